Source: an optimization exercise on an open RTL-to-GDS flow (aim: small area). Production flows keep margins and buffers that such runs may drop. RTL that was checked went through simulation tests only; none was proved equivalent to the original. The runs stand in the order in which they began. Some may have run side by side, so a run need not build on the results above it, and the first need not be the original design. The series may have gaps, and a smaller design here may also do less where the tests do not look. For runs 5 and 6, only the layout was checked, not whether the RTL still works. Power and IR drop assume default switching activity.

<file path="flow/run.sh">
#!/bin/bash
# synth_recipe.tcl (not shown) runs the flow's synth.tcl, then flattens the netlist and writes it again
# the make line also repeats each setting of config.mk as NAME=value (left out here)
make -C /OpenROAD-flow-scripts/flow DESIGN_CONFIG=/design/flow/config.mk WORK_HOME=/design/flow/orfs CLKGATE_MAP_FILE= SYNTH_SCRIPT=/design/flow/synth_recipe.tcl finish
</file>
<file path="flow/config.mk">
export PLATFORM = sky130hd
export DESIGN_NAME = Smiley_Block_T
export DESIGN_NICKNAME = Smiley_Block_T
export VERILOG_FILES = /design/flow/design.v
export SDC_FILE = /design/flow/constraint.sdc
export NUM_CORES = 4
export LEC_CHECK = 0
export CAP_MARGIN = 20
export CORE_MARGIN = 2
export CORE_UTILIZATION = 40
export SLEW_MARGIN = 20
</file>
<file path="flow/constraint.sdc">
create_clock -name core_clock -period 8.0 [get_ports {clk}]
set_input_delay 1.6000 -clock core_clock [delete_from_list [all_inputs] [get_ports {clk}]]
set_output_delay 1.6000 -clock core_clock [all_outputs]
set_load 0.01 [all_outputs]
</file>
<file path="flow/design.v">
module	smiley_move	(	
					input	logic	clk,
					input	logic	resetN,
					input	logic	startOfFrame,   
					input	logic	up_key,   
					input	logic	down_key,   
					input	logic	right_key,   
					input	logic	left_key,   
					input logic collision,   
					input	logic	[3:0] HitEdgeCode,  
					output	 logic signed 	[10:0]	topLeftX,  
					output	 logic signed	[10:0]	topLeftY,   
					output    logic         [1:0]    direction,
					output    logic         move   
);
parameter int INITIAL_X = 280;
parameter int INITIAL_Y = 185;
parameter int SPEED = 150;
parameter int up = 0;
parameter int down = 1;
parameter int right = 2;
parameter int left = 3;
localparam int MAX_Y_speed = 400;
const int	FIXED_POINT_MULTIPLIER	=	64;  
const int   OBJECT_WIDTH_X = 64;
const int   OBJECT_HIGHT_Y = 64;
const int	SafetyMargin =	2;
const int	x_FRAME_LEFT	=	(SafetyMargin)* FIXED_POINT_MULTIPLIER; 
const int	x_FRAME_RIGHT	=	(639 - SafetyMargin - OBJECT_WIDTH_X)* FIXED_POINT_MULTIPLIER; 
const int	y_FRAME_TOP		=	(SafetyMargin) * FIXED_POINT_MULTIPLIER;
const int	y_FRAME_BOTTOM	=	(479 -SafetyMargin - OBJECT_HIGHT_Y ) * FIXED_POINT_MULTIPLIER;  
enum  logic [2:0] {IDLE_ST,  
					MOVE_ST,  
					WAIT_FOR_EOF_ST,  
					POSITION_CHANGE_ST, 
					POSITION_LIMITS_ST  
					}  SM_PS, 
						SM_NS ;
 int Xspeed_PS,  Xspeed_NS  ;  
 int Yspeed_PS,  Yspeed_NS  ; 
 int Xposition_PS, Xposition_NS ;  
 int Yposition_PS, Yposition_NS ;  
 int direction_PS, direction_NS ;  
 always_ff @(posedge clk or negedge resetN)
		begin : fsm_sync_proc
			if (resetN == 1'b0) begin 
				SM_PS <= IDLE_ST ; 
				Xspeed_PS <= 0   ; 
				Yspeed_PS <= 0  ; 
				Xposition_PS <= 0  ; 
				Yposition_PS <= 0   ;
				direction_PS <= 0;
			end 	
			else begin 
				SM_PS  <= SM_NS ;
				Xspeed_PS   <= Xspeed_NS    ; 
				Yspeed_PS    <=   Yspeed_NS  ; 
				Xposition_PS <=  Xposition_NS    ; 
				Yposition_PS <=  Yposition_NS    ;
				direction_PS <= direction_NS  ;
			end ; 
		end  
always_comb 
begin
		 SM_NS = SM_PS  ;
		 Xspeed_NS  = Xspeed_PS ; 
		 Yspeed_NS  = Yspeed_PS  ; 
		 Xposition_NS =  Xposition_PS ; 
		 Yposition_NS  = Yposition_PS ; 
		 direction_NS = direction_PS  ;
	case(SM_PS)
		IDLE_ST: begin
		 Xspeed_NS  = SPEED ; 
		 Yspeed_NS  = SPEED  ; 
		 Xposition_NS = INITIAL_X; 
		 Yposition_NS = INITIAL_Y; 
		 if (startOfFrame) 
				SM_NS = MOVE_ST ;
	end
		MOVE_ST:  begin      
			if (up_key) begin
						Yspeed_NS = -SPEED ;
						Xspeed_NS = 0 ;
						direction_NS = up;
			end 
			else if (down_key) begin
						Yspeed_NS = SPEED ;
						Xspeed_NS = 0 ;
						direction_NS = down;
			end 
			else if (right_key) begin
						Yspeed_NS = 0 ;
						Xspeed_NS = SPEED ;
						direction_NS = right;
			end 
			else if (left_key) begin
						Yspeed_NS = 0 ;
						Xspeed_NS = -SPEED ;
						direction_NS = left;
			end 
			if (collision) begin   
					if (HitEdgeCode [2] == 1 )   
								Yposition_NS = Yposition_PS + SafetyMargin;
								Yspeed_NS = 0 ; 
					if ( HitEdgeCode [0] == 1 ) 
							Yposition_NS = Yposition_PS - SafetyMargin;
							Yspeed_NS = 0 ; 
					if (HitEdgeCode [3] == 1)   
						Xposition_NS = Xposition_PS + SafetyMargin;
						Xspeed_NS = 0 ; 
					if ( HitEdgeCode [1] == 1 )    
						Xposition_NS = Xposition_PS - SafetyMargin;
						Xspeed_NS = 0 ; 
					SM_NS = WAIT_FOR_EOF_ST ; 
				end 	
			if (startOfFrame) 
						SM_NS = POSITION_CHANGE_ST ; 
		end 
		WAIT_FOR_EOF_ST: begin   
			if (startOfFrame) 
				SM_NS = POSITION_CHANGE_ST ; 
		end 
 		POSITION_CHANGE_ST : begin   
			 Xposition_NS =  Xposition_PS + Xspeed_PS; 
			 Yposition_NS  = Yposition_PS + Yspeed_PS ;
				SM_NS = POSITION_LIMITS_ST ; 
		end
		POSITION_LIMITS_ST : begin   
				 if (Xposition_PS < x_FRAME_LEFT ) 
						begin  
							Xposition_NS = x_FRAME_LEFT; 
							if (Xspeed_PS < 0 )  
									Xspeed_NS = 0- Xspeed_PS ;  
						end ; 
				 if (Xposition_PS > x_FRAME_RIGHT) 
						begin  
							Xposition_NS = x_FRAME_RIGHT; 
							if (Xspeed_PS > 0 )  
									Xspeed_NS = 0- Xspeed_PS ;  
						end ; 
				if (Yposition_PS < y_FRAME_TOP ) 
						begin  
							Yposition_NS = y_FRAME_TOP; 
							if (Yspeed_PS < 0 )  
									Yspeed_NS = 0- Yspeed_PS ;  
						end ; 
				 if (Yposition_PS > y_FRAME_BOTTOM) 
						begin  
							Yposition_NS = y_FRAME_BOTTOM; 
							if (Yspeed_PS > 0 )  
									Yspeed_NS = 0- Yspeed_PS ;  
						end ;
			SM_NS = MOVE_ST ; 
		end
endcase   
end		
assign 	topLeftX = Xposition_PS / FIXED_POINT_MULTIPLIER ;    
assign 	topLeftY = Yposition_PS / FIXED_POINT_MULTIPLIER ;
assign   direction = direction_PS;    
assign	move = ( Yspeed_PS != 0 ||  Xspeed_PS != 0) ;
endmodule	
module	square_object	(	
					input		logic	clk,
					input		logic	resetN,
					input 	logic signed	[10:0] pixelX, 
					input 	logic signed	[10:0] pixelY,
					input 	logic signed	[10:0] topLeftX,  
					input 	logic	signed [10:0] topLeftY,    
					output 	logic	[10:0] offsetX, 
					output 	logic	[10:0] offsetY,
					output	logic	drawingRequest,  
					output	logic	[7:0]	 RGBout  
);
parameter  int OBJECT_WIDTH_X = 100;
parameter  int OBJECT_HEIGHT_Y = 100;
parameter  logic [7:0] OBJECT_COLOR = 8'h5b ; 
localparam logic [7:0] TRANSPARENT_ENCODING = 8'hFF ; 
int rightX ;  
int bottomY ;
logic insideBracket ; 
assign rightX	= (topLeftX + OBJECT_WIDTH_X);
assign bottomY	= (topLeftY + OBJECT_HEIGHT_Y);
assign	insideBracket  = 	 ( (pixelX  >= topLeftX) &&  (pixelX < rightX)  
						   && (pixelY  >= topLeftY) &&  (pixelY < bottomY) )  ;  
always_ff@(posedge clk or negedge resetN)
begin
	if(!resetN) begin
		RGBout			<=	8'b0;
		drawingRequest	<=	1'b0;
	end
	else begin 
	      RGBout <= TRANSPARENT_ENCODING ;  
			drawingRequest <= 1'b0 ; 
			offsetX	<= 0;  
			offsetY	<= 0;  
		if (insideBracket)  
		begin 
			RGBout  <= OBJECT_COLOR ;	 
			drawingRequest <= 1'b1 ;
			offsetX	<= (pixelX - topLeftX);  
			offsetY	<= (pixelY - topLeftY);
		end 
	end
end 
endmodule 
module	smileyBitMap	(	
					input	logic	clk,
					input	logic	resetN,
					input logic	[10:0] offsetX, 
					input logic	[10:0] offsetY,
					input	logic	InsideRectangle,  
					input    logic [1:0] direction,
					output	logic	drawingRequest,  
					output	logic	[7:0] RGBout,   
					output	logic	[3:0] HitEdgeCode  
 ) ;
localparam  int OBJECT_NUMBER_OF_Y_BITS = 5;   
localparam  int OBJECT_NUMBER_OF_X_BITS = 5;   
localparam  int OBJECT_HEIGHT_Y = 1 <<  OBJECT_NUMBER_OF_Y_BITS ;
localparam  int OBJECT_WIDTH_X = 1 <<  OBJECT_NUMBER_OF_X_BITS;
localparam  int OBJECT_HEIGHT_Y_DIVIDER = OBJECT_NUMBER_OF_Y_BITS - 2;  
localparam  int OBJECT_WIDTH_X_DIVIDER =  OBJECT_NUMBER_OF_X_BITS - 2;
localparam  int UP = 0;
localparam  int DOWN = 1;
localparam  int RIGHT = 2;
localparam  int LEFT = 3;
localparam logic [7:0] TRANSPARENT_ENCODING = 8'hFF ; 
wire logic[0:31][0:31][7:0] object_colors = {
	{8'hff,8'hff,8'hff,8'hff,8'hff,8'hff,8'hff,8'hff,8'hff,8'hff,8'hff,8'hff,8'hff,8'hff,8'hfc,8'hfc,8'hfc,8'hfc,8'hfc,8'hfe,8'hff,8'hff,8'hff,8'hff,8'hff,8'hff,8'hff,8'hff,8'hff,8'hff,8'hff,8'hff},
	{8'hff,8'hff,8'hff,8'hff,8'hff,8'hff,8'hff,8'hff,8'hff,8'hff,8'hfe,8'hfc,8'hfc,8'hfc,8'hfc,8'hfc,8'hfc,8'hfc,8'hfc,8'hfc,8'hfc,8'hfc,8'hfc,8'hff,8'hff,8'hff,8'hff,8'hff,8'hff,8'hff,8'hff,8'hff},
	{8'hff,8'hff,8'hff,8'hff,8'hff,8'hff,8'hff,8'hff,8'hfc,8'hfc,8'hfc,8'hfc,8'hfc,8'hfc,8'hfc,8'hfc,8'hfc,8'hfc,8'hfc,8'hfc,8'hfc,8'hfc,8'hfc,8'hfc,8'hfc,8'hff,8'hff,8'hff,8'hff,8'hff,8'hff,8'hff},
	{8'hff,8'hff,8'hff,8'hff,8'hff,8'hff,8'hff,8'hfc,8'hfc,8'hfc,8'hfc,8'hfc,8'hfc,8'hfc,8'hfc,8'hfc,8'hfc,8'hfc,8'hfc,8'hfc,8'hfc,8'hfc,8'hfc,8'hfc,8'hfc,8'hfc,8'hfc,8'hff,8'hff,8'hff,8'hff,8'hff},
	{8'hff,8'hff,8'hff,8'hff,8'hff,8'hfd,8'hfc,8'hfc,8'hfc,8'hfc,8'hfc,8'hfc,8'hfc,8'hfc,8'hfc,8'hfc,8'hfc,8'hfc,8'hfc,8'hfc,8'hfc,8'hfc,8'hfc,8'hfc,8'hfc,8'hfc,8'hfc,8'hfc,8'hff,8'hff,8'hff,8'hff},
	{8'hff,8'hff,8'hff,8'hff,8'hfd,8'hfc,8'hfc,8'hfc,8'hfc,8'hfc,8'hfc,8'hfc,8'hfc,8'hfc,8'hfc,8'hfc,8'hfc,8'hfc,8'hfc,8'hfc,8'hfc,8'hfc,8'hfc,8'hfc,8'hfc,8'hfc,8'hfc,8'hfc,8'hfc,8'hff,8'hff,8'hff},
	{8'hff,8'hff,8'hff,8'hff,8'hfc,8'hfc,8'hfc,8'hfc,8'hfc,8'hfc,8'hfc,8'hfc,8'hfc,8'hfc,8'hfc,8'hfc,8'hfc,8'hfc,8'hfc,8'hfc,8'hfc,8'hfc,8'hfc,8'hfc,8'hfc,8'hfc,8'hfc,8'hfc,8'hfc,8'hfc,8'hff,8'hff},
	{8'hff,8'hff,8'hff,8'hfc,8'hfc,8'hfc,8'hfc,8'hfc,8'hfc,8'hfc,8'hfc,8'hfc,8'hfc,8'hfc,8'hfc,8'hfc,8'hfc,8'hfc,8'hfc,8'hfc,8'hfc,8'hfc,8'hfc,8'hfc,8'hfc,8'hfc,8'hfc,8'hfc,8'hfc,8'hfc,8'hfc,8'hff},
	{8'hff,8'hff,8'hfc,8'hfc,8'hfc,8'hfc,8'hfc,8'hfc,8'hfc,8'hfc,8'hfc,8'hfc,8'hfc,8'hfc,8'hfc,8'hfc,8'hfc,8'hfc,8'hfc,8'hfc,8'hfc,8'hfc,8'hfc,8'hfc,8'hfc,8'hfc,8'hfc,8'hfc,8'hfc,8'hfc,8'hfc,8'hff},
	{8'hff,8'hff,8'hfc,8'hfc,8'hfc,8'hfc,8'hfc,8'hfc,8'hfc,8'hfc,8'hfc,8'hfc,8'hfc,8'hfc,8'hfc,8'hfc,8'hfc,8'hfc,8'hfc,8'hfc,8'hfc,8'hfc,8'hfc,8'hfc,8'hfc,8'hfc,8'hfc,8'hfc,8'hfc,8'hfc,8'hfd,8'hff},
	{8'hff,8'hfc,8'hfc,8'hfc,8'hfc,8'hfc,8'hfc,8'hfc,8'hfc,8'hfc,8'hfc,8'hfc,8'hfc,8'hfc,8'hfc,8'hfc,8'hfc,8'hfc,8'hfc,8'hfc,8'hfc,8'hfc,8'hfc,8'hfc,8'hfc,8'hfc,8'hfc,8'hfc,8'hfd,8'hff,8'hff,8'hff},
	{8'hff,8'hfc,8'hfc,8'hfc,8'hfc,8'hfc,8'hfc,8'hfc,8'hfc,8'hfc,8'hfc,8'hfc,8'hfc,8'hfc,8'hfc,8'hfc,8'hfc,8'hfc,8'hfc,8'hfc,8'hfc,8'hfc,8'hfc,8'hfc,8'hfc,8'hfc,8'hff,8'hff,8'hff,8'hff,8'hff,8'hff},
	{8'hff,8'hfc,8'hfc,8'hfc,8'hfc,8'hfc,8'hfc,8'hfc,8'hfc,8'hfc,8'hfc,8'hfc,8'hfc,8'hfc,8'hfc,8'hfc,8'hfc,8'hfc,8'hfc,8'hfc,8'hfc,8'hfc,8'hfc,8'hfc,8'hff,8'hff,8'hff,8'hff,8'hff,8'hff,8'hff,8'hff},
	{8'hfc,8'hfc,8'hfc,8'hfc,8'hfc,8'hfc,8'hfc,8'hfc,8'hfc,8'hfc,8'hfc,8'hfc,8'hfc,8'hfc,8'hfc,8'hfc,8'hfc,8'hfc,8'hfc,8'hfc,8'hfc,8'hfc,8'hff,8'hff,8'hff,8'hff,8'hff,8'hff,8'hff,8'hff,8'hff,8'hff},
	{8'hfc,8'hfc,8'hfc,8'hfc,8'hfc,8'hfc,8'hfc,8'hfc,8'hfc,8'hfc,8'hfc,8'hfc,8'hfc,8'hfc,8'hfc,8'hfc,8'hfc,8'hfc,8'hfc,8'hfc,8'hff,8'hff,8'hff,8'hff,8'hff,8'hff,8'hff,8'hff,8'hff,8'hff,8'hff,8'hff},
	{8'hfc,8'hfc,8'hfc,8'hfc,8'hfc,8'hfc,8'hfc,8'hfc,8'hfc,8'hfc,8'hfc,8'hfc,8'hfc,8'hfc,8'hfc,8'hfc,8'hfc,8'hfc,8'hff,8'hff,8'hff,8'hff,8'hff,8'hff,8'hff,8'hff,8'hff,8'hff,8'hff,8'hff,8'hff,8'hff},
	{8'hfc,8'hfc,8'hfc,8'hfc,8'hfc,8'hfc,8'hfc,8'hfc,8'hfc,8'hfc,8'hfc,8'hfc,8'hfc,8'hfc,8'hfc,8'hfc,8'hfc,8'hfc,8'hff,8'hff,8'hff,8'hff,8'hff,8'hff,8'hff,8'hff,8'hff,8'hff,8'hff,8'hff,8'hff,8'hff},
	{8'hfc,8'hfc,8'hfc,8'hfc,8'hfc,8'hfc,8'hfc,8'hfc,8'hfc,8'hfc,8'hfc,8'hfc,8'hfc,8'hfc,8'hfc,8'hfc,8'hfc,8'hfc,8'hfc,8'hfc,8'hff,8'hff,8'hff,8'hff,8'hff,8'hff,8'hff,8'hff,8'hff,8'hff,8'hff,8'hff},
	{8'hfc,8'hfc,8'hfc,8'hfc,8'hfc,8'hfc,8'hfc,8'hfc,8'hfc,8'hfc,8'hfc,8'hfc,8'hfc,8'hfc,8'hfc,8'hfc,8'hfc,8'hfc,8'hfc,8'hfc,8'hfc,8'hfc,8'hff,8'hff,8'hff,8'hff,8'hff,8'hff,8'hff,8'hff,8'hff,8'hff},
	{8'hff,8'hfc,8'hfc,8'hfc,8'hfc,8'hfc,8'hfc,8'hfc,8'hfc,8'hfc,8'hfc,8'hfc,8'hfc,8'hfc,8'hfc,8'hfc,8'hfc,8'hfc,8'hfc,8'hfc,8'hfc,8'hfc,8'hfc,8'hfc,8'hff,8'hff,8'hff,8'hff,8'hff,8'hff,8'hff,8'hff},
	{8'hff,8'hfc,8'hfc,8'hfc,8'hfc,8'hfc,8'hfc,8'hfc,8'hfc,8'hfc,8'hfc,8'hfc,8'hfc,8'hfc,8'hfc,8'hfc,8'hfc,8'hfc,8'hfc,8'hfc,8'hfc,8'hfc,8'hfc,8'hfc,8'hfc,8'hfc,8'hff,8'hff,8'hff,8'hff,8'hff,8'hff},
	{8'hff,8'hfc,8'hfc,8'hfc,8'hfc,8'hfc,8'hfc,8'hfc,8'hfc,8'hfc,8'hfc,8'hfc,8'hfc,8'hfc,8'hfc,8'hfc,8'hfc,8'hfc,8'hfc,8'hfc,8'hfc,8'hfc,8'hfc,8'hfc,8'hfc,8'hfc,8'hfc,8'hfc,8'hff,8'hff,8'hff,8'hff},
	{8'hff,8'hff,8'hfc,8'hfc,8'hfc,8'hfc,8'hfc,8'hfc,8'hfc,8'hfc,8'hfc,8'hfc,8'hfc,8'hfc,8'hfc,8'hfc,8'hfc,8'hfc,8'hfc,8'hfc,8'hfc,8'hfc,8'hfc,8'hfc,8'hfc,8'hfc,8'hfc,8'hfc,8'hfc,8'hfc,8'hff,8'hff},
	{8'hff,8'hff,8'hfc,8'hfc,8'hfc,8'hfc,8'hfc,8'hfc,8'hfc,8'hfc,8'hfc,8'hfc,8'hfc,8'hfc,8'hfc,8'hfc,8'hfc,8'hfc,8'hfc,8'hfc,8'hfc,8'hfc,8'hfc,8'hfc,8'hfc,8'hfc,8'hfc,8'hfc,8'hfc,8'hfc,8'hfc,8'hff},
	{8'hff,8'hff,8'hff,8'hfc,8'hfc,8'hfc,8'hfc,8'hfc,8'hfc,8'hfc,8'hfc,8'hfc,8'hfc,8'hfc,8'hfc,8'hfc,8'hfc,8'hfc,8'hfc,8'hfc,8'hfc,8'hfc,8'hfc,8'hfc,8'hfc,8'hfc,8'hfc,8'hfc,8'hfc,8'hfc,8'hfc,8'hff},
	{8'hff,8'hff,8'hff,8'hfd,8'hfc,8'hfc,8'hfc,8'hfc,8'hfc,8'hfc,8'hfc,8'hfc,8'hfc,8'hfc,8'hfc,8'hfc,8'hfc,8'hfc,8'hfc,8'hfc,8'hfc,8'hfc,8'hfc,8'hfc,8'hfc,8'hfc,8'hfc,8'hfc,8'hfc,8'hfc,8'hff,8'hff},
	{8'hff,8'hff,8'hff,8'hff,8'hfc,8'hfc,8'hfc,8'hfc,8'hfc,8'hfc,8'hfc,8'hfc,8'hfc,8'hfc,8'hfc,8'hfc,8'hfc,8'hfc,8'hfc,8'hfc,8'hfc,8'hfc,8'hfc,8'hfc,8'hfc,8'hfc,8'hfc,8'hfc,8'hfc,8'hff,8'hff,8'hff},
	{8'hff,8'hff,8'hff,8'hff,8'hff,8'hfc,8'hfc,8'hfc,8'hfc,8'hfc,8'hfc,8'hfc,8'hfc,8'hfc,8'hfc,8'hfc,8'hfc,8'hfc,8'hfc,8'hfc,8'hfc,8'hfc,8'hfc,8'hfc,8'hfc,8'hfc,8'hfc,8'hfc,8'hff,8'hff,8'hff,8'hff},
	{8'hff,8'hff,8'hff,8'hff,8'hff,8'hff,8'hff,8'hfc,8'hfc,8'hfc,8'hfc,8'hfc,8'hfc,8'hfc,8'hfc,8'hfc,8'hfc,8'hfc,8'hfc,8'hfc,8'hfc,8'hfc,8'hfc,8'hfc,8'hfc,8'hfc,8'hfc,8'hff,8'hff,8'hff,8'hff,8'hff},
	{8'hff,8'hff,8'hff,8'hff,8'hff,8'hff,8'hff,8'hff,8'hfc,8'hfc,8'hfc,8'hfc,8'hfc,8'hfc,8'hfc,8'hfc,8'hfc,8'hfc,8'hfc,8'hfc,8'hfc,8'hfc,8'hfc,8'hfc,8'hfc,8'hff,8'hff,8'hff,8'hff,8'hff,8'hff,8'hff},
	{8'hff,8'hff,8'hff,8'hff,8'hff,8'hff,8'hff,8'hff,8'hff,8'hff,8'hfc,8'hfc,8'hfc,8'hfc,8'hfc,8'hfc,8'hfc,8'hfc,8'hfc,8'hfc,8'hfc,8'hfc,8'hfc,8'hff,8'hff,8'hff,8'hff,8'hff,8'hff,8'hff,8'hff,8'hff},
	{8'hff,8'hff,8'hff,8'hff,8'hff,8'hff,8'hff,8'hff,8'hff,8'hff,8'hff,8'hff,8'hff,8'hfd,8'hfc,8'hfc,8'hfc,8'hfc,8'hfc,8'hfc,8'hff,8'hff,8'hff,8'hff,8'hff,8'hff,8'hff,8'hff,8'hff,8'hff,8'hff,8'hff}};
wire logic [0:3] [0:3] [3:0] hit_colors = 
		  {16'hC446,     
			16'h8C62,    
			16'h8932,
			16'h9113};
always_ff@(posedge clk or negedge resetN)
begin
	if(!resetN) begin
		HitEdgeCode <= 4'h0;
		RGBout <= 8'h00;
	end
	else begin
		RGBout <= TRANSPARENT_ENCODING ;  
		HitEdgeCode <= 4'h0;
		if (InsideRectangle == 1'b1 ) 
		begin  
			HitEdgeCode <= hit_colors[offsetY >> OBJECT_HEIGHT_Y_DIVIDER][offsetX >> OBJECT_WIDTH_X_DIVIDER];	 
			case(direction)
				UP: RGBout <= object_colors[offsetX][OBJECT_HEIGHT_Y-offsetY -1];
				DOWN: RGBout <= object_colors[offsetX][offsetY];
				RIGHT: RGBout <= object_colors[offsetY][offsetX];
				LEFT: RGBout <= object_colors[offsetY][OBJECT_WIDTH_X-offsetX -1];
			endcase
		end  	
	end
end
assign drawingRequest = (RGBout != TRANSPARENT_ENCODING ) ? 1'b1 : 1'b0 ;  
endmodule
module	Smiley_Block_T	(
					input	logic	clk,
					input	logic	resetN,
					input	logic	startOfFrame,
					input	logic	[10:0] pixelX,
					input	logic	[10:0] pixelY,
					input	logic	collision,
					input	logic	up_key,
					input	logic	down_key,
					input	logic	right_key,
					input	logic	left_key,
					output	logic	smileyDR,
					output	logic	[7:0] smileyRGB,
					output	logic	move,
					output	logic	[10:0] topLeftX,
					output	logic	[10:0] topLeftY
);
logic	[10:0] offsetX;
logic	[10:0] offsetY;
logic	insideRect;
logic	[7:0] squareRGB;
logic	[1:0] direction;
logic	[3:0] HitEdgeCode;
smiley_move #(
	.INITIAL_X(280),
	.INITIAL_Y(185),
	.SPEED(40),
	.up(0),
	.down(1),
	.right(2),
	.left(3)
) inst (
	.clk(clk),
	.resetN(resetN),
	.startOfFrame(startOfFrame),
	.up_key(up_key),
	.down_key(down_key),
	.right_key(right_key),
	.left_key(left_key),
	.collision(collision),
	.HitEdgeCode(HitEdgeCode),
	.topLeftX(topLeftX),
	.topLeftY(topLeftY),
	.direction(direction),
	.move(move)
);
square_object #(
	.OBJECT_WIDTH_X(32),
	.OBJECT_HEIGHT_Y(32),
	.OBJECT_COLOR(8'h00)
) inst6 (
	.clk(clk),
	.resetN(resetN),
	.pixelX(pixelX),
	.pixelY(pixelY),
	.topLeftX(topLeftX),
	.topLeftY(topLeftY),
	.offsetX(offsetX),
	.offsetY(offsetY),
	.drawingRequest(insideRect),
	.RGBout(squareRGB)
);
smileyBitMap inst1 (
	.clk(clk),
	.resetN(resetN),
	.offsetX(offsetX),
	.offsetY(offsetY),
	.InsideRectangle(insideRect),
	.direction(direction),
	.drawingRequest(smileyDR),
	.RGBout(smileyRGB),
	.HitEdgeCode(HitEdgeCode)
);
endmodule
</file>
==> metrics.md, run 1 <==
| Metric | Value |
|---|---|
| R2r setup slk | 3.16 ns |
| Most common cell in the synthesized netlist | o21ai_0 |
| Crit path DAT | 3.96 ns |
| Via count | 18,400 |
| Maxcap violations | 0 |
| Worst Path Max Fanout | 6 |
| Clock latency (worst-skew pair) | 0.47 ns |
| Routed Antenna Nets | 0 |
| Diodes inserted | 0 |
| Hold EP | inst.Xspeed_PS[23]$_DFFE_PN0P_ |
| Area of the multi-input gates | 0.0140 sq mm |
| Filler cell count | 4,614 |
| Post-route DRC | 0 |
| WS Path Type | reg -> out |
| Synth top area share | 18.6% |
| Simple logic cell fraction of the synthesized area | 19.3% |
| RD Place Congestion | 0.907 |
| TritonCTS clock tree | done |
| Crit path launch | inst.Xspeed_PS[1]$_DFFE_PN0P_ |
| Most frequent CP cell | or3_1 |
| R2r startpoint | inst.Yspeed_PS[8]$_DFFE_PN0P_ |
| Ys async rst share | 86.5% |
| Status | complete, no violations |
| TritonRoute pass-1 iters | 6 |
| Resized Gates After CTS | 0 |
| Worst Hold Class | reg -> reg |
| Max-Slew Margin vs Limit | 35.9% |
| H-tree Lvls | 4 |
| Adder-Cell Fraction of Synth Area | 14.4% |
| Die ar. | 0.0493 sq mm |
| Final HPWL from detailed placement | 43,700 microns |
| CP Capture Type | output port |
| Bufs on Longest Clock Path | 2 |
| Type of origin of the critical path | flop |
| Final hold viol count | 0 |
| Root buffer cell | clkbuf_16 |
| CP cell instances | inv_1 > ha_1 > nand3_1 > nor2_1 > and3_1 > nand2_1 > or3_1 > or4_1 > or3_1 > or2_1 > clkdlybuf4s50_1 |
| Netlist cell types | 90 |
| Chip Height | 222 microns |
| Worst path max stage delay | 0.51 ns |
| Gate Count Post-Synth | 2,470 |
| Share of cells above drive strength 1 | 4.14% |
| Cts-stage hold buffer count | 0 |
| Clock sink total | 163 |
| Core area | 0.0468 sq mm |
| Peak supply drop | 0.000218 V |
| Final setup vio count | 0 |
| Leakage power total | 9.40 nW |
| # rows | 79 |
| Largest family of logic cells by synthesized area | compound AO/OA/AOI/OAI gates |
| Mux contribution to synthesized area | 1.56% |
| Post-CTS setup buffers | 0 |
| Worst-Margin Slew | 0.961 ns |
| Largest net degree at the start of global routing | 71 |
| Seq cells post-synth | 163 |
| Ys Warns | 3 |
| CP delay by family, top | simple AND/OR/NAND/NOR gates |
| Initial antenna violation count | 0 |
| Dpl cell area | 0.0202 sq mm |
| Grt ovf | 0 |
| Final TNS setup | 0 ns |
| Pre-CTS setup slack | 2.91 ns |
| Synth area leaders | dfrtp_1, ha_1, xnor2_1 |
| Area leader, netlist | dfrtp_1 |
| Final period util | 69.5% |
| Worst-path clk slew | 0.07 ns |
| Unrepaired setup endpoints after global routing | false |
| Syn_area_per_cell | 7.70 sq um |
| Wirelength per Cell | 18.7 microns |
| Critical Path RT | 6.40 ns |
| GRT Overall Usage | 23.3% |
| XOR/XNOR share of the synthesized area | 9.95% |
| Clock skew | 0.0149 ns |
| Routed wire length | 57,800 microns |
| Post-synthesis cell area | 0.0190 sq mm |
| Synth Area in Compound Gates | 28.2% |
| Minimum clock period | 5.56 ns |
| Post-synth EDFFs | 22 |
| Synth top cells by count | o21ai_0, nand2_1, a21oi_1 |
| IO buf count | 61 |
| # nets final | 2,715 |
| Pwr dens | 357 mW/mm^2 |
| R2r endpoint | inst.Yspeed_PS[23]$_DFFE_PN0P_ |
| Slowest cell on crit path | clkdlybuf4s50_1 |
| Vias/cell | 5.96 |
| Area grow syn2layout | 9.43% |
| Starting density of the core | 40.7% |
| R2R depth | 16 |
| Vias in the first global route | 17,600 |
| I/O pin count | 62 |
| CTS buffer count | 17 |
| Leading register cell type out of synthesis | dfrtp_1 |
| Highest Clock Rate | 180 MHz |
| First-pass GRT wire length | 93,400 microns |
| Post-route cell area | 0.0208 sq mm |
| DR iter-0 viols | 1,530 |
| Setup slack after layout | 2.44 ns |
| Storage cell area | 0.00419 sq mm |
| Post-synthesis sequential area ratio | 22.0% |
| Critical path buffers and inverters | 2 |
| Hold Path Origin | inst.Xspeed_PS[23]$_DFFE_PN0P_ |
| Horiz. Die Dim | 222 microns |
| Hold Path Depth | 2 |
| Max-slew violations | 0 |
metal layers:
metal  up-vias  track usage, %  wire length, microns
li1       9072               -                     -
met1      8783            30.7                 26600
met2       476            39.8                 27400
met3        90            2.90                  2370
met4         0            7.02                  1450
met5         -               0                     0
cells by family (layout without fill, tap and decap cells):
family / after synthesis / count (layout)
simple gates: 775 / 775
mux: 24 / 24
compound gates: 857 / 857
buf+inv: 222 / 238
flops: 163 / 163
fa+ha+maj: 213 / 213
xor+xnor: 216 / 216
cells in the final DEF (no fill, tap or decap), drive strengths merged, types with 78 or more instances in the layout:
cell type  instances
o21ai            262
nand2            243
a21oi            243
ha               201
nor2             192
xnor2            147
dfrtp            141
inv              126
nor3              79
a21o              78
final cells by class:
type                    count  share of cell area, %
multi-input cells        2085                   67.2
flip-flops and latches    163                   20.1
repair buffers             85                   3.84
well taps                 607                   3.65
inverters                 121                   2.18
clock buffers              18                   2.16
clock inverters            14                  0.788
metrics by stage:
stage	hold slack (ns)	cells	utilization [%]	power (mW)
finish	0.554	3093	44.5	7.42
global route	0.577	3093	44.5	8.09
CTS	0.558	3093	44.5	7.38
detailed placement	0.546	3061	43.2	6.46
global placement	0.529	3060	43.2	6.39
floorplan	0.443	2470	-	5.17
state kept, by name, summed over array words and instances (netlist names), 3 cells and up:
register and cells:
inst.Yposition_PS 32, inst.SM_PS 3, inst.Xposition_PS 32, inst.Yspeed_PS 32, inst6.offsetX 11, inst1.HitEdgeCode 4, inst.Xspeed_PS 32, inst1.RGBout 3
inst6.offsetY 11
report_power, final:
group / switching, mW / internal, mW / total [mW]
combinational: 3.13 / 1.87 / 5.00
clock: 0.400 / 0.487 / 0.887
sequential: 0.449 / 1.08 / 1.53
how the worst max path moves through the flow:
stage                                                end  slack [ns]  cells past startpoint
after floorplan           inst6.offsetY[2]$_SDFFCE_PN0P_        3.77                     13
after global placement    inst6.offsetX[7]$_SDFFCE_PN0P_        3.02                     17
after detailed placement  inst6.offsetY[2]$_SDFFCE_PN0P_        2.91                     17
after CTS                                           move        2.43                     11
after global routing                                move        2.21                     11
final                                               move        2.44                     11
worst min-delay path, delay by kind of cell (launching register included):
kind,cells,cell delay (ns)
AOI/OAI and AO/OA,1,0.07
DFF,1,0.39
and+or+nand+nor,1,0.06
==> run 2: changes to the inputs <==
==> flow/design.v (replaced) <==
module	Smiley_Block_T	(
					input	logic	clk,
					input	logic	resetN,
					input	logic	startOfFrame,
					input	logic	[10:0] pixelX,
					input	logic	[10:0] pixelY,
					input	logic	collision,
					input	logic	up_key,
					input	logic	down_key,
					input	logic	right_key,
					input	logic	left_key,
					output	logic	smileyDR,
					output	logic	[7:0] smileyRGB,
					output	logic	move,
					output	logic	[10:0] topLeftX,
					output	logic	[10:0] topLeftY
);
localparam logic [2:0] IDLE0 = 3'd0, IDLE1 = 3'd1, MOVE = 3'd2, WAITF = 3'd3,
                       PCHG = 3'd4, PLIM = 3'd5;
logic [2:0]  state, state_n;
logic [15:1] xpos, xpos_n;       
logic [14:0] ypos, ypos_n;       
logic [15:6] xpos_h;             
logic [5:1]  xpos_l;             
logic [14:6] ypos_h;
logic [5:0]  ypos_l;
assign xpos = {xpos_h, xpos_l};
assign ypos = {ypos_h, ypos_l};
logic        xnz, xneg, ynz, yneg;       
logic        xnz_n, xneg_n, ynz_n, yneg_n;
logic [1:0]  dir, dir_n;         
logic        inbox;             
logic [4:0]  offx, offy;         
logic [1:0]  rgb;                
logic [3:0]  hit;                
logic        started;            
assign started = (state != IDLE0);
logic [15:1] xadd;
logic [14:0] yadd;
logic        xlo, xhi, ylo, yhi;
always_comb begin
	xadd = '0;
	yadd = '0;
	if (state == PCHG) begin
		if (xnz) xadd = xneg ? -15'sd20 : 15'sd20;
		if (ynz) yadd = yneg ? -15'sd40 : 15'sd40;
	end else if (state == MOVE && collision) begin
		if (hit[1])      xadd = -15'sd1;
		else if (hit[3]) xadd = 15'sd1;
		if (hit[0])      yadd = -15'sd2;
		else if (hit[2]) yadd = 15'sd2;
	end
end
assign xlo = (xpos[15:7] == 9'd0);                                   
assign xhi = xpos[15] & (&xpos[11:8]) & xpos[6] & (|xpos[5:1]);      
assign ylo = (ypos[14:7] == 8'd0);                                   
assign yhi = ypos[14] & ypos[13] & (&ypos[10:8]) & ypos[6] & (|ypos[5:0]);  
always_comb begin
	state_n = state;
	xpos_n  = xpos + xadd;
	ypos_n  = ypos + yadd;
	xnz_n = xnz; xneg_n = xneg; ynz_n = ynz; yneg_n = yneg;
	dir_n = dir;
	case (state)
	IDLE0, IDLE1: begin
		xpos_n = 15'd140;    
		ypos_n = 15'd185;
		xnz_n = 1'b1; xneg_n = 1'b0; ynz_n = 1'b1; yneg_n = 1'b0;
		state_n = startOfFrame ? MOVE : IDLE1;
	end
	MOVE: begin
		if (up_key) begin
			ynz_n = 1'b1; yneg_n = 1'b1; xnz_n = 1'b0; dir_n = 2'd0;
		end else if (down_key) begin
			ynz_n = 1'b1; yneg_n = 1'b0; xnz_n = 1'b0; dir_n = 2'd1;
		end else if (right_key) begin
			xnz_n = 1'b1; xneg_n = 1'b0; ynz_n = 1'b0; dir_n = 2'd2;
		end else if (left_key) begin
			xnz_n = 1'b1; xneg_n = 1'b1; ynz_n = 1'b0; dir_n = 2'd3;
		end
		if (collision) begin
			xnz_n = 1'b0; ynz_n = 1'b0;
			state_n = WAITF;
		end
		if (startOfFrame) state_n = PCHG;
	end
	WAITF: if (startOfFrame) state_n = PCHG;
	PCHG: state_n = PLIM;
	PLIM: begin
		if (xlo) begin xpos_n = 15'd64;    xneg_n = 1'b0; end    
		if (xhi) begin xpos_n = 15'd18336; xneg_n = 1'b1; end    
		if (ylo) begin ypos_n = 15'd128;   yneg_n = 1'b0; end
		if (yhi) begin ypos_n = 15'd26432; yneg_n = 1'b1; end
		state_n = MOVE;
	end
	default: state_n = IDLE0;
	endcase
end
always_ff @(posedge clk or negedge resetN)
	if (!resetN) begin
		state <= IDLE0;
		dir   <= 2'd0;
		xpos_h <= '0;
		ypos_h <= '0;
	end else begin
		state <= state_n;
		dir   <= dir_n;
		xpos_h <= xpos_n[15:6];
		ypos_h <= ypos_n[14:6];
	end
always_ff @(posedge clk) begin
	xpos_l <= xpos_n[5:1];
	ypos_l <= ypos_n[5:0];
	xnz <= xnz_n; xneg <= xneg_n; ynz <= ynz_n; yneg <= yneg_n;
end
assign topLeftX = {1'b0, xpos[15:6]};
assign topLeftY = {2'b0, ypos[14:6]};
assign move     = started & (xnz | ynz);
logic [11:0] dx, dy;
assign dx = {pixelX[10], pixelX} - {2'b0, xpos[15:6]};
assign dy = {pixelY[10], pixelY} - {3'b0, ypos[14:6]};
always_ff @(posedge clk or negedge resetN)
	if (!resetN) inbox <= 1'b0;
	else         inbox <= (dx[11:5] == 7'd0) && (dy[11:5] == 7'd0);
always_ff @(posedge clk) begin
	offx <= dx[4:0];
	offy <= dy[4:0];
end
logic [4:0] row, col;
always_comb begin
	case (dir)
	2'd0: begin row = offx; col = ~offy; end
	2'd1: begin row = offx; col = offy;  end
	2'd2: begin row = offy; col = offx;  end
	default: begin row = offy; col = ~offx; end
	endcase
end
logic [4:0] l1, r1, l0, r0;
always_comb
	case (row)
	5'd0: l1 = 5'd14;
	5'd1: l1 = 5'd11;
	5'd2: l1 = 5'd8;
	5'd3: l1 = 5'd7;
	5'd4: l1 = 5'd5;
	5'd5: l1 = 5'd4;
	5'd6: l1 = 5'd4;
	5'd7: l1 = 5'd3;
	5'd8: l1 = 5'd2;
	5'd9: l1 = 5'd2;
	5'd10: l1 = 5'd1;
	5'd11: l1 = 5'd1;
	5'd12: l1 = 5'd1;
	5'd13: l1 = 5'd0;
	5'd14: l1 = 5'd0;
	5'd15: l1 = 5'd0;
	5'd16: l1 = 5'd0;
	5'd17: l1 = 5'd0;
	5'd18: l1 = 5'd0;
	5'd19: l1 = 5'd1;
	5'd20: l1 = 5'd1;
	5'd21: l1 = 5'd1;
	5'd22: l1 = 5'd2;
	5'd23: l1 = 5'd2;
	5'd24: l1 = 5'd3;
	5'd25: l1 = 5'd3;
	5'd26: l1 = 5'd4;
	5'd27: l1 = 5'd5;
	5'd28: l1 = 5'd7;
	5'd29: l1 = 5'd8;
	5'd30: l1 = 5'd10;
	5'd31: l1 = 5'd13;
	endcase
always_comb
	case (row)
	5'd0: r1 = 5'd18;
	5'd1: r1 = 5'd22;
	5'd2: r1 = 5'd24;
	5'd3: r1 = 5'd26;
	5'd4: r1 = 5'd27;
	5'd5: r1 = 5'd28;
	5'd6: r1 = 5'd29;
	5'd7: r1 = 5'd30;
	5'd8: r1 = 5'd30;
	5'd9: r1 = 5'd30;
	5'd10: r1 = 5'd28;
	5'd11: r1 = 5'd25;
	5'd12: r1 = 5'd23;
	5'd13: r1 = 5'd21;
	5'd14: r1 = 5'd19;
	5'd15: r1 = 5'd17;
	5'd16: r1 = 5'd17;
	5'd17: r1 = 5'd19;
	5'd18: r1 = 5'd21;
	5'd19: r1 = 5'd23;
	5'd20: r1 = 5'd25;
	5'd21: r1 = 5'd27;
	5'd22: r1 = 5'd29;
	5'd23: r1 = 5'd30;
	5'd24: r1 = 5'd30;
	5'd25: r1 = 5'd29;
	5'd26: r1 = 5'd28;
	5'd27: r1 = 5'd27;
	5'd28: r1 = 5'd26;
	5'd29: r1 = 5'd24;
	5'd30: r1 = 5'd22;
	5'd31: r1 = 5'd19;
	endcase
always_comb
	case (row)
	5'd0: l0 = 5'd14;
	5'd1: l0 = 5'd10;
	5'd2: l0 = 5'd8;
	5'd3: l0 = 5'd7;
	5'd4: l0 = 5'd6;
	5'd5: l0 = 5'd5;
	5'd6: l0 = 5'd4;
	5'd7: l0 = 5'd3;
	5'd8: l0 = 5'd2;
	5'd9: l0 = 5'd2;
	5'd10: l0 = 5'd1;
	5'd11: l0 = 5'd1;
	5'd12: l0 = 5'd1;
	5'd13: l0 = 5'd0;
	5'd14: l0 = 5'd0;
	5'd15: l0 = 5'd0;
	5'd16: l0 = 5'd0;
	5'd17: l0 = 5'd0;
	5'd18: l0 = 5'd0;
	5'd19: l0 = 5'd1;
	5'd20: l0 = 5'd1;
	5'd21: l0 = 5'd1;
	5'd22: l0 = 5'd2;
	5'd23: l0 = 5'd2;
	5'd24: l0 = 5'd3;
	5'd25: l0 = 5'd4;
	5'd26: l0 = 5'd4;
	5'd27: l0 = 5'd5;
	5'd28: l0 = 5'd7;
	5'd29: l0 = 5'd8;
	5'd30: l0 = 5'd10;
	5'd31: l0 = 5'd14;
	endcase
always_comb
	case (row)
	5'd0: r0 = 5'd19;
	5'd1: r0 = 5'd22;
	5'd2: r0 = 5'd24;
	5'd3: r0 = 5'd26;
	5'd4: r0 = 5'd27;
	5'd5: r0 = 5'd28;
	5'd6: r0 = 5'd29;
	5'd7: r0 = 5'd30;
	5'd8: r0 = 5'd30;
	5'd9: r0 = 5'd29;
	5'd10: r0 = 5'd27;
	5'd11: r0 = 5'd25;
	5'd12: r0 = 5'd23;
	5'd13: r0 = 5'd21;
	5'd14: r0 = 5'd19;
	5'd15: r0 = 5'd17;
	5'd16: r0 = 5'd17;
	5'd17: r0 = 5'd19;
	5'd18: r0 = 5'd21;
	5'd19: r0 = 5'd23;
	5'd20: r0 = 5'd25;
	5'd21: r0 = 5'd27;
	5'd22: r0 = 5'd29;
	5'd23: r0 = 5'd30;
	5'd24: r0 = 5'd30;
	5'd25: r0 = 5'd29;
	5'd26: r0 = 5'd28;
	5'd27: r0 = 5'd27;
	5'd28: r0 = 5'd26;
	5'd29: r0 = 5'd24;
	5'd30: r0 = 5'd22;
	5'd31: r0 = 5'd19;
	endcase
function automatic logic ge5(input logic [4:0] a, input logic [4:0] b);
	logic g;
	g = 1'b1;
	for (int i = 0; i < 5; i++)
		g = (a[i] & ~b[i]) | ((a[i] | ~b[i]) & g);
	ge5 = g;
endfunction
logic [1:0] pix;
assign pix[1] = ~(ge5(col, l1) & ge5(r1, col));
assign pix[0] = ~(ge5(col, l0) & ge5(r0, col));
logic [3:0] hit_lut;
always_comb begin
	case ({offy[4:3], offx[4:3]})
	4'h0: hit_lut = 4'hC; 4'h1: hit_lut = 4'h4; 4'h2: hit_lut = 4'h4; 4'h3: hit_lut = 4'h6;
	4'h4: hit_lut = 4'h8; 4'h5: hit_lut = 4'hC; 4'h6: hit_lut = 4'h6; 4'h7: hit_lut = 4'h2;
	4'h8: hit_lut = 4'h8; 4'h9: hit_lut = 4'h9; 4'hA: hit_lut = 4'h3; 4'hB: hit_lut = 4'h2;
	4'hC: hit_lut = 4'h9; 4'hD: hit_lut = 4'h1; 4'hE: hit_lut = 4'h1; default: hit_lut = 4'h3;
	endcase
end
always_ff @(posedge clk or negedge resetN)
	if (!resetN) rgb <= 2'b00;
	else         rgb <= inbox ? pix : 2'b11;
always_ff @(posedge clk)
	hit <= inbox ? hit_lut : 4'h0;
assign smileyRGB = {{6{started}}, rgb};
assign smileyDR  = ~(started & rgb[1] & rgb[0]);
endmodule
--- a/flow/config.mk
+++ b/flow/config.mk
@@ -8,4 +8,4 @@
 export CAP_MARGIN = 20
 export CORE_MARGIN = 2
-export CORE_UTILIZATION = 40
+export CORE_UTILIZATION = 65
 export SLEW_MARGIN = 20
==> run 2 against run 1 <==
Effect of this change: first-iteration DRC count shrank 79%; combinational power shrank 71%; core utilization grew 30 points; wire length shrank 78%; hold slack gained 0.028 ns; sequential power shrank 66%; non-clock buffer count shrank 25; via count shrank 75%; highest routed layer unchanged.
==> metrics.md, run 2 <==
| Metric | Value |
|---|---|
| Share of cells above drive strength 1 | 4.95% (+0.81 points) |
| Crit path launch | collision |
| R2r endpoint | xpos_h[15]$_DFF_PN0_ |
| R2r setup slk | 4.03 ns (+0.87 ns) |
| Worst-Margin Slew | 0.917 ns (-0.0445 ns) |
| H-tree Lvls | 2 (-2) |
| Syn_area_per_cell | 8.31 sq um (+8.0%) |
| Chip Height | 93.0 microns (-58%) |
| Gate Count Post-Synth | 619 (-75%) |
| Worst-path clk slew | 0.10 ns (+0.03 ns) |
| Ys Warns | 1 (-2) |
| Ys async rst share | 48.2% (-38 points) |
| Maxcap violations | 0 (unchanged) |
| Final HPWL from detailed placement | 9960 microns (-77%) |
| Wirelength per Cell | 17.1 microns (-8.2%) |
| Synth area leaders | dfrtp_1, ha_1, dfxtp_1 |
| Most common cell after layout, fill and taps aside | clkdlybuf4s50_1 |
| Core area | 0.00769 sq mm (-84%) |
| DR iter-0 viols | 316 (-79%) |
| Vias in the first global route | 4,433 (-75%) |
| Synth top area share | 13.1% (-5.4 points) |
| Leakage power total | 2.59 nW (-72%) |
| Peak supply drop | 0.000156 V (-28%) |
| Hold EP | hit[0]$_SDFF_PN0_ |
| # rows | 32 (-59%) |
| IO buf count | 58 (-4.9%) |
| Routed Antenna Nets | 0 (unchanged) |
| Starting density of the core | 66.9% (+26 points) |
| R2r startpoint | state[2]$_DFFE_PN0P_ |
| Max-slew violations | 0 (unchanged) |
| Seq cells post-synth | 56 (-66%) |
| Routed wire length | 12,800 microns (-78%) |
| Horiz. Die Dim | 93.0 microns (-58%) |
| Post-synthesis cell area | 0.00515 sq mm (-73%) |
| Via count | 4,589 (-75%) |
| Most frequent cells in the layout | clkdlybuf4s50_1, inv_1, ha_1, nand2_1, a21oi_1 |
| GRT Overall Usage | 30.7% (+7.4 points) |
| Clock latency (worst-skew pair) | 0.31 ns (-0.16 ns) |
| Final period util | 56.0% (-14 points) |
| Unrepaired setup endpoints after global routing | false |
| Hold Path Origin | offy[4]$_DFF_P_ |
| Final setup vio count | 0 (unchanged) |
| Pwr dens | 377 mW/mm^2 (+5.8%) |
| Clock sink total | 56 (-66%) |
| R2R depth | 10 (-6) |
| Area leader, netlist | dfrtp_1 |
| CTS buffer count | 5 (-12) |
| WS Path Type | in -> reg |
| Minimum clock period | 4.48 ns (-1.08 ns) |
| Post-synthesis sequential area ratio | 25.4% (+3.4 points) |
| TritonRoute pass-1 iters | 5 (-1) |
| Clock skew | 0.00892 ns (-0.00600 ns) |
| Die ar. | 0.00865 sq mm (-82%) |
| Leading register cell type out of synthesis | dfrtp_1 |
| Final hold slack | 0.582 ns (+0.0281 ns) |
| Total Power | 2.15 mW (-71%) |
| Hold Path Depth | 1 (-1) |
| Crit path DAT | 4.71 ns (+0.75 ns) |
| Type of origin of the critical path | input pin |
| Diodes inserted | 0 (unchanged) |
| First-pass GRT wire length | 21,200 microns (-77%) |
| RD Place Congestion | 0.890 (-1.9%) |
| # nets final | 732 (-73%) |
| Max-Slew Margin vs Limit | 37.1% (+1.2 points) |
| Worst Hold Class | reg -> reg |
| Area grow syn2layout | 10.8% |
| Largest net degree at the start of global routing | 28 (-61%) |
| Cts-stage hold buffer count | 0 (unchanged) |
| Post-route DRC | 0 (unchanged) |
| Root buffer cell | clkbuf_8 |
| Final hold viol count | 0 (unchanged) |
| Netlist cell types | 70 (-22%) |
| Highest Clock Rate | 223 MHz (+24%) |
| Top Registers | xpos_h x10, ypos_h x9, ypos_l x6 |
| I/O pin count | 62 (unchanged) |
| Post-synth EDFFs | 5 (-77%) |
| Initial antenna violation count | 0 (unchanged) |
| Critical Path RT | 8.23 ns (+1.83 ns) |
| CP Capture Type | flop |
| Bufs on Longest Clock Path | 2 (unchanged) |
| Grt ovf | 0 (unchanged) |
| Final TNS setup | 0 ns (unchanged) |
| Synth top cells by count | ha_1, inv_1, nand2_1 |
| Max reg flops | 10 |
| Core Util, Final | 74.2% (+30 points) |
| Largest Register | xpos_h |
| TritonCTS clock tree | done |
| Worst Path Max Fanout | 11 (+5) |
| Resized Gates After CTS | 0 (unchanged) |
| Vias/cell | 6.14 (+3.0%) |
| Post-CTS setup buffers | 0 (unchanged) |
| Status | complete, no violations |
==> run 2: routing by layer <==
metal	wire length (microns)	vias up	share of wire, %	GRT usage [%]
li1	-	2215	-	-
met1	5700	2158	44	41.8
met2	6110	190	48	51.5
met3	778	26	6.1	4.03
met4	238	0	1.9	8.46
met5	0	-	0	0
==> run 2: power breakdown <==
group / switching (mW) / internal (mW)
Sequential: 0.140 / 0.376
Clock: 0.0981 / 0.100
Combinational: 0.811 / 0.625
==> run 2: cell type report <==
| cell class | instances | area [sq um] |
|---|---|---|
| fill | 634 | 1990 |
| timing repair buffer | 60 | 596 |
| sequential | 56 | 1310 |
| inverter | 54 | 208 |
| multi-input combinational | 468 | 3340 |
| tap | 102 | 128 |
| clock buffer | 8 | 123 |
==> run 2: cell families after synthesis <==
kind of cell,after synthesis,share of synthesized area [%]
other,1,0.0729
multiplexers,16,3.79
adder cells (fa/ha/maj),66,16.3
XOR/XNOR,43,7.85
AO/OA/AOI/OAI,172,21.3
buffers and inverters,97,9.82
AND/OR/NAND/NOR,168,15.6
flip-flops,56,25.4
==> run 2: worst max-delay path by stage <==
stage | end | slack (ns) | cells past startpoint
4_1_cts | xpos_h[15]$_DFF_PN0_ | 3.61 | 11
6_report | xpos_h[15]$_DFF_PN0_ | 3.52 | 11
2_1_floorplan | ypos_h[13]$_DFF_PN0_ | 4.22 | 12
5_1_grt | xpos_h[15]$_DFF_PN0_ | 3.29 | 11
3_5_place_dp | xpos_h[15]$_DFF_PN0_ | 3.30 | 11
3_3_place_gp | xpos_h[15]$_DFF_PN0_ | 3.47 | 11
==> run 2: worst max-delay path, stage by stage <==
cell	delay, ns
clkdlybuf4s50_1	0.61
and3_1	0.30
a31o_2	0.32
ha_1	0.33
a21oi_1	0.22
o21bai_1	0.12
a31oi_1	0.36
o211ai_1	0.14
a31oi_1	0.26
xnor3_1	0.28
o21ai_0	0.17
==> run 2: through the flow <==
stage | worst slack, ns | area (sq um) | cells
finish | 3.52 | 5700 | 748
global route | 3.29 | 5700 | 748
detailed placement | 3.30 | 5580 | 740
CTS | 3.61 | 5700 | 748
global placement | 3.47 | 5580 | 740
floorplan | 4.22 | 5150 | 621
==> run 3: changes to the inputs <==
==> flow/flow/run.sh (new file) <==
#!/bin/bash
# Own layout flow: the standard layout (standard.sh), with two changes:
#  - synthesis maps the logic with an area-oriented ABC script (flow/area.abc)
#    and without adder-cell extraction; registers are mapped as in the
#    standard synthesis (flow/synth_area.tcl sources synth_recipe.tcl's steps);
#  - port buffers use the smallest buffer cell (buf_1).
# Each tool's output is in orfs/logs; make's own output is in flow_make.log.
set -euo pipefail
W=$(pwd)
export AREA_ABC_SCRIPT=$W/flow/area.abc
bash standard.sh SYNTH_SCRIPT=$W/flow/synth_area.tcl \
  "BUFFER_PORTS_ARGS=-buffer_cell sky130_fd_sc_hd__buf_1" finish > $W/flow_make.log 2>&1
==> flow/flow/area.abc (new file) <==
strash
&get -n
&deepsyn -J 50 -T 120 -S 1
&put
dch -f
amap
topo
==> flow/flow/synth_area.tcl (new file) <==
# The standard flow's synthesis (synth_recipe.tcl) with an area-oriented ABC script in place of
# ORFS's, and without the full/half adder cell extraction. Registers are
# mapped exactly as in the standard synthesis (ABC only remaps the logic).
proc synth {args} { yosys synth -nofsm -noshare {*}$args }
proc extract_fa {args} { }
proc abc {args} {
  set i [lsearch -exact $args -script]
  if { $i >= 0 } { set args [lreplace $args $i [expr {$i + 1}] -script $::env(AREA_ABC_SCRIPT)] }
  set i [lsearch -exact $args -D]
  if { $i >= 0 } { set args [lreplace $args $i [expr {$i + 1}]] }
  yosys abc {*}$args
}
source $::env(SCRIPTS_DIR)/synth.tcl
# left out here: clear keep_hierarchy, flatten, clean up, hide names made inside functions, write 1_2_yosys.v
==> flow/standard.sh (new file) <==
#!/bin/bash
# synth_recipe.tcl (not shown) runs the flow's synth.tcl, then flattens the netlist and writes it again
# the make line also repeats each setting of config.mk as NAME=value (left out here)
make -C /OpenROAD-flow-scripts/flow DESIGN_CONFIG=/design/flow/config.mk WORK_HOME=/design/flow/orfs CLKGATE_MAP_FILE= SYNTH_SCRIPT=/design/flow/synth_recipe.tcl "${@:-finish}"
removed: flow/run.sh
==> run 3 against run 2 <==
Effect of this change: still clean on timing, DRC and antenna; synthesized cell count fell by 14%; global-route usage decreased by 1.5 points; via count is 18% lower; sequential power shrank 9.7%; critical endpoint unchanged; clock power hardly changed; first-iteration DRC count fell by 42%; core utilization is 2.3 points lower; highest routed layer unchanged; critical path type unchanged.
==> metrics.md, run 3 <==
| Metric | Value |
|---|---|
| CP Capture Type | flop |
| Post-synthesis sequential area ratio | 35.1% (+9.8 points) |
| Max reg flops | 10 (unchanged) |
| Chip Height | 79.6 microns (-14%) |
| Vias/cell | 5.83 (-5.0%) |
| Minimum clock period | 4.82 ns (+0.342 ns) |
| Clock skew | 0.0172 ns (+0.00828 ns) |
| Max-slew violations | 0 (unchanged) |
| H-tree Lvls | 2 (unchanged) |
| Pre-CTS setup slack | 2.99 ns (-0.307 ns) |
| Share of cells above drive strength 1 | 1.74% (-3.2 points) |
| Clock sink total | 56 (unchanged) |
| Clock latency (worst-skew pair) | 0.32 ns (about the same) |
| Worst-Margin Slew | 0.836 ns (-0.0806 ns) |
| Setup slack after layout | 3.18 ns (-0.342 ns) |
| GRT Overall Usage | 29.2% (-1.5 points) |
| Synth area leaders | dfrtp_1, dfxtp_1, nor2_1 |
| IO buf count | 58 (unchanged) |
| Worst Path Max Fanout | 6 (-5) |
| Leakage power total | 1.46 nW (-43%) |
| Area grow syn2layout | 6.50% |
| Status | complete, no violations |
| Post-Place Cells | 640 (-14%) |
| Highest Clock Rate | 207 MHz (-7.1%) |
| Top Registers | xpos_h x10, ypos_h x9, ypos_l x6 |
| Diodes inserted | 0 (unchanged) |
| Max-Slew Margin vs Limit | 44.3% (+7.1 points) |
| Final TNS setup | 0 ns (unchanged) |
| Type of origin of the critical path | input pin |
| Bufs on Longest Clock Path | 2 (unchanged) |
| Slowest cell on crit path | nor4_1 |
| Routed Antenna Nets | 0 (unchanged) |
| Syn_area_per_cell | 6.96 sq um (-16%) |
| Ys async rst share | 48.2% (unchanged) |
| Cts-stage hold buffer count | 0 (unchanged) |
| Core Util, Final | 71.9% (-2.3 points) |
| Filler-free cell count of the finished design | 648 (-13%) |
| Leading register cell type out of synthesis | dfrtp_1 |
| Post-synthesis cell area | 0.00372 sq mm (-28%) |
| Ys Warns | 1 (unchanged) |
| Final HPWL from detailed placement | 6860 microns (-31%) |
| Vias in the first global route | 3,330 (-25%) |
| Area leader, netlist | dfrtp_1 |
| Horiz. Die Dim | 79.6 microns (-14%) |
| Peak supply drop | 0.000206 V (+32%) |
| Initial antenna violation count | 0 (unchanged) |
| Final period util | 60.3% (+4.3 points) |
| Worst path max stage delay | 0.41 ns (-0.20 ns) |
| CTS buffer count | 5 (unchanged) |
| DR iter-0 viols | 182 (-42%) |
| Wirelength per Cell | 13.5 microns (-21%) |
| TritonRoute pass-1 iters | 5 (unchanged) |
| Synth top area share | 18.2% (+5.0 points) |
| Crit path DAT | 5.05 ns (+0.34 ns) |
| Post-CTS setup buffers | 0 (unchanged) |
| Grt ovf | 0 (unchanged) |
| Maxcap violations | 0 (unchanged) |
| Largest net degree at the start of global routing | 28 (unchanged) |
| Most common cell after layout, fill and taps aside | nor2_1 |
| Gate Count Post-Synth | 534 (-14%) |
| Final setup vio count | 0 (unchanged) |
| Synth top cells by count | nor2_1, clkinv_1, nand2_1 |
| # rows | 27 (-16%) |
| Most frequent cells in the layout | nor2_1, clkinv_1, buf_1, nand2_1, o21ai_0 |
| Seq cells post-synth | 56 (unchanged) |
| Post-synth EDFFs | 5 (unchanged) |
| Final hold viol count | 0 (unchanged) |
| Largest Register | xpos_h |
| TritonCTS clock tree | done |
| RD Place Congestion | 0.904 (+1.6%) |
| Post-route DRC | 0 (unchanged) |
| Root buffer cell | clkbuf_8 |
| Netlist cell types | 41 (-41%) |
| WS Path Type | in -> reg |
| Unrepaired setup endpoints after global routing | false |
| Critical Path RT | 8.23 ns (about the same) |
| Via count | 3,775 (-18%) |
| CP cell instances | buf_1 > nand2_1 > clkinv_1 > o21ai_0 > o21ai_0 > nand2_1 > nand2_1 > o211ai_1 > o21ai_0 > nand2_1 > o21ai_0 > clkinv_1 > nor3_1 > clkinv_1 > nor4_1 > a22oi_1 > clkinv_1 > o221ai_1 > nor2_1 > nor2_1 > a211oi_1 |
| # nets final | 605 (-17%) |
| Resized Gates After CTS | 0 (unchanged) |
| Die ar. | 0.00634 sq mm (-27%) |
| Core area | 0.00551 sq mm (-28%) |
| Filler cell count | 461 (-27%) |
| I/O pin count | 62 (unchanged) |
| Pwr dens | 412 mW/mm^2 (+9.4%) |
| Worst-path clk slew | 0.10 ns (about the same) |
| First-pass GRT wire length | 14,700 microns (-31%) |
| Worst Hold Class | reg -> reg |
| Routed wire length | 8740 microns (-32%) |
| Most common cell in the synthesized netlist | nor2_1 |
| Starting density of the core | 67.5% (+0.56 points) |
-- run 3: metal layers --
metal  track usage, %  vias to the layer above  wire, microns
li1                 -                     1940              -
met2             48.7                      122           4140
met5                0                        -              0
met4             11.0                        0            215
met3             5.09                       18            418
met1             38.0                     1695           3970
-- run 3: path summary, 6_finish.rpt --
kind / startpoint / to / slack (ns) / cells after the start
worst max-delay path: collision / xpos_h[15]$_DFF_PN0_ / 3.18 / 21
worst min-delay path: offx[4]$_DFF_P_ / hit[3]$_SDFF_PN0_ / 0.48 / 1
worst max register to register: state[2]$_DFFE_PN0P_ / xpos_h[15]$_DFF_PN0_ / 3.68 / 23
worst min register to register: offx[4]$_DFF_P_ / hit[3]$_SDFF_PN0_ / 0.48 / 1
max in group asynchronous: resetN / ypos_h[6]$_DFF_PN0_ / 6.44 / 2
min in group asynchronous: resetN / xpos_h[14]$_DFF_PN0_ / 1.26 / 2
-- run 3: kinds of logic after synthesis --
group | after synthesis | share of synthesized area, %
and+or+nand+nor | 216 | 24.4
xor gates and xnor gates | 1 | 0.236
other | 1 | 0.101
buffers and inverters | 97 | 12.6
AOI/OAI and AO/OA | 163 | 27.5
DFF | 56 | 35.1
-- run 3: power by group --
part	leakage [nW]	switching [mW]	internal (mW)
logic	0.812	0.639	0.331
clock network	0.0614	0.0936	0.102
registers	0.591	0.0902	0.375
total	1.46	0.823	0.809
-- run 3: worst max-delay path: cells and delay by family --
kind | cells | cell delay (ns)
compound gates | 8 | 1.41
simple gates | 8 | 1.37
buf+inv | 5 | 0.67
-- run 3: area by class of cell --
cell class / instances / area [sq um] / share of cell area [%]
Clock buffer: 6 / 82.6 / 2.09
Tap cell: 72 / 90.1 / 2.28
Timing Repair Buffer: 60 / 233 / 5.88
Inverter: 69 / 259 / 6.54
Sequential cell: 56 / 1310 / 33.0
Multi-Input combinational cell: 383 / 1950 / 49.2
Clock inverter: 2 / 38.8 / 0.980
-- run 3: through the flow --
step / hold slack [ns] / instance area (sq um) / power, mW
after detailed placement: 0.465 / 3840 / 1.42
after global placement: 0.466 / 3840 / 1.40
final: 0.477 / 3960 / 1.63
after global routing: 0.489 / 3960 / 1.79
after floorplan: 0.421 / 3720 / 1.23
after CTS: 0.471 / 3960 / 1.62
==> run 4: changes to the inputs <==
==> flow/flow/run.sh (replaced) <==
#!/bin/bash
# Own layout flow: the standard layout (standard.sh), with two changes:
#  - synthesis maps the logic with an area-oriented ABC script (flow/area.abc)
#    and without adder-cell extraction; registers are mapped as in the
#    standard synthesis (flow/synth_area.tcl sources synth_recipe.tcl's steps);
#  - port buffers use the smallest buffer cell (buf_1);
#  - clock tree synthesis without dummy loads, from the smaller clock buffers.
# Each tool's output is in orfs/logs; make's own output is in flow_make.log.
set -euo pipefail
W=$(pwd)
export AREA_ABC_SCRIPT=$W/flow/area.abc
bash standard.sh SYNTH_SCRIPT=$W/flow/synth_area.tcl \
  "BUFFER_PORTS_ARGS=-buffer_cell sky130_fd_sc_hd__buf_1" \
  "CTS_ARGS=-sink_clustering_enable -repair_clock_nets -dont_use_dummy_load -buf_list {sky130_fd_sc_hd__clkbuf_4 sky130_fd_sc_hd__clkbuf_8}" \
  finish > $W/flow_make.log 2>&1
==> run 4 against run 3 <==
Effect of this change: count of clock-buffer cells in the layout is 1 lower; critical path depth stayed put; sequential cell count stayed put; wire length is 0.54% lower; area after synthesis stayed put; still clean; combinational power hardly changed.
==> metrics.md, run 4 <==
| Metric | Value |
|---|---|
| Status | complete, no violations |
| Switch share | 51.5% (+1.1 points) |
| Worst-Margin Slew | 0.836 ns (-0.00000554 ns) |
| Die ar. | 0.00634 sq mm (unchanged) |
| Clock power share | 9.0% (-3.0 points) |
| Ys Warns | 1 (unchanged) |
| Max-Slew Margin vs Limit | 44.3% (about the same) |
| Peak supply drop | 0.000205 V (-0.48%) |
| Initial antenna violation count | 0 (unchanged) |
| Most common cell in the synthesized netlist | nor2_1 |
| M3 GR Usage | 5.32% (+0.23 points) |
| Post-synth EDFFs | 5 (unchanged) |
| Worst Hold Class | reg -> reg |
| Synth top area share | 18.2% (unchanged) |
| Pwr dens | 403 mW/mm^2 (-2.2%) |
| Area leader, netlist | dfrtp_1 |
| Leakage power total | 1.44 nW (-1.7%) |
| Total Power | 1.58 mW (-3.5%) |
| Post-synthesis cell area | 0.00372 sq mm (unchanged) |
| Post-route DRC | 0 (unchanged) |
| Top Registers | xpos_h x10, ypos_h x9, ypos_l x6 |
| IO buf count | 58 (unchanged) |
| Leading register cell type out of synthesis | dfrtp_1 |
| Post-CTS setup buffers | 0 (unchanged) |
| Chip Height | 79.6 microns (unchanged) |
| First-pass GRT wire length | 14,700 microns (-0.28%) |
| Final setup vio count | 0 (unchanged) |
| I/O pin count | 62 (unchanged) |
| Share of cells above drive strength 1 | 1.22% (-0.51 points) |
| Starting density of the core | 67.5% (unchanged) |
| Synth top cells by count | nor2_1, clkinv_1, nand2_1 |
| Routed Antenna Nets | 0 (unchanged) |
| Via count | 3,765 (-0.26%) |
| Seq cells post-synth | 56 (unchanged) |
| CP delay by family, top | compound AO/OA/AOI/OAI gates |
| Syn_area_per_cell | 6.96 sq um (unchanged) |
| GR Layer Usage met2 | 48.8% (+0.17 points) |
| Worst Path Max Fanout | 6 (unchanged) |
| Final period util | 60.2% (about the same) |
| Largest Register | xpos_h |
| DR iter-0 viols | 206 (+13%) |
| Type of origin of the critical path | input pin |
| Clock skew | 0.0296 ns (+0.0124 ns) |
| Crit path DAT | 5.04 ns (about the same) |
| Diodes inserted | 0 (unchanged) |
| Critical Path RT | 8.22 ns (about the same) |
| Post-route cell area | 0.00391 sq mm (-1.3%) |
| Unrepaired setup endpoints after global routing | false |
| Routed wire length | 8700 microns (-0.54%) |
| Ys async rst share | 48.2% (unchanged) |
| RD Place Congestion | 0.904 (unchanged) |
| Max reg flops | 10 (unchanged) |
| CTS buffer count | 5 (unchanged) |
| Most common cell after layout, fill and taps aside | nor2_1 |
| H-tree Lvls | 2 (unchanged) |
| Final TNS setup | 0 ns (unchanged) |
| # rows | 27 (unchanged) |
| Worst-path clk slew | 0.10 ns (about the same) |
| Core area | 0.00551 sq mm (unchanged) |
| Post-synthesis sequential area ratio | 35.1% (unchanged) |
| Most frequent cells in the layout | nor2_1, clkinv_1, buf_1, nand2_1, o21ai_0 |
| TritonCTS clock tree | done |
| Minimum clock period | 4.82 ns (-0.00175 ns) |
| Netlist cell types | 41 (unchanged) |
| CP Capture Type | flop |
| Wirelength per Cell | 13.5 microns (about the same) |
| TritonRoute pass-1 iters | 6 (+1) |
| Vias in the first global route | 3,330 (unchanged) |
| Synth area leaders | dfrtp_1, dfxtp_1, nor2_1 |
| Largest net degree at the start of global routing | 28 (unchanged) |
| Slowest cell on crit path | nor4_1 |
| Sequential share of power | 29.5% (+1.0 points) |
| Final hold viol count | 0 (unchanged) |
| Filler cell count | 470 (+2.0%) |
| Max-slew violations | 0 (unchanged) |
| Bufs on Longest Clock Path | 2 (unchanged) |
| Gate Count Post-Synth | 534 (unchanged) |
| GRT met1 Usage | 37.7% (-0.22 points) |
| Final HPWL from detailed placement | 6860 microns (unchanged) |
| Cts-stage hold buffer count | 0 (unchanged) |
| Grt ovf | 0 (unchanged) |
| Clock latency (worst-skew pair) | 0.31 ns (about the same) |
| Global routing's busiest layer | met2 |
| Logic pwr share | 61.5% (+2.0 points) |
| Dpl cell area | 0.00384 sq mm (unchanged) |
| # nets final | 605 (unchanged) |
| Core Util, Final | 70.9% (-0.95 points) |
| Area grow syn2layout | 5.08% |
| Maxcap violations | 0 (unchanged) |
| P_int | 0.764 mW (-5.6%) |
| Horiz. Die Dim | 79.6 microns (unchanged) |
| Root buffer cell | clkbuf_8 |
| Worst path max stage delay | 0.42 ns (about the same) |
| Critical path buffers and inverters | 5 (unchanged) |
| CP cell instances | buf_1 > nand2_1 > clkinv_1 > o21ai_0 > o21ai_0 > nand2_1 > nand2_1 > o211ai_1 > o21ai_0 > nand2_1 > o21ai_0 > clkinv_1 > nor3_1 > clkinv_1 > nor4_1 > a22oi_1 > clkinv_1 > o221ai_1 > nor2_1 > nor2_1 > a211oi_1 |
| Clock sink total | 56 (unchanged) |
| Resized Gates After CTS | 0 (unchanged) |
| Vias/cell | 5.84 (+0.20%) |
| GRT Overall Usage | 29.1% (-0.14 points) |
| Net Switching | 0.812 mW (-1.3%) |
| WS Path Type | in -> reg |
| Highest Clock Rate | 207 MHz (about the same) |
## run 4: final timing paths
path	start	endpoint	slack (ns)	depth (start not counted)
min in group asynchronous	resetN	xpos_h[14]$_DFF_PN0_	1.28	2
worst min-delay path	offy[4]$_DFF_P_	hit[2]$_SDFF_PP0_	0.47	1
worst min register to register	offy[4]$_DFF_P_	hit[2]$_SDFF_PP0_	0.47	1
max in group asynchronous	resetN	ypos_h[6]$_DFF_PN0_	6.42	2
worst max register to register	state[2]$_DFFE_PN0P_	xpos_h[15]$_DFF_PN0_	3.68	23
worst max-delay path	collision	xpos_h[15]$_DFF_PN0_	3.18	21
## run 4: through the flow
step           cells  setup slack, ns  hold slack (ns)
3_5_place_dp     640             2.99            0.465
2_1_floorplan    536             3.66            0.421
4_1_cts          645             3.28            0.452
3_3_place_gp     640             3.17            0.466
6_report         645             3.18            0.466
5_1_grt          645             2.75            0.468
## run 4: kinds of logic (layout without fill, tap and decap cells)
kind of cell	Yosys count	in the layout	synth area share (%)
DFF	56	56	35.1
other	1	3	0.101
buffers and inverters	97	134	12.6
and+or+nand+nor	216	216	24.4
xor gates and xnor gates	1	1	0.236
AOI/OAI and AO/OA	163	163	27.5
## run 4: layout make-up
type / instances / area, sq um / share of cell area, %
Inverter: 69 / 259 / 6.63
Clock buffer: 5 / 68.8 / 1.76
Timing Repair Buffer: 60 / 233 / 5.96
Sequential cell: 56 / 1310 / 33.4
Multi-Input combinational cell: 383 / 1950 / 49.9
Tap cell: 72 / 90.1 / 2.31
## run 4: power groups by stage
stage	sequential (mW)	combinational, mW	clock [mW]
2_1_floorplan	0.446	0.788	0
3_3_place_gp	0.467	0.930	0
3_5_place_dp	0.468	0.952	0
4_1_cts	0.462	0.956	0.144
5_1_grt	0.479	1.10	0.154
6_report	0.465	0.969	0.142
## run 4: routing by layer
metal / vias to the layer above / part of all wire [%]
met1: 1680 / 45
met4: 0 / 2.1
li1: 1938 / -
met3: 16 / 5.3
met5: - / 0
met2: 131 / 47
## run 4: worst reg2reg max path, delay by kind of cell, from the launching register on
kind | cells | cell delay [ns]
and+or+nand+nor | 10 | 1.74
AOI/OAI and AO/OA | 8 | 1.41
buffers and inverters | 5 | 0.64
DFF | 1 | 0.43
==> run 5: changes to the inputs <==
--- a/flow/design.v
+++ b/flow/design.v
@@ -30,8 +30,8 @@
 logic        xnz_n, xneg_n, ynz_n, yneg_n;
 logic [1:0]  dir, dir_n;         
-logic        inbox;             
+logic        inbox;              
 logic [4:0]  offx, offy;         
-logic [1:0]  rgb;                
-logic [3:0]  hit;                
+logic [1:0]  rgb1, rgb;          
+logic [3:0]  hit1, hit;          
 logic        started;            
 assign started = (state != IDLE0);
@@ -120,14 +120,10 @@
 assign dx = {pixelX[10], pixelX} - {2'b0, xpos[15:6]};
 assign dy = {pixelY[10], pixelY} - {3'b0, ypos[14:6]};
-always_ff @(posedge clk or negedge resetN)
-	if (!resetN) inbox <= 1'b0;
-	else         inbox <= (dx[11:5] == 7'd0) && (dy[11:5] == 7'd0);
-always_ff @(posedge clk) begin
-	offx <= dx[4:0];
-	offy <= dy[4:0];
-end
+assign inbox = (dx[11:5] == 7'd0) && (dy[11:5] == 7'd0);
+assign offx = dx[4:0];
+assign offy = dy[4:0];
 logic [4:0] row, col;
 always_comb begin
-	case (dir)
+	case (dir_n)
 	2'd0: begin row = offx; col = ~offy; end
 	2'd1: begin row = offx; col = offy;  end
@@ -297,8 +293,15 @@
 end
 always_ff @(posedge clk or negedge resetN)
-	if (!resetN) rgb <= 2'b00;
-	else         rgb <= inbox ? pix : 2'b11;
+	if (!resetN) begin
+		rgb1 <= 2'b11;
+		hit1 <= 4'h0;
+		rgb  <= 2'b00;
+	end else begin
+		rgb1 <= inbox ? pix : 2'b11;
+		hit1 <= inbox ? hit_lut : 4'h0;
+		rgb  <= rgb1;
+	end
 always_ff @(posedge clk)
-	hit <= inbox ? hit_lut : 4'h0;
+	hit <= hit1;
 assign smileyRGB = {{6{started}}, rgb};
 assign smileyDR  = ~(started & rgb[1] & rgb[0]);
==> run 5 against run 4 <==
Effect of this change: cell area shrank 1.7%; core utilization shrank 0.75 points; still clean; area after synthesis shrank 1.4%; global-route usage grew 5.2 points; sequential cell count shrank 5; synthesized cell count shrank 0.19%; first-iteration DRC count grew 90%; critical endpoint is now rgb1[0]$_DFF_PN1_; wire length grew 18%; largest cell class unchanged; highest routed layer unchanged.
==> metrics.md, run 5 <==
| Metric | Value |
|---|---|
| Final hold slack | 0.334 ns (-0.132 ns) |
| Routed wire length | 10,300 microns (+18%) |
| Clock skew | 0.0227 ns (-0.00687 ns) |
| Grt ovf | 0 (unchanged) |
| Core area | 0.00547 sq mm (-0.61%) |
| Highest Clock Rate | 174 MHz (-16%) |
| Slowest cell on crit path | o21ai_0 |
| Top Registers | xpos_h x10, ypos_h x9, ypos_l x6 |
| RD Place Congestion | 1.03 (+14%) |
| Synth top cells by count | nor2_1, clkinv_1, o21ai_0 |
| Worst-Margin Slew | 0.887 ns (+0.0504 ns) |
| Critical path buffers and inverters | 5 (unchanged) |
| Die ar. | 0.00626 sq mm (-1.3%) |
| Pwr dens | 442 mW/mm^2 (+9.5%) |
| Initial antenna violation count | 0 (unchanged) |
| Routed Antenna Nets | 0 (unchanged) |
| I/O pin count | 62 (unchanged) |
| Post-route DRC | 0 (unchanged) |
| Wirelength per Cell | 16.0 microns (+18%) |
| Clock sink total | 51 (-8.9%) |
| Gate Count Post-Synth | 533 (-0.19%) |
| Largest net degree at the start of global routing | 33 (+18%) |
| Bufs on Longest Clock Path | 2 (unchanged) |
| Vias in the first global route | 3,668 (+10%) |
| # nets final | 602 (-0.50%) |
| WS Path Type | in -> reg |
| Post-synthesis cell area | 0.00367 sq mm (-1.4%) |
| Unrepaired setup endpoints after global routing | false |
| DR iter-0 viols | 391 (+90%) |
| Chip Height | 79.1 microns (-0.66%) |
| Final HPWL from detailed placement | 7980 microns (+16%) |
| Ys async rst share | 62.7% (+15 points) |
| Most common cell after layout, fill and taps aside | nor2_1 |
| Diodes inserted | 0 (unchanged) |
| Most frequent cells in the layout | nor2_1, clkinv_1, buf_1, o21ai_0, nand2_1 |
| Max reg flops | 10 (unchanged) |
| Maxcap violations | 0 (unchanged) |
| Seq cells post-synth | 51 (-8.9%) |
| Leading register cell type out of synthesis | dfrtp_1 |
| Status | complete, no violations |
| Synth area leaders | dfrtp_1, nor2_1, clkinv_1 |
| Synth top area share | 20.5% (+2.3 points) |
| Post-synthesis sequential area ratio | 33.7% (-1.5 points) |
| Resized Gates After CTS | 0 (unchanged) |
| Worst Path Max Fanout | 12 (+6) |
| Type of origin of the critical path | input pin |
| # rows | 27 (unchanged) |
| Largest Register | xpos_h |
| Final hold viol count | 0 (unchanged) |
| CP delay by family, top | compound AO/OA/AOI/OAI gates |
| Leakage power total | 1.40 nW (-2.8%) |
| Area grow syn2layout | 4.78% |
| Minimum clock period | 5.75 ns (+0.932 ns) |
| Horiz. Die Dim | 79.1 microns (-0.66%) |
| Peak supply drop | 0.000233 V (+14%) |
| Share of cells above drive strength 1 | 1.40% (+0.18 points) |
| Cts-stage hold buffer count | 0 (unchanged) |
| Critical Path RT | 8.20 ns (-0.02 ns) |
| Via count | 4,007 (+6.4%) |
| IO buf count | 58 (unchanged) |
| Most common cell in the synthesized netlist | nor2_1 |
| Total Power | 1.70 mW (+7.7%) |
| Most frequent CP cell | clkinv_1 |
| Ys Warns | 1 (unchanged) |
| Filler cell count | 451 (-4.0%) |
| TritonCTS clock tree | done |
| CTS buffer count | 5 (unchanged) |
| Vias/cell | 6.24 (+6.9%) |
| Final period util | 71.9% (+12 points) |
| Worst path max stage delay | 0.81 ns (+0.39 ns) |
| Netlist cell types | 39 (-4.9%) |
| Max-Slew Margin vs Limit | 40.3% (-4.0 points) |
| Final TNS setup | 0 ns (unchanged) |
| Root buffer cell | clkbuf_8 |
| Starting density of the core | 67.0% (-0.52 points) |
| Worst-path clk slew | 0.09 ns (about the same) |
| Syn_area_per_cell | 6.88 sq um (-1.2%) |
| Post-Place Cells | 637 (-0.47%) |
| Post-CTS setup buffers | 0 (unchanged) |
| First-pass GRT wire length | 17,000 microns (+15%) |
| TritonRoute pass-1 iters | 6 (unchanged) |
| Crit path DAT | 5.95 ns (+0.91 ns) |
| Worst Hold Class | reg -> reg |
| Filler-free cell count of the finished design | 642 (-0.47%) |
| GRT Overall Usage | 34.3% (+5.2 points) |
| H-tree Lvls | 2 (unchanged) |
| Clock latency (worst-skew pair) | 0.31 ns (about the same) |
| Final setup vio count | 0 (unchanged) |
| CP Capture Type | flop |
| Area leader, netlist | dfrtp_1 |
| Post-synth EDFFs | 5 (unchanged) |
| CP cell instances | buf_1 > o21ai_0 > clkinv_1 > o22ai_1 > clkinv_1 > o21ai_0 > clkinv_1 > nor2_1 > nor2_1 > nand2_1 > nand2_1 > nor2_1 > o21a_1 > nor3_1 > a221oi_1 > clkinv_1 > a31oi_1 > o221ai_1 |
| Max-slew violations | 0 (unchanged) |
==> run 5: cell types whose count changed in the layout (fill, tap and decap cells not counted), sizes merged, moves of 4 or more <==
cell | before | now
o21ai | 49 | 56
o22ai | 16 | 23
nand2 | 56 | 48
dfxtp | 24 | 14
a31oi | 4 | 8
clkinv | 69 | 81
nor2 | 112 | 104
==> run 5: per-layer routing <==
layer	wire, microns	track usage (%)	vias to the layer above
li1	-	-	1928
met1	4270	43.1	1817
met5	0	0	-
met4	354	17.1	0
met3	745	4.89	37
met2	4890	57.8	225
==> run 5: cell type report <==
cell class / instances / area (sq um) / share of cell area [%]
sequential: 51 / 1230 / 32.1
timing repair buffer: 58 / 219 / 5.70
inverter: 81 / 304 / 7.92
tap: 72 / 90.1 / 2.35
clock buffer: 5 / 68.8 / 1.79
multi-input combinational: 375 / 1930 / 50.1
==> run 5: final timing paths <==
| kind | slack (ns) | startpoint | end | cells past startpoint |
|---|---|---|---|---|
| setup / recovery | 2.25 | right_key | rgb1[0]$_DFF_PN1_ | 18 |
| hold / removal | 0.33 | hit1[0]$_DFF_PN0_ | hit[0]$_DFF_P_ | 0 |
| setup reg to reg | 2.91 | state[2]$_DFFE_PN0P_ | rgb1[0]$_DFF_PN1_ | 19 |
| hold reg to reg | 0.33 | hit1[0]$_DFF_PN0_ | hit[0]$_DFF_P_ | 0 |
| max in group asynchronous | 6.06 | resetN | rgb[1]$_DFF_PN0_ | 1 |
| min in group asynchronous | 1.39 | resetN | state[0]$_DFFE_PN0P_ | 1 |
==> run 5: cells by family (layout without fill, tap and decap cells) <==
group	Yosys count	in the layout	synth area share, %
compound gates	178	178	30.2
buf+inv	109	144	14.0
flops	51	51	33.7
other cells	1	3	0.102
simple gates	194	194	22.0
==> run 5: power by group <==
group	switching (mW)	internal, mW
Combinational	0.805	0.361
Clock	0.0804	0.0567
Sequential	0.0640	0.330
Total	0.949	0.748
==> run 5: through the flow <==
| step | utilization, % | setup WS, ns | instance area (sq um) |
|---|---|---|---|
| global placement | 68.9 | 2.22 | 3770 |
| detailed placement | 68.9 | 2.20 | 3770 |
| finish | 70.2 | 2.25 | 3840 |
| floorplan | - | 3.07 | 3670 |
| CTS | 70.2 | 2.40 | 3840 |
| global route | 70.2 | 1.91 | 3840 |
==> run 6: changes to the inputs <==
--- a/flow/flow/run.sh
+++ b/flow/flow/run.sh
@@ -12,4 +12,4 @@
 bash standard.sh SYNTH_SCRIPT=$W/flow/synth_area.tcl \
   "BUFFER_PORTS_ARGS=-buffer_cell sky130_fd_sc_hd__buf_1" \
-  "CTS_ARGS=-sink_clustering_enable -repair_clock_nets -dont_use_dummy_load -buf_list {sky130_fd_sc_hd__clkbuf_4 sky130_fd_sc_hd__clkbuf_8}" \
+  "CTS_ARGS=-sink_clustering_enable -sink_clustering_size 64 -sink_clustering_max_diameter 300 -repair_clock_nets -dont_use_dummy_load -buf_list {sky130_fd_sc_hd__clkbuf_16}" \
   finish > $W/flow_make.log 2>&1
==> run 6 against run 5 <==
Effect of this change: first-iteration DRC count down 5.4%; clock skew fell by 0.010 ns; sequential share of layout area is 0.46 points lower; hold slack improved by 0.0059 ns; non-clock buffer count is the same; cell area is 1.5% higher; clock power grew 43%; worst setup slack improved by 0.0064 ns.
==> metrics.md, run 6 <==
| Metric | Value |
|---|---|
| Status | complete, no violations |
| Storage cell area | 0.00123 sq mm (unchanged) |
| Horiz. Die Dim | 79.1 microns (unchanged) |
| Most common cell after layout, fill and taps aside | nor2_1 |
| Final setup vio count | 0 (unchanged) |
| Leakage power total | 1.42 nW (+1.8%) |
| Routed wire length | 10,300 microns (+0.73%) |
| Unrepaired setup endpoints after global routing | false |
| Vias/cell | 6.33 (+1.5%) |
| CTS buffer count | 5 (unchanged) |
| Final period util | 71.8% (-0.080 points) |
| Grt ovf | 0 (unchanged) |
| Maxcap violations | 0 (unchanged) |
| Final TNS setup | 0 ns (unchanged) |
| Largest net degree at the start of global routing | 33 (unchanged) |
| Root buffer cell | clkbuf_16 |
| Crit path launch | right_key |
| Vias in the first global route | 3,647 (-0.57%) |
| Core Util, Final | 71.2% (+1.0 points) |
| Area grow syn2layout | 6.31% |
| Worst Hold Class | reg -> reg |
| Most common cell in the synthesized netlist | nor2_1 |
| Largest family of logic cells by synthesized area | compound AO/OA/AOI/OAI gates |
| Cts-stage hold buffer count | 0 (unchanged) |
| Setup slack after layout | 2.25 ns (+0.00640 ns) |
| RD Place Congestion | 1.03 (unchanged) |
| Critical Path RT | 8.19 ns (about the same) |
| Max reg flops | 10 (unchanged) |
| Worst Path Max Fanout | 12 (unchanged) |
| Total Power | 1.76 mW (+3.5%) |
| Area leader, netlist | dfrtp_1 |
| Most frequent cells in the layout | nor2_1, clkinv_1, buf_1, o21ai_0, nand2_1 |
| Synth Area in Compound Gates | 30.2% (unchanged) |
| Clock skew | 0.0125 ns (-0.0103 ns) |
| Synth top cells by count | nor2_1, clkinv_1, o21ai_0 |
| Post-synthesis sequential area ratio | 33.7% (unchanged) |
| Minimum clock period | 5.75 ns (-0.00640 ns) |
| Netlist cell types | 39 (unchanged) |
| Share of cells above drive strength 1 | 1.40% (unchanged) |
| Resized Gates After CTS | 0 (unchanged) |
| GRT Overall Usage | 34.4% (+0.13 points) |
| Hold Path Origin | hit1[0]$_DFF_PN0_ |
| Largest Register | xpos_h |
| Post-Place Cells | 637 (unchanged) |
| Ys async rst share | 62.7% (unchanged) |
| Chip Height | 79.1 microns (unchanged) |
| Peak supply drop | 0.000225 V (-3.6%) |
| Post-synthesis cell area | 0.00367 sq mm (unchanged) |
| Routed Antenna Nets | 0 (unchanged) |
| Filler cell count | 441 (-2.2%) |
| Synth top area share | 20.5% (unchanged) |
| R2r startpoint | state[2]$_DFFE_PN0P_ |
| Synth area leaders | dfrtp_1, nor2_1, clkinv_1 |
| Die ar. | 0.00626 sq mm (unchanged) |
| Adder-Cell Fraction of Synth Area | 0% (unchanged) |
| Post-route DRC | 0 (unchanged) |
| Leading register cell type out of synthesis | dfrtp_1 |
| Bufs on Longest Clock Path | 2 (unchanged) |
| Post-synth EDFFs | 5 (unchanged) |
| Type of origin of the critical path | input pin |
| Filler-free cell count of the finished design | 642 (unchanged) |
| # nets final | 602 (unchanged) |
| Final hold viol count | 0 (unchanged) |
| Via count | 4,067 (+1.5%) |
| Starting density of the core | 67.0% (unchanged) |
| Max-slew violations | 0 (unchanged) |
| CP Capture Type | flop |
| Global routing's busiest layer | met2 |
| Clock sink total | 51 (unchanged) |
| Core area | 0.00547 sq mm (unchanged) |
| Worst-path clk slew | 0.06 ns (-0.03 ns) |
| Crit path DAT | 5.93 ns (-0.02 ns) |
| TritonCTS clock tree | done |
| Clock latency (worst-skew pair) | 0.29 ns (-0.02 ns) |
| Area of the multi-input gates | 0.00193 sq mm (unchanged) |
| WS Path Type | in -> reg |
| # rows | 27 (unchanged) |
| DR iter-0 viols | 370 (-5.4%) |
| Initial antenna violation count | 0 (unchanged) |
| H-tree Lvls | 2 (unchanged) |
| Seq cells post-synth | 51 (unchanged) |
| GR Layer Usage met2 | 57.8% (unchanged) |
| Pwr dens | 451 mW/mm^2 (+2.0%) |
| M3 GR Usage | 6.36% (+1.5 points) |
| Max-Slew Margin vs Limit | 41.5% (+1.2 points) |
| I/O pin count | 62 (unchanged) |
| Top Registers | xpos_h x10, ypos_h x9, ypos_l x6 |
| Wirelength per Cell | 16.1 microns (+0.73%) |
| XOR/XNOR share of the synthesized area | 0% (unchanged) |
| Worst-Margin Slew | 0.868 ns (-0.0185 ns) |
| Post-CTS setup buffers | 0 (unchanged) |
| TritonRoute pass-1 iters | 7 (+1) |
| Mux contribution to synthesized area | 0% (unchanged) |
| Final HPWL from detailed placement | 7980 microns (unchanged) |
| Syn_area_per_cell | 6.88 sq um (unchanged) |
| Simple logic cell fraction of the synthesized area | 22.0% (unchanged) |
| Highest Clock Rate | 174 MHz (+0.11%) |
| Diodes inserted | 0 (unchanged) |
| IO buf count | 58 (unchanged) |
| GRT met1 Usage | 43.7% (+0.62 points) |
| Gate Count Post-Synth | 533 (unchanged) |
| Ys Warns | 1 (unchanged) |
| First-pass GRT wire length | 17,000 microns (+0.45%) |
| Pre-CTS setup slack | 2.20 ns (unchanged) |
==> run 6: cell count changes in the layout (fill, tap and decap cells not counted) <==
cell	delta
clkbuf_8	-5
clkbuf_16	+5
==> run 6: cells by family (layout without fill, tap and decap cells) <==
kind of cell           Yosys count  after routing
AOI/OAI and AO/OA              178            178
buffers and inverters          109            144
DFF                             51             51
other                            1              3
and+or+nand+nor                194            194
==> run 6: worst paths after layout <==
| path | to | slack (ns) | cells after the start |
|---|---|---|---|
| max | rgb1[0]$_DFF_PN1_ | 2.25 | 18 |
| min | hit[0]$_DFF_P_ | 0.34 | 0 |
| max reg2reg | rgb1[0]$_DFF_PN1_ | 2.93 | 19 |
| min reg2reg | hit[0]$_DFF_P_ | 0.34 | 0 |
| max in group asynchronous | rgb[1]$_DFF_PN0_ | 6.03 | 1 |
| min in group asynchronous | xpos_h[13]$_DFF_PN0_ | 1.42 | 1 |
==> run 6: metrics by stage <==
step / hold WS [ns] / cell area (sq um)
after floorplan: 0.324 / 3670
after global placement: 0.325 / 3770
after detailed placement: 0.335 / 3770
after CTS: 0.339 / 3900
after global routing: 0.351 / 3900
final: 0.340 / 3900
==> run 6: layout make-up <==
cell class	count	area share, %
timing repair buffer	58	5.62
tap	72	2.31
inverter	81	7.80
multi-input combinational	375	49.4
clock buffer	5	3.21
sequential	51	31.7
==> run 6: power by group <==
group,leakage (nW),internal (mW),switching (mW)
clock network,0.0616,0.111,0.0857
registers,0.567,0.331,0.0653
logic,0.796,0.361,0.804
total,1.42,0.802,0.955
==> run 6: metal layers <==
| layer | part of all wire (%) | wire length (microns) |
|---|---|---|
| met3 | 9.0 | 925 |
| met5 | 0 | 0 |
| met1 | 40 | 4130 |
| met4 | 3.5 | 357 |
| met2 | 48 | 4920 |
==> run 6: worst max-delay path: stages <==
cell and delay, ns:
buf_1 0.12, o21ai_0 0.27, clkinv_1 0.14, o22ai_1 0.54
clkinv_1 0.46, o21ai_0 0.80, clkinv_1 0.37, nor2_1 0.28
nor2_1 0.10, nand2_1 0.11, nand2_1 0.06, nor2_1 0.13
o21a_1 0.15, nor3_1 0.05, a221oi_1 0.35, clkinv_1 0.12
a31oi_1 0.16, o221ai_1 0.13
==> run 7: changes to the inputs <==
--- a/flow/design.v
+++ b/flow/design.v
@@ -46,8 +46,8 @@
 		if (ynz) yadd = yneg ? -15'sd40 : 15'sd40;
 	end else if (state == MOVE && collision) begin
-		if (hit[1])      xadd = -15'sd1;
-		else if (hit[3]) xadd = 15'sd1;
-		if (hit[0])      yadd = -15'sd2;
-		else if (hit[2]) yadd = 15'sd2;
+		if (hit[3])      xadd = -15'sd1;
+		else if (hit[2]) xadd = 15'sd1;
+		if (hit[1])      yadd = -15'sd2;
+		else if (hit[0]) yadd = 15'sd2;
 	end
 end
@@ -64,6 +64,8 @@
 	case (state)
 	IDLE0, IDLE1: begin
-		xpos_n = 15'd140;    
-		ypos_n = 15'd185;
+		xpos_n[8]   = 1'b1;
+		xpos_n[5:1] = 5'b01100;
+		ypos_n[7]   = 1'b1;
+		ypos_n[5:0] = 6'b111001;
 		xnz_n = 1'b1; xneg_n = 1'b0; ynz_n = 1'b1; yneg_n = 1'b0;
 		state_n = startOfFrame ? MOVE : IDLE1;
@@ -88,8 +90,8 @@
 	PCHG: state_n = PLIM;
 	PLIM: begin
-		if (xlo) begin xpos_n = 15'd64;    xneg_n = 1'b0; end    
-		if (xhi) begin xpos_n = 15'd18336; xneg_n = 1'b1; end    
-		if (ylo) begin ypos_n = 15'd128;   yneg_n = 1'b0; end
-		if (yhi) begin ypos_n = 15'd26432; yneg_n = 1'b1; end
+		if (xlo) begin xpos_n[7:1] = 7'b1000000; xneg_n = 1'b0; end    
+		if (xhi) begin xpos_n[5:1] = 5'b00000;   xneg_n = 1'b1; end    
+		if (ylo) begin ypos_n[7:0] = 8'b10000000; yneg_n = 1'b0; end   
+		if (yhi) begin ypos_n[5:0] = 6'b000000;  yneg_n = 1'b1; end    
 		state_n = MOVE;
 	end
@@ -132,144 +134,74 @@
 	endcase
 end
-logic [4:0] l1, r1, l0, r0;
+logic [4:0] lb, rb;
 always_comb
 	case (row)
-	5'd0: l1 = 5'd14;
-	5'd1: l1 = 5'd11;
-	5'd2: l1 = 5'd8;
-	5'd3: l1 = 5'd7;
-	5'd4: l1 = 5'd5;
-	5'd5: l1 = 5'd4;
-	5'd6: l1 = 5'd4;
-	5'd7: l1 = 5'd3;
-	5'd8: l1 = 5'd2;
-	5'd9: l1 = 5'd2;
-	5'd10: l1 = 5'd1;
-	5'd11: l1 = 5'd1;
-	5'd12: l1 = 5'd1;
-	5'd13: l1 = 5'd0;
-	5'd14: l1 = 5'd0;
-	5'd15: l1 = 5'd0;
-	5'd16: l1 = 5'd0;
-	5'd17: l1 = 5'd0;
-	5'd18: l1 = 5'd0;
-	5'd19: l1 = 5'd1;
-	5'd20: l1 = 5'd1;
-	5'd21: l1 = 5'd1;
-	5'd22: l1 = 5'd2;
-	5'd23: l1 = 5'd2;
-	5'd24: l1 = 5'd3;
-	5'd25: l1 = 5'd3;
-	5'd26: l1 = 5'd4;
-	5'd27: l1 = 5'd5;
-	5'd28: l1 = 5'd7;
-	5'd29: l1 = 5'd8;
-	5'd30: l1 = 5'd10;
-	5'd31: l1 = 5'd13;
+	5'd0: lb = 5'd14;
+	5'd1: lb = 5'd10;
+	5'd2: lb = 5'd8;
+	5'd3: lb = 5'd7;
+	5'd4: lb = 5'd5;
+	5'd5: lb = 5'd4;
+	5'd6: lb = 5'd4;
+	5'd7: lb = 5'd3;
+	5'd8: lb = 5'd2;
+	5'd9: lb = 5'd2;
+	5'd10: lb = 5'd1;
+	5'd11: lb = 5'd1;
+	5'd12: lb = 5'd1;
+	5'd13: lb = 5'd0;
+	5'd14: lb = 5'd0;
+	5'd15: lb = 5'd0;
+	5'd16: lb = 5'd0;
+	5'd17: lb = 5'd0;
+	5'd18: lb = 5'd0;
+	5'd19: lb = 5'd1;
+	5'd20: lb = 5'd1;
+	5'd21: lb = 5'd1;
+	5'd22: lb = 5'd2;
+	5'd23: lb = 5'd2;
+	5'd24: lb = 5'd3;
+	5'd25: lb = 5'd3;
+	5'd26: lb = 5'd4;
+	5'd27: lb = 5'd5;
+	5'd28: lb = 5'd7;
+	5'd29: lb = 5'd8;
+	5'd30: lb = 5'd10;
+	5'd31: lb = 5'd13;
 	endcase
 always_comb
 	case (row)
-	5'd0: r1 = 5'd18;
-	5'd1: r1 = 5'd22;
-	5'd2: r1 = 5'd24;
-	5'd3: r1 = 5'd26;
-	5'd4: r1 = 5'd27;
-	5'd5: r1 = 5'd28;
-	5'd6: r1 = 5'd29;
-	5'd7: r1 = 5'd30;
-	5'd8: r1 = 5'd30;
-	5'd9: r1 = 5'd30;
-	5'd10: r1 = 5'd28;
-	5'd11: r1 = 5'd25;
-	5'd12: r1 = 5'd23;
-	5'd13: r1 = 5'd21;
-	5'd14: r1 = 5'd19;
-	5'd15: r1 = 5'd17;
-	5'd16: r1 = 5'd17;
-	5'd17: r1 = 5'd19;
-	5'd18: r1 = 5'd21;
-	5'd19: r1 = 5'd23;
-	5'd20: r1 = 5'd25;
-	5'd21: r1 = 5'd27;
-	5'd22: r1 = 5'd29;
-	5'd23: r1 = 5'd30;
-	5'd24: r1 = 5'd30;
-	5'd25: r1 = 5'd29;
-	5'd26: r1 = 5'd28;
-	5'd27: r1 = 5'd27;
-	5'd28: r1 = 5'd26;
-	5'd29: r1 = 5'd24;
-	5'd30: r1 = 5'd22;
-	5'd31: r1 = 5'd19;
-	endcase
-always_comb
-	case (row)
-	5'd0: l0 = 5'd14;
-	5'd1: l0 = 5'd10;
-	5'd2: l0 = 5'd8;
-	5'd3: l0 = 5'd7;
-	5'd4: l0 = 5'd6;
-	5'd5: l0 = 5'd5;
-	5'd6: l0 = 5'd4;
-	5'd7: l0 = 5'd3;
-	5'd8: l0 = 5'd2;
-	5'd9: l0 = 5'd2;
-	5'd10: l0 = 5'd1;
-	5'd11: l0 = 5'd1;
-	5'd12: l0 = 5'd1;
-	5'd13: l0 = 5'd0;
-	5'd14: l0 = 5'd0;
-	5'd15: l0 = 5'd0;
-	5'd16: l0 = 5'd0;
-	5'd17: l0 = 5'd0;
-	5'd18: l0 = 5'd0;
-	5'd19: l0 = 5'd1;
-	5'd20: l0 = 5'd1;
-	5'd21: l0 = 5'd1;
-	5'd22: l0 = 5'd2;
-	5'd23: l0 = 5'd2;
-	5'd24: l0 = 5'd3;
-	5'd25: l0 = 5'd4;
-	5'd26: l0 = 5'd4;
-	5'd27: l0 = 5'd5;
-	5'd28: l0 = 5'd7;
-	5'd29: l0 = 5'd8;
-	5'd30: l0 = 5'd10;
-	5'd31: l0 = 5'd14;
-	endcase
-always_comb
-	case (row)
-	5'd0: r0 = 5'd19;
-	5'd1: r0 = 5'd22;
-	5'd2: r0 = 5'd24;
-	5'd3: r0 = 5'd26;
-	5'd4: r0 = 5'd27;
-	5'd5: r0 = 5'd28;
-	5'd6: r0 = 5'd29;
-	5'd7: r0 = 5'd30;
-	5'd8: r0 = 5'd30;
-	5'd9: r0 = 5'd29;
-	5'd10: r0 = 5'd27;
-	5'd11: r0 = 5'd25;
-	5'd12: r0 = 5'd23;
-	5'd13: r0 = 5'd21;
-	5'd14: r0 = 5'd19;
-	5'd15: r0 = 5'd17;
-	5'd16: r0 = 5'd17;
-	5'd17: r0 = 5'd19;
-	5'd18: r0 = 5'd21;
-	5'd19: r0 = 5'd23;
-	5'd20: r0 = 5'd25;
-	5'd21: r0 = 5'd27;
-	5'd22: r0 = 5'd29;
-	5'd23: r0 = 5'd30;
-	5'd24: r0 = 5'd30;
-	5'd25: r0 = 5'd29;
-	5'd26: r0 = 5'd28;
-	5'd27: r0 = 5'd27;
-	5'd28: r0 = 5'd26;
-	5'd29: r0 = 5'd24;
-	5'd30: r0 = 5'd22;
-	5'd31: r0 = 5'd19;
+	5'd0: rb = 5'd19;
+	5'd1: rb = 5'd22;
+	5'd2: rb = 5'd24;
+	5'd3: rb = 5'd26;
+	5'd4: rb = 5'd27;
+	5'd5: rb = 5'd28;
+	5'd6: rb = 5'd29;
+	5'd7: rb = 5'd30;
+	5'd8: rb = 5'd30;
+	5'd9: rb = 5'd30;
+	5'd10: rb = 5'd28;
+	5'd11: rb = 5'd25;
+	5'd12: rb = 5'd23;
+	5'd13: rb = 5'd21;
+	5'd14: rb = 5'd19;
+	5'd15: rb = 5'd17;
+	5'd16: rb = 5'd17;
+	5'd17: rb = 5'd19;
+	5'd18: rb = 5'd21;
+	5'd19: rb = 5'd23;
+	5'd20: rb = 5'd25;
+	5'd21: rb = 5'd27;
+	5'd22: rb = 5'd29;
+	5'd23: rb = 5'd30;
+	5'd24: rb = 5'd30;
+	5'd25: rb = 5'd29;
+	5'd26: rb = 5'd28;
+	5'd27: rb = 5'd27;
+	5'd28: rb = 5'd26;
+	5'd29: rb = 5'd24;
+	5'd30: rb = 5'd22;
+	5'd31: rb = 5'd19;
 	endcase
 function automatic logic ge5(input logic [4:0] a, input logic [4:0] b);
@@ -280,7 +212,10 @@
 	ge5 = g;
 endfunction
+logic inr, is1, is2;
+assign inr = ge5(col, lb) & ge5(rb, col);
+assign is1 = ({row,col}==10'd133) | ({row,col}==10'd164) | ({row,col}==10'd318) | ({row,col}==10'd348) | ({row,col}==10'd803) | ({row,col}==10'd1005);
+assign is2 = ({row,col}==10'd19) | ({row,col}==10'd42);
 logic [1:0] pix;
-assign pix[1] = ~(ge5(col, l1) & ge5(r1, col));
-assign pix[0] = ~(ge5(col, l0) & ge5(r0, col));
+assign pix = {~inr | is2, ~inr | is1};
 logic [3:0] hit_lut;
 always_comb begin
@@ -299,5 +234,5 @@
 	end else begin
 		rgb1 <= inbox ? pix : 2'b11;
-		hit1 <= inbox ? hit_lut : 4'h0;
+		hit1 <= inbox ? {hit_lut[1], hit_lut[3] & ~hit_lut[1], hit_lut[0], hit_lut[2] & ~hit_lut[0]} : 4'h0;
 		rgb  <= rgb1;
 	end
--- a/flow/flow/run.sh
+++ b/flow/flow/run.sh
@@ -12,4 +12,4 @@
 bash standard.sh SYNTH_SCRIPT=$W/flow/synth_area.tcl \
   "BUFFER_PORTS_ARGS=-buffer_cell sky130_fd_sc_hd__buf_1" \
-  "CTS_ARGS=-sink_clustering_enable -sink_clustering_size 64 -sink_clustering_max_diameter 300 -repair_clock_nets -dont_use_dummy_load -buf_list {sky130_fd_sc_hd__clkbuf_16}" \
+  "CTS_ARGS=-sink_clustering_enable -repair_clock_nets -dont_use_dummy_load -buf_list {sky130_fd_sc_hd__clkbuf_4 sky130_fd_sc_hd__clkbuf_8}" \
   finish > $W/flow_make.log 2>&1
==> run 7 against run 6 <==
Effect of this change: combinational power up 3%; critical path depth up 1; core utilization up 0.56 points; highest routed layer unchanged; sequential share of layout area up 1.4 points; sequential cell count unchanged; cell area down 4.1%; count of clock-buffer cells in the layout unchanged; hold slack better by 0.0094 ns; non-clock buffer count unchanged; worst setup slack better by 0.093 ns; power up 1.4%; largest cell class unchanged.
==> metrics.md, run 7 <==
| Metric | Value |
|---|---|
| Dpl cell area | 0.00367 sq mm (-2.8%) |
| Peak supply drop | 0.000431 V (+92%) |
| Critical Path RT | 8.21 ns (+0.02 ns) |
| Most frequent cells in the layout | nor2_1, clkinv_1, buf_1, nand2_1, o21ai_0 |
| # nets final | 590 (-2.0%) |
| CP Capture Type | flop |
| Syn_area_per_cell | 6.84 sq um (-0.56%) |
| CP delay by family, top | compound AO/OA/AOI/OAI gates |
| Horiz. Die Dim | 78.0 microns (-1.3%) |
| Met3 routed WL | 625 microns (-32%) |
| Final hold viol count | 0 (unchanged) |
| I/O pin count | 62 (unchanged) |
| Highest Clock Rate | 177 MHz (+1.7%) |
| Critical path buffers and inverters | 5 (unchanged) |
| Worst Hold Class | reg -> reg |
| Post-CTS setup buffers | 0 (unchanged) |
| Routed Antenna Nets | 0 (unchanged) |
| Resized Gates After CTS | 0 (unchanged) |
| Switch share | 55.5% (+1.2 points) |
| Leakage power total | 1.39 nW (-2.7%) |
| Final HPWL from detailed placement | 6880 microns (-14%) |
| Bufs on Longest Clock Path | 2 (unchanged) |
| Post-synth EDFFs | 5 (unchanged) |
| Final setup vio count | 0 (unchanged) |
| Pwr dens | 477 mW/mm^2 (+5.7%) |
| Grt ovf | 0 (unchanged) |
| Most common cell in the synthesized netlist | nor2_1 |
| Largest net degree at the start of global routing | 33 (unchanged) |
| Max-Slew Margin vs Limit | 42.7% (+1.2 points) |
| Wirelength per Cell | 14.0 microns (-13%) |
| Ys Warns | 1 (unchanged) |
| Clock skew | 0.0149 ns (+0.00242 ns) |
| Initial antenna violation count | 0 (unchanged) |
| IO buf count | 58 (unchanged) |
| Type of origin of the critical path | input pin |
| Net Switching | 0.988 mW (+3.5%) |
| Gate Count Post-Synth | 521 (-2.3%) |
| Clock sink total | 51 (unchanged) |
| Worst-Margin Slew | 0.860 ns (-0.00844 ns) |
| Status | complete, no violations |
| TritonRoute pass-1 iters | 6 (-1) |
| Slowest cell on crit path | o22ai_1 |
| # rows | 26 (-3.7%) |
| Total Power | 1.78 mW (+1.4%) |
| Synth area leaders | dfrtp_1, nor2_1, dfxtp_1 |
| Routed wire length | 8780 microns (-15%) |
| Final hold slack | 0.349 ns (+0.00938 ns) |
| Final TNS setup | 0 ns (unchanged) |
| Hold Path Depth | 0 (unchanged) |
| R2r setup slk | 2.64 ns (-0.29 ns) |
| Top Registers | xpos_h x10, ypos_h x9, ypos_l x6 |
| Post-route cell area | 0.00374 sq mm (-4.1%) |
| Most common cell after layout, fill and taps aside | nor2_1 |
| H-tree Lvls | 2 (unchanged) |
| Crit path DAT | 5.86 ns (-0.07 ns) |
| Share of cells above drive strength 1 | 1.43% (+0.030 points) |
| Synth top cells by count | nor2_1, clkinv_1, nand2_1 |
| Top sig layer | met4 |
| DR iter-0 viols | 292 (-21%) |
| Post-synthesis cell area | 0.00356 sq mm (-2.8%) |
| Cts-stage hold buffer count | 0 (unchanged) |
| Routed wire length on met2 | 4150 microns (-16%) |
| GRT Overall Usage | 29.4% (-5.1 points) |
| Filler cell count | 456 (+3.4%) |
| R2R depth | 19 (unchanged) |
| Vias in the first global route | 3,355 (-8.0%) |
| Leading register cell type out of synthesis | dfrtp_1 |
| Die ar. | 0.00609 sq mm (-2.7%) |
| Clock latency (worst-skew pair) | 0.30 ns (about the same) |
| TritonCTS clock tree | done |
| Seq cells post-synth | 51 (unchanged) |
| Ys async rst share | 62.7% (unchanged) |
| Worst path max stage delay | 0.63 ns (-0.17 ns) |
| Sequential share of power | 24.8% (+2.3 points) |
| RD Place Congestion | 1.01 (-1.9%) |
| Clock power share | 7.7% (-3.5 points) |
| Wl on met1 | 3760 microns (-9.0%) |
| Worst Path Max Fanout | 12 (unchanged) |
| Area leader, netlist | dfrtp_1 |
| Core area | 0.00520 sq mm (-4.9%) |
| Post-synthesis sequential area ratio | 34.6% (+0.97 points) |
| Post-route DRC | 0 (unchanged) |
| Worst-path clk slew | 0.09 ns (+0.03 ns) |
| Chip Height | 78.0 microns (-1.3%) |
| Max-slew violations | 0 (unchanged) |
| Netlist cell types | 39 (unchanged) |
| Logic pwr share | 67.5% (+1.2 points) |
| Number of cells on the critical path | 19 (+1) |
| Maxcap violations | 0 (unchanged) |
| Minimum clock period | 5.65 ns (-0.0933 ns) |
| Via count | 3,692 (-9.2%) |
| Starting density of the core | 68.5% (+1.5 points) |
| CP cell instances | buf_1 > o21ai_0 > clkinv_1 > o22ai_1 > clkinv_1 > o22ai_1 > clkinv_1 > nor2_1 > clkinv_1 > o21ai_0 > nand2_1 > o21a_1 > o21ai_0 > nor2_1 > o21a_1 > o21ai_0 > nand3_1 > a311oi_1 > o311ai_0 |
| Unrepaired setup endpoints after global routing | false |
| P_int | 0.793 mW (-1.2%) |
| Root buffer cell | clkbuf_8 |
| Final period util | 70.6% (-1.2 points) |
| Area grow syn2layout | 4.85% |
| Max reg flops | 10 (unchanged) |
| WS Path Type | in -> reg |
| Synth top area share | 21.1% (+0.59 points) |
| Largest Register | xpos_h |
| Vias/cell | 5.88 (-7.2%) |
| CTS buffer count | 5 (unchanged) |
| First-pass GRT wire length | 14,400 microns (-15%) |
| Diodes inserted | 0 (unchanged) |
[run 7: cell types whose count changed after synthesis, sizes merged, moves of 6 or more]
cell | previous run | this run
a211oi | 17 | 7
a21oi | 33 | 46
a31oi | 8 | 2
clkinv | 81 | 68
nand2 | 48 | 56
o22ai | 23 | 16
or2 | 6 | 0
[run 7: cell families after synthesis]
| kind of cell | after synthesis | share of synthesized area, % |
|---|---|---|
| AO/OA/AOI/OAI | 164 | 27.9 |
| AND/OR/NAND/NOR | 209 | 24.3 |
| buffers and inverters | 96 | 13.1 |
| other | 1 | 0.105 |
| flip-flops | 51 | 34.6 |
[run 7: through the flow]
| step | cells | setup WS [ns] | utilization, % |
|---|---|---|---|
| 2_1_floorplan | 523 | 2.97 | - |
| 3_3_place_gp | 623 | 2.47 | 70.5 |
| 3_5_place_dp | 623 | 2.16 | 70.5 |
| 4_1_cts | 628 | 2.48 | 71.8 |
| 5_1_grt | 628 | 1.83 | 71.8 |
| 6_report | 628 | 2.35 | 71.8 |
[run 7: area by class of cell]
type | instances | area (sq um) | area share [%]
timing repair buffer | 58 | 219 | 5.86
clock buffer | 5 | 68.8 | 1.84
multi-input combinational | 376 | 1870 | 50.1
tap | 70 | 87.6 | 2.34
sequential | 51 | 1230 | 33.0
inverter | 68 | 255 | 6.83
[run 7: metal layers]
layer	vias to the layer above	GRT usage, %
met4	0	13.7
met2	154	49.1
met5	-	0
li1	1867	-
met1	1643	37.2
met3	28	5.06
[run 7: worst paths after layout]
kind | start | to
worst max-delay path | left_key | rgb1[0]$_DFF_PN1_
worst min-delay path | hit1[0]$_DFF_PN0_ | hit[0]$_DFF_P_
worst max register to register | state[1]$_DFFE_PN0P_ | rgb1[0]$_DFF_PN1_
worst min register to register | hit1[0]$_DFF_PN0_ | hit[0]$_DFF_P_
max in group asynchronous | resetN | ypos_h[10]$_DFF_PN0_
min in group asynchronous | resetN | state[1]$_DFFE_PN0P_
[run 7: power by group through the flow]
stage / sequential [mW] / clock [mW] / combinational [mW]
after floorplan: 0.423 / 0 / 0.972
after global placement: 0.440 / 0 / 1.11
after detailed placement: 0.445 / 0 / 1.16
after CTS: 0.440 / 0.138 / 1.17
after global routing: 0.455 / 0.147 / 1.33
final: 0.442 / 0.137 / 1.20
==> run 8: changes to the inputs <==
--- a/flow/design.v
+++ b/flow/design.v
@@ -134,88 +134,1035 @@
 	endcase
 end
-logic [4:0] lb, rb;
+logic [3:0] u, v;
+assign u = row[3:0] ^ {4{~row[4]}};
+assign v = col[3:0] ^ {4{~col[4]}};
+logic [1:0] pix;    
 always_comb
-	case (row)
-	5'd0: lb = 5'd14;
-	5'd1: lb = 5'd10;
-	5'd2: lb = 5'd8;
-	5'd3: lb = 5'd7;
-	5'd4: lb = 5'd5;
-	5'd5: lb = 5'd4;
-	5'd6: lb = 5'd4;
-	5'd7: lb = 5'd3;
-	5'd8: lb = 5'd2;
-	5'd9: lb = 5'd2;
-	5'd10: lb = 5'd1;
-	5'd11: lb = 5'd1;
-	5'd12: lb = 5'd1;
-	5'd13: lb = 5'd0;
-	5'd14: lb = 5'd0;
-	5'd15: lb = 5'd0;
-	5'd16: lb = 5'd0;
-	5'd17: lb = 5'd0;
-	5'd18: lb = 5'd0;
-	5'd19: lb = 5'd1;
-	5'd20: lb = 5'd1;
-	5'd21: lb = 5'd1;
-	5'd22: lb = 5'd2;
-	5'd23: lb = 5'd2;
-	5'd24: lb = 5'd3;
-	5'd25: lb = 5'd3;
-	5'd26: lb = 5'd4;
-	5'd27: lb = 5'd5;
-	5'd28: lb = 5'd7;
-	5'd29: lb = 5'd8;
-	5'd30: lb = 5'd10;
-	5'd31: lb = 5'd13;
+	case ({row[4], col[4], u, v})
+	10'd255: pix = 2'd3;
+	10'd254: pix = 2'd3;
+	10'd253: pix = 2'd3;
+	10'd252: pix = 2'd3;
+	10'd251: pix = 2'd3;
+	10'd250: pix = 2'd3;
+	10'd249: pix = 2'd3;
+	10'd248: pix = 2'd3;
+	10'd247: pix = 2'd3;
+	10'd246: pix = 2'd3;
+	10'd245: pix = 2'd3;
+	10'd244: pix = 2'd3;
+	10'd243: pix = 2'd3;
+	10'd242: pix = 2'd3;
+	10'd241: pix = 2'd0;
+	10'd240: pix = 2'd0;
+	10'd496: pix = 2'd0;
+	10'd497: pix = 2'd0;
+	10'd498: pix = 2'd0;
+	10'd499: pix = 2'd2;
+	10'd500: pix = 2'd3;
+	10'd501: pix = 2'd3;
+	10'd502: pix = 2'd3;
+	10'd503: pix = 2'd3;
+	10'd504: pix = 2'd3;
+	10'd505: pix = 2'd3;
+	10'd506: pix = 2'd3;
+	10'd507: pix = 2'd3;
+	10'd508: pix = 2'd3;
+	10'd509: pix = 2'd3;
+	10'd510: pix = 2'd3;
+	10'd511: pix = 2'd3;
+	10'd239: pix = 2'd3;
+	10'd238: pix = 2'd3;
+	10'd237: pix = 2'd3;
+	10'd236: pix = 2'd3;
+	10'd235: pix = 2'd3;
+	10'd234: pix = 2'd3;
+	10'd233: pix = 2'd3;
+	10'd232: pix = 2'd3;
+	10'd231: pix = 2'd3;
+	10'd230: pix = 2'd3;
+	10'd229: pix = 2'd2;
+	10'd228: pix = 2'd0;
+	10'd227: pix = 2'd0;
+	10'd226: pix = 2'd0;
+	10'd225: pix = 2'd0;
+	10'd224: pix = 2'd0;
+	10'd480: pix = 2'd0;
+	10'd481: pix = 2'd0;
+	10'd482: pix = 2'd0;
+	10'd483: pix = 2'd0;
+	10'd484: pix = 2'd0;
+	10'd485: pix = 2'd0;
+	10'd486: pix = 2'd0;
+	10'd487: pix = 2'd3;
+	10'd488: pix = 2'd3;
+	10'd489: pix = 2'd3;
+	10'd490: pix = 2'd3;
+	10'd491: pix = 2'd3;
+	10'd492: pix = 2'd3;
+	10'd493: pix = 2'd3;
+	10'd494: pix = 2'd3;
+	10'd495: pix = 2'd3;
+	10'd223: pix = 2'd3;
+	10'd222: pix = 2'd3;
+	10'd221: pix = 2'd3;
+	10'd220: pix = 2'd3;
+	10'd219: pix = 2'd3;
+	10'd218: pix = 2'd3;
+	10'd217: pix = 2'd3;
+	10'd216: pix = 2'd3;
+	10'd215: pix = 2'd0;
+	10'd214: pix = 2'd0;
+	10'd213: pix = 2'd0;
+	10'd212: pix = 2'd0;
+	10'd211: pix = 2'd0;
+	10'd210: pix = 2'd0;
+	10'd209: pix = 2'd0;
+	10'd208: pix = 2'd0;
+	10'd464: pix = 2'd0;
+	10'd465: pix = 2'd0;
+	10'd466: pix = 2'd0;
+	10'd467: pix = 2'd0;
+	10'd468: pix = 2'd0;
+	10'd469: pix = 2'd0;
+	10'd470: pix = 2'd0;
+	10'd471: pix = 2'd0;
+	10'd472: pix = 2'd0;
+	10'd473: pix = 2'd3;
+	10'd474: pix = 2'd3;
+	10'd475: pix = 2'd3;
+	10'd476: pix = 2'd3;
+	10'd477: pix = 2'd3;
+	10'd478: pix = 2'd3;
+	10'd479: pix = 2'd3;
+	10'd207: pix = 2'd3;
+	10'd206: pix = 2'd3;
+	10'd205: pix = 2'd3;
+	10'd204: pix = 2'd3;
+	10'd203: pix = 2'd3;
+	10'd202: pix = 2'd3;
+	10'd201: pix = 2'd3;
+	10'd200: pix = 2'd0;
+	10'd199: pix = 2'd0;
+	10'd198: pix = 2'd0;
+	10'd197: pix = 2'd0;
+	10'd196: pix = 2'd0;
+	10'd195: pix = 2'd0;
+	10'd194: pix = 2'd0;
+	10'd193: pix = 2'd0;
+	10'd192: pix = 2'd0;
+	10'd448: pix = 2'd0;
+	10'd449: pix = 2'd0;
+	10'd450: pix = 2'd0;
+	10'd451: pix = 2'd0;
+	10'd452: pix = 2'd0;
+	10'd453: pix = 2'd0;
+	10'd454: pix = 2'd0;
+	10'd455: pix = 2'd0;
+	10'd456: pix = 2'd0;
+	10'd457: pix = 2'd0;
+	10'd458: pix = 2'd0;
+	10'd459: pix = 2'd3;
+	10'd460: pix = 2'd3;
+	10'd461: pix = 2'd3;
+	10'd462: pix = 2'd3;
+	10'd463: pix = 2'd3;
+	10'd191: pix = 2'd3;
+	10'd190: pix = 2'd3;
+	10'd189: pix = 2'd3;
+	10'd188: pix = 2'd3;
+	10'd187: pix = 2'd3;
+	10'd186: pix = 2'd1;
+	10'd185: pix = 2'd0;
+	10'd184: pix = 2'd0;
+	10'd183: pix = 2'd0;
+	10'd182: pix = 2'd0;
+	10'd181: pix = 2'd0;
+	10'd180: pix = 2'd0;
+	10'd179: pix = 2'd0;
+	10'd178: pix = 2'd0;
+	10'd177: pix = 2'd0;
+	10'd176: pix = 2'd0;
+	10'd432: pix = 2'd0;
+	10'd433: pix = 2'd0;
+	10'd434: pix = 2'd0;
+	10'd435: pix = 2'd0;
+	10'd436: pix = 2'd0;
+	10'd437: pix = 2'd0;
+	10'd438: pix = 2'd0;
+	10'd439: pix = 2'd0;
+	10'd440: pix = 2'd0;
+	10'd441: pix = 2'd0;
+	10'd442: pix = 2'd0;
+	10'd443: pix = 2'd0;
+	10'd444: pix = 2'd3;
+	10'd445: pix = 2'd3;
+	10'd446: pix = 2'd3;
+	10'd447: pix = 2'd3;
+	10'd175: pix = 2'd3;
+	10'd174: pix = 2'd3;
+	10'd173: pix = 2'd3;
+	10'd172: pix = 2'd3;
+	10'd171: pix = 2'd1;
+	10'd170: pix = 2'd0;
+	10'd169: pix = 2'd0;
+	10'd168: pix = 2'd0;
+	10'd167: pix = 2'd0;
+	10'd166: pix = 2'd0;
+	10'd165: pix = 2'd0;
+	10'd164: pix = 2'd0;
+	10'd163: pix = 2'd0;
+	10'd162: pix = 2'd0;
+	10'd161: pix = 2'd0;
+	10'd160: pix = 2'd0;
+	10'd416: pix = 2'd0;
+	10'd417: pix = 2'd0;
+	10'd418: pix = 2'd0;
+	10'd419: pix = 2'd0;
+	10'd420: pix = 2'd0;
+	10'd421: pix = 2'd0;
+	10'd422: pix = 2'd0;
+	10'd423: pix = 2'd0;
+	10'd424: pix = 2'd0;
+	10'd425: pix = 2'd0;
+	10'd426: pix = 2'd0;
+	10'd427: pix = 2'd0;
+	10'd428: pix = 2'd0;
+	10'd429: pix = 2'd3;
+	10'd430: pix = 2'd3;
+	10'd431: pix = 2'd3;
+	10'd159: pix = 2'd3;
+	10'd158: pix = 2'd3;
+	10'd157: pix = 2'd3;
+	10'd156: pix = 2'd3;
+	10'd155: pix = 2'd0;
+	10'd154: pix = 2'd0;
+	10'd153: pix = 2'd0;
+	10'd152: pix = 2'd0;
+	10'd151: pix = 2'd0;
+	10'd150: pix = 2'd0;
+	10'd149: pix = 2'd0;
+	10'd148: pix = 2'd0;
+	10'd147: pix = 2'd0;
+	10'd146: pix = 2'd0;
+	10'd145: pix = 2'd0;
+	10'd144: pix = 2'd0;
+	10'd400: pix = 2'd0;
+	10'd401: pix = 2'd0;
+	10'd402: pix = 2'd0;
+	10'd403: pix = 2'd0;
+	10'd404: pix = 2'd0;
+	10'd405: pix = 2'd0;
+	10'd406: pix = 2'd0;
+	10'd407: pix = 2'd0;
+	10'd408: pix = 2'd0;
+	10'd409: pix = 2'd0;
+	10'd410: pix = 2'd0;
+	10'd411: pix = 2'd0;
+	10'd412: pix = 2'd0;
+	10'd413: pix = 2'd0;
+	10'd414: pix = 2'd3;
+	10'd415: pix = 2'd3;
+	10'd143: pix = 2'd3;
+	10'd142: pix = 2'd3;
+	10'd141: pix = 2'd3;
+	10'd140: pix = 2'd0;
+	10'd139: pix = 2'd0;
+	10'd138: pix = 2'd0;
+	10'd137: pix = 2'd0;
+	10'd136: pix = 2'd0;
+	10'd135: pix = 2'd0;
+	10'd134: pix = 2'd0;
+	10'd133: pix = 2'd0;
+	10'd132: pix = 2'd0;
+	10'd131: pix = 2'd0;
+	10'd130: pix = 2'd0;
+	10'd129: pix = 2'd0;
+	10'd128: pix = 2'd0;
+	10'd384: pix = 2'd0;
+	10'd385: pix = 2'd0;
+	10'd386: pix = 2'd0;
+	10'd387: pix = 2'd0;
+	10'd388: pix = 2'd0;
+	10'd389: pix = 2'd0;
+	10'd390: pix = 2'd0;
+	10'd391: pix = 2'd0;
+	10'd392: pix = 2'd0;
+	10'd393: pix = 2'd0;
+	10'd394: pix = 2'd0;
+	10'd395: pix = 2'd0;
+	10'd396: pix = 2'd0;
+	10'd397: pix = 2'd0;
+	10'd398: pix = 2'd0;
+	10'd399: pix = 2'd3;
+	10'd127: pix = 2'd3;
+	10'd126: pix = 2'd3;
+	10'd125: pix = 2'd0;
+	10'd124: pix = 2'd0;
+	10'd123: pix = 2'd0;
+	10'd122: pix = 2'd0;
+	10'd121: pix = 2'd0;
+	10'd120: pix = 2'd0;
+	10'd119: pix = 2'd0;
+	10'd118: pix = 2'd0;
+	10'd117: pix = 2'd0;
+	10'd116: pix = 2'd0;
+	10'd115: pix = 2'd0;
+	10'd114: pix = 2'd0;
+	10'd113: pix = 2'd0;
+	10'd112: pix = 2'd0;
+	10'd368: pix = 2'd0;
+	10'd369: pix = 2'd0;
+	10'd370: pix = 2'd0;
+	10'd371: pix = 2'd0;
+	10'd372: pix = 2'd0;
+	10'd373: pix = 2'd0;
+	10'd374: pix = 2'd0;
+	10'd375: pix = 2'd0;
+	10'd376: pix = 2'd0;
+	10'd377: pix = 2'd0;
+	10'd378: pix = 2'd0;
+	10'd379: pix = 2'd0;
+	10'd380: pix = 2'd0;
+	10'd381: pix = 2'd0;
+	10'd382: pix = 2'd0;
+	10'd383: pix = 2'd3;
+	10'd111: pix = 2'd3;
+	10'd110: pix = 2'd3;
+	10'd109: pix = 2'd0;
+	10'd108: pix = 2'd0;
+	10'd107: pix = 2'd0;
+	10'd106: pix = 2'd0;
+	10'd105: pix = 2'd0;
+	10'd104: pix = 2'd0;
+	10'd103: pix = 2'd0;
+	10'd102: pix = 2'd0;
+	10'd101: pix = 2'd0;
+	10'd100: pix = 2'd0;
+	10'd99: pix = 2'd0;
+	10'd98: pix = 2'd0;
+	10'd97: pix = 2'd0;
+	10'd96: pix = 2'd0;
+	10'd352: pix = 2'd0;
+	10'd353: pix = 2'd0;
+	10'd354: pix = 2'd0;
+	10'd355: pix = 2'd0;
+	10'd356: pix = 2'd0;
+	10'd357: pix = 2'd0;
+	10'd358: pix = 2'd0;
+	10'd359: pix = 2'd0;
+	10'd360: pix = 2'd0;
+	10'd361: pix = 2'd0;
+	10'd362: pix = 2'd0;
+	10'd363: pix = 2'd0;
+	10'd364: pix = 2'd0;
+	10'd365: pix = 2'd0;
+	10'd366: pix = 2'd1;
+	10'd367: pix = 2'd3;
+	10'd95: pix = 2'd3;
+	10'd94: pix = 2'd0;
+	10'd93: pix = 2'd0;
+	10'd92: pix = 2'd0;
+	10'd91: pix = 2'd0;
+	10'd90: pix = 2'd0;
+	10'd89: pix = 2'd0;
+	10'd88: pix = 2'd0;
+	10'd87: pix = 2'd0;
+	10'd86: pix = 2'd0;
+	10'd85: pix = 2'd0;
+	10'd84: pix = 2'd0;
+	10'd83: pix = 2'd0;
+	10'd82: pix = 2'd0;
+	10'd81: pix = 2'd0;
+	10'd80: pix = 2'd0;
+	10'd336: pix = 2'd0;
+	10'd337: pix = 2'd0;
+	10'd338: pix = 2'd0;
+	10'd339: pix = 2'd0;
+	10'd340: pix = 2'd0;
+	10'd341: pix = 2'd0;
+	10'd342: pix = 2'd0;
+	10'd343: pix = 2'd0;
+	10'd344: pix = 2'd0;
+	10'd345: pix = 2'd0;
+	10'd346: pix = 2'd0;
+	10'd347: pix = 2'd0;
+	10'd348: pix = 2'd1;
+	10'd349: pix = 2'd3;
+	10'd350: pix = 2'd3;
+	10'd351: pix = 2'd3;
+	10'd79: pix = 2'd3;
+	10'd78: pix = 2'd0;
+	10'd77: pix = 2'd0;
+	10'd76: pix = 2'd0;
+	10'd75: pix = 2'd0;
+	10'd74: pix = 2'd0;
+	10'd73: pix = 2'd0;
+	10'd72: pix = 2'd0;
+	10'd71: pix = 2'd0;
+	10'd70: pix = 2'd0;
+	10'd69: pix = 2'd0;
+	10'd68: pix = 2'd0;
+	10'd67: pix = 2'd0;
+	10'd66: pix = 2'd0;
+	10'd65: pix = 2'd0;
+	10'd64: pix = 2'd0;
+	10'd320: pix = 2'd0;
+	10'd321: pix = 2'd0;
+	10'd322: pix = 2'd0;
+	10'd323: pix = 2'd0;
+	10'd324: pix = 2'd0;
+	10'd325: pix = 2'd0;
+	10'd326: pix = 2'd0;
+	10'd327: pix = 2'd0;
+	10'd328: pix = 2'd0;
+	10'd329: pix = 2'd0;
+	10'd330: pix = 2'd3;
+	10'd331: pix = 2'd3;
+	10'd332: pix = 2'd3;
+	10'd333: pix = 2'd3;
+	10'd334: pix = 2'd3;
+	10'd335: pix = 2'd3;
+	10'd63: pix = 2'd3;
+	10'd62: pix = 2'd0;
+	10'd61: pix = 2'd0;
+	10'd60: pix = 2'd0;
+	10'd59: pix = 2'd0;
+	10'd58: pix = 2'd0;
+	10'd57: pix = 2'd0;
+	10'd56: pix = 2'd0;
+	10'd55: pix = 2'd0;
+	10'd54: pix = 2'd0;
+	10'd53: pix = 2'd0;
+	10'd52: pix = 2'd0;
+	10'd51: pix = 2'd0;
+	10'd50: pix = 2'd0;
+	10'd49: pix = 2'd0;
+	10'd48: pix = 2'd0;
+	10'd304: pix = 2'd0;
+	10'd305: pix = 2'd0;
+	10'd306: pix = 2'd0;
+	10'd307: pix = 2'd0;
+	10'd308: pix = 2'd0;
+	10'd309: pix = 2'd0;
+	10'd310: pix = 2'd0;
+	10'd311: pix = 2'd0;
+	10'd312: pix = 2'd3;
+	10'd313: pix = 2'd3;
+	10'd314: pix = 2'd3;
+	10'd315: pix = 2'd3;
+	10'd316: pix = 2'd3;
+	10'd317: pix = 2'd3;
+	10'd318: pix = 2'd3;
+	10'd319: pix = 2'd3;
+	10'd47: pix = 2'd0;
+	10'd46: pix = 2'd0;
+	10'd45: pix = 2'd0;
+	10'd44: pix = 2'd0;
+	10'd43: pix = 2'd0;
+	10'd42: pix = 2'd0;
+	10'd41: pix = 2'd0;
+	10'd40: pix = 2'd0;
+	10'd39: pix = 2'd0;
+	10'd38: pix = 2'd0;
+	10'd37: pix = 2'd0;
+	10'd36: pix = 2'd0;
+	10'd35: pix = 2'd0;
+	10'd34: pix = 2'd0;
+	10'd33: pix = 2'd0;
+	10'd32: pix = 2'd0;
+	10'd288: pix = 2'd0;
+	10'd289: pix = 2'd0;
+	10'd290: pix = 2'd0;
+	10'd291: pix = 2'd0;
+	10'd292: pix = 2'd0;
+	10'd293: pix = 2'd0;
+	10'd294: pix = 2'd3;
+	10'd295: pix = 2'd3;
+	10'd296: pix = 2'd3;
+	10'd297: pix = 2'd3;
+	10'd298: pix = 2'd3;
+	10'd299: pix = 2'd3;
+	10'd300: pix = 2'd3;
+	10'd301: pix = 2'd3;
+	10'd302: pix = 2'd3;
+	10'd303: pix = 2'd3;
+	10'd31: pix = 2'd0;
+	10'd30: pix = 2'd0;
+	10'd29: pix = 2'd0;
+	10'd28: pix = 2'd0;
+	10'd27: pix = 2'd0;
+	10'd26: pix = 2'd0;
+	10'd25: pix = 2'd0;
+	10'd24: pix = 2'd0;
+	10'd23: pix = 2'd0;
+	10'd22: pix = 2'd0;
+	10'd21: pix = 2'd0;
+	10'd20: pix = 2'd0;
+	10'd19: pix = 2'd0;
+	10'd18: pix = 2'd0;
+	10'd17: pix = 2'd0;
+	10'd16: pix = 2'd0;
+	10'd272: pix = 2'd0;
+	10'd273: pix = 2'd0;
+	10'd274: pix = 2'd0;
+	10'd275: pix = 2'd0;
+	10'd276: pix = 2'd3;
+	10'd277: pix = 2'd3;
+	10'd278: pix = 2'd3;
+	10'd279: pix = 2'd3;
+	10'd280: pix = 2'd3;
+	10'd281: pix = 2'd3;
+	10'd282: pix = 2'd3;
+	10'd283: pix = 2'd3;
+	10'd284: pix = 2'd3;
+	10'd285: pix = 2'd3;
+	10'd286: pix = 2'd3;
+	10'd287: pix = 2'd3;
+	10'd15: pix = 2'd0;
+	10'd14: pix = 2'd0;
+	10'd13: pix = 2'd0;
+	10'd12: pix = 2'd0;
+	10'd11: pix = 2'd0;
+	10'd10: pix = 2'd0;
+	10'd9: pix = 2'd0;
+	10'd8: pix = 2'd0;
+	10'd7: pix = 2'd0;
+	10'd6: pix = 2'd0;
+	10'd5: pix = 2'd0;
+	10'd4: pix = 2'd0;
+	10'd3: pix = 2'd0;
+	10'd2: pix = 2'd0;
+	10'd1: pix = 2'd0;
+	10'd0: pix = 2'd0;
+	10'd256: pix = 2'd0;
+	10'd257: pix = 2'd0;
+	10'd258: pix = 2'd3;
+	10'd259: pix = 2'd3;
+	10'd260: pix = 2'd3;
+	10'd261: pix = 2'd3;
+	10'd262: pix = 2'd3;
+	10'd263: pix = 2'd3;
+	10'd264: pix = 2'd3;
+	10'd265: pix = 2'd3;
+	10'd266: pix = 2'd3;
+	10'd267: pix = 2'd3;
+	10'd268: pix = 2'd3;
+	10'd269: pix = 2'd3;
+	10'd270: pix = 2'd3;
+	10'd271: pix = 2'd3;
+	10'd527: pix = 2'd0;
+	10'd526: pix = 2'd0;
+	10'd525: pix = 2'd0;
+	10'd524: pix = 2'd0;
+	10'd523: pix = 2'd0;
+	10'd522: pix = 2'd0;
+	10'd521: pix = 2'd0;
+	10'd520: pix = 2'd0;
+	10'd519: pix = 2'd0;
+	10'd518: pix = 2'd0;
+	10'd517: pix = 2'd0;
+	10'd516: pix = 2'd0;
+	10'd515: pix = 2'd0;
+	10'd514: pix = 2'd0;
+	10'd513: pix = 2'd0;
+	10'd512: pix = 2'd0;
+	10'd768: pix = 2'd0;
+	10'd769: pix = 2'd0;
+	10'd770: pix = 2'd3;
+	10'd771: pix = 2'd3;
+	10'd772: pix = 2'd3;
+	10'd773: pix = 2'd3;
+	10'd774: pix = 2'd3;
+	10'd775: pix = 2'd3;
+	10'd776: pix = 2'd3;
+	10'd777: pix = 2'd3;
+	10'd778: pix = 2'd3;
+	10'd779: pix = 2'd3;
+	10'd780: pix = 2'd3;
+	10'd781: pix = 2'd3;
+	10'd782: pix = 2'd3;
+	10'd783: pix = 2'd3;
+	10'd543: pix = 2'd0;
+	10'd542: pix = 2'd0;
+	10'd541: pix = 2'd0;
+	10'd540: pix = 2'd0;
+	10'd539: pix = 2'd0;
+	10'd538: pix = 2'd0;
+	10'd537: pix = 2'd0;
+	10'd536: pix = 2'd0;
+	10'd535: pix = 2'd0;
+	10'd534: pix = 2'd0;
+	10'd533: pix = 2'd0;
+	10'd532: pix = 2'd0;
+	10'd531: pix = 2'd0;
+	10'd530: pix = 2'd0;
+	10'd529: pix = 2'd0;
+	10'd528: pix = 2'd0;
+	10'd784: pix = 2'd0;
+	10'd785: pix = 2'd0;
+	10'd786: pix = 2'd0;
+	10'd787: pix = 2'd0;
+	10'd788: pix = 2'd3;
+	10'd789: pix = 2'd3;
+	10'd790: pix = 2'd3;
+	10'd791: pix = 2'd3;
+	10'd792: pix = 2'd3;
+	10'd793: pix = 2'd3;
+	10'd794: pix = 2'd3;
+	10'd795: pix = 2'd3;
+	10'd796: pix = 2'd3;
+	10'd797: pix = 2'd3;
+	10'd798: pix = 2'd3;
+	10'd799: pix = 2'd3;
+	10'd559: pix = 2'd0;
+	10'd558: pix = 2'd0;
+	10'd557: pix = 2'd0;
+	10'd556: pix = 2'd0;
+	10'd555: pix = 2'd0;
+	10'd554: pix = 2'd0;
+	10'd553: pix = 2'd0;
+	10'd552: pix = 2'd0;
+	10'd551: pix = 2'd0;
+	10'd550: pix = 2'd0;
+	10'd549: pix = 2'd0;
+	10'd548: pix = 2'd0;
+	10'd547: pix = 2'd0;
+	10'd546: pix = 2'd0;
+	10'd545: pix = 2'd0;
+	10'd544: pix = 2'd0;
+	10'd800: pix = 2'd0;
+	10'd801: pix = 2'd0;
+	10'd802: pix = 2'd0;
+	10'd803: pix = 2'd0;
+	10'd804: pix = 2'd0;
+	10'd805: pix = 2'd0;
+	10'd806: pix = 2'd3;
+	10'd807: pix = 2'd3;
+	10'd808: pix = 2'd3;
+	10'd809: pix = 2'd3;
+	10'd810: pix = 2'd3;
+	10'd811: pix = 2'd3;
+	10'd812: pix = 2'd3;
+	10'd813: pix = 2'd3;
+	10'd814: pix = 2'd3;
+	10'd815: pix = 2'd3;
+	10'd575: pix = 2'd3;
+	10'd574: pix = 2'd0;
+	10'd573: pix = 2'd0;
+	10'd572: pix = 2'd0;
+	10'd571: pix = 2'd0;
+	10'd570: pix = 2'd0;
+	10'd569: pix = 2'd0;
+	10'd568: pix = 2'd0;
+	10'd567: pix = 2'd0;
+	10'd566: pix = 2'd0;
+	10'd565: pix = 2'd0;
+	10'd564: pix = 2'd0;
+	10'd563: pix = 2'd0;
+	10'd562: pix = 2'd0;
+	10'd561: pix = 2'd0;
+	10'd560: pix = 2'd0;
+	10'd816: pix = 2'd0;
+	10'd817: pix = 2'd0;
+	10'd818: pix = 2'd0;
+	10'd819: pix = 2'd0;
+	10'd820: pix = 2'd0;
+	10'd821: pix = 2'd0;
+	10'd822: pix = 2'd0;
+	10'd823: pix = 2'd0;
+	10'd824: pix = 2'd3;
+	10'd825: pix = 2'd3;
+	10'd826: pix = 2'd3;
+	10'd827: pix = 2'd3;
+	10'd828: pix = 2'd3;
+	10'd829: pix = 2'd3;
+	10'd830: pix = 2'd3;
+	10'd831: pix = 2'd3;
+	10'd591: pix = 2'd3;
+	10'd590: pix = 2'd0;
+	10'd589: pix = 2'd0;
+	10'd588: pix = 2'd0;
+	10'd587: pix = 2'd0;
+	10'd586: pix = 2'd0;
+	10'd585: pix = 2'd0;
+	10'd584: pix = 2'd0;
+	10'd583: pix = 2'd0;
+	10'd582: pix = 2'd0;
+	10'd581: pix = 2'd0;
+	10'd580: pix = 2'd0;
+	10'd579: pix = 2'd0;
+	10'd578: pix = 2'd0;
+	10'd577: pix = 2'd0;
+	10'd576: pix = 2'd0;
+	10'd832: pix = 2'd0;
+	10'd833: pix = 2'd0;
+	10'd834: pix = 2'd0;
+	10'd835: pix = 2'd0;
+	10'd836: pix = 2'd0;
+	10'd837: pix = 2'd0;
+	10'd838: pix = 2'd0;
+	10'd839: pix = 2'd0;
+	10'd840: pix = 2'd0;
+	10'd841: pix = 2'd0;
+	10'd842: pix = 2'd3;
+	10'd843: pix = 2'd3;
+	10'd844: pix = 2'd3;
+	10'd845: pix = 2'd3;
+	10'd846: pix = 2'd3;
+	10'd847: pix = 2'd3;
+	10'd607: pix = 2'd3;
+	10'd606: pix = 2'd0;
+	10'd605: pix = 2'd0;
+	10'd604: pix = 2'd0;
+	10'd603: pix = 2'd0;
+	10'd602: pix = 2'd0;
+	10'd601: pix = 2'd0;
+	10'd600: pix = 2'd0;
+	10'd599: pix = 2'd0;
+	10'd598: pix = 2'd0;
+	10'd597: pix = 2'd0;
+	10'd596: pix = 2'd0;
+	10'd595: pix = 2'd0;
+	10'd594: pix = 2'd0;
+	10'd593: pix = 2'd0;
+	10'd592: pix = 2'd0;
+	10'd848: pix = 2'd0;
+	10'd849: pix = 2'd0;
+	10'd850: pix = 2'd0;
+	10'd851: pix = 2'd0;
+	10'd852: pix = 2'd0;
+	10'd853: pix = 2'd0;
+	10'd854: pix = 2'd0;
+	10'd855: pix = 2'd0;
+	10'd856: pix = 2'd0;
+	10'd857: pix = 2'd0;
+	10'd858: pix = 2'd0;
+	10'd859: pix = 2'd0;
+	10'd860: pix = 2'd3;
+	10'd861: pix = 2'd3;
+	10'd862: pix = 2'd3;
+	10'd863: pix = 2'd3;
+	10'd623: pix = 2'd3;
+	10'd622: pix = 2'd3;
+	10'd621: pix = 2'd0;
+	10'd620: pix = 2'd0;
+	10'd619: pix = 2'd0;
+	10'd618: pix = 2'd0;
+	10'd617: pix = 2'd0;
+	10'd616: pix = 2'd0;
+	10'd615: pix = 2'd0;
+	10'd614: pix = 2'd0;
+	10'd613: pix = 2'd0;
+	10'd612: pix = 2'd0;
+	10'd611: pix = 2'd0;
+	10'd610: pix = 2'd0;
+	10'd609: pix = 2'd0;
+	10'd608: pix = 2'd0;
+	10'd864: pix = 2'd0;
+	10'd865: pix = 2'd0;
+	10'd866: pix = 2'd0;
+	10'd867: pix = 2'd0;
+	10'd868: pix = 2'd0;
+	10'd869: pix = 2'd0;
+	10'd870: pix = 2'd0;
+	10'd871: pix = 2'd0;
+	10'd872: pix = 2'd0;
+	10'd873: pix = 2'd0;
+	10'd874: pix = 2'd0;
+	10'd875: pix = 2'd0;
+	10'd876: pix = 2'd0;
+	10'd877: pix = 2'd0;
+	10'd878: pix = 2'd3;
+	10'd879: pix = 2'd3;
+	10'd639: pix = 2'd3;
+	10'd638: pix = 2'd3;
+	10'd637: pix = 2'd0;
+	10'd636: pix = 2'd0;
+	10'd635: pix = 2'd0;
+	10'd634: pix = 2'd0;
+	10'd633: pix = 2'd0;
+	10'd632: pix = 2'd0;
+	10'd631: pix = 2'd0;
+	10'd630: pix = 2'd0;
+	10'd629: pix = 2'd0;
+	10'd628: pix = 2'd0;
+	10'd627: pix = 2'd0;
+	10'd626: pix = 2'd0;
+	10'd625: pix = 2'd0;
+	10'd624: pix = 2'd0;
+	10'd880: pix = 2'd0;
+	10'd881: pix = 2'd0;
+	10'd882: pix = 2'd0;
+	10'd883: pix = 2'd0;
+	10'd884: pix = 2'd0;
+	10'd885: pix = 2'd0;
+	10'd886: pix = 2'd0;
+	10'd887: pix = 2'd0;
+	10'd888: pix = 2'd0;
+	10'd889: pix = 2'd0;
+	10'd890: pix = 2'd0;
+	10'd891: pix = 2'd0;
+	10'd892: pix = 2'd0;
+	10'd893: pix = 2'd0;
+	10'd894: pix = 2'd0;
+	10'd895: pix = 2'd3;
+	10'd655: pix = 2'd3;
+	10'd654: pix = 2'd3;
+	10'd653: pix = 2'd3;
+	10'd652: pix = 2'd0;
+	10'd651: pix = 2'd0;
+	10'd650: pix = 2'd0;
+	10'd649: pix = 2'd0;
+	10'd648: pix = 2'd0;
+	10'd647: pix = 2'd0;
+	10'd646: pix = 2'd0;
+	10'd645: pix = 2'd0;
+	10'd644: pix = 2'd0;
+	10'd643: pix = 2'd0;
+	10'd642: pix = 2'd0;
+	10'd641: pix = 2'd0;
+	10'd640: pix = 2'd0;
+	10'd896: pix = 2'd0;
+	10'd897: pix = 2'd0;
+	10'd898: pix = 2'd0;
+	10'd899: pix = 2'd0;
+	10'd900: pix = 2'd0;
+	10'd901: pix = 2'd0;
+	10'd902: pix = 2'd0;
+	10'd903: pix = 2'd0;
+	10'd904: pix = 2'd0;
+	10'd905: pix = 2'd0;
+	10'd906: pix = 2'd0;
+	10'd907: pix = 2'd0;
+	10'd908: pix = 2'd0;
+	10'd909: pix = 2'd0;
+	10'd910: pix = 2'd0;
+	10'd911: pix = 2'd3;
+	10'd671: pix = 2'd3;
+	10'd670: pix = 2'd3;
+	10'd669: pix = 2'd3;
+	10'd668: pix = 2'd1;
+	10'd667: pix = 2'd0;
+	10'd666: pix = 2'd0;
+	10'd665: pix = 2'd0;
+	10'd664: pix = 2'd0;
+	10'd663: pix = 2'd0;
+	10'd662: pix = 2'd0;
+	10'd661: pix = 2'd0;
+	10'd660: pix = 2'd0;
+	10'd659: pix = 2'd0;
+	10'd658: pix = 2'd0;
+	10'd657: pix = 2'd0;
+	10'd656: pix = 2'd0;
+	10'd912: pix = 2'd0;
+	10'd913: pix = 2'd0;
+	10'd914: pix = 2'd0;
+	10'd915: pix = 2'd0;
+	10'd916: pix = 2'd0;
+	10'd917: pix = 2'd0;
+	10'd918: pix = 2'd0;
+	10'd919: pix = 2'd0;
+	10'd920: pix = 2'd0;
+	10'd921: pix = 2'd0;
+	10'd922: pix = 2'd0;
+	10'd923: pix = 2'd0;
+	10'd924: pix = 2'd0;
+	10'd925: pix = 2'd0;
+	10'd926: pix = 2'd3;
+	10'd927: pix = 2'd3;
+	10'd687: pix = 2'd3;
+	10'd686: pix = 2'd3;
+	10'd685: pix = 2'd3;
+	10'd684: pix = 2'd3;
+	10'd683: pix = 2'd0;
+	10'd682: pix = 2'd0;
+	10'd681: pix = 2'd0;
+	10'd680: pix = 2'd0;
+	10'd679: pix = 2'd0;
+	10'd678: pix = 2'd0;
+	10'd677: pix = 2'd0;
+	10'd676: pix = 2'd0;
+	10'd675: pix = 2'd0;
+	10'd674: pix = 2'd0;
+	10'd673: pix = 2'd0;
+	10'd672: pix = 2'd0;
+	10'd928: pix = 2'd0;
+	10'd929: pix = 2'd0;
+	10'd930: pix = 2'd0;
+	10'd931: pix = 2'd0;
+	10'd932: pix = 2'd0;
+	10'd933: pix = 2'd0;
+	10'd934: pix = 2'd0;
+	10'd935: pix = 2'd0;
+	10'd936: pix = 2'd0;
+	10'd937: pix = 2'd0;
+	10'd938: pix = 2'd0;
+	10'd939: pix = 2'd0;
+	10'd940: pix = 2'd0;
+	10'd941: pix = 2'd3;
+	10'd942: pix = 2'd3;
+	10'd943: pix = 2'd3;
+	10'd703: pix = 2'd3;
+	10'd702: pix = 2'd3;
+	10'd701: pix = 2'd3;
+	10'd700: pix = 2'd3;
+	10'd699: pix = 2'd3;
+	10'd698: pix = 2'd0;
+	10'd697: pix = 2'd0;
+	10'd696: pix = 2'd0;
+	10'd695: pix = 2'd0;
+	10'd694: pix = 2'd0;
+	10'd693: pix = 2'd0;
+	10'd692: pix = 2'd0;
+	10'd691: pix = 2'd0;
+	10'd690: pix = 2'd0;
+	10'd689: pix = 2'd0;
+	10'd688: pix = 2'd0;
+	10'd944: pix = 2'd0;
+	10'd945: pix = 2'd0;
+	10'd946: pix = 2'd0;
+	10'd947: pix = 2'd0;
+	10'd948: pix = 2'd0;
+	10'd949: pix = 2'd0;
+	10'd950: pix = 2'd0;
+	10'd951: pix = 2'd0;
+	10'd952: pix = 2'd0;
+	10'd953: pix = 2'd0;
+	10'd954: pix = 2'd0;
+	10'd955: pix = 2'd0;
+	10'd956: pix = 2'd3;
+	10'd957: pix = 2'd3;
+	10'd958: pix = 2'd3;
+	10'd959: pix = 2'd3;
+	10'd719: pix = 2'd3;
+	10'd718: pix = 2'd3;
+	10'd717: pix = 2'd3;
+	10'd716: pix = 2'd3;
+	10'd715: pix = 2'd3;
+	10'd714: pix = 2'd3;
+	10'd713: pix = 2'd3;
+	10'd712: pix = 2'd0;
+	10'd711: pix = 2'd0;
+	10'd710: pix = 2'd0;
+	10'd709: pix = 2'd0;
+	10'd708: pix = 2'd0;
+	10'd707: pix = 2'd0;
+	10'd706: pix = 2'd0;
+	10'd705: pix = 2'd0;
+	10'd704: pix = 2'd0;
+	10'd960: pix = 2'd0;
+	10'd961: pix = 2'd0;
+	10'd962: pix = 2'd0;
+	10'd963: pix = 2'd0;
+	10'd964: pix = 2'd0;
+	10'd965: pix = 2'd0;
+	10'd966: pix = 2'd0;
+	10'd967: pix = 2'd0;
+	10'd968: pix = 2'd0;
+	10'd969: pix = 2'd0;
+	10'd970: pix = 2'd0;
+	10'd971: pix = 2'd3;
+	10'd972: pix = 2'd3;
+	10'd973: pix = 2'd3;
+	10'd974: pix = 2'd3;
+	10'd975: pix = 2'd3;
+	10'd735: pix = 2'd3;
+	10'd734: pix = 2'd3;
+	10'd733: pix = 2'd3;
+	10'd732: pix = 2'd3;
+	10'd731: pix = 2'd3;
+	10'd730: pix = 2'd3;
+	10'd729: pix = 2'd3;
+	10'd728: pix = 2'd3;
+	10'd727: pix = 2'd0;
+	10'd726: pix = 2'd0;
+	10'd725: pix = 2'd0;
+	10'd724: pix = 2'd0;
+	10'd723: pix = 2'd0;
+	10'd722: pix = 2'd0;
+	10'd721: pix = 2'd0;
+	10'd720: pix = 2'd0;
+	10'd976: pix = 2'd0;
+	10'd977: pix = 2'd0;
+	10'd978: pix = 2'd0;
+	10'd979: pix = 2'd0;
+	10'd980: pix = 2'd0;
+	10'd981: pix = 2'd0;
+	10'd982: pix = 2'd0;
+	10'd983: pix = 2'd0;
+	10'd984: pix = 2'd0;
+	10'd985: pix = 2'd3;
+	10'd986: pix = 2'd3;
+	10'd987: pix = 2'd3;
+	10'd988: pix = 2'd3;
+	10'd989: pix = 2'd3;
+	10'd990: pix = 2'd3;
+	10'd991: pix = 2'd3;
+	10'd751: pix = 2'd3;
+	10'd750: pix = 2'd3;
+	10'd749: pix = 2'd3;
+	10'd748: pix = 2'd3;
+	10'd747: pix = 2'd3;
+	10'd746: pix = 2'd3;
+	10'd745: pix = 2'd3;
+	10'd744: pix = 2'd3;
+	10'd743: pix = 2'd3;
+	10'd742: pix = 2'd3;
+	10'd741: pix = 2'd0;
+	10'd740: pix = 2'd0;
+	10'd739: pix = 2'd0;
+	10'd738: pix = 2'd0;
+	10'd737: pix = 2'd0;
+	10'd736: pix = 2'd0;
+	10'd992: pix = 2'd0;
+	10'd993: pix = 2'd0;
+	10'd994: pix = 2'd0;
+	10'd995: pix = 2'd0;
+	10'd996: pix = 2'd0;
+	10'd997: pix = 2'd0;
+	10'd998: pix = 2'd0;
+	10'd999: pix = 2'd3;
+	10'd1000: pix = 2'd3;
+	10'd1001: pix = 2'd3;
+	10'd1002: pix = 2'd3;
+	10'd1003: pix = 2'd3;
+	10'd1004: pix = 2'd3;
+	10'd1005: pix = 2'd3;
+	10'd1006: pix = 2'd3;
+	10'd1007: pix = 2'd3;
+	10'd767: pix = 2'd3;
+	10'd766: pix = 2'd3;
+	10'd765: pix = 2'd3;
+	10'd764: pix = 2'd3;
+	10'd763: pix = 2'd3;
+	10'd762: pix = 2'd3;
+	10'd761: pix = 2'd3;
+	10'd760: pix = 2'd3;
+	10'd759: pix = 2'd3;
+	10'd758: pix = 2'd3;
+	10'd757: pix = 2'd3;
+	10'd756: pix = 2'd3;
+	10'd755: pix = 2'd3;
+	10'd754: pix = 2'd1;
+	10'd753: pix = 2'd0;
+	10'd752: pix = 2'd0;
+	10'd1008: pix = 2'd0;
+	10'd1009: pix = 2'd0;
+	10'd1010: pix = 2'd0;
+	10'd1011: pix = 2'd0;
+	10'd1012: pix = 2'd3;
+	10'd1013: pix = 2'd3;
+	10'd1014: pix = 2'd3;
+	10'd1015: pix = 2'd3;
+	10'd1016: pix = 2'd3;
+	10'd1017: pix = 2'd3;
+	10'd1018: pix = 2'd3;
+	10'd1019: pix = 2'd3;
+	10'd1020: pix = 2'd3;
+	10'd1021: pix = 2'd3;
+	10'd1022: pix = 2'd3;
+	10'd1023: pix = 2'd3;
 	endcase
-always_comb
-	case (row)
-	5'd0: rb = 5'd19;
-	5'd1: rb = 5'd22;
-	5'd2: rb = 5'd24;
-	5'd3: rb = 5'd26;
-	5'd4: rb = 5'd27;
-	5'd5: rb = 5'd28;
-	5'd6: rb = 5'd29;
-	5'd7: rb = 5'd30;
-	5'd8: rb = 5'd30;
-	5'd9: rb = 5'd30;
-	5'd10: rb = 5'd28;
-	5'd11: rb = 5'd25;
-	5'd12: rb = 5'd23;
-	5'd13: rb = 5'd21;
-	5'd14: rb = 5'd19;
-	5'd15: rb = 5'd17;
-	5'd16: rb = 5'd17;
-	5'd17: rb = 5'd19;
-	5'd18: rb = 5'd21;
-	5'd19: rb = 5'd23;
-	5'd20: rb = 5'd25;
-	5'd21: rb = 5'd27;
-	5'd22: rb = 5'd29;
-	5'd23: rb = 5'd30;
-	5'd24: rb = 5'd30;
-	5'd25: rb = 5'd29;
-	5'd26: rb = 5'd28;
-	5'd27: rb = 5'd27;
-	5'd28: rb = 5'd26;
-	5'd29: rb = 5'd24;
-	5'd30: rb = 5'd22;
-	5'd31: rb = 5'd19;
-	endcase
-function automatic logic ge5(input logic [4:0] a, input logic [4:0] b);
-	logic g;
-	g = 1'b1;
-	for (int i = 0; i < 5; i++)
-		g = (a[i] & ~b[i]) | ((a[i] | ~b[i]) & g);
-	ge5 = g;
-endfunction
-logic inr, is1, is2;
-assign inr = ge5(col, lb) & ge5(rb, col);
-assign is1 = ({row,col}==10'd133) | ({row,col}==10'd164) | ({row,col}==10'd318) | ({row,col}==10'd348) | ({row,col}==10'd803) | ({row,col}==10'd1005);
-assign is2 = ({row,col}==10'd19) | ({row,col}==10'd42);
-logic [1:0] pix;
-assign pix = {~inr | is2, ~inr | is1};
 logic [3:0] hit_lut;
 always_comb begin
==> run 8 against run 7 <==
Effect of this change: area after synthesis shrank 1.2%; sequential share of layout area rose by 0.39 points; clock skew grew 0.0078 ns; final cell count is 2.5% lower; worst setup slack got worse by 0.72 ns; via count is 1.7% lower; critical path depth is 1 higher; sequential power is 7.2% lower; global-route usage fell by 1.5 points.
==> metrics.md, run 8 <==
| Metric | Value |
|---|---|
| Max-Slew Margin vs Limit | 36.0% (-6.7 points) |
| Top Registers | xpos_h x10, ypos_h x9, ypos_l x6 |
| Area leader, netlist | dfrtp_1 |
| XOR/XNOR share of the synthesized area | 0% (unchanged) |
| Synth top cells by count | nor2_1, clkinv_1, nand2_1 |
| Worst Hold Class | reg -> reg |
| Core Util, Final | 71.4% (-0.40 points) |
| Clock sink total | 51 (unchanged) |
| H-tree Lvls | 2 (unchanged) |
| Leading register cell type out of synthesis | dfrtp_1 |
| Unrepaired setup endpoints after global routing | false |
| Post-CTS setup buffers | 0 (unchanged) |
| I/O pin count | 62 (unchanged) |
| Filler cell count | 452 (-0.88%) |
| Max reg flops | 10 (unchanged) |
| Type of origin of the critical path | input pin |
| Pwr dens | 445 mW/mm^2 (-6.7%) |
| CP Capture Type | flop |
| Post-Place Cells | 607 (-2.6%) |
| # rows | 26 (unchanged) |
| Horiz. Die Dim | 77.6 microns (-0.58%) |
| Chip Height | 77.6 microns (-0.58%) |
| Syn_area_per_cell | 6.97 sq um (+1.9%) |
| Post-route cell area | 0.00369 sq mm (-1.2%) |
| Clock latency (worst-skew pair) | 0.30 ns (about the same) |
| Gate Count Post-Synth | 505 (-3.1%) |
| Wirelength per Cell | 14.0 microns (+0.31%) |
| Filler-free cell count of the finished design | 612 (-2.5%) |
| TritonRoute pass-1 iters | 5 (-1) |
| Dpl cell area | 0.00362 sq mm (-1.2%) |
| Ys async rst share | 62.7% (unchanged) |
| Final period util | 79.6% (+9.0 points) |
| IO buf count | 58 (unchanged) |
| First-pass GRT wire length | 13,600 microns (-5.6%) |
| Most common cell after layout, fill and taps aside | nor2_1 |
| CTS buffer count | 5 (unchanged) |
| Post-synth EDFFs | 5 (unchanged) |
| Clock skew | 0.0227 ns (+0.00778 ns) |
| Bufs on Longest Clock Path | 2 (unchanged) |
| Status | complete, no violations |
| GRT Overall Usage | 27.9% (-1.5 points) |
| Synth area leaders | dfrtp_1, nor2_1, dfxtp_1 |
| Seq cells post-synth | 51 (unchanged) |
| Worst Path Max Fanout | 13 (+1) |
| Netlist cell types | 40 (+2.6%) |
| TritonCTS clock tree | done |
| Max-slew violations | 0 (unchanged) |
| Initial antenna violation count | 0 (unchanged) |
| Final TNS setup | 0 ns (unchanged) |
| Most frequent cells in the layout | nor2_1, clkinv_1, buf_1, nand2_1, o21ai_0 |
| Grt ovf | 0 (unchanged) |
| Vias/cell | 5.93 (+0.84%) |
| Via count | 3,628 (-1.7%) |
| Ys Warns | 1 (unchanged) |
| Routed Antenna Nets | 0 (unchanged) |
| Logic pwr share | 66.9% (-0.6 points) |
| Synth Area in Compound Gates | 28.5% (+0.63 points) |
| Adder-Cell Fraction of Synth Area | 0% (unchanged) |
| Mux contribution to synthesized area | 0% (unchanged) |
| Most common cell in the synthesized netlist | nor2_1 |
| Area grow syn2layout | 4.91% (about the same) |
| Maxcap violations | 0 (unchanged) |
| Largest net degree at the start of global routing | 33 (unchanged) |
| R2r startpoint | state[2]$_DFFE_PN0P_ |
| Net Switching | 0.903 mW (-8.6%) |
| Synth top area share | 21.3% (+0.26 points) |
| Final hold slack | 0.327 ns (-0.0225 ns) |
| Final setup vio count | 0 (unchanged) |
| Switch share | 55.0% (-0.47 points) |
| Cts-stage hold buffer count | 0 (unchanged) |
| Vias in the first global route | 3,135 (-6.6%) |
| Leakage power total | 1.34 nW (-3.5%) |
| Resized Gates After CTS | 0 (unchanged) |
| Diodes inserted | 0 (unchanged) |
| Peak supply drop | 0.000431 V (about the same) |
| Highest Clock Rate | 157 MHz (-11%) |
| WS Path Type | in -> reg |
| Worst-path clk slew | 0.09 ns (about the same) |
| P_int | 0.738 mW (-6.9%) |
| Largest Register | xpos_h |
| Crit path launch | up_key |
| Clock power share | 8.1% (+0.4 points) |
| Crit path DAT | 6.54 ns (+0.68 ns) |
| Hold Path Origin | hit1[1]$_DFF_PN0_ |
| RD Place Congestion | 0.975 (-3.2%) |
| Share of cells above drive strength 1 | 1.48% (+0.042 points) |
| Core area | 0.00517 sq mm (-0.62%) |
| Critical Path RT | 8.17 ns (-0.04 ns) |
| Post-route DRC | 0 (unchanged) |
| Die ar. | 0.00602 sq mm (-1.2%) |
| Worst-Margin Slew | 0.960 ns (+0.100 ns) |
| Post-synthesis sequential area ratio | 35.1% (+0.43 points) |
| DR iter-0 viols | 244 (-16%) |
| Largest family of logic cells by synthesized area | compound AO/OA/AOI/OAI gates |
| Root buffer cell | clkbuf_8 |
| # nets final | 574 (-2.7%) |
| Minimum clock period | 6.37 ns (+0.720 ns) |
| Sequential share of power | 25.0% (+0.2 points) |
| Starting density of the core | 68.0% (-0.42 points) |
| Final HPWL from detailed placement | 6790 microns (-1.4%) |
| Routed wire length | 8580 microns (-2.2%) |
| Final hold viol count | 0 (unchanged) |
| Post-synthesis cell area | 0.00352 sq mm (-1.2%) |
| Simple logic cell fraction of the synthesized area | 23.7% (-0.59 points) |
==> run 8: changes by cell type in the layout (fill, tap and decap cells not counted), moves of 3 or more <==
cell,before,now
nand4_1,1,4
nor2_1,109,93
o21a_1,11,7
o221ai_1,7,4
a31oi_1,2,6
nor3_1,16,13
clkinv_1,68,62
nand3_1,9,12
o31ai_1,2,5
or2_0,0,4
==> run 8: layout make-up <==
class	count	area, sq um	share of cell area, %
clock buffer	5	68.8	1.86
inverter	62	233	6.30
multi-input combinational	366	1850	50.1
sequential	51	1230	33.4
tap	70	87.6	2.37
timing repair buffer	58	219	5.93
==> run 8: power groups by stage <==
| stage | clock network (mW) | registers (mW) | logic [mW] |
|---|---|---|---|
| after floorplan | 0 | 0.396 | 0.889 |
| after global placement | 0 | 0.410 | 1.02 |
| after detailed placement | 0 | 0.412 | 1.07 |
| after CTS | 0.139 | 0.407 | 1.07 |
| after global routing | 0.148 | 0.420 | 1.23 |
| final | 0.133 | 0.410 | 1.10 |
==> run 8: logic make-up after synthesis <==
kind of cell / count (synthesis)
compound gates: 166
buf+inv: 90
flops: 51
other cells: 1
simple gates: 197
==> run 8: metal layers <==
| metal | vias to the layer above | global-route usage (%) | part of all wire (%) |
|---|---|---|---|
| met2 | 157 | 49.8 | 49 |
| li1 | 1825 | - | - |
| met4 | 0 | 8.75 | 1.5 |
| met5 | - | 0 | 0 |
| met3 | 21 | 4.19 | 5.5 |
| met1 | 1625 | 34.5 | 44 |
==> run 8: final timing paths <==
check | to | slack [ns] | cells after the start
min in group asynchronous | state[1]$_DFFE_PN0P_ | 1.39 | 1
hold reg to reg | hit[1]$_DFF_P_ | 0.33 | 0
setup reg to reg | rgb1[1]$_DFF_PN1_ | 2.11 | 21
setup / recovery | rgb1[1]$_DFF_PN1_ | 1.63 | 20
hold / removal | hit[1]$_DFF_P_ | 0.33 | 0
max in group asynchronous | hit1[1]$_DFF_PN0_ | 6.05 | 1
==> run 8: critical path, cell delays in order <==
cell,delay (ns)
buf_1,0.11
nor2_1,0.20
nor2_1,0.08
a21oi_1,0.74
clkinv_1,0.48
o22ai_1,0.48
clkinv_1,0.24
o21ai_0,0.50
clkinv_1,0.33
or2_0,0.33
a21oi_1,0.12
nor2_1,0.06
a21oi_1,0.19
o31a_1,0.19
a31oi_1,0.08
nor3_1,0.22
o41ai_1,0.11
clkinv_1,0.08
a211oi_1,0.04
o311ai_0,0.36
==> run 8: through the flow <==
step                      power (mW)  worst slack [ns]
after detailed placement        1.48              1.52
final                           1.64              1.63
after global placement          1.43              1.97
after global routing            1.80              1.17
after floorplan                 1.29              2.56
after CTS                       1.62              1.82
==> run 9: changes to the inputs <==
--- a/flow/flow/run.sh
+++ b/flow/flow/run.sh
@@ -12,4 +12,4 @@
 bash standard.sh SYNTH_SCRIPT=$W/flow/synth_area.tcl \
   "BUFFER_PORTS_ARGS=-buffer_cell sky130_fd_sc_hd__buf_1" \
-  "CTS_ARGS=-sink_clustering_enable -repair_clock_nets -dont_use_dummy_load -buf_list {sky130_fd_sc_hd__clkbuf_4 sky130_fd_sc_hd__clkbuf_8}" \
+  "CTS_ARGS=-repair_clock_nets -dont_use_dummy_load -buf_list {sky130_fd_sc_hd__clkbuf_16}" \
   finish > $W/flow_make.log 2>&1
==> run 9 against run 8 <==
Effect of this change: global-route usage increased by 0.44 points; die area did not move; synthesized cell count unchanged; worst setup slack better by 0.0031 ns; critical path type unchanged; largest power group unchanged.
==> metrics.md, run 9 <==
| Metric | Value |
|---|---|
| Wirelength per Cell | 14.2 microns (+1.6%) |
| Ys Warns | 1 (unchanged) |
| I/O pin count | 62 (unchanged) |
| Post-route DRC | 0 (unchanged) |
| Post-CTS setup buffers | 0 (unchanged) |
| Largest net degree at the start of global routing | 33 (unchanged) |
| Most common cell after layout, fill and taps aside | nor2_1 |
| Worst Path Max Fanout | 13 (unchanged) |
| H-tree Lvls | 2 (unchanged) |
| TritonCTS clock tree | done |
| Leakage power total | 1.36 nW (+1.9%) |
| Net Switching | 0.913 mW (+1.1%) |
| RD Place Congestion | 0.975 (unchanged) |
| Worst Hold Class | reg -> reg |
| Resized Gates After CTS | 0 (unchanged) |
| Clock power share | 11.4% (+3.3 points) |
| Area grow syn2layout | 6.51% |
| Cts-stage hold buffer count | 0 (unchanged) |
| Crit path DAT | 6.53 ns (about the same) |
| Clock sink total | 51 (unchanged) |
| Largest Register | xpos_h |
| Final period util | 79.6% (about the same) |
| Core Util, Final | 72.5% (+1.1 points) |
| Ys async rst share | 62.7% (unchanged) |
| Maxcap violations | 0 (unchanged) |
| IO buf count | 58 (unchanged) |
| Horiz. Die Dim | 77.6 microns (unchanged) |
| Routed wire length | 8720 microns (+1.6%) |
| Post-Place Cells | 607 (unchanged) |
| Grt ovf | 0 (unchanged) |
| Vias/cell | 5.96 (+0.58%) |
| Seq cells post-synth | 51 (unchanged) |
| Synth top area share | 21.3% (unchanged) |
| Filler-free cell count of the finished design | 612 (unchanged) |
| Starting density of the core | 68.0% (unchanged) |
| Logic pwr share | 64.6% (-2.3 points) |
| Max reg flops | 10 (unchanged) |
| P_int | 0.793 mW (+7.4%) |
| Leading register cell type out of synthesis | dfrtp_1 |
| Top Registers | xpos_h x10, ypos_h x9, ypos_l x6 |
| Final setup vio count | 0 (unchanged) |
| Clock latency (worst-skew pair) | 0.29 ns (about the same) |
| Total Power | 1.71 mW (+3.9%) |
| Max-slew violations | 0 (unchanged) |
| Diodes inserted | 0 (unchanged) |
| Netlist cell types | 40 (unchanged) |
| Switch share | 53.5% (-1.5 points) |
| Syn_area_per_cell | 6.97 sq um (unchanged) |
| Root buffer cell | clkbuf_16 |
| Critical Path RT | 8.16 ns (about the same) |
| Post-synthesis cell area | 0.00352 sq mm (unchanged) |
| Share of cells above drive strength 1 | 1.48% (unchanged) |
| Unrepaired setup endpoints after global routing | false |
| Status | complete, no violations |
| Initial antenna violation count | 0 (unchanged) |
| Chip Height | 77.6 microns (unchanged) |
| Type of origin of the critical path | input pin |
| Die ar. | 0.00602 sq mm (unchanged) |
| Final hold viol count | 0 (unchanged) |
| TritonRoute pass-1 iters | 5 (unchanged) |
| Max-Slew Margin vs Limit | 37.1% (+1.1 points) |
| Vias in the first global route | 3,158 (+0.73%) |
| Post-synth EDFFs | 5 (unchanged) |
| Routed Antenna Nets | 0 (unchanged) |
| Crit path launch | up_key |
| Core area | 0.00517 sq mm (unchanged) |
| GRT Overall Usage | 28.3% (+0.44 points) |
| Worst-Margin Slew | 0.944 ns (-0.0163 ns) |
| Gate Count Post-Synth | 505 (unchanged) |
| Most common cell in the synthesized netlist | nor2_1 |
| Synth area leaders | dfrtp_1, nor2_1, dfxtp_1 |
| WS Path Type | in -> reg |
| Bufs on Longest Clock Path | 2 (unchanged) |
| Area leader, netlist | dfrtp_1 |
| R2r startpoint | state[2]$_DFFE_PN0P_ |
| Synth top cells by count | nor2_1, clkinv_1, nand2_1 |
| Final TNS setup | 0 ns (unchanged) |
| Final HPWL from detailed placement | 6790 microns (unchanged) |
| Worst-path clk slew | 0.06 ns (-0.03 ns) |
| CTS buffer count | 5 (unchanged) |
| First-pass GRT wire length | 13,800 microns (+1.2%) |
| Via count | 3,649 (+0.58%) |
| Minimum clock period | 6.37 ns (-0.00314 ns) |
| Most frequent cells in the layout | nor2_1, clkinv_1, buf_1, nand2_1, o21ai_0 |
| Highest Clock Rate | 157 MHz (about the same) |
| Sequential share of power | 24.0% (-1.0 points) |
| Hold Path Origin | hit1[2]$_DFF_PN0_ |
| Clock skew | 0.0150 ns (-0.00766 ns) |
| # nets final | 574 (unchanged) |
| Peak supply drop | 0.000452 V (+4.7%) |
| Pwr dens | 455 mW/mm^2 (+2.4%) |
| CP Capture Type | flop |
| # rows | 26 (unchanged) |
| DR iter-0 viols | 284 (+16%) |
| Post-synthesis sequential area ratio | 35.1% (unchanged) |
## run 9: cell types whose count changed in the layout (fill, tap and decap cells not counted)
cell,change
clkbuf_16,+5
clkbuf_8,-5
## run 9: power groups by stage
stage,combinational [mW],clock [mW],sequential [mW]
2_1_floorplan,0.889,0,0.396
3_3_place_gp,1.02,0,0.410
3_5_place_dp,1.07,0,0.412
4_1_cts,1.07,0.198,0.407
5_1_grt,1.23,0.207,0.420
6_report,1.10,0.194,0.410
## run 9: logic make-up (layout without fill, tap and decap cells)
group,count (synthesis),after routing,share of synthesized area [%]
AOI/OAI and AO/OA,166,166,28.5
buffers and inverters,90,125,12.6
DFF,51,51,35.1
other,1,3,0.107
and+or+nand+nor,197,197,23.7
## run 9: metrics by stage
step | setup slack [ns] | instance area (sq um) | hold WS (ns)
3_5_place_dp | 1.52 | 3620 | 0.327
2_1_floorplan | 2.56 | 3530 | 0.324
3_3_place_gp | 1.97 | 3620 | 0.329
5_1_grt | 1.15 | 3750 | 0.341
4_1_cts | 1.81 | 3750 | 0.335
6_report | 1.63 | 3750 | 0.337
## run 9: worst max-delay path: stages
cell	delay [ns]
buf_1	0.11
nor2_1	0.22
nor2_1	0.08
a21oi_1	0.73
clkinv_1	0.47
o22ai_1	0.47
clkinv_1	0.24
o21ai_0	0.51
clkinv_1	0.33
or2_0	0.32
a21oi_1	0.12
nor2_1	0.06
a21oi_1	0.19
o31a_1	0.19
a31oi_1	0.08
nor3_1	0.22
o41ai_1	0.11
clkinv_1	0.08
a211oi_1	0.04
o311ai_0	0.36
## run 9: area by class of cell
type                            count  area, sq um
Clock buffer                        5          125
Multi-Input combinational cell    366         1850
Fill cell                         434         1420
Tap cell                           70         87.6
Timing Repair Buffer               58          219
Inverter                           62          233
Sequential cell                    51         1230
## run 9: metal layers
| layer | GRT usage, % | vias up | share of wire (%) |
|---|---|---|---|
| met2 | 52.2 | 146 | 51 |
| met4 | 8.21 | 0 | 1.4 |
| met3 | 3.84 | 16 | 5.1 |
| met1 | 34.1 | 1658 | 43 |
| met5 | 0 | - | 0 |
| li1 | - | 1829 | - |
## run 9: path summary, 6_finish.rpt
path	end	slack (ns)	cells past startpoint
min in group asynchronous	state[1]$_DFFE_PN0P_	1.41	1
setup / recovery	rgb1[1]$_DFF_PN1_	1.63	20
max in group asynchronous	rgb[0]$_DFF_PN0_	6.03	1
hold reg to reg	hit[2]$_DFF_P_	0.34	0
setup reg to reg	rgb1[1]$_DFF_PN1_	2.15	21
hold / removal	hit[2]$_DFF_P_	0.34	0
==> run 10: changes to the inputs <==
--- a/flow/flow/run.sh
+++ b/flow/flow/run.sh
@@ -12,4 +12,4 @@
 bash standard.sh SYNTH_SCRIPT=$W/flow/synth_area.tcl \
   "BUFFER_PORTS_ARGS=-buffer_cell sky130_fd_sc_hd__buf_1" \
-  "CTS_ARGS=-repair_clock_nets -dont_use_dummy_load -buf_list {sky130_fd_sc_hd__clkbuf_16}" \
+  "CTS_ARGS=-sink_clustering_enable -sink_clustering_levels 1 -sink_clustering_size 60 -sink_clustering_max_diameter 400 -repair_clock_nets -dont_use_dummy_load -buf_list {sky130_fd_sc_hd__clkbuf_8 sky130_fd_sc_hd__clkbuf_16}" \
   finish > $W/flow_make.log 2>&1
==> run 10 against run 9 <==
Effect of this change: wire length down 1.5%; clock power down 31%; cell area down 1.5%; global-route usage down 0.44 points; critical path type unchanged; core utilization down 1.1 points; non-clock buffer count unchanged.
==> metrics.md, run 10 <==
| Metric | Value |
|---|---|
| Mux contribution to synthesized area | 0% (unchanged) |
| Ys Warns | 1 (unchanged) |
| Final setup vio count | 0 (unchanged) |
| Simple logic cell fraction of the synthesized area | 23.7% (unchanged) |
| Syn_area_per_cell | 6.97 sq um (unchanged) |
| Largest family of logic cells by synthesized area | compound AO/OA/AOI/OAI gates |
| Ys async rst share | 62.7% (unchanged) |
| Critical Path RT | 8.17 ns (about the same) |
| Area grow syn2layout | 4.91% |
| Gate Count Post-Synth | 505 (unchanged) |
| R2r startpoint | state[2]$_DFFE_PN0P_ |
| Most frequent CP cell | clkinv_1 |
| Diodes inserted | 0 (unchanged) |
| Final TNS setup | 0 ns (unchanged) |
| Wirelength per Cell | 14.0 microns (-1.5%) |
| Switch share | 55.0% (+1.5 points) |
| Seq cells post-synth | 51 (unchanged) |
| Post-CTS setup buffers | 0 (unchanged) |
| Final period util | 79.6% (about the same) |
| Hold Path Depth | 0 (unchanged) |
| Post-route DRC | 0 (unchanged) |
| Most common cell in the synthesized netlist | nor2_1 |
| Cts-stage hold buffer count | 0 (unchanged) |
| Synth top area share | 21.3% (unchanged) |
| Adder-Cell Fraction of Synth Area | 0% (unchanged) |
| Worst path max stage delay | 0.74 ns (about the same) |
| Final hold slack | 0.327 ns (-0.0103 ns) |
| Most common cell after layout, fill and taps aside | nor2_1 |
| Hold Path Origin | hit1[1]$_DFF_PN0_ |
| Share of cells above drive strength 1 | 1.48% (unchanged) |
| Highest Clock Rate | 157 MHz (about the same) |
| R2R depth | 21 (unchanged) |
| Clock sink total | 51 (unchanged) |
| Maxcap violations | 0 (unchanged) |
| Logic pwr share | 66.9% (+2.3 points) |
| Post-synthesis cell area | 0.00352 sq mm (unchanged) |
| GRT Overall Usage | 27.9% (-0.44 points) |
| Vias in the first global route | 3,135 (-0.73%) |
| Netlist cell types | 40 (unchanged) |
| DR iter-0 viols | 244 (-14%) |
| Final hold viol count | 0 (unchanged) |
| Largest net degree at the start of global routing | 33 (unchanged) |
| Minimum clock period | 6.37 ns (+0.00314 ns) |
| Clock power share | 8.1% (-3.3 points) |
| Synth area leaders | dfrtp_1, nor2_1, dfxtp_1 |
| Die ar. | 0.00602 sq mm (unchanged) |
| Vias/cell | 5.93 (-0.58%) |
| Routed Antenna Nets | 0 (unchanged) |
| # rows | 26 (unchanged) |
| TritonCTS clock tree | done |
| Clock latency (worst-skew pair) | 0.30 ns (about the same) |
| Max reg flops | 10 (unchanged) |
| CP Capture Type | flop |
| Worst Path Max Fanout | 13 (unchanged) |
| Leakage power total | 1.34 nW (-1.9%) |
| Sequential share of power | 25.0% (+1.0 points) |
| Synth Area in Compound Gates | 28.5% (unchanged) |
| Unrepaired setup endpoints after global routing | false |
| Synth top cells by count | nor2_1, clkinv_1, nand2_1 |
| Max-slew violations | 0 (unchanged) |
| Via count | 3,628 (-0.58%) |
| I/O pin count | 62 (unchanged) |
| IO buf count | 58 (unchanged) |
| Post-synthesis sequential area ratio | 35.1% (unchanged) |
| Final HPWL from detailed placement | 6790 microns (unchanged) |
| P_int | 0.738 mW (-6.9%) |
| Chip Height | 77.6 microns (unchanged) |
| Most frequent cells in the layout | nor2_1, clkinv_1, buf_1, nand2_1, o21ai_0 |
| XOR/XNOR share of the synthesized area | 0% (unchanged) |
| Status | complete, no violations |
| Root buffer cell | clkbuf_8 |
| Pwr dens | 445 mW/mm^2 (-2.3%) |
| # nets final | 574 (unchanged) |
| Slowest cell on crit path | a21oi_1 |
| Largest Register | xpos_h |
| Core area | 0.00517 sq mm (unchanged) |
| Starting density of the core | 68.0% (unchanged) |
| Horiz. Die Dim | 77.6 microns (unchanged) |
| Top Registers | xpos_h x10, ypos_h x9, ypos_l x6 |
| R2r setup slk | 2.11 ns (-0.04 ns) |
| Max-Slew Margin vs Limit | 36.0% (-1.1 points) |
| Clock skew | 0.0227 ns (+0.00766 ns) |
| Worst-Margin Slew | 0.960 ns (+0.0163 ns) |
| Total Power | 1.64 mW (-3.8%) |
| First-pass GRT wire length | 13,600 microns (-1.2%) |
| Bufs on Longest Clock Path | 2 (unchanged) |
| RD Place Congestion | 0.975 (unchanged) |
| TritonRoute pass-1 iters | 5 (unchanged) |
| Routed wire length | 8580 microns (-1.5%) |
| Critical path buffers and inverters | 5 (unchanged) |
| Worst Hold Class | reg -> reg |
| CP delay by family, top | compound AO/OA/AOI/OAI gates |
| Crit path DAT | 6.54 ns (about the same) |
| Type of origin of the critical path | input pin |
| Grt ovf | 0 (unchanged) |
| Worst-path clk slew | 0.09 ns (+0.03 ns) |
| Peak supply drop | 0.000431 V (-4.5%) |
| Area leader, netlist | dfrtp_1 |
| Hold EP | hit[1]$_DFF_P_ |
| Resized Gates After CTS | 0 (unchanged) |
| WS Path Type | in -> reg |
| Leading register cell type out of synthesis | dfrtp_1 |
| Net Switching | 0.903 mW (-1.1%) |
| R2r endpoint | rgb1[1]$_DFF_PN1_ |
| CTS buffer count | 5 (unchanged) |
| CP cell instances | buf_1 > nor2_1 > nor2_1 > a21oi_1 > clkinv_1 > o22ai_1 > clkinv_1 > o21ai_0 > clkinv_1 > or2_0 > a21oi_1 > nor2_1 > a21oi_1 > o31a_1 > a31oi_1 > nor3_1 > o41ai_1 > clkinv_1 > a211oi_1 > o311ai_0 |
| Initial antenna violation count | 0 (unchanged) |
| H-tree Lvls | 2 (unchanged) |
| Post-synth EDFFs | 5 (unchanged) |
==> run 10: through the flow <==
| stage | utilization [%] | setup WS [ns] | std cells | instance area [sq um] |
|---|---|---|---|---|
| CTS | 71.4 | 1.82 | 612 | 3690 |
| finish | 71.4 | 1.63 | 612 | 3690 |
| floorplan | - | 2.56 | 507 | 3530 |
| detailed placement | 70.1 | 1.52 | 607 | 3620 |
| global route | 71.4 | 1.17 | 612 | 3690 |
| global placement | 70.1 | 1.97 | 607 | 3620 |
==> run 10: layout make-up <==
type                    instances  area [sq um]
clock buffers                   5          68.8
fillers                       452          1480
inverters                      62           233
multi-input cells             366          1850
flip-flops and latches         51          1230
well taps                      70          87.6
repair buffers                 58           219
==> run 10: worst max-delay path by stage <==
stage,cells after the start,end,start
3_5_place_dp,20,rgb1[1]$_DFF_PN1_,up_key
5_1_grt,20,rgb1[1]$_DFF_PN1_,up_key
4_1_cts,20,rgb1[1]$_DFF_PN1_,up_key
6_report,20,rgb1[1]$_DFF_PN1_,up_key
2_1_floorplan,19,rgb1[1]$_DFF_PN1_,up_key
3_3_place_gp,20,rgb1[1]$_DFF_PN1_,up_key
==> run 10: kinds of logic (layout without fill, tap and decap cells) <==
| kind of cell | after synthesis | count (layout) |
|---|---|---|
| flops | 51 | 51 |
| buf+inv | 90 | 125 |
| simple gates | 197 | 197 |
| compound gates | 166 | 166 |
| other cells | 1 | 3 |
==> run 10: power groups by stage <==
stage / Sequential, mW / Combinational, mW / Clock (mW)
final: 0.410 / 1.10 / 0.133
after global routing: 0.420 / 1.23 / 0.148
after CTS: 0.407 / 1.07 / 0.139
after detailed placement: 0.412 / 1.07 / 0
after global placement: 0.410 / 1.02 / 0
after floorplan: 0.396 / 0.889 / 0
==> run 10: worst reg2reg max path: stages, from the launching register on <==
cell	delay [ns]
dfrtp_1	0.47
clkinv_1	0.11
nand2_1	0.09
nor2_1	0.26
o21ai_0	0.22
a21oi_1	0.81
clkinv_1	0.48
o22ai_1	0.48
clkinv_1	0.24
o21ai_0	0.50
clkinv_1	0.33
or2_0	0.33
a21oi_1	0.12
nor2_1	0.06
a21oi_1	0.19
o31a_1	0.19
a31oi_1	0.08
nor3_1	0.22
o41ai_1	0.11
clkinv_1	0.08
a211oi_1	0.04
o311ai_0	0.36
==> run 10: per-layer routing <==
metal  vias to the layer above  global-route usage [%]  part of all wire [%]
li1                       1825                       -                     -
met1                      1625                    34.5                    44
met2                       157                    49.8                    49
met3                        21                    4.19                   5.5
met4                         0                    8.75                   1.5
met5                         -                       0                     0
==> run 11: changes to the inputs <==
--- a/flow/flow/run.sh
+++ b/flow/flow/run.sh
@@ -12,4 +12,4 @@
 bash standard.sh SYNTH_SCRIPT=$W/flow/synth_area.tcl \
   "BUFFER_PORTS_ARGS=-buffer_cell sky130_fd_sc_hd__buf_1" \
-  "CTS_ARGS=-sink_clustering_enable -sink_clustering_levels 1 -sink_clustering_size 60 -sink_clustering_max_diameter 400 -repair_clock_nets -dont_use_dummy_load -buf_list {sky130_fd_sc_hd__clkbuf_8 sky130_fd_sc_hd__clkbuf_16}" \
+  "CTS_ARGS=-sink_clustering_enable -repair_clock_nets -dont_use_dummy_load -buf_list {sky130_fd_sc_hd__clkbuf_4 sky130_fd_sc_hd__clkbuf_8}" \
   finish > $W/flow_make.log 2>&1
--- a/flow/config.mk
+++ b/flow/config.mk
@@ -8,4 +8,4 @@
 export CAP_MARGIN = 20
 export CORE_MARGIN = 2
-export CORE_UTILIZATION = 65
+export CORE_UTILIZATION = 50
 export SLEW_MARGIN = 20
==> run 11 against run 10 <==
Effect of this change: final cell count is 4.2% higher; clock power hardly changed; non-clock buffer count stayed put; combinational power hardly changed; critical path depth stayed put; largest power group unchanged; highest routed layer unchanged.
==> metrics.md, run 11 <==
| Metric | Value |
|---|---|
| Minimum clock period | 6.27 ns (-0.0997 ns) |
| CP cell instances | buf_1 > nor2_1 > nor2_1 > a21oi_1 > clkinv_1 > o22ai_1 > clkinv_1 > o21ai_0 > clkinv_1 > or2_0 > a21oi_1 > nor2_1 > a21oi_1 > o31a_1 > a31oi_1 > nor3_1 > o41ai_1 > clkinv_1 > a211oi_1 > o311ai_0 |
| Seq cells post-synth | 51 (unchanged) |
| Sequential share of power | 25.3% (+0.3 points) |
| Switch share | 54.7% (-0.34 points) |
| Die ar. | 0.00773 sq mm (+28%) |
| Ys Warns | 1 (unchanged) |
| Critical path buffers and inverters | 5 (unchanged) |
| Root buffer cell | clkbuf_8 |
| Leakage power total | 1.34 nW (unchanged) |
| Crit path DAT | 6.44 ns (-0.10 ns) |
| Routed Antenna Nets | 0 (unchanged) |
| Synth top cells by count | nor2_1, clkinv_1, nand2_1 |
| Crit path launch | up_key |
| Net Switching | 0.891 mW (-1.4%) |
| Area grow syn2layout | 5.83% |
| Wirelength per Cell | 13.4 microns (-4.5%) |
| Worst Path Max Fanout | 13 (unchanged) |
| Cts-stage hold buffer count | 0 (unchanged) |
| # nets final | 574 (unchanged) |
| Most common cell after layout, fill and taps aside | nor2_1 |
| DR iter-0 viols | 181 (-26%) |
| Vias/cell | 5.47 (-7.7%) |
| Most frequent cells in the layout | nor2_1, clkinv_1, buf_1, nand2_1, o21ai_0 |
| Leading register cell type out of synthesis | dfrtp_1 |
| Final TNS setup | 0 ns (unchanged) |
| Share of cells above drive strength 1 | 1.48% (unchanged) |
| Logic pwr share | 66.5% (-0.4 points) |
| Clock skew | 0.0287 ns (+0.00609 ns) |
| WS Path Type | in -> reg |
| Wl on met1 | 4080 microns (+8.9%) |
| Synth area leaders | dfrtp_1, nor2_1, dfxtp_1 |
| Filler cell count | 675 (+49%) |
| GRT Overall Usage | 23.1% (-4.8 points) |
| RD Place Congestion | 1.01 (+3.7%) |
| Max reg flops | 10 (unchanged) |
| I/O pin count | 62 (unchanged) |
| P_int | 0.738 mW (about the same) |
| Routed wire length on met2 | 3980 microns (-5.8%) |
| Highest Clock Rate | 159 MHz (+1.6%) |
| Maxcap violations | 0 (unchanged) |
| Top Registers | xpos_h x10, ypos_h x9, ypos_l x6 |
| Post-route DRC | 0 (unchanged) |
| Peak supply drop | 0.000374 V (-13%) |
| Most common cell in the synthesized netlist | nor2_1 |
| CP Capture Type | flop |
| First-pass GRT wire length | 14,200 microns (+4.5%) |
| Resized Gates After CTS | 0 (unchanged) |
| Post-synthesis sequential area ratio | 35.1% (unchanged) |
| TritonRoute pass-1 iters | 5 (unchanged) |
| Final period util | 78.4% (-1.2 points) |
| Area leader, netlist | dfrtp_1 |
| Chip Height | 87.9 microns (+13%) |
| Synth top area share | 21.3% (unchanged) |
| Final setup vio count | 0 (unchanged) |
| Largest Register | xpos_h |
| Worst path max stage delay | 0.74 ns (about the same) |
| Status | complete, no violations |
| # rows | 30 (+15%) |
| Hold Path Origin | hit1[3]$_DFF_PN0_ |
| Pwr dens | 437 mW/mm^2 (-1.6%) |
| Worst Hold Class | reg -> reg |
| Top sig layer | met4 |
| Most frequent CP cell | clkinv_1 |
| Clock latency (worst-skew pair) | 0.31 ns (about the same) |
| R2r setup slk | 2.18 ns (+0.07 ns) |
| Filler-free cell count of the finished design | 638 (+4.2%) |
| Slowest cell on crit path | a21oi_1 |
| Diodes inserted | 0 (unchanged) |
| IO buf count | 58 (unchanged) |
| Met3 routed WL | 392 microns (-16%) |
| Netlist cell types | 40 (unchanged) |
| Via count | 3,490 (-3.8%) |
| Routed wire length | 8540 microns (-0.45%) |
| Setup slack after layout | 1.73 ns (+0.0997 ns) |
| Largest net degree at the start of global routing | 33 (unchanged) |
| Bufs on Longest Clock Path | 2 (unchanged) |
| Grt ovf | 0 (unchanged) |
| Final hold slack | 0.332 ns (+0.00546 ns) |
| Clock sink total | 51 (unchanged) |
| Syn_area_per_cell | 6.97 sq um (unchanged) |
| Vias in the first global route | 3,080 (-1.8%) |
| Type of origin of the critical path | input pin |
| Gate Count Post-Synth | 505 (unchanged) |
| Starting density of the core | 51.8% (-16 points) |
| H-tree Lvls | 2 (unchanged) |
| Final hold viol count | 0 (unchanged) |
| Worst-Margin Slew | 0.947 ns (-0.0130 ns) |
| CP delay by family, top | compound AO/OA/AOI/OAI gates |
| Post-synth EDFFs | 5 (unchanged) |
| Initial antenna violation count | 0 (unchanged) |
| Clock power share | 8.2% (about the same) |
| Worst-path clk slew | 0.08 ns (about the same) |
| Max-slew violations | 0 (unchanged) |
| Max-Slew Margin vs Limit | 36.9% (+0.86 points) |
| Horiz. Die Dim | 87.9 microns (+13%) |
| Critical Path RT | 8.17 ns (about the same) |
| Unrepaired setup endpoints after global routing | false |
| Pre-CTS setup slack | 1.57 ns (+0.0568 ns) |
| CTS buffer count | 5 (unchanged) |
| Post-CTS setup buffers | 0 (unchanged) |
| Final HPWL from detailed placement | 6870 microns (+1.3%) |
| TritonCTS clock tree | done |
| Core area | 0.00679 sq mm (+31%) |
| Ys async rst share | 62.7% (unchanged) |
| R2r startpoint | state[2]$_DFFE_PN0P_ |
| Post-Place Cells | 633 (+4.3%) |
| Post-synthesis cell area | 0.00352 sq mm (unchanged) |
[run 11: logic make-up (layout without fill, tap and decap cells)]
| family | Yosys count | after routing | share of synthesized area, % |
|---|---|---|---|
| AOI/OAI and AO/OA | 166 | 166 | 28.5 |
| buffers and inverters | 90 | 125 | 12.6 |
| and+or+nand+nor | 197 | 197 | 23.7 |
| other | 1 | 3 | 0.107 |
| DFF | 51 | 51 | 35.1 |
[run 11: final cells by class]
| cell class | instances | area [sq um] | share of cell area (%) |
|---|---|---|---|
| inverter | 62 | 233 | 6.25 |
| multi-input combinational | 366 | 1850 | 49.7 |
| clock buffer | 5 | 68.8 | 1.85 |
| tap | 96 | 120 | 3.22 |
| timing repair buffer | 58 | 219 | 5.88 |
| sequential | 51 | 1230 | 33.1 |
[run 11: layer usage]
metal	vias up	GRT usage, %
met4	0	4.48
met5	-	0
met1	1545	32.0
li1	1833	-
met2	103	38.6
met3	9	3.58
[run 11: worst register-to-register path, delay by kind of cell (launching register included)]
kind / cells / cell delay (ns)
compound gates: 11 / 3.06
buf+inv: 5 / 1.21
flops: 1 / 0.46
simple gates: 5 / 0.95
[run 11: power groups by stage]
stage	clock [mW]	sequential (mW)	combinational [mW]
finish	0.134	0.412	1.08
global route	0.151	0.424	1.24
detailed placement	0	0.415	1.06
floorplan	0	0.396	0.889
CTS	0.139	0.410	1.06
global placement	0	0.414	1.06
[run 11: final timing paths]
path                                endpoint  depth (start not counted)
max                        rgb1[1]$_DFF_PN1_                         20
min                           hit[3]$_DFF_P_                          0
max reg2reg                rgb1[1]$_DFF_PN1_                         21
min reg2reg                   hit[3]$_DFF_P_                          0
max in group asynchronous   rgb[0]$_DFF_PN0_                          1
min in group asynchronous  hit1[0]$_DFF_PN0_                          1
[run 11: metrics by stage]
| step | util, % | power, mW | instance area (sq um) |
|---|---|---|---|
| 6_report | 54.8 | 1.63 | 3720 |
| 5_1_grt | 54.8 | 1.81 | 3720 |
| 4_1_cts | 54.8 | 1.61 | 3720 |
| 3_5_place_dp | 53.8 | 1.48 | 3660 |
| 3_3_place_gp | 53.8 | 1.48 | 3660 |
| 2_1_floorplan | - | 1.29 | 3530 |
==> run 12: changes to the inputs <==
--- a/flow/config.mk
+++ b/flow/config.mk
@@ -8,4 +8,4 @@
 export CAP_MARGIN = 20
 export CORE_MARGIN = 2
-export CORE_UTILIZATION = 50
+export CORE_UTILIZATION = 85
 export SLEW_MARGIN = 20
==> run 12 against run 11 <==
Effect of this change: the run now fails in global placement without I/O (3_1_place_gp_skip_io); area after synthesis unchanged; synthesized cell count did not move.
==> metrics.md, run 12 <==
| Metric | Value |
|---|---|
| Status | did not finish |
| Stopped at | global placement without I/O (3_1_place_gp_skip_io) |
| Error | [ERROR GPL-0301] Utilization 104.636 % exceeds 100%. |
| Synth Area in Compound Gates | 28.5% (unchanged) |
| Ys async rst share | 62.7% (unchanged) |
| Syn_area_per_cell | 6.97 sq um (unchanged) |
| Synth top area share | 21.3% (unchanged) |
| Synth top cells by count | nor2_1, clkinv_1, nand2_1 |
| Starting density of the core | 88.0% (+36 points) |
| Gate Count Post-Synth | 505 (unchanged) |
| Netlist cell types | 40 (unchanged) |
| Leading register cell type out of synthesis | dfrtp_1 |
| Post-synthesis cell area | 0.00352 sq mm (unchanged) |
| Most common cell in the synthesized netlist | nor2_1 |
| # rows | 23 (-23%) |
| Chip Height | 68.4 microns (-22%) |
| Adder-Cell Fraction of Synth Area | 0% (unchanged) |
| Synth area leaders | dfrtp_1, nor2_1, dfxtp_1 |
| Post-synth EDFFs | 5 (unchanged) |
| Simple logic cell fraction of the synthesized area | 23.7% (unchanged) |
| Horiz. Die Dim | 68.4 microns (-22%) |
| Area leader, netlist | dfrtp_1 |
| Post-synthesis sequential area ratio | 35.1% (unchanged) |
| Mux contribution to synthesized area | 0% (unchanged) |
| Seq cells post-synth | 51 (unchanged) |
| XOR/XNOR share of the synthesized area | 0% (unchanged) |
| Largest family of logic cells by synthesized area | compound AO/OA/AOI/OAI gates |
| Ys Warns | 1 (unchanged) |
==> run 12: cell counts after synthesis <==
Identical to the previous run, type by type.
==> run 12: cell families after synthesis <==
group           Yosys count
buf+inv                  90
flops                    51
other cells               1
simple gates            197
compound gates          166

## re-timing with driven ports
How much do the figures lean on ideal ports? The routed layouts below were timed once more, with nothing changed but the port constraints.
Step 1 (the two cells are an assumption about what drives the block):
set clk [get_ports {clk}]
set_driving_cell -lib_cell sky130_fd_sc_hd__clkbuf_16 $clk
set_driving_cell -lib_cell sky130_fd_sc_hd__buf_2 [delete_from_list [all_inputs] $clk]
Step 2 adds t to the input delays and takes it off the output delays; t is the mean of the earliest and latest rising clock arrival at the registers after step 1. Input paths then give back, and output paths get back, about the clock's delay inside the block.
Three values: no drivers, after step 1, after step 2; two values: the first two.
run	shift t [ns]	setup slack, ns	worst hold slack (ns)	worst register clock-pin slew, ns
run 1	0.516	2.436 / 2.378 / 2.895	0.554 / 0.554 / 0.554	0.08 / 0.08
run 2	0.342	3.520 / 3.531 / 3.189	0.582 / 0.582 / 0.582	0.11 / 0.11
run 3	0.341	3.178 / 3.181 / 2.841	0.477 / 0.477 / 0.477	0.11 / 0.11
run 4	0.331	3.180 / 3.183 / 2.852	0.466 / 0.466 / 0.466	0.10 / 0.10
run 5	0.328	2.248 / 2.259 / 1.931	0.334 / 0.334 / 0.334	0.10 / 0.10
run 6	0.317	2.255 / 2.270 / 1.954	0.340 / 0.340 / 0.340	0.07 / 0.07
run 7	0.326	2.348 / 2.354 / 2.029	0.349 / 0.349 / 0.349	0.09 / 0.09
run 8	0.317	1.628 / 1.636 / 1.320	0.327 / 0.327 / 0.327	0.09 / 0.09
run 9	0.315	1.631 / 1.646 / 1.331	0.337 / 0.337 / 0.337	0.07 / 0.07
run 10	0.317	1.628 / 1.636 / 1.320	0.327 / 0.327 / 0.327	0.09 / 0.09
run 11	0.323	1.728 / 1.738 / 1.416	0.332 / 0.332 / 0.332	0.10 / 0.10
After both steps every run listed still meets setup and hold. The setup slack of run 3, which loses most, moves by +0.003 ns with the drivers and by -0.337 ns with both steps.
